Source: an optimization exercise on an open RTL-to-GDS flow (aim: small area and a short achievable clock period). Production flows keep margins and buffers that such runs may drop. Where RTL was checked, it was by simulation tests only, not by an equivalence proof against the original. Runs are listed by start time; runs that overlapped did not see each other's results, and the first one shown may already differ from the original design. The series may have gaps, and a smaller design here may also do less where the tests do not look. Function not checked in runs 8, 10, 11, 13 and 14: the RTL went through the layout flow alone. Power is estimated from default activity; no workload was simulated.

File: config.mk
export PLATFORM = sky130hd
export DESIGN_NAME = ALU2
export DESIGN_NICKNAME = ALU2
export VERILOG_FILES = /design/flow/design.v
export SDC_FILE = /design/flow/constraint.sdc
export NUM_CORES = 4
export LEC_CHECK = 0
export CAP_MARGIN = 20
export CORE_MARGIN = 2
export CORE_UTILIZATION = 55
export PLACE_DENSITY = 0.7
export SLEW_MARGIN = 20
File: constraint.sdc
create_clock -name core_clock -period 75.0 [get_ports {clk}]
set_input_delay 15.0000 -clock core_clock [delete_from_list [all_inputs] [get_ports {clk}]]
set_output_delay 15.0000 -clock core_clock [all_outputs]
set_load 0.01 [all_outputs]
File: design.v
module NOT_gate(
	input logic a,
	output logic y
);
	assign y = ~a;
endmodule
module AND_gate
	#(parameter width = 4)(
	input logic [width-1:0]a,
	input logic [width-1:0]b,
	output logic [width-1:0]y,
	output logic N,
   output logic Z,
   output logic C,
   output logic V
);		
	assign y = a & b;
	assign N = y[3];        
	assign Z = (y == 4'd0);  
	assign C = 1'b0;         
	assign V = 1'b0;        
endmodule
module OR_gate
	#(parameter width = 4)(
	input logic  [width-1:0]a,
	input logic  [width-1:0]b,
	output logic [width-1:0]y,
	output logic N,
   output logic Z,
   output logic C,
   output logic V
);			
	assign y = a | b;
	assign N = y[3];        
	assign Z = (y == 4'd0);  
	assign C = 1'b0;         
	assign V = 1'b0;         
endmodule
module XOR_gate
	#(parameter width = 4)(
	input logic [width-1:0]a,
	input logic [width-1:0]b,
	output logic [width-1:0]y,
	output logic N,
   output logic Z,
   output logic C,
   output logic V
);		
	assign y = a ^ b;
	assign N = y[3];        
	assign Z = (y == 4'd0);  
	assign C = 1'b0;	 
	assign V = 1'b0;         
endmodule
module Full_Adder(
	input logic A,
	input logic B,
	input logic Cin,
	output logic Sum,
	output logic Cout
);
	logic xor1;
	XOR_gate xora (.a(A),    .b(B),   .y(xor1));
	XOR_gate xorb (.a(xor1), .b(Cin), .y(Sum));
	logic and1, and2;
	AND_gate anda (.a(A),  .b(B),    .y(and1));
	AND_gate andb(.a(Cin), .b(xor1), .y(and2));
	OR_gate ora(.a(and1),  .b(and2), .y(Cout));
endmodule
module Full_Substractor (
	input logic A,
	input logic B,
	input logic Cin,
	output logic Sub,
	output logic Cout
);
	logic xor1;
	XOR_gate xora(.a(A), .b(B), .y(xor1));
	XOR_gate xorb(.a(xor1), .b(Cin), .y(Sub));
	logic and1, and2, nA, nxor1;
	NOT_gate nota(.a(A), .y(nA));
	NOT_gate notb(.a(xor1), .y(nxor1));
	AND_gate anda(.a(nA), .b(B), .y(and1));
	AND_gate andb(.a(Cin), .b(nxor1), .y(and2));
	OR_gate or1(.a(and1), .b(and2), .y(Cout));
endmodule
module Ripple_carry_adder32(
	input logic [31:0] A,
	input logic [31:0] B, 
	input logic Cin,
	output logic [31:0] Sum,
	output logic Cout,
	output logic N,
   output logic Z,
   output logic C,
   output logic V
);
	logic c[31:0];
	Full_Adder a0 (.A(A[0]), .B(B[0]), .Cin(Cin), .Sum(Sum[0]), .Cout(c[0]));
	Full_Adder a1 (.A(A[1]), .B(B[1]), .Cin(c[0]), .Sum(Sum[1]), .Cout(c[1]));
	Full_Adder a2 (.A(A[2]), .B(B[2]), .Cin(c[1]), .Sum(Sum[2]), .Cout(c[2]));
	Full_Adder a3 (.A(A[3]), .B(B[3]), .Cin(c[2]), .Sum(Sum[3]), .Cout(c[3]));
	Full_Adder a4 (.A(A[4]), .B(B[4]), .Cin(c[3]), .Sum(Sum[4]), .Cout(c[4]));
	Full_Adder a5 (.A(A[5]), .B(B[5]), .Cin(c[4]), .Sum(Sum[5]), .Cout(c[5]));
	Full_Adder a6 (.A(A[6]), .B(B[6]), .Cin(c[5]), .Sum(Sum[6]), .Cout(c[6]));
	Full_Adder a7 (.A(A[7]), .B(B[7]), .Cin(c[6]), .Sum(Sum[7]), .Cout(c[7]));
	Full_Adder a8 (.A(A[8]), .B(B[8]), .Cin(c[7]), .Sum(Sum[8]), .Cout(c[8]));
	Full_Adder a9 (.A(A[9]), .B(B[9]), .Cin(c[8]), .Sum(Sum[9]), .Cout(c[9]));
	Full_Adder a10 (.A(A[10]), .B(B[10]), .Cin(c[9]), .Sum(Sum[10]), .Cout(c[10]));
	Full_Adder a11 (.A(A[11]), .B(B[11]), .Cin(c[10]), .Sum(Sum[11]), .Cout(c[11]));
	Full_Adder a12 (.A(A[12]), .B(B[12]), .Cin(c[11]), .Sum(Sum[12]), .Cout(c[12]));
	Full_Adder a13 (.A(A[13]), .B(B[13]), .Cin(c[12]), .Sum(Sum[13]), .Cout(c[13]));
	Full_Adder a14 (.A(A[14]), .B(B[14]), .Cin(c[13]), .Sum(Sum[14]), .Cout(c[14]));
	Full_Adder a15 (.A(A[15]), .B(B[15]), .Cin(c[14]), .Sum(Sum[15]), .Cout(c[15]));
	Full_Adder a16 (.A(A[16]), .B(B[16]), .Cin(c[15]), .Sum(Sum[16]), .Cout(c[16]));
	Full_Adder a17 (.A(A[17]), .B(B[17]), .Cin(c[16]), .Sum(Sum[17]), .Cout(c[17]));
	Full_Adder a18 (.A(A[18]), .B(B[18]), .Cin(c[17]), .Sum(Sum[18]), .Cout(c[18]));
	Full_Adder a19 (.A(A[19]), .B(B[19]), .Cin(c[18]), .Sum(Sum[19]), .Cout(c[19]));
	Full_Adder a20 (.A(A[20]), .B(B[20]), .Cin(c[19]), .Sum(Sum[20]), .Cout(c[20]));
	Full_Adder a21 (.A(A[21]), .B(B[21]), .Cin(c[20]), .Sum(Sum[21]), .Cout(c[21]));
	Full_Adder a22 (.A(A[22]), .B(B[22]), .Cin(c[21]), .Sum(Sum[22]), .Cout(c[22]));
	Full_Adder a23 (.A(A[23]), .B(B[23]), .Cin(c[22]), .Sum(Sum[23]), .Cout(c[23]));
	Full_Adder a24 (.A(A[24]), .B(B[24]), .Cin(c[23]), .Sum(Sum[24]), .Cout(c[24]));
	Full_Adder a25 (.A(A[25]), .B(B[25]), .Cin(c[24]), .Sum(Sum[25]), .Cout(c[25]));
	Full_Adder a26 (.A(A[26]), .B(B[26]), .Cin(c[25]), .Sum(Sum[26]), .Cout(c[26]));
	Full_Adder a27 (.A(A[27]), .B(B[27]), .Cin(c[26]), .Sum(Sum[27]), .Cout(c[27]));
	Full_Adder a28 (.A(A[28]), .B(B[28]), .Cin(c[27]), .Sum(Sum[28]), .Cout(c[28]));
	Full_Adder a29 (.A(A[29]), .B(B[29]), .Cin(c[28]), .Sum(Sum[29]), .Cout(c[29]));
	Full_Adder a30 (.A(A[30]), .B(B[30]), .Cin(c[29]), .Sum(Sum[30]), .Cout(c[30]));
	Full_Adder a31 (.A(A[31]), .B(B[31]), .Cin(c[30]), .Sum(Sum[31]), .Cout(Cout));
   assign N = Sum[31];           
   assign Z = (Sum == 32'd0);    
   assign C = Cout;             
   assign V = (~(A[31] ^ B[31])) & (A[31] ^ Sum[31]);  
endmodule
module Full_subtractor32(
	input logic [31:0] A,
	input logic [31:0] B, 
	input logic Cin,
	output logic [31:0] Sub,
	output logic Cout,
	output logic N,
   output logic Z,
   output logic C,
   output logic V
);
	logic c[31:0];
	Full_Substractor a0 (.A(A[0]), .B(B[0]), .Cin(Cin), .Sub(Sub[0]), .Cout(c[0]));
	Full_Substractor a1 (.A(A[1]), .B(B[1]), .Cin(c[0]), .Sub(Sub[1]), .Cout(c[1]));
	Full_Substractor a2 (.A(A[2]), .B(B[2]), .Cin(c[1]), .Sub(Sub[2]), .Cout(c[2]));
	Full_Substractor a3 (.A(A[3]), .B(B[3]), .Cin(c[2]), .Sub(Sub[3]), .Cout(c[3]));
	Full_Substractor a4 (.A(A[4]), .B(B[4]), .Cin(c[3]), .Sub(Sub[4]), .Cout(c[4]));
	Full_Substractor a5 (.A(A[5]), .B(B[5]), .Cin(c[4]), .Sub(Sub[5]), .Cout(c[5]));
	Full_Substractor a6 (.A(A[6]), .B(B[6]), .Cin(c[5]), .Sub(Sub[6]), .Cout(c[6]));
	Full_Substractor a7 (.A(A[7]), .B(B[7]), .Cin(c[6]), .Sub(Sub[7]), .Cout(c[7]));
	Full_Substractor a8 (.A(A[8]), .B(B[8]), .Cin(c[7]), .Sub(Sub[8]), .Cout(c[8]));
	Full_Substractor a9 (.A(A[9]), .B(B[9]), .Cin(c[8]), .Sub(Sub[9]), .Cout(c[9]));
	Full_Substractor a10 (.A(A[10]), .B(B[10]), .Cin(c[9]), .Sub(Sub[10]), .Cout(c[10]));
	Full_Substractor a11 (.A(A[11]), .B(B[11]), .Cin(c[10]), .Sub(Sub[11]), .Cout(c[11]));
	Full_Substractor a12 (.A(A[12]), .B(B[12]), .Cin(c[11]), .Sub(Sub[12]), .Cout(c[12]));
	Full_Substractor a13 (.A(A[13]), .B(B[13]), .Cin(c[12]), .Sub(Sub[13]), .Cout(c[13]));
	Full_Substractor a14 (.A(A[14]), .B(B[14]), .Cin(c[13]), .Sub(Sub[14]), .Cout(c[14]));
	Full_Substractor a15 (.A(A[15]), .B(B[15]), .Cin(c[14]), .Sub(Sub[15]), .Cout(c[15]));
	Full_Substractor a16 (.A(A[16]), .B(B[16]), .Cin(c[15]), .Sub(Sub[16]), .Cout(c[16]));
	Full_Substractor a17 (.A(A[17]), .B(B[17]), .Cin(c[16]), .Sub(Sub[17]), .Cout(c[17]));
	Full_Substractor a18 (.A(A[18]), .B(B[18]), .Cin(c[17]), .Sub(Sub[18]), .Cout(c[18]));
	Full_Substractor a19 (.A(A[19]), .B(B[19]), .Cin(c[18]), .Sub(Sub[19]), .Cout(c[19]));
	Full_Substractor a20 (.A(A[20]), .B(B[20]), .Cin(c[19]), .Sub(Sub[20]), .Cout(c[20]));
	Full_Substractor a21 (.A(A[21]), .B(B[21]), .Cin(c[20]), .Sub(Sub[21]), .Cout(c[21]));
	Full_Substractor a22 (.A(A[22]), .B(B[22]), .Cin(c[21]), .Sub(Sub[22]), .Cout(c[22]));
	Full_Substractor a23 (.A(A[23]), .B(B[23]), .Cin(c[22]), .Sub(Sub[23]), .Cout(c[23]));
	Full_Substractor a24 (.A(A[24]), .B(B[24]), .Cin(c[23]), .Sub(Sub[24]), .Cout(c[24]));
	Full_Substractor a25 (.A(A[25]), .B(B[25]), .Cin(c[24]), .Sub(Sub[25]), .Cout(c[25]));
	Full_Substractor a26 (.A(A[26]), .B(B[26]), .Cin(c[25]), .Sub(Sub[26]), .Cout(c[26]));
	Full_Substractor a27 (.A(A[27]), .B(B[27]), .Cin(c[26]), .Sub(Sub[27]), .Cout(c[27]));
	Full_Substractor a28 (.A(A[28]), .B(B[28]), .Cin(c[27]), .Sub(Sub[28]), .Cout(c[28]));
	Full_Substractor a29 (.A(A[29]), .B(B[29]), .Cin(c[28]), .Sub(Sub[29]), .Cout(c[29]));
	Full_Substractor a30 (.A(A[30]), .B(B[30]), .Cin(c[29]), .Sub(Sub[30]), .Cout(c[30]));
	Full_Substractor a31 (.A(A[31]), .B(B[31]), .Cin(c[30]), .Sub(Sub[31]), .Cout(Cout));
   assign N = Sub[31];           
   assign Z = (Sub == 32'd0);    
   assign C = Cout;             
   assign V = (~(A[31] ^ B[31])) & (A[31] ^ Sub[31]);  
endmodule
module Multiplicacion32 (
    input logic [31:0] A,
    input logic [31:0] B,
    output logic [31:0] P,    
    output logic N,
    output logic Z,
    output logic C,
    output logic V
);
	logic [63:0] Pf;
   assign Pf = A * B;
   assign P = Pf[31:0];
   assign N = P[31];                 
   assign Z = (P == 32'd0);          
   assign C = 1'b0;                  
   assign V = (Pf[63:32] != 0);  
endmodule
module Division
	#(parameter width = 4)(
	input logic [width-1:0] a,
	input logic [width-1:0] b,
	output logic [width-1:0] y,
	output logic N,
   output logic Z,
   output logic C,
   output logic V
);		
	assign y = (b == '0) ? {width{1'b1}} : a / b;
   assign N = y[3];           
   assign Z = (y == 4'd0);    
   assign C = 1'b0;            
   assign V = 1'b0;            
endmodule
module Modulo
	#(parameter width = 4)(
	input logic [width-1:0] a,
	input logic [width-1:0] b,
	output logic [width-1:0] y,
	output logic N,
   output logic Z,
   output logic C,
   output logic V
);	
	assign y = (b == '0) ? a : a % b;
   assign N = y[3];           
   assign Z = (y == 4'd0);    
   assign C = 1'b0;            
   assign V = 1'b0;            
endmodule
module shift_left
	#(parameter width = 4)(
	input logic [width-1:0]a,
	input logic [width-1:0]b,     
	output logic [width-1:0]y,
	output logic N,
   output logic Z,
   output logic C,
   output logic V
);				
	logic [width:0] temp;
	assign temp = {1'b0, a} << b;
	assign y = temp[width-1:0];
   assign N    = y[width-1];                 
   assign Z    = (y == 4'd0);          
	assign C    = temp[width];              
   assign V    = 1'b0;                 
endmodule
module shift_right
	#(parameter width = 4)(
	input logic [width-1:0]a,
	input logic [width-1:0]b,     
	output logic [width-1:0]y,
	output logic N,
   output logic Z,
   output logic C,
   output logic V
);				
	logic [width:0] temp;
	assign temp = {a, 1'b0} >> b;
	assign y = temp[width:1];
   assign N    = y[width-1];                 
   assign Z    = (y == 4'd0);          
	assign C    = temp[0];              
   assign V    = 1'b0;                 
endmodule
module Alu_control2(
    input  logic [31:0] A,
    input  logic [31:0] B,
    input  logic [3:0] op,
    output logic [31:0] Y,
    output logic N,
    output logic Z,
    output logic C,
    output logic V
);
    logic [31:0] y_sum, y_sub, y_mult, y_div, y_mod, y_and, y_or, y_xor, y_shiftl, y_shiftr;
    logic z_sum, n_sum, c_sum, v_sum;
    logic z_sub, n_sub, c_sub, v_sub;
    logic z_mult, n_mult, c_mult, v_mult;
    logic z_div, n_div, c_div, v_div;
    logic z_mod, n_mod, c_mod, v_mod;
    logic z_and, n_and, c_and, v_and;  
    logic z_or, n_or, c_or, v_or;
    logic z_xor, n_xor, c_xor, v_xor;   
    logic z_shiftl, n_shiftl, c_shiftl, v_shiftl;
    logic z_shiftr, n_shiftr, c_shiftr, v_shiftr;
    Ripple_carry_adder32 suma (.A(A), .B(B), .Cin(1'b0), .Sum(y_sum), .N(n_sum), .Z(z_sum), .C(c_sum), .V(v_sum));
    Full_subtractor32 suba (.A(A), .B(B), .Cin(1'b0), .Sub(y_sub), .N(n_sub), .Z(z_sub), .C(c_sub), .V(v_sub));
    Multiplicacion32 multi (.A(A), .B(B), .P(y_mult), .N(n_mult), .Z(z_mult), .C(c_mult), .V(v_mult));
    Division #(32) diva (.a(A), .b(B), .y(y_div), .N(n_div), .Z(z_div), .C(c_div), .V(v_div));
    Modulo #(32) moda (.a(A), .b(B), .y(y_mod), .N(n_mod), .Z(z_mod), .C(c_mod), .V(v_mod));
    AND_gate #(32) anda (.a(A), .b(B), .y(y_and), .N(n_and), .Z(z_and), .C(c_and), .V(v_and));
    OR_gate #(32) ora (.a(A), .b(B), .y(y_or), .N(n_or), .Z(z_or), .C(c_or), .V(v_or));
    XOR_gate #(32) xora (.a(A), .b(B), .y(y_xor), .N(n_xor), .Z(z_xor), .C(c_xor), .V(v_xor));
    shift_left #(32) shiftl (.a(A), .b(B), .y(y_shiftl), .N(n_shiftl), .Z(z_shiftl), .C(c_shiftl), .V(v_shiftl));
    shift_right #(32) shiftr (.a(A), .b(B), .y(y_shiftr), .N(n_shiftr), .Z(z_shiftr), .C(c_shiftr), .V(v_shiftr));
    logic sel_sum, sel_sub, sel_mult, sel_div, sel_mod, sel_and, sel_or, sel_xor, sel_shiftl, sel_shiftr;
    assign sel_sum = (op == 4'b0000);
    assign sel_sub = (op == 4'b0001);
    assign sel_mult = (op == 4'b0010);
    assign sel_div = (op == 4'b0011);
    assign sel_mod = (op == 4'b0100);
    assign sel_and = (op == 4'b0101);
    assign sel_or = (op == 4'b0110);
    assign sel_xor = (op == 4'b0111);
    assign sel_shiftl = (op == 4'b1000);
    assign sel_shiftr = (op == 4'b1001);
    genvar i;
    generate
      for (i = 0; i < 32; i++) begin: loop
        assign Y[i] =
             (y_sum[i] & sel_sum)    |
             (y_sub[i] & sel_sub)    |
             (y_mult[i] & sel_mult)   |
             (y_div[i] & sel_div)    |
             (y_mod[i] & sel_mod)    |
             (y_and[i] & sel_and)    |
             (y_or[i] & sel_or)     |
             (y_xor[i] & sel_xor)    |
             (y_shiftl[i] & sel_shiftl) |
             (y_shiftr[i] & sel_shiftr);
      end
    endgenerate
    assign N = (n_sum & sel_sum) |
               (n_sub & sel_sub) |
               (n_mult & sel_mult) |
               (n_div & sel_div) |
               (n_mod & sel_mod) |
               (n_and & sel_and) |
               (n_or & sel_or) |
               (n_xor & sel_xor) |
               (n_shiftl & sel_shiftl) |
               (n_shiftr & sel_shiftr);
    assign Z = (z_sum & sel_sum) |
               (z_sub & sel_sub) |
               (z_mult & sel_mult) |
               (z_div & sel_div) |
               (z_mod & sel_mod) |
               (z_and & sel_and) |
               (z_or & sel_or) |
               (z_xor & sel_xor) |
               (z_shiftl & sel_shiftl) |
               (z_shiftr & sel_shiftr);
    assign C = (c_sum & sel_sum) |
               (c_sub & sel_sub) |
               (c_mult & sel_mult) |
               (c_div & sel_div) |
               (c_mod & sel_mod) |
               (c_and & sel_and) |
               (c_or & sel_or) |
               (c_xor & sel_xor) |
               (c_shiftl & sel_shiftl) |
               (c_shiftr & sel_shiftr);
    assign V = (v_sum & sel_sum) |
               (v_sub & sel_sub) |
               (v_mult & sel_mult) |
               (v_div & sel_div) |
               (v_mod & sel_mod) |
               (v_and & sel_and) |
               (v_or & sel_or) |
               (v_xor & sel_xor) |
               (v_shiftl & sel_shiftl) |
               (v_shiftr & sel_shiftr);
endmodule
module ALU2 (
    input  logic clk,
    input  logic reset,
    input  logic [31:0] A, B,
    input  logic [3:0] op,
    output logic [31:0] Y
);
    logic [31:0] regA, regB;
    logic [31:0] aluO;
    always_ff @(posedge clk or posedge reset) begin
        if (reset) begin
            regA <= '0;
            regB <= '0;
        end else begin
            regA <= A;
            regB <= B;
        end
    end
    Alu_control2 alu (.A(regA), .B(regB), .op(op), .Y(aluO));
    always_ff @(posedge clk or posedge reset) begin
        if (reset)
            Y <= '0;
        else
            Y <= aluO;
    end
endmodule
File: run.sh
#!/bin/bash
# synth_recipe.tcl (not shown) runs the flow's synth.tcl, then flattens the netlist and writes it again
# the make line also repeats each setting of config.mk as NAME=value (left out here)
make -C /OpenROAD-flow-scripts/flow DESIGN_CONFIG=/design/flow/config.mk WORK_HOME=/design/flow/orfs CLKGATE_MAP_FILE= SYNTH_SCRIPT=/design/flow/synth_recipe.tcl finish
==> results.json, run 1 <==
{
  "grt_pass1_vias": 62776,
  "initial_core_util_pct": 55.7,
  "synth_top_family_by_area": "adder cells",
  "ant_nets": 0,
  "rows": 116,
  "preCtsSetupSlack_ps": -1210,
  "power_density_nw_per_um2": 39.6,
  "drive_above_1_share_pct": 11.8,
  "crit_family": "compound AO/OA/AOI/OAI gates",
  "netlist_area_um2": 55800,
  "yosysSeqAreaShare_pct": 4.30,
  "core-area_um2": 100000,
  "crit_type": "register to register",
  "cts_max_level": 3,
  "place_congestion": 1.14,
  "hold_path_class": "register to register",
  "worstReg2RegEnd": "Y[20]",
  "cp.required_ps": 75300,
  "synthArstFlopShare_pct": 100,
  "synthSimpleGateAreaFrac_pct": 20.8,
  "cp_slowest_cell": "nor3_2",
  "yosys.area_share.adder_pct": 32.9,
  "worstPathMaxFanout": 23,
  "die-area_um2": 104000,
  "yosys.area.top_type": "fa_1",
  "grt_max_degree": 84,
  "min_period_ps": 72040,
  "synth_fp_nets": 8816,
  "worstHoldEndpoint": "Y[30]",
  "synth_edf_count": 0,
  "cts_tree": "yes",
  "period_share_pct": 96.1,
  "hold_depth": 3,
  "ys.flop_type": "dfrtp_1",
  "r2r_setup_slack_ps": 2960,
  "slew-limit-headroom_pct": 12.3,
  "drt_pass1_iterations": 12,
  "wirelength_mm": 277,
  "timing.final.ws_setup_ps": 2960,
  "vdd_ir_drop_max_mv": 0.131,
  "vias": 65172,
  "slowest_delay_ps": 870,
  "worstReg2RegStart": "regB[31]",
  "ios": 102,
  "clk-insertion-delay-late_ps": 430,
  "place_area_um2": 62100,
  "hold_viol": 0,
  "fin_area_um2": 63000,
  "cts_buffer_depth": 2,
  "cts_sinks": 96,
  "nets": 9214,
  "p_leak_nw": 29.0,
  "grt.overflow.total": 0,
  "max_cap_viol_count": 0,
  "wire_per_inst_um": 29.7,
  "seq_area_um2": 2410,
  "tightest_slew_ps": 1300,
  "clock.fmax_ghz": 0.0139,
  "dpl.hpwl_mm": 216,
  "setup_viol": 0,
  "r2r.worst_path.cells": 293,
  "synth_area_leaders": "fa_1 17%, ha_1 16%, nor2_1 7.2%",
  "slew_viol_final": 0,
  "n_fill_cell": 8904,
  "synthMuxAreaShare_pct": 2.62,
  "synth_xor_area_share_pct": 6.89,
  "synth_cell_types": 113,
  "multiInputGateArea_um2": 50300,
  "antenna_found_initial": 22,
  "area_growth_pct": 12.9,
  "synth_warnings": 35,
  "avgSynthCellArea_um2": 7.39,
  "drc": 0,
  "skew_ps": 21.3,
  "portBuffers": 101,
  "timing.critical_path.mode_cell": "ha_1",
  "synth_top_area_share_pct": 16.8,
  "cts_root_buffer": "clkbuf_16",
  "outcome": "no timing/DRC/antenna violations",
  "min_from": "regA[30]",
  "die_x_um": 323,
  "clk_pin_slew_ps": 90,
  "worstSetupStartpointType": "register",
  "via_per_inst": 6.99,
  "cts_hold_buf": 0,
  "syn-instance-count": 7558,
  "cts-buffers-inserted": 9,
  "final_core_util_pct": 62.8,
  "grt_pass1_wl_mm": 401,
  "dr.first_iter.drc_count": 9682,
  "cp.arrival_ps": 72340,
  "cp.depth": 293,
  "grt.total_usage_pct": 51.9,
  "yosys_register_bits": 96,
  "path_buf_inv": 34,
  "end_kind": "register",
  "dieHeight_um": 323,
  "synth_compound_area_share_pct": 25.8
}
[through the flow]
step	hold slack [ps]	total power, mW	TNS (ps)	instances
floorplan	675	1.62	0	7558
finish	897	2.49	0	9330
detailed placement	859	2.31	-29180	9288
global placement	856	2.26	-15620	9288
CTS	876	2.39	0	9304
global route	917	2.66	-870	9318
[cell usage in the layout (no fill, tap or decap), types with 72 or more instances in the layout]
| cell | synthesis | layout |
|---|---|---|
| buf_4 | 1 | 616 |
| clkdlybuf4s50_1 | 0 | 101 |
| or3_1 | 72 | 72 |
| o21a_1 | 122 | 119 |
| fa_1 | 469 | 469 |
| a211oi_1 | 91 | 85 |
| dfrtp_1 | 96 | 93 |
| a31oi_1 | 85 | 83 |
| nand4_1 | 77 | 77 |
| nand3_1 | 144 | 141 |
| inv_1 | 604 | 592 |
| xor2_1 | 160 | 160 |
| a21o_1 | 205 | 204 |
| nand2_1 | 616 | 615 |
| o211ai_1 | 109 | 109 |
| nor2_1 | 1077 | 1064 |
| nor3_1 | 179 | 171 |
| xnor2_1 | 279 | 279 |
| ha_1 | 719 | 719 |
| a21oi_1 | 527 | 517 |
| o21ai_0 | 446 | 432 |
[per-layer routing]
metal / routed length (µm) / track usage (%)
met2: 110000 / 74.8
met1: 98200 / 63.9
met4: 27200 / 40.2
met3: 40900 / 17.1
met5: 77 / 0.139
[layout make-up]
class / count / share of cell area (%)
Clock inverter: 5 / 0.0914
Multi-Input combinational cell: 6496 / 79.9
Tap cell: 1357 / 2.70
Clock buffer: 11 / 0.369
Sequential cell: 96 / 3.82
Antenna cell: 12 / 0.0477
Inverter: 624 / 3.74
Timing Repair Buffer: 729 / 9.31
[state kept, by name, indices dropped and copies added (netlist names)]
name	cells
Y	32
regA	32
regB	32
[what timing repair did]
action / CTS / global route
setup buffers: 0 / 13
setup endpoints to repair: 32 / 32
gates cloned: 0 / 1
pin swaps: 0 / 10
gates resized for setup: 12 / 99
[logic make-up after synthesis]
family | after synthesis
simple gates | 2563
compound gates | 2177
fa+ha+maj | 1188
buf+inv | 967
xor+xnor | 439
mux | 128
flops | 96
[synth_stat cells, types with 160 or more instances]
master,count
nor2_1,1077
xnor2_1,279
a21oi_1,527
xor2_1,160
o21ai_0,446
ha_1,719
fa_1,469
inv_1,604
nor3_1,179
nand2_1,616
clkbuf_1,257
a21o_1,205
[power breakdown]
part           switching, mW  internal (mW)
combinational           1.43          0.942
sequential            0.0111         0.0598
clock                 0.0286         0.0259
[worst max path at each step]
stage / startpoint / to
after floorplan: regB[0] / Y[9]
after global placement: regB[31] / Y[20]
after detailed placement: regB[31] / Y[20]
after CTS: regB[31] / Y[20]
after global routing: regB[19] / Y[20]
final: regB[31] / Y[20]
[worst min-delay path, cell delays in order (launching register included)]
cell and delay, ps:
dfrtp_1 360, buf_4 210, o211ai_1 210, o21ai_1 70
==> run 2: changes to the inputs <==
==> design.v (replaced) <==
module ALU2 #(parameter K = 16) (
    input  logic clk,
    input  logic reset,
    input  logic [31:0] A, B,
    input  logic [3:0] op,
    output logic [31:0] Y
);
    logic [31:0] x1 [32:K];
    logic [31:K] q1;
    assign x1[32] = A;
    genvar j;
    generate
      for (j = 31; j >= K; j--) begin : s1
        localparam int W = 32 - j;
        logic [W:0] d;
        logic hi;
        assign d  = {1'b0, x1[j+1][31:j]} - {1'b0, B[W-1:0]};
        if (W < 32) begin : g_hi
          assign hi = |B[31:W];
        end else begin : g_nohi
          assign hi = 1'b0;
        end
        assign q1[j] = ~d[W] & ~hi;
        if (j > 0) begin : g_lo
          assign x1[j] = q1[j] ? {d[W-1:0], x1[j+1][j-1:0]} : x1[j+1];
        end else begin : g_nolo
          assign x1[j] = q1[j] ? d[W-1:0] : x1[j+1];
        end
      end
    endgenerate
    logic [31:0] regA, regB;
    logic [31:K] regR, regQ;
    always_ff @(posedge clk or posedge reset) begin
        if (reset) begin
            regA <= '0;
            regB <= '0;
            regR <= '0;
            regQ <= '1;
        end else begin
            regA <= A;
            regB <= B;
            regR <= x1[K][31:K];
            regQ <= q1;
        end
    end
    logic [31:0] x2 [K:0];
    logic [K-1:0] q2;
    assign x2[K] = {regR, regA[K-1:0]};
    generate
      for (j = K-1; j >= 0; j--) begin : s2
        localparam int W = 32 - j;
        logic [W:0] d;
        logic hi;
        assign d  = {1'b0, x2[j+1][31:j]} - {1'b0, regB[W-1:0]};
        if (W < 32) begin : g_hi
          assign hi = |regB[31:W];
        end else begin : g_nohi
          assign hi = 1'b0;
        end
        assign q2[j] = ~d[W] & ~hi;
        if (j > 0) begin : g_lo
          assign x2[j] = q2[j] ? {d[W-1:0], x2[j+1][j-1:0]} : x2[j+1];
        end else begin : g_nolo
          assign x2[j] = q2[j] ? d[W-1:0] : x2[j+1];
        end
      end
    endgenerate
    logic [31:0] quo, rem, prod, aluO;
    assign quo  = {regQ, q2};
    assign rem  = x2[0];
    assign prod = regA * regB;
    always_comb begin
        case (op)
            4'd0: aluO = regA + regB;
            4'd1: aluO = regA - regB;
            4'd2: aluO = prod;
            4'd3: aluO = quo;
            4'd4: aluO = rem;
            4'd5: aluO = regA & regB;
            4'd6: aluO = regA | regB;
            4'd7: aluO = regA ^ regB;
            4'd8: aluO = regA << regB;
            4'd9: aluO = regA >> regB;
            default: aluO = '0;
        endcase
    end
    always_ff @(posedge clk or posedge reset) begin
        if (reset)
            Y <= '0;
        else
            Y <= aluO;
    end
endmodule
==> run 2 against run 1 <==
Effect of this change: setup slack improved by 22000 ps; hold slack improved by 180 ps; clock skew increased by 12 ps; non-clock buffer count decreased by 476; first-iteration DRC count decreased by 23%.
==> results.json, run 2 <==
{
  "max_cap_viol_count": 0,
  "synth_area_leaders": "ha_1 16%, fa_1 15%, nand2_1 6.5%",
  "end_kind": "register",
  "grt_pass1_wl_mm": 375,
  "p_leak_nw": 29.3,
  "p_comb_share_pct": 93.3,
  "period_share_pct": 67.2,
  "r2r.worst_path.cells": 151,
  "drt_pass1_iterations": 9,
  "cp_slowest_cell": "dfrtp_1",
  "clock.fmax_ghz": 0.0198,
  "slew-limit-headroom_pct": 8.91,
  "ant_nets": 0,
  "crit_type": "register to register",
  "synthArstFlopShare_pct": 100,
  "vdd_ir_drop_max_mv": 0.217,
  "top_regs": "Y x32, regA x32, regB x32",
  "layout.cells.non_filler": 9449,
  "cp.depth": 151,
  "cts-buffers-inserted": 17,
  "hold_path_class": "register to register",
  "yosysSeqAreaShare_pct": 5.46,
  "drive_above_1_share_pct": 4.90,
  "rsz0062_at_grt": "false",
  "worstPathMaxFanout": 46,
  "cts_max_level": 4,
  "p_sw_share_pct": 61.0,
  "dieHeight_um": 332,
  "path_buf_inv": 12,
  "area_growth_pct": 5.75,
  "synth_warnings": 3,
  "layout_common_cells": "1,027 x nand2_1, 760 x ha_1, 748 x inv_1, 721 x nor2_1, 570 x a21oi_1",
  "wirelength_mm": 253,
  "syn-instance-count": 8067,
  "clk_pin_slew_ps": 90,
  "ys.flop_type": "dfrtp_1",
  "worstReg2RegEnd": "Y[26]",
  "drc": 0,
  "initial_core_util_pct": 55.3,
  "switching_power_mw": 1.61,
  "crit_family": "compound AO/OA/AOI/OAI gates",
  "slowest_delay_ps": 980,
  "vias": 63616,
  "nets": 9292,
  "die-area_um2": 110000,
  "skew_ps": 33.0,
  "setup_viol": 0,
  "antenna_found_initial": 17,
  "dpl.hpwl_mm": 197,
  "cp-startpoint": "regB[16]",
  "die_x_um": 332,
  "place_congestion": 1.08,
  "dr.first_iter.drc_count": 7486,
  "synth_edf_count": 0,
  "yosys.area.top_type": "ha_1",
  "hold_viol": 0,
  "grt.overflow.total": 0,
  "via_per_inst": 6.73,
  "critPathCapture": "Y[26]",
  "avgSynthCellArea_um2": 7.32,
  "timing.critical_path.mode_cell": "ha_1",
  "worstSetupStartpointType": "register",
  "r2r_setup_slack_ps": 24580,
  "clk-insertion-delay-late_ps": 530,
  "cts_sinks": 128,
  "synth_fp_nets": 9337,
  "cts_buffer_depth": 2,
  "cts_root_buffer": "clkbuf_16",
  "outcome": "no timing/DRC/antenna violations",
  "p_clk_share_pct": 3.3,
  "synth_cell_types": 90,
  "dp_cells": 9404,
  "cp.required_ps": 75320,
  "rows": 120,
  "core-area_um2": 107000,
  "tightest_slew_ps": 1350,
  "grt_pass1_vias": 60325,
  "ios": 102,
  "synth_top_area_share_pct": 16.1,
  "cp.arrival_ps": 50740,
  "cts_resized": 0,
  "cts_setup_buffers": 0,
  "worstReg2RegStart": "regB[16]",
  "slew_viol_final": 0,
  "cts_hold_buf": 0,
  "cts_tree": "yes",
  "yosys_register_bits": 128,
  "grt.total_usage_pct": 44.7,
  "tns_ps": 0,
  "synthTopCellsByCount": "1,027 x nand2_1, 760 x ha_1, 751 x inv_1, 723 x nor2_1, 572 x a21oi_1",
  "grt_max_degree": 69,
  "final_core_util_pct": 58.5,
  "min_period_ps": 50420,
  "portBuffers": 101,
  "seqPwrFrac_pct": 3.4,
  "mostFrequentLayoutCell": "nand2_1",
  "wire_per_inst_um": 26.8,
  "power_density_nw_per_um2": 42.2,
  "yosysMostFrequentCell": "nand2_1",
  "intPower_mw": 1.03,
  "netlist_area_um2": 59100
}
## run 2: power groups by stage
stage	Sequential, mW	Clock (mW)	Combinational (mW)
after global routing	0.0890	0.0908	2.64
after global placement	0.0891	0	2.35
after CTS	0.0878	0.0882	2.38
after detailed placement	0.0889	0	2.36
after floorplan	0.0855	0	1.60
final	0.0891	0.0877	2.46
## run 2: routing by layer
metal	GRT usage, %	vias up	share of wire (%)
met2	64.7	3944	40
met3	15.2	960	14
met1	58.0	30285	39
met5	0.304	-	0.063
li1	-	28409	-
met4	25.3	18	6.9
## run 2: final cells by class
class	count	area, µm²
antenna	11	27.5
clock buffer	19	443
timing repair buffer	253	2150
multi-input combinational	6856	51900
clock inverter	13	103
sequential	128	3240
tap	1403	1760
fill	10352	44300
inverter	766	2880
## run 2: tightest hold or removal path, cell delays in order, from the launching register on
cell and delay (ps):
dfrtp_1 360, buf_4 270, mux2i_1 190, o221ai_1 170
## run 2: how the worst min path moves through the flow
stage	start	end	slack (ps)	cells past startpoint
floorplan	regB[19]	Y[19]	790	6
CTS	regA[0]	Y[0]	1050	3
detailed placement	regA[0]	Y[0]	1040	3
global placement	regA[0]	Y[0]	1040	3
global route	regA[0]	Y[0]	1080	3
finish	regA[0]	Y[0]	1080	3
## run 2: logic make-up after synthesis
group	after synthesis	synth area share, %
flip-flops	128	5.46
buffers and inverters	1083	6.90
multiplexers	161	2.95
adder cells (fa/ha/maj)	1200	31.0
XOR/XNOR	490	7.26
AND/OR/NAND/NOR	2656	20.3
AO/OA/AOI/OAI	2349	26.1
## run 2: metrics by stage
stage / instance area [µm²] / hold WS [ps] / total power [mW] / setup WS [ps]
6_report: 62500 / 1080 / 2.64 / 24580
2_1_floorplan: 59100 / 792 / 1.68 / 31120
4_1_cts: 62400 / 1050 / 2.56 / 25440
3_3_place_gp: 61900 / 1040 / 2.44 / 25200
5_1_grt: 62500 / 1080 / 2.82 / 21940
3_5_place_dp: 61900 / 1040 / 2.45 / 25040
--- run 3: outline of the changes from run 2 ---
design.v: 93 -> 6949 lines; modules unchanged: 0
  FA: new, 4 lines
  HA: new, 4 lines
  XOR2: new, 3 lines
  NOR2: new, 3 lines
  ALU2: edited, 93 -> 6935 lines, shown in part
==> module FA as of run 3 <==
module FA (input logic a, b, c, output logic s, co);
    assign s  = a ^ b ^ c;
    assign co = (a & b) | (a & c) | (b & c);
endmodule
==> module HA as of run 3 <==
module HA (input logic a, b, output logic s, co);
    assign s  = a ^ b;
    assign co = a & b;
endmodule
==> module XOR2 as of run 3 <==
module XOR2 (input logic a, b, output logic y);
    assign y = a ^ b;
endmodule
==> module NOR2 as of run 3 <==
module NOR2 (input logic a, b, output logic y);
    assign y = ~(a | b);
endmodule
==> module ALU2, changes in run 3, first 52 of 6978 lines <==
@@ -1,3 +1,3 @@
-module ALU2 #(parameter K = 16) (
+module ALU2 (
     input  logic clk,
     input  logic reset,
@@ -6,29 +6,865 @@
     output logic [31:0] Y
 );
-    logic [31:0] x1 [32:K];
-    logic [31:K] q1;
-    assign x1[32] = A;
-    genvar j;
-    generate
-      for (j = 31; j >= K; j--) begin : s1
-        localparam int W = 32 - j;
-        logic [W:0] d;
-        logic hi;
-        assign d  = {1'b0, x1[j+1][31:j]} - {1'b0, B[W-1:0]};
-        if (W < 32) begin : g_hi
-          assign hi = |B[31:W];
-        end else begin : g_nohi
-          assign hi = 1'b0;
-        end
-        assign q1[j] = ~d[W] & ~hi;
-        if (j > 0) begin : g_lo
-          assign x1[j] = q1[j] ? {d[W-1:0], x1[j+1][j-1:0]} : x1[j+1];
-        end else begin : g_nolo
-          assign x1[j] = q1[j] ? d[W-1:0] : x1[j+1];
-        end
-      end
-    endgenerate
+    wire [31:0] nB = ~B;
+    wire [31:18] q1;
+    wire s1_hi31 = |B[31:1];
+    wire s1_r31_t0, s1_r31_g0_0;
+    HA s1_r31_ha0 (.a(A[31]), .b(nB[0]), .s(s1_r31_t0), .co(s1_r31_g0_0));
+    wire s1_r31_g0_0x = s1_r31_g0_0 | s1_r31_t0;
+    assign q1[31] = s1_r31_g0_0x & ~s1_hi31;
+    wire s1_r31_d0 = ~s1_r31_t0;
+    wire s1_x31_0 = q1[31] ? s1_r31_d0 : A[31];
+    wire s1_hi30 = |B[31:2];
+    wire s1_r30_t0, s1_r30_g0_0;
+    HA s1_r30_ha0 (.a(A[30]), .b(nB[0]), .s(s1_r30_t0), .co(s1_r30_g0_0));
+    wire s1_r30_t1, s1_r30_g1_1;
+    HA s1_r30_ha1 (.a(s1_x31_0), .b(nB[1]), .s(s1_r30_t1), .co(s1_r30_g1_1));
+    wire s1_r30_p1_1 = s1_r30_t1;
+    wire s1_r30_g0_0x = s1_r30_g0_0 | s1_r30_t0;
+    wire s1_r30_g0_1 = s1_r30_g1_1 | (s1_r30_p1_1 & s1_r30_g0_0x);
+    assign q1[30] = s1_r30_g0_1 & ~s1_hi30;
+    wire s1_r30_d0 = ~s1_r30_t0;
+    wire s1_x30_0 = q1[30] ? s1_r30_d0 : A[30];
+    wire s1_r30_d1;
--- a/config.mk
+++ b/config.mk
@@ -6,4 +6,5 @@
 export NUM_CORES = 4
 export LEC_CHECK = 0
+export ABC_AREA = 1
 export CAP_MARGIN = 20
 export CORE_MARGIN = 2
@@ -11,2 +12,4 @@
 export PLACE_DENSITY = 0.7
 export SLEW_MARGIN = 20
+export SYNTH_HIERARCHICAL = 1
+export SYNTH_MINIMUM_KEEP_SIZE = 0
==> run 3 against run 2 <==
Effect of this change: still clean; highest routed layer unchanged; synthesized cell count down 16%; area after synthesis down 15%; clock skew down 6.7 ps; utilization up 0.57 points.
==> results.json, run 3 <==
{
  "outcome": "no timing/DRC/antenna violations",
  "period_share_pct": 68.8,
  "dr.first_iter.drc_count": 4593,
  "dpl.hpwl_mm": 142,
  "skew_ps": 26.3,
  "synth_edf_count": 0,
  "rsz0062_at_grt": "false",
  "end_kind": "register",
  "hold_path_class": "register to register",
  "worstPathMaxFanout": 60,
  "cp.arrival_ps": 52040,
  "grt_pass1_wl_mm": 281,
  "area_growth_pct": 6.11,
  "synth_area_leaders": "ha_1 28%, fa_1 19%, nand2_1 10%",
  "drt_pass1_iterations": 9,
  "clk-insertion-delay-late_ps": 530,
  "min_period_ps": 51630,
  "synth_fp_nets": 8411,
  "cp_slowest_cell": "nand2_2",
  "timing.critical_path.mode_cell": "nand2_1",
  "ys.flop_type": "dfrtp_1",
  "yosys.area.top_type": "ha_1",
  "cts_sinks": 124,
  "die-area_um2": 93900,
  "yosysSeqAreaShare_pct": 6.21,
  "setup_viol": 0,
  "initial_core_util_pct": 55.7,
  "slew_viol_final": 0,
  "drc": 0,
  "ios": 102,
  "yosysMostFrequentCell": "nand2_1",
  "worstSetupStartpointType": "register",
  "cts_buffer_depth": 2,
  "final_core_util_pct": 59.1,
  "vias": 47399,
  "synthArstFlopShare_pct": 100,
  "place_congestion": 1.04,
  "hold_viol": 0,
  "tightest_slew_ps": 1150,
  "grt_max_degree": 61,
  "wire_per_inst_um": 22.9,
  "fin_area_um2": 53400,
  "synth_cell_types": 71,
  "cts_max_level": 4,
  "wirelength_mm": 183,
  "grt.total_usage_pct": 39.4,
  "cts_setup_buffers": 0,
  "slowest_delay_ps": 670,
  "synth_top_area_share_pct": 27.8,
  "grt.overflow.total": 0,
  "synthTopCellsByCount": "1,403 x nand2_1, 1,118 x ha_1, 882 x nor2_1, 718 x inv_1, 467 x fa_1",
  "top_regs": "Y x32, regA x32, regB x32",
  "cts-buffers-inserted": 17,
  "antenna_found_initial": 6,
  "grt_pass1_vias": 47101,
  "layout_common_cells": "1,402 x nand2_1, 1,118 x ha_1, 876 x nor2_1, 699 x inv_1, 467 x fa_1",
  "via_per_inst": 5.91,
  "netlist_area_um2": 50300,
  "max_cap_viol_count": 0,
  "clk_pin_slew_ps": 70,
  "drive_above_1_share_pct": 7.00,
  "cts_resized": 0,
  "synth_warnings": 7,
  "cts_hold_buf": 0,
  "ant_nets": 0,
  "avgSynthCellArea_um2": 7.44,
  "vdd_ir_drop_max_mv": 0.300,
  "yosys_register_bits": 124,
  "die_x_um": 306,
  "power_density_nw_per_um2": 24.5,
  "place_area_um2": 52800,
  "rows": 110,
  "portBuffers": 101,
  "whs_ps": 927,
  "syn-instance-count": 6756,
  "clock.fmax_ghz": 0.0194,
  "mostFrequentLayoutCell": "nand2_1",
  "slew-limit-headroom_pct": 23.2,
  "nets": 8480,
  "cts_tree": "yes",
  "core-area_um2": 90300,
  "p_leak_nw": 29.6,
  "dieHeight_um": 306,
  "cp.required_ps": 75410,
  "tns_ps": 0,
  "cts_root_buffer": "clkbuf_16",
  "crit_type": "register to register"
}
[run 3: per-layer routing]
| metal | up-vias | wire, µm | global-route usage (%) |
|---|---|---|---|
| li1 | 22003 | - | - |
| met1 | 22118 | 73000 | 50.1 |
| met2 | 2529 | 77500 | 60.4 |
| met3 | 747 | 19100 | 9.24 |
| met4 | 2 | 13800 | 24.6 |
| met5 | - | 12 | 0 |
[run 3: cells by family after synthesis]
kind of cell | Yosys count | synth area share [%]
AO/OA/AOI/OAI | 881 | 11.2
XOR/XNOR | 61 | 1.06
adder cells (fa/ha/maj) | 1585 | 46.4
buffers and inverters | 891 | 7.11
flip-flops | 124 | 6.21
multiplexers | 8 | 0.159
AND/OR/NAND/NOR | 3206 | 27.8
[run 3: through the flow]
step                      std cells  total power, mW  setup slack [ps]
after detailed placement       7982             1.17             24200
after floorplan                6756            0.805             36340
final                          8020             1.31             23370
after global routing           8018             1.43             17430
after global placement         7982             1.17             25930
after CTS                      8014             1.28             24060
[run 3: Yosys stat by module (local to each module, per instance)]
module  copies in the design  cells inside
HA                      1054             1
NOR2                     528             1
FA                       467             1
XOR2                      32             5
ALU2                       1          4547
[run 3: path summary, 6_finish.rpt]
kind | startpoint | endpoint | slack (ps) | depth (start not counted)
worst min-delay path | regQ[20] | Y[20] | 930 | 4
min in group asynchronous | reset | regA[12] | 14830 | 2
worst max register to register | regB[2] | Y[1] | 23370 | 299
max in group asynchronous | reset | regB[30] | 58460 | 4
worst min register to register | regQ[20] | Y[20] | 930 | 4
worst max-delay path | regB[2] | Y[1] | 23370 | 299
[run 3: layout make-up]
| type | count | area [µm²] |
|---|---|---|
| multi-input cells | 5741 | 43600 |
| fillers | 8474 | 36900 |
| flip-flops and latches | 124 | 3120 |
| inverters | 743 | 2800 |
| repair buffers | 198 | 1740 |
| well taps | 1176 | 1470 |
| clock buffers | 19 | 443 |
| clock inverters | 13 | 133 |
| diodes | 6 | 15.0 |
[run 3: worst max-delay path, delay by kind of cell (launching register included)]
family	cells	cell delay, ps
and+or+nand+nor	165	23580
AOI/OAI and AO/OA	81	14980
adders and majority gates	18	6210
buffers and inverters	35	6130
DFF	1	330
[run 3: where the power goes]
group / switching, mW / internal (mW)
registers: 0.00927 / 0.0747
clock network: 0.0441 / 0.0473
logic: 0.663 / 0.472
total: 0.716 / 0.594
==> run 4: too many edits to list; what changed since run 3 <==
design.v: 6949 -> 8411 lines; modules unchanged: 4
  ALU2: edited, 6935 -> 8397 lines, shown in part
==> module ALU2, changes in run 4, first 33 of 4732 lines <==
@@ -39,6 +39,8 @@
     wire s1_r29_p2_2 = s1_r29_t2;
     wire s1_r29_g0_0x = s1_r29_g0_0 | s1_r29_t0;
+    wire s1_r29_g1_2 = s1_r29_g2_2 | (s1_r29_p2_2 & s1_r29_g1_1);
+    wire s1_r29_p1_2 = s1_r29_p2_2 & s1_r29_p1_1;
     wire s1_r29_g0_1 = s1_r29_g1_1 | (s1_r29_p1_1 & s1_r29_g0_0x);
-    wire s1_r29_g0_2 = s1_r29_g2_2 | (s1_r29_p2_2 & s1_r29_g0_1);
+    wire s1_r29_g0_2 = s1_r29_g1_2 | (s1_r29_p1_2 & s1_r29_g0_0x);
     assign q1[29] = s1_r29_g0_2 & ~s1_hi29;
     wire s1_r29_d0 = ~s1_r29_t0;
@@ -63,9 +65,11 @@
     wire s1_r28_p3_3 = s1_r28_t3;
     wire s1_r28_g0_0x = s1_r28_g0_0 | s1_r28_t0;
-    wire s1_r28_g0_1 = s1_r28_g1_1 | (s1_r28_p1_1 & s1_r28_g0_0x);
     wire s1_r28_g2_3 = s1_r28_g3_3 | (s1_r28_p3_3 & s1_r28_g2_2);
     wire s1_r28_p2_3 = s1_r28_p3_3 & s1_r28_p2_2;
-    wire s1_r28_g0_2 = s1_r28_g2_2 | (s1_r28_p2_2 & s1_r28_g0_1);
+    wire s1_r28_g1_2 = s1_r28_g2_2 | (s1_r28_p2_2 & s1_r28_g1_1);
+    wire s1_r28_p1_2 = s1_r28_p2_2 & s1_r28_p1_1;
+    wire s1_r28_g0_1 = s1_r28_g1_1 | (s1_r28_p1_1 & s1_r28_g0_0x);
     wire s1_r28_g0_3 = s1_r28_g2_3 | (s1_r28_p2_3 & s1_r28_g0_1);
+    wire s1_r28_g0_2 = s1_r28_g1_2 | (s1_r28_p1_2 & s1_r28_g0_0x);
     assign q1[28] = s1_r28_g0_3 & ~s1_hi28;
     wire s1_r28_d0 = ~s1_r28_t0;
@@ -96,10 +100,16 @@
     wire s1_r27_p4_4 = s1_r27_t4;
     wire s1_r27_g0_0x = s1_r27_g0_0 | s1_r27_t0;
-    wire s1_r27_g0_1 = s1_r27_g1_1 | (s1_r27_p1_1 & s1_r27_g0_0x);
+    wire s1_r27_g3_4 = s1_r27_g4_4 | (s1_r27_p4_4 & s1_r27_g3_3);
+    wire s1_r27_p3_4 = s1_r27_p4_4 & s1_r27_p3_3;
     wire s1_r27_g2_3 = s1_r27_g3_3 | (s1_r27_p3_3 & s1_r27_g2_2);
     wire s1_r27_p2_3 = s1_r27_p3_3 & s1_r27_p2_2;
-    wire s1_r27_g0_2 = s1_r27_g2_2 | (s1_r27_p2_2 & s1_r27_g0_1);
removed: run.sh
==> flow/run.sh (new file) <==
#!/bin/bash
set -euo pipefail
bash standard.sh SETUP_SLACK_MARGIN=33 finish > standard_flow.log 2>&1
==> standard.sh (new file) <==
#!/bin/bash
# synth_recipe.tcl (not shown) runs the flow's synth.tcl, then flattens the netlist and writes it again
# the make line also repeats each setting of config.mk as NAME=value (left out here)
make -C /OpenROAD-flow-scripts/flow DESIGN_CONFIG=/design/flow/config.mk WORK_HOME=/design/flow/orfs CLKGATE_MAP_FILE= SYNTH_SCRIPT=/design/flow/synth_recipe.tcl "${@:-finish}"
==> run 4 against run 3 <==
Effect of this change: register-to-register slack improved by 12000 ps; sequential share of layout area fell by 0.43 points; clock skew fell by 0.99 ps; via count rose by 7.7%; fmax rose by 28%; non-clock buffer count rose by 195; first-iteration DRC count rose by 15%; highest routed layer unchanged; sequential cell count did not move; final area rose by 8.4%.
==> results.json, run 4 <==
{
  "outcome": "no timing/DRC/antenna violations",
  "yosys.area_share.adder_pct": 45.8,
  "cts_max_level": 4,
  "netlist_area_um2": 50900,
  "place_area_um2": 53600,
  "synth_edf_count": 0,
  "core-area_um2": 91700,
  "slew_viol_final": 0,
  "clock.fmax_ghz": 0.0249,
  "crit_family": "compound AO/OA/AOI/OAI gates",
  "grt_pass1_vias": 48121,
  "synthSimpleGateAreaFrac_pct": 27.8,
  "synth_top_area_share_pct": 27.5,
  "synth_area_leaders": "ha_1 27%, fa_1 18%, nand2_1 12%",
  "cts_sinks": 124,
  "die_x_um": 308,
  "worstSetupStartpointType": "input port",
  "antenna_found_initial": 14,
  "n_fill_cell": 8379,
  "grt.overflow.total": 0,
  "slowest_delay_ps": 460,
  "area_growth_pct": 13.6,
  "cts_tree": "yes",
  "wire_per_inst_um": 22.7,
  "yosysSeqAreaShare_pct": 6.13,
  "die-area_um2": 95000,
  "yosys_register_bits": 124,
  "nets": 8993,
  "cts-buffers-inserted": 17,
  "rows": 111,
  "grt.total_usage_pct": 39.4,
  "synth_top_family_by_area": "adder cells",
  "top_regs": "Y x32, regA x32, regB x32",
  "cp.required_ps": 75390,
  "slew-limit-headroom_pct": 21.0,
  "mostFrequentLayoutCell": "nand2_1",
  "setup_viol": 0,
  "synthArstFlopShare_pct": 100,
  "drive_above_1_share_pct": 12.4,
  "power_density_nw_per_um2": 26.3,
  "cts_buffer_depth": 2,
  "crit_type": "input port to register",
  "vias": 51067,
  "hold_viol": 0,
  "worstReg2RegEnd": "Y[29]",
  "synth_compound_area_share_pct": 12.2,
  "synthTopCellsByCount": "1,627 x nand2_1, 1,118 x ha_1, 819 x nor2_1, 710 x inv_1, 524 x nand3_1",
  "synth_fp_nets": 8708,
  "hold_path_class": "register to register",
  "ant_nets": 0,
  "rsz0062_at_grt": "false",
  "ios": 102,
  "cp_slowest_cell": "clkdlybuf4s50_1",
  "ys.flop_type": "dfrtp_1",
  "dieHeight_um": 308,
  "r2r_setup_slack_ps": 35710,
  "clk_pin_slew_ps": 70,
  "portBuffers": 101,
  "final_core_util_pct": 63.1,
  "syn-instance-count": 7053,
  "cts_root_buffer": "clkbuf_16",
  "cp.arrival_ps": 40610,
  "avgSynthCellArea_um2": 7.22,
  "dr.first_iter.drc_count": 5284,
  "initial_core_util_pct": 55.6,
  "period_share_pct": 53.6,
  "path_buf_inv": 46,
  "end_kind": "register",
  "layout_common_cells": "1,574 x nand2_1, 1,082 x ha_1, 802 x nor2_1, 673 x inv_1, 515 x nand3_1",
  "preCtsSetupSlack_ps": 27740,
  "yosysMostFrequentCell": "nand2_1",
  "vdd_ir_drop_max_mv": 0.0976,
  "dpl.hpwl_mm": 143,
  "r2r.worst_path.cells": 295,
  "drt_pass1_iterations": 6,
  "skew_ps": 25.3,
  "p_leak_nw": 31.0,
  "timing.final.ws_setup_ps": 34780,
  "clk-insertion-delay-late_ps": 470,
  "via_per_inst": 5.98,
  "grt_pass1_wl_mm": 284,
  "wirelength_mm": 194,
  "fin_area_um2": 57900,
  "max_cap_viol_count": 0,
  "drc": 0,
  "min_period_ps": 40220,
  "worstPathMaxFanout": 13,
  "synth_xor_area_share_pct": 1.05,
  "grt_max_degree": 68,
  "place_congestion": 1.06,
  "worstHoldEndpoint": "Y[29]",
  "yosys.area.top_type": "ha_1",
  "synthMuxAreaShare_pct": 0.157,
  "worstReg2RegStart": "regB[2]",
  "tightest_slew_ps": 1170,
  "hold_depth": 2,
  "min_from": "regQ[29]",
  "synth_cell_types": 65,
  "tns_ps": 0,
  "timing.critical_path.mode_cell": "inv_1",
  "synth_warnings": 7
}
-- run 4: cell families (layout without fill, tap and decap cells) --
group                      Yosys count  count (layout)
and+or+nand+nor                   3342            3362
adders and majority gates         1585            1585
AOI/OAI and AO/OA                 1056            1056
buffers and inverters              877            1155
DFF                                124             124
xor gates and xnor gates            61              61
muxes                                8               8
other                                0               3
-- run 4: timing repair --
action                                  4_1_cts  5_1_grt
hold buffers                                  0        0
setup buffers                                13      157
pin swaps                                    10      135
endpoints found under the setup margin       47       47
gates cloned                                 10       23
gates resized for setup                      85      389
-- run 4: modules after synthesis (local to each module, per instance) --
| module | area [µm²] | flip-flops and latches | copies in the design |
|---|---|---|---|
| HA | 12.5 | 0 | 1054 |
| ALU2 | 25800 | 124 | 1 |
| FA | 20.0 | 0 | 467 |
| NOR2 | 3.75 | 0 | 528 |
| XOR2 | 18.8 | 0 | 32 |
-- run 4: through the flow --
stage          cells  hold WS (ps)  total power, mW
2_1_floorplan   7053           639            0.846
3_3_place_gp    8301           775             1.31
3_5_place_dp    8302           768             1.31
4_1_cts         8357           779             1.44
5_1_grt         8537           789             1.62
6_report        8540           749             1.52
-- run 4: report_power, final --
| group | switching, mW | internal, mW |
|---|---|---|
| Combinational | 0.792 | 0.548 |
| Clock | 0.0380 | 0.0572 |
| Sequential | 0.00817 | 0.0748 |
| Total | 0.839 | 0.680 |
-- run 4: cell type report --
cell class	count	area (µm²)	area share [%]
antenna	3	7.51	0.0130
sequential	124	3140	5.42
inverter	727	2850	4.92
clock buffer	18	439	0.759
timing repair buffer	393	3570	6.18
multi-input combinational	6072	46200	79.8
timing repair inverter	3	17.5	0.0303
tap	1186	1480	2.56
clock inverter	14	203	0.350
-- run 4: how the worst max path moves through the flow --
| stage | end | startpoint | slack, ps | depth (start not counted) |
|---|---|---|---|---|
| floorplan | Y[31] | regB[1] | 36930 | 311 |
| global placement | Y[31] | regB[20] | 28400 | 299 |
| detailed placement | Y[29] | regB[28] | 27740 | 302 |
| CTS | Y[29] | regB[1] | 33000 | 314 |
| global route | Y[27] | regB[2] | 32520 | 310 |
| finish | regR[27] | B[28] | 34780 | 195 |
-- run 4: worst min-delay path, delay by kind of cell, from the launching register on --
family / cells / cell delay (ps)
DFF: 1 / 530
AOI/OAI and AO/OA: 1 / 110
and+or+nand+nor: 1 / 80
-- run 4: per-layer routing --
| layer | track usage, % | share of wire, % |
|---|---|---|
| met5 | 0 | 0.087 |
| met4 | 20.6 | 6.5 |
| met3 | 11.7 | 12 |
| met2 | 59.2 | 42 |
| met1 | 51.0 | 40 |
==> run 5: changes to the inputs <==
==> flow/run.sh (replaced) <==
#!/bin/bash
set -euo pipefail
bash standard.sh SETUP_SLACK_MARGIN=38 finish > standard_flow.log 2>&1
==> run 5 against run 4 <==
Effect of this change: the layout now fails its checks (max-capacitance violations, max-slew violations); fmax shrank 1.1%; sequential share of layout area is 0.88 points lower; synthesized cell count unchanged; count of clock-buffer cells in the layout down 1; area after synthesis did not move; largest cell class unchanged; first-iteration DRC count rose by 42%; critical path type unchanged.
==> results.json, run 5 <==
{
  "ant_nets": 0,
  "grt_pass1_wl_mm": 325,
  "hold_path_class": "register to register",
  "top_regs": "Y x32, regA x32, regB x32",
  "dieHeight_um": 308,
  "place_area_um2": 53600,
  "n_fill_cell": 6262,
  "place_congestion": 1.03,
  "die_x_um": 308,
  "grt_pass1_vias": 56531,
  "slew_viol_final": 2,
  "dpl.hpwl_mm": 141,
  "grt_max_degree": 65,
  "syn-instance-count": 7053,
  "tightest_slew_ps": 2480,
  "power_density_nw_per_um2": 25.2,
  "fin_area_um2": 69300,
  "layout.cells.non_filler": 9361,
  "dr.first_iter.drc_count": 7519,
  "cts_sinks": 124,
  "vias": 60027,
  "outcome": "failed layout checks",
  "dp_cells": 8294,
  "synthTopCellsByCount": "1,627 x nand2_1, 1,118 x ha_1, 819 x nor2_1, 710 x inv_1, 524 x nand3_1",
  "min_period_ps": 40670,
  "rows": 111,
  "synth_cell_types": 65,
  "synth_area_leaders": "ha_1 27%, fa_1 18%, nand2_1 12%",
  "portBuffers": 101,
  "cts_buffer_depth": 2,
  "via_per_inst": 6.41,
  "synth_warnings": 7,
  "cp.arrival_ps": 41010,
  "end_kind": "register",
  "slew-limit-headroom_pct": -69.8,
  "vdd_ir_drop_max_mv": 0.189,
  "cts_root_buffer": "clkbuf_16",
  "cts_max_level": 4,
  "core-area_um2": 91700,
  "seq_area_um2": 3150,
  "rsz0062_at_grt": "true",
  "whs_ps": 795,
  "ios": 102,
  "mostFrequentLayoutCell": "nand2_1",
  "synthArstFlopShare_pct": 100,
  "layout_common_cells": "1,327 x nand2_1, 1,012 x buf_4, 910 x ha_1, 763 x nor2_1, 585 x inv_1",
  "setup_viol": 0,
  "clk_pin_slew_ps": 70,
  "timing.critical_path.mode_cell": "a21oi_2",
  "skew_ps": 20.6,
  "wire_per_inst_um": 26.0,
  "crit_type": "input port to register",
  "drive_above_1_share_pct": 31.1,
  "yosys_register_bits": 124,
  "timing.final.ws_setup_ps": 34330,
  "p_leak_nw": 35.8,
  "tns_ps": 0,
  "preCtsSetupSlack_ps": 26690,
  "grt.total_usage_pct": 45.1,
  "period_share_pct": 54.2,
  "slowest_delay_ps": 340,
  "synth_edf_count": 0,
  "yosysMostFrequentCell": "nand2_1",
  "clock.fmax_ghz": 0.0246,
  "initial_core_util_pct": 55.6,
  "cts_tree": "yes",
  "cts_hold_buf": 0,
  "ys.flop_type": "dfrtp_1",
  "antenna_found_initial": 15,
  "clk-insertion-delay-late_ps": 480,
  "max_cap_viol_count": 1,
  "drt_pass1_iterations": 10,
  "synth_top_area_share_pct": 27.5,
  "worstSetupStartpointType": "input port",
  "wirelength_mm": 243,
  "hold_viol": 0,
  "yosysSeqAreaShare_pct": 6.13,
  "drc": 0,
  "cts-buffers-inserted": 17,
  "area_growth_pct": 36.1,
  "avgSynthCellArea_um2": 7.22,
  "multiInputGateArea_um2": 51100,
  "cp_slowest_cell": "ha_1",
  "synth_fp_nets": 8708,
  "nets": 9810,
  "failed_checks": "max-capacitance violations, max-slew violations",
  "worstPathMaxFanout": 10,
  "yosys.area.top_type": "ha_1",
  "grt.overflow.total": 0,
  "netlist_area_um2": 50900,
  "cp.required_ps": 75340,
  "die-area_um2": 95000
}
==> run 5: cell counts after synthesis <==
No cell type changed its count.
==> run 5: final cells by class <==
type,count,share of cell area (%)
clock buffer,17,0.614
inverter,727,4.25
clock inverter,15,0.184
timing repair buffer,1200,14.3
antenna,7,0.0253
sequential,124,4.54
timing repair inverter,12,0.222
multi-input combinational,6073,73.7
tap,1186,2.14
==> run 5: Yosys stat by module (local to each module, per instance) <==
module | copies in the design | area (µm²)
ALU2 | 1 | 25800
NOR2 | 528 | 3.75
FA | 467 | 20.0
HA | 1054 | 12.5
XOR2 | 32 | 18.8
==> run 5: cell families (layout without fill, tap and decap cells) <==
group	count (synthesis)	in the layout	synth area share, %
other cells	0	7	0
mux	8	8	0.157
compound gates	1056	1056	12.2
xor+xnor	61	61	1.05
flops	124	124	6.13
fa+ha+maj	1585	1585	45.8
buf+inv	877	1971	6.76
simple gates	3342	3363	27.8
==> run 5: per-layer routing <==
metal	vias to the layer above	track usage (%)	routed length [µm]
li1	25270	-	-
met1	27926	53.6	83900
met2	4939	68.6	99700
met3	1866	15.4	34700
met4	26	31.3	24600
met5	-	0.827	208
==> run 5: stage by stage <==
step | power, mW | utilization (%)
final | 1.74 | 75.6
after global routing | 1.83 | 75.6
after CTS | 1.55 | 69.3
after detailed placement | 1.35 | 58.4
after floorplan | 0.846 | -
after global placement | 1.35 | 58.4
==> run 5: worst paths after layout <==
path	slack, ps	startpoint	depth (start not counted)	to
min	800	regQ[29]	2	Y[29]
max	34330	B[21]	193	regR[31]
max in group asynchronous	58620	reset	3	regB[0]
min reg2reg	800	regQ[29]	2	Y[29]
min in group asynchronous	14990	reset	2	regR[29]
max reg2reg	35410	regB[6]	290	Y[28]
==> run 5: repair_timing <==
item                                    in CTS  in global routing
cloned                                      39                  6
buffers inserted                           761                221
hold endpoints to repair                     0                  0
resized for setup                          776                883
pin swaps                                  358                562
endpoints found under the setup margin      48                 48
==> run 5: critical path: cells and delay by family <==
kind / cells / cell delay [ps]
compound gates: 72 / 11710
fa+ha+maj: 14 / 3750
buf+inv: 48 / 4270
simple gates: 59 / 6260
==> run 5: power by group <==
group,internal (mW),switching (mW)
sequential,0.0749,0.00862
combinational,0.642,0.934
clock,0.0433,0.0417
==> run 6: changes to the inputs <==
==> flow/run.sh (replaced) <==
#!/bin/bash
set -euo pipefail
bash standard.sh SETUP_SLACK_MARGIN=30 finish > standard_flow.log 2>&1
==> run 6 against run 5 <==
Effect of this change: now clean on timing, DRC and antenna; register-to-register slack got worse by 1800 ps; final cell count fell by 10%; synthesized cell count did not move; die area did not move; utilization fell by 15 points; hold slack got worse by 43 ps; final area fell by 20%; critical path depth fell by 2; power fell by 14%; first-iteration DRC count fell by 32%; global-route usage fell by 6.1 points; critical endpoint is now regR[26]; largest cell class unchanged; largest power group unchanged.
==> results.json, run 6 <==
{
  "multiInputGateArea_um2": 45000,
  "worstPathMaxFanout": 24,
  "nets": 8878,
  "top_regs": "Y x32, regA x32, regB x32",
  "via_per_inst": 5.95,
  "cts_sinks": 124,
  "power_density_nw_per_um2": 27.0,
  "synth_warnings": 7,
  "cp_slowest_cell": "clkdlybuf4s50_1",
  "wirelength_mm": 188,
  "crit_type": "input port to register",
  "clk_pin_slew_ps": 70,
  "slowest_delay_ps": 460,
  "p_leak_nw": 30.2,
  "drc": 0,
  "die-area_um2": 95000,
  "initial_core_util_pct": 55.6,
  "synthTopCellsByCount": "1,627 x nand2_1, 1,118 x ha_1, 819 x nor2_1, 710 x inv_1, 524 x nand3_1",
  "antenna_found_initial": 14,
  "yosys_register_bits": 124,
  "netlist_area_um2": 50900,
  "skew_ps": 24.8,
  "synthArstFlopShare_pct": 100,
  "layout.cells.non_filler": 8429,
  "mostFrequentLayoutCell": "nand2_1",
  "synth_top_area_share_pct": 27.5,
  "ys.flop_type": "dfrtp_1",
  "n_fill_cell": 8695,
  "min_period_ps": 42200,
  "drt_pass1_iterations": 6,
  "max_cap_viol_count": 0,
  "slew-limit-headroom_pct": 12.9,
  "tightest_slew_ps": 1300,
  "cts_tree": "yes",
  "grt_pass1_vias": 47746,
  "syn-instance-count": 7053,
  "cts_max_level": 4,
  "cts_buffer_depth": 2,
  "cp.arrival_ps": 42550,
  "cts_root_buffer": "clkbuf_16",
  "dieHeight_um": 308,
  "drive_above_1_share_pct": 8.17,
  "dr.first_iter.drc_count": 5092,
  "cts-buffers-inserted": 17,
  "grt_max_degree": 68,
  "yosysSeqAreaShare_pct": 6.13,
  "synth_edf_count": 0,
  "synth_fp_nets": 8708,
  "ios": 102,
  "vias": 50139,
  "avgSynthCellArea_um2": 7.22,
  "core-area_um2": 91700,
  "end_kind": "register",
  "dpl.hpwl_mm": 143,
  "grt.overflow.total": 0,
  "worstSetupStartpointType": "input port",
  "hold_viol": 0,
  "dp_cells": 8302,
  "layout_common_cells": "1,611 x nand2_1, 1,116 x ha_1, 808 x nor2_1, 683 x inv_1, 522 x nand3_1",
  "hold_path_class": "register to register",
  "cp.required_ps": 75350,
  "grt.total_usage_pct": 39.0,
  "outcome": "no timing/DRC/antenna violations",
  "period_share_pct": 56.3,
  "setup_viol": 0,
  "area_growth_pct": 9.12,
  "cts_hold_buf": 0,
  "rows": 111,
  "clock.fmax_ghz": 0.0237,
  "die_x_um": 308,
  "synth_area_leaders": "ha_1 27%, fa_1 18%, nand2_1 12%",
  "yosysMostFrequentCell": "nand2_1",
  "yosys.area.top_type": "ha_1",
  "synth_cell_types": 65,
  "rsz0062_at_grt": "false",
  "tns_ps": 0,
  "place_congestion": 1.06,
  "slew_viol_final": 0,
  "ant_nets": 0,
  "clk-insertion-delay-late_ps": 470,
  "grt_pass1_wl_mm": 281,
  "wire_per_inst_um": 22.3,
  "vdd_ir_drop_max_mv": 0.100,
  "portBuffers": 101,
  "seq_area_um2": 3120
}
## run 6: critical path: cells and delay by family
kind	cells	cell delay [ps]
adder cells (fa/ha/maj)	13	3940
AND/OR/NAND/NOR	57	7770
AO/OA/AOI/OAI	77	11880
buffers and inverters	44	3940
## run 6: kinds of logic after synthesis
family                   after synthesis  synth area share (%)
AO/OA/AOI/OAI                       1056                  12.2
AND/OR/NAND/NOR                     3342                  27.8
XOR/XNOR                              61                  1.05
multiplexers                           8                 0.157
buffers and inverters                877                  6.76
flip-flops                           124                  6.13
adder cells (fa/ha/maj)             1585                  45.8
## run 6: metal layers
layer  global-route usage (%)  vias to the layer above  routed length (µm)
li1                         -                    23357                   -
met1                     50.3                    23546               75300
met2                     58.6                     2553               78800
met3                     12.1                      665               22700
met4                     20.2                       18               11200
met5                        0                        -                 117
## run 6: worst paths after layout
check	start	endpoint	slack [ps]	depth (start not counted)
worst min-delay path	regQ[29]	Y[29]	750	2
worst max register to register	regB[2]	Y[31]	33560	304
max in group asynchronous	reset	Y[1]	58650	3
worst min register to register	regQ[29]	Y[29]	750	2
worst max-delay path	B[28]	regR[26]	32800	191
min in group asynchronous	reset	regB[18]	14970	2
## run 6: per-stage QoR
stage	utilization, %	instance area, µm²	hold WS (ps)	power [mW]	worst slack (ps)
floorplan	-	50900	639	0.846	36930
global placement	58.4	53600	775	1.31	28400
detailed placement	58.5	53600	768	1.31	27740
CTS	59.2	54300	779	1.43	30120
global route	60.6	55500	786	1.61	29730
finish	60.6	55600	752	1.50	32800
## run 6: report_power, final
group	internal [mW]	total, mW	switching [mW]
Clock	0.0572	0.0950	0.0378
Sequential	0.0748	0.0828	0.00802
Combinational	0.538	1.32	0.786
Total	0.670	1.50	0.831
## run 6: repair_timing
item                                    CTS  global route
buffers inserted                          0            68
endpoints found under the setup margin   32            47
gates cloned                              1            19
resized for setup                        13           168
endpoints found under the hold margin     0             0
pin swaps                                 0            22
## run 6: cell type report
type | instances | area share [%]
Antenna cell | 7 | 0.0315
Inverter | 727 | 5.04
Tap cell | 1186 | 2.67
Timing Repair inverter | 3 | 0.0270
Timing Repair Buffer | 282 | 4.51
Clock buffer | 18 | 0.790
Multi-Input combinational cell | 6068 | 81.0
Sequential cell | 124 | 5.62
Clock inverter | 14 | 0.365
## run 6: Yosys stat by module, one instance, submodules excluded
module	area, µm²	cells inside	flip-flops and latches	copies in the design
ALU2	25800	4844	124	1
XOR2	18.8	5	0	32
NOR2	3.75	1	0	528
FA	20.0	1	0	467
HA	12.5	1	0	1054
==> run 7: changes to the inputs <==
==> flow/run.sh (replaced) <==
#!/bin/bash
set -euo pipefail
R=$PWD/orfs/results/sky130hd/ALU2/base
bash standard.sh $R/1_2_yosys.v > synth_flow.log 2>&1
python3 flow/ha2xor.py $R/1_2_yosys.v > ha2xor.log 2>&1
bash standard.sh SETUP_SLACK_MARGIN=33 finish > layout_flow.log 2>&1
==> flow/ha2xor.py (new file) <==
#!/usr/bin/env python3
"""Replace each sky130 half adder whose carry output drives nothing with an
XOR2 cell (same function on the used output, a third less area).
usage: ha2xor.py NETLIST.v   (edited in place)"""
import re, sys
p = sys.argv[1]
t = open(p).read()
inst = re.compile(r'(  sky130_fd_sc_hd__ha_1 (\S+) \(\n\s*\.A\(([^)]*)\),\n\s*\.B\(([^)]*)\),\n\s*\.COUT\(([^)]*)\),\n\s*\.SUM\(([^)]*)\)\n\s*\);)')
# count every use of every net name in pin connections / assigns
uses = {}
for m in re.finditer(r'\.\w+\(([^()]*)\)', t):
    n = m.group(1).strip()
    uses[n] = uses.get(n, 0) + 1
for m in re.finditer(r'assign\s+([^=]+)=([^;]+);', t):
    for n in re.findall(r'[\\\w$.\[\]:]+ ?', m.group(0)):
        n = n.strip()
        uses[n] = uses.get(n, 0) + 1
cnt = 0
def rep(m):
    global cnt
    whole, name, a, b, co, s = m.groups()
    co = co.strip()
    if co == '' or uses.get(co, 0) <= 1:
        cnt += 1
        return f"  sky130_fd_sc_hd__xor2_1 {name} (\n    .A({a}),\n    .B({b}),\n    .X({s})\n  );"
    return whole
t2 = inst.sub(rep, t)
open(p, 'w').write(t2)
print(f"ha2xor: replaced {cnt} half adders")
==> run 7 against run 6 <==
Effect of this change: still clean on timing, DRC and antenna; area after synthesis is 3.7% lower; utilization is 3.5 points higher; die area fell by 3.6%; sequential power up 2%; sequential share of layout area down 0.066 points; combinational power is 11% lower; count of clock-buffer cells in the layout shrank 1; setup slack better by 2100 ps; final cell count up 1.2%; first-iteration DRC count is 3.1% lower; clock power up 7%; power is 8.7% lower; critical endpoint is now regR[28]; highest routed layer unchanged.
==> results.json, run 7 <==
{
  "outcome": "no timing/DRC/antenna violations",
  "min_period_ps": 40150,
  "ant_nets": 0,
  "rsz0062_at_grt": "true",
  "avgSynthCellArea_um2": 6.96,
  "slew_viol_final": 0,
  "cts_tree": "yes",
  "hold_path_class": "register to register",
  "nets": 8509,
  "finalPower_mw": 1.37,
  "core-area_um2": 88400,
  "grt.overflow.total": 0,
  "dieHeight_um": 303,
  "mostFrequentLayoutCell": "nand2_1",
  "worstPathMaxFanout": 13,
  "p_clk_share_pct": 7.4,
  "via_per_inst": 5.99,
  "max_cap_viol_count": 0,
  "synth_warnings": 7,
  "crit_type": "input port to register",
  "grt_max_degree": 66,
  "grt.total_usage_pct": 39.7,
  "grt_pass1_vias": 48411,
  "wire_per_inst_um": 22.3,
  "drt_pass1_iterations": 6,
  "end_kind": "register",
  "cts_sinks": 124,
  "skew_ps": 20.9,
  "initial_core_util_pct": 55.5,
  "drc": 0,
  "drive_above_1_share_pct": 13.0,
  "slew-limit-headroom_pct": 15.2,
  "setup_viol": 0,
  "dpl.hpwl_mm": 138,
  "die_x_um": 303,
  "period_share_pct": 53.5,
  "antenna_found_initial": 6,
  "cts_hold_buf": 0,
  "clock.fmax_ghz": 0.0249,
  "cp.required_ps": 75410,
  "switching_power_mw": 0.724,
  "rows": 109,
  "power_density_nw_per_um2": 24.2,
  "slowest_delay_ps": 490,
  "clk-insertion-delay-late_ps": 490,
  "tightest_slew_ps": 1270,
  "p_leak_nw": 29.5,
  "seqPwrFrac_pct": 6.2,
  "worstSetupStartpointType": "input port",
  "tns_ps": 0,
  "area_growth_pct": 15.4,
  "clk_pin_slew_ps": 70,
  "top_regs": "Y x32, regA x32, regB x32",
  "timing.critical_path.mode_cell": "inv_1",
  "cp.arrival_ps": 40560,
  "place_congestion": 1.03,
  "cts_max_level": 4,
  "grt_pass1_wl_mm": 277,
  "wirelength_mm": 190,
  "vias": 51067,
  "cts_root_buffer": "clkbuf_16",
  "final_core_util_pct": 64.1,
  "p_comb_share_pct": 86.4,
  "ios": 102,
  "portBuffers": 101,
  "synth_fp_nets": 8212,
  "p_sw_share_pct": 52.8,
  "hold_viol": 0,
  "vdd_ir_drop_max_mv": 0.0697,
  "netlist_area_um2": 49100,
  "cts_buffer_depth": 2,
  "cts-buffers-inserted": 17,
  "intPower_mw": 0.647,
  "layout_common_cells": "1,565 x nand2_1, 798 x nor2_1, 674 x inv_1, 566 x ha_1, 524 x xor2_1",
  "whs_ps": 811,
  "n_fill_cell": 8084,
  "cp_slowest_cell": "clkdlybuf4s50_1",
  "syn-instance-count": 7053,
  "dr.first_iter.drc_count": 4933,
  "die-area_um2": 91600
}
## run 7: worst paths after layout
kind                            end  slack [ps]      from  cells past startpoint
hold / removal                Y[29]         810  regQ[29]                      2
max in group asynchronous  regB[30]       58700     reset                      3
hold reg to reg               Y[29]         810  regQ[29]                      2
setup / recovery           regR[28]       34850     B[30]                    196
min in group asynchronous  regA[14]       15000     reset                      2
setup reg to reg              Y[31]       35450   regB[2]                    295
## run 7: power by group through the flow
stage                     Sequential [mW]  Combinational [mW]  Clock, mW
after floorplan                    0.0825               0.788          0
after global placement             0.0852                1.09          0
after detailed placement           0.0853                1.11          0
after CTS                          0.0843                1.13      0.102
after global routing               0.0847                1.30      0.105
final                              0.0845                1.18      0.102
## run 7: final cells by class
cell class                      count  area [µm²]  share of cell area (%)
Antenna cell                        1        2.50                 0.00442
Inverter                          727        2890                    5.09
Clock inverter                     15         259                   0.457
Tap cell                         1165        1460                    2.57
Sequential cell                   124        3140                    5.55
Clock buffer                       17         425                   0.751
Timing Repair Buffer              401        3720                    6.57
Multi-Input combinational cell   6076       44700                    79.0
Timing Repair inverter              3        20.0                  0.0353
## run 7: per-layer routing
layer | global-route usage (%) | part of all wire [%]
met4 | 23.5 | 7.3
met1 | 50.1 | 38
met5 | 0 | 0.027
met2 | 61.3 | 43
met3 | 10.5 | 11
## run 7: metrics by stage
step / instances / area, µm² / setup WS, ps
floorplan: 7053 / 49100 / 36590
global placement: 8260 / 51500 / 26880
detailed placement: 8260 / 51500 / 26010
CTS: 8316 / 52800 / 33000
global route: 8528 / 56600 / 32330
finish: 8529 / 56600 / 34850
## run 7: repair_timing
action                                  CTS  global route
buffers inserted                         14           184
pin swaps                                 8           161
resized for setup                       126           443
cloned                                   10            28
endpoints found under the setup margin   47            47
## run 7: critical path, delay by kind of cell
kind / cells / cell delay [ps]
buffers and inverters: 46 / 4190
adders and majority gates: 13 / 3930
and+or+nand+nor: 60 / 6220
AOI/OAI and AO/OA: 77 / 11160
--- run 8: outline of the changes from run 7 ---
design.v: 8411 -> 6485 lines; modules unchanged: 4
  ALU2: edited, 8397 -> 6471 lines, shown in part
==> module ALU2, changes in run 8, first 34 of 4268 lines <==
@@ -39,8 +39,6 @@
     wire s1_r29_p2_2 = s1_r29_t2;
     wire s1_r29_g0_0x = s1_r29_g0_0 | s1_r29_t0;
-    wire s1_r29_g1_2 = s1_r29_g2_2 | (s1_r29_p2_2 & s1_r29_g1_1);
-    wire s1_r29_p1_2 = s1_r29_p2_2 & s1_r29_p1_1;
     wire s1_r29_g0_1 = s1_r29_g1_1 | (s1_r29_p1_1 & s1_r29_g0_0x);
-    wire s1_r29_g0_2 = s1_r29_g1_2 | (s1_r29_p1_2 & s1_r29_g0_0x);
+    wire s1_r29_g0_2 = s1_r29_g2_2 | (s1_r29_p2_2 & s1_r29_g0_1);
     assign q1[29] = s1_r29_g0_2 & ~s1_hi29;
     wire s1_r29_d0 = ~s1_r29_t0;
@@ -65,11 +63,9 @@
     wire s1_r28_p3_3 = s1_r28_t3;
     wire s1_r28_g0_0x = s1_r28_g0_0 | s1_r28_t0;
+    wire s1_r28_g0_1 = s1_r28_g1_1 | (s1_r28_p1_1 & s1_r28_g0_0x);
     wire s1_r28_g2_3 = s1_r28_g3_3 | (s1_r28_p3_3 & s1_r28_g2_2);
     wire s1_r28_p2_3 = s1_r28_p3_3 & s1_r28_p2_2;
-    wire s1_r28_g1_2 = s1_r28_g2_2 | (s1_r28_p2_2 & s1_r28_g1_1);
-    wire s1_r28_p1_2 = s1_r28_p2_2 & s1_r28_p1_1;
-    wire s1_r28_g0_1 = s1_r28_g1_1 | (s1_r28_p1_1 & s1_r28_g0_0x);
     wire s1_r28_g0_3 = s1_r28_g2_3 | (s1_r28_p2_3 & s1_r28_g0_1);
-    wire s1_r28_g0_2 = s1_r28_g1_2 | (s1_r28_p1_2 & s1_r28_g0_0x);
+    wire s1_r28_g0_2 = s1_r28_g2_2 | (s1_r28_p2_2 & s1_r28_g0_1);
     assign q1[28] = s1_r28_g0_3 & ~s1_hi28;
     wire s1_r28_d0 = ~s1_r28_t0;
@@ -100,16 +96,10 @@
     wire s1_r27_p4_4 = s1_r27_t4;
     wire s1_r27_g0_0x = s1_r27_g0_0 | s1_r27_t0;
-    wire s1_r27_g3_4 = s1_r27_g4_4 | (s1_r27_p4_4 & s1_r27_g3_3);
-    wire s1_r27_p3_4 = s1_r27_p4_4 & s1_r27_p3_3;
+    wire s1_r27_g0_1 = s1_r27_g1_1 | (s1_r27_p1_1 & s1_r27_g0_0x);
     wire s1_r27_g2_3 = s1_r27_g3_3 | (s1_r27_p3_3 & s1_r27_g2_2);
     wire s1_r27_p2_3 = s1_r27_p3_3 & s1_r27_p2_2;
-    wire s1_r27_g1_2 = s1_r27_g2_2 | (s1_r27_p2_2 & s1_r27_g1_1);
-    wire s1_r27_p1_2 = s1_r27_p2_2 & s1_r27_p1_1;
==> run 8 against run 7 <==
Effect of this change: sequential share of layout area about the same; combinational power about the same; hold slack improved by 64 ps; setup slack got worse by 580 ps; first-iteration DRC count decreased by 7.4%; global-route usage decreased by 0.46 points; via count decreased by 4.7%; largest cell class unchanged; sequential cell count unchanged; register-to-register slack got worse by 950 ps; utilization increased by 1.8 points; still clean; highest routed layer unchanged.
==> results.json, run 8 <==
{
  "via_per_inst": 5.99,
  "slowest_delay_ps": 320,
  "cts_max_level": 4,
  "rsz0062_at_grt": "false",
  "crit_family": "compound AO/OA/AOI/OAI gates",
  "clock.fmax_ghz": 0.0246,
  "hold_path_class": "register to register",
  "vias": 48676,
  "clk_pin_slew_ps": 70,
  "grt_max_degree": 86,
  "cts_sinks": 124,
  "setup_viol": 0,
  "grt_pass1_vias": 46867,
  "cts_buffer_depth": 2,
  "finalPower_mw": 1.38,
  "preCtsSetupSlack_ps": 21430,
  "cp.arrival_ps": 41160,
  "final_core_util_pct": 65.9,
  "slew_viol_final": 0,
  "vdd_ir_drop_max_mv": 0.0663,
  "ios": 102,
  "hold_viol": 0,
  "tns_ps": 0,
  "max_cap_viol_count": 0,
  "drc": 0,
  "grt_pass1_wl_mm": 269,
  "cts_root_buffer": "clkbuf_16",
  "layout_common_cells": "1,280 x nand2_1, 710 x nor2_1, 577 x inv_1, 540 x ha_1, 524 x xor2_1",
  "drive_above_1_share_pct": 18.3,
  "worstSetupStartpointType": "input port",
  "clk-insertion-delay-late_ps": 570,
  "rows": 108,
  "cts_tree": "yes",
  "top_regs": "Y x32, regA x32, regB x32",
  "cp.required_ps": 75430,
  "wire_per_inst_um": 22.6,
  "core-area_um2": 86500,
  "crit_type": "input port to register",
  "area_growth_pct": 19.0,
  "p_leak_nw": 29.5,
  "syn-instance-count": 6595,
  "grt.overflow.total": 0,
  "place_congestion": 1.02,
  "die-area_um2": 89500,
  "netlist_area_um2": 47900,
  "initial_core_util_pct": 55.4,
  "dieHeight_um": 299,
  "synth_warnings": 7,
  "portBuffers": 101,
  "dpl.hpwl_mm": 129,
  "path_buf_inv": 33,
  "cp_slowest_cell": "dlygate4sd2_1",
  "synth_fp_nets": 7754,
  "wirelength_mm": 184,
  "drt_pass1_iterations": 6,
  "period_share_pct": 54.3,
  "dr.first_iter.drc_count": 4567,
  "grt.total_usage_pct": 39.3,
  "avgSynthCellArea_um2": 7.26,
  "outcome": "no timing/DRC/antenna violations",
  "power_density_nw_per_um2": 24.2,
  "slew-limit-headroom_pct": 6.87,
  "nets": 8121,
  "r2r_setup_slack_ps": 34500,
  "ant_nets": 0,
  "worstPathMaxFanout": 7,
  "min_period_ps": 40730,
  "cts-buffers-inserted": 17,
  "timing.critical_path.mode_cell": "a21o_1",
  "mostFrequentLayoutCell": "nand2_1",
  "tightest_slew_ps": 1390,
  "die_x_um": 299,
  "timing.final.ws_setup_ps": 34270,
  "skew_ps": 48.4,
  "antenna_found_initial": 3,
  "end_kind": "register"
}
run 8: changes by cell type in the layout (fill, tap and decap cells not counted), moves of 47 or more:
cell     previous run  this run
a21o_1            104       186
a21oi_1           357       149
and2_1            106       159
buf_4             263       335
inv_1             674       577
nand2_1          1565      1280
nand2_2            73       190
nand3_1           517       381
nand3_2             6        86
nor2_1            798       710
o21ai_0           244       164
or2_2             145        98
run 8: layout make-up:
class,instances,area [µm²]
repair buffers,463,4020
repair inverters,8,78.8
multi-input cells,5690,45100
inverters,658,2640
clock buffers,18,429
fillers,7414,29500
well taps,1155,1450
flip-flops and latches,124,3150
diodes,1,2.50
clock inverters,14,175
run 8: power by group:
group / total [mW] / internal [mW] / switching [mW]
clock: 0.0968 / 0.0503 / 0.0465
sequential: 0.0838 / 0.0749 / 0.00894
combinational: 1.20 / 0.526 / 0.674
total: 1.38 / 0.651 / 0.729
run 8: path summary, 6_finish.rpt:
kind,from,endpoint,cells past startpoint
setup / recovery,B[31],regR[25],196
hold / removal,regA[0],Y[0],2
setup reg to reg,regB[9],Y[0],365
hold reg to reg,regA[0],Y[0],2
max in group asynchronous,reset,regB[30],3
min in group asynchronous,reset,regA[11],2
run 8: stage by stage:
| step | instances | hold WS [ps] | instance area [µm²] |
|---|---|---|---|
| final | 8131 | 875 | 57000 |
| after global routing | 8130 | 904 | 57000 |
| after CTS | 7930 | 876 | 52600 |
| after detailed placement | 7771 | 862 | 50100 |
| after global placement | 7770 | 861 | 50100 |
| after floorplan | 6595 | 639 | 47900 |
run 8: routing by layer:
layer  routed length [µm]  GRT usage (%)
met1                69900           48.8
met2                82200           62.3
met3                18500           8.61
met4                13400           24.2
met5                   23              0
run 8: worst min-delay path, cell delays in order, from the launching register on:
cell and delay [ps]:
dfrtp_1 510, o21ai_0 220, o21ai_0 90
run 8: timing repair:
item,CTS,global route
hold buffers,0,0
endpoints found under the setup margin,47,47
resized for setup,196,574
buffers inserted,97,184
cloned,30,16
pin swaps,74,293
==> run 9: changes to the inputs <==
==> design.v: back to that of run 3 <==
==> run 9 against run 8 <==
Effect of this change: sequential share of layout area increased by 0.17 points; critical path type unchanged; critical endpoint is now regR[29]; die area increased by 1.1%; combinational power decreased by 4%; clock skew decreased by 21 ps; largest cell class unchanged; area after synthesis increased by 1.1%.
==> results.json, run 9 <==
{
  "cp_slowest_cell": "clkdlybuf4s50_1",
  "cts-buffers-inserted": 17,
  "timing.final.ws_setup_ps": 34890,
  "ant_nets": 0,
  "switching_power_mw": 0.709,
  "crit_type": "input port to register",
  "synth_fp_nets": 7915,
  "final_core_util_pct": 63.5,
  "grt_pass1_vias": 46895,
  "cts_buffer_depth": 2,
  "cts_root_buffer": "clkbuf_16",
  "intPower_mw": 0.625,
  "period_share_pct": 53.5,
  "area_growth_pct": 14.1,
  "setup_viol": 0,
  "seqPwrFrac_pct": 6.5,
  "r2r.worst_path.cells": 303,
  "via_per_inst": 5.98,
  "nets": 8178,
  "max_cap_viol_count": 0,
  "drive_above_1_share_pct": 13.0,
  "place_congestion": 1.02,
  "rsz0062_at_grt": "false",
  "p_clk_share_pct": 7.4,
  "worstPathMaxFanout": 11,
  "p_comb_share_pct": 86.2,
  "cp.required_ps": 75420,
  "mostFrequentLayoutCell": "nand2_1",
  "wire_per_inst_um": 23.1,
  "slew-limit-headroom_pct": 25.2,
  "cts_tree": "yes",
  "drt_pass1_iterations": 6,
  "clock.fmax_ghz": 0.0249,
  "p_leak_nw": 29.3,
  "worstSetupStartpointType": "input port",
  "cp-startpoint": "B[25]",
  "dp_cells": 7947,
  "netlist_area_um2": 48400,
  "worstReg2RegStart": "regB[29]",
  "skew_ps": 27.3,
  "power_density_nw_per_um2": 24.1,
  "grt_pass1_wl_mm": 275,
  "min_period_ps": 40110,
  "grt_max_degree": 76,
  "tightest_slew_ps": 1120,
  "outcome": "no timing/DRC/antenna violations",
  "dieHeight_um": 301,
  "ios": 102,
  "clk_pin_slew_ps": 70,
  "vdd_ir_drop_max_mv": 0.0778,
  "avgSynthCellArea_um2": 7.17,
  "drc": 0,
  "rows": 108,
  "slowest_delay_ps": 460,
  "dr.first_iter.drc_count": 4768,
  "timing.critical_path.mode_cell": "nand2_1",
  "cp.arrival_ps": 40530,
  "min_from": "regA[0]",
  "hold_viol": 0,
  "grt.overflow.total": 0,
  "clk-insertion-delay-late_ps": 530,
  "tns_ps": 0,
  "portBuffers": 101,
  "die_x_um": 301,
  "grt.total_usage_pct": 40.3,
  "p_sw_share_pct": 53.2,
  "vias": 48937,
  "layout_common_cells": "1,343 x nand2_1, 868 x nor2_1, 690 x inv_1, 576 x ha_1, 525 x xor2_1",
  "core-area_um2": 87000,
  "wirelength_mm": 189,
  "slew_viol_final": 0,
  "hold_path_class": "register to register",
  "cts_sinks": 124,
  "synth_warnings": 7,
  "critPathCapture": "regR[29]",
  "r2r_setup_slack_ps": 35000,
  "layout.cells.non_filler": 8188,
  "die-area_um2": 90400,
  "antenna_found_initial": 7,
  "syn-instance-count": 6756,
  "initial_core_util_pct": 55.6,
  "cts_max_level": 4,
  "preCtsSetupSlack_ps": 23700,
  "worstReg2RegEnd": "Y[23]",
  "end_kind": "register",
  "dpl.hpwl_mm": 137,
  "top_regs": "Y x32, regA x32, regB x32"
}
[run 9: changes by cell type in the layout (fill, tap and decap cells not counted), sizes merged, moves of 16 or more]
cell,previous run,this run
inv,655,734
a21oi,218,198
nor2,727,891
nand3b,0,18
o21bai,24,8
nand2,1552,1462
or2,193,159
o21ai,239,287
buf,355,254
a221oi,46,29
[run 9: metal layers]
metal / vias up / global-route usage, % / wire (µm)
li1: 22432 / - / -
met1: 22968 / 48.7 / 70700
met2: 2679 / 63.5 / 83500
met3: 848 / 11.0 / 20400
met4: 10 / 25.3 / 14200
met5: - / 0 / 57
[run 9: worst max-delay path, delay by kind of cell]
family | cells | cell delay (ps)
adder cells (fa/ha/maj) | 13 | 3760
buffers and inverters | 26 | 2530
AO/OA/AOI/OAI | 75 | 12210
AND/OR/NAND/NOR | 79 | 6950
[run 9: how the worst min path moves through the flow]
stage / end / slack (ps) / cells past startpoint
2_1_floorplan: Y[0] / 630 / 2
3_3_place_gp: Y[0] / 780 / 2
3_5_place_dp: Y[0] / 760 / 2
4_1_cts: Y[0] / 790 / 2
5_1_grt: Y[0] / 830 / 2
6_report: Y[0] / 800 / 2
[run 9: what timing repair did]
item | 4_1_cts | 5_1_grt
pin swaps | 19 | 91
setup endpoints to repair | 47 | 47
cloned | 18 | 20
gates resized for setup | 108 | 323
setup buffers | 30 | 140
hold buffers | 0 | 0
[run 9: final cells by class]
type                       instances  area [µm²]
fill                            7918       31800
inverter                         743        2940
multi-input combinational       5761       43500
tap                             1155        1450
timing repair inverter             7        56.3
clock inverter                    12         159
clock buffer                      20         467
sequential                       124        3140
timing repair buffer             365        3520
antenna                            1        2.50
[run 9: per-stage QoR]
step	cell area (µm²)	total power, mW	hold slack [ps]
global route	55300	1.45	833
floorplan	48400	0.830	629
detailed placement	50800	1.16	764
CTS	52300	1.28	786
finish	55300	1.33	801
global placement	50800	1.15	781
[run 9: power by group through the flow]
stage               clock, mW  sequential, mW  combinational, mW
CTS                     0.100          0.0859               1.10
global placement            0          0.0870               1.06
detailed placement          0          0.0870               1.07
floorplan                   0          0.0825              0.748
finish                 0.0983          0.0865               1.15
global route            0.101          0.0867               1.27
## Run 10: large edit since run 9, in outline
design.v: 6949 -> 11133 lines; modules unchanged: 4
  ALU2: edited, 6935 -> 11119 lines, shown in part
==> module ALU2 as of run 10, first 40 of 11119 lines <==
module ALU2 (
    input  logic clk,
    input  logic reset,
    input  logic [31:0] A, B,
    input  logic [3:0] op,
    output logic [31:0] Y
);
    wire [31:0] nB = ~B;
    wire [33:0] B3 = {2'b00, B} + {1'b0, B, 1'b0};
    wire [33:0] nB3 = ~B3;
    wire [31:16] q1;
    wire s1_r30_at0, s1_r30_ag0_0;
    HA s1_r30_aha0 (.a(A[30]), .b(nB[0]), .s(s1_r30_at0), .co(s1_r30_ag0_0));
    wire s1_r30_at1, s1_r30_ag1_1;
    HA s1_r30_aha1 (.a(A[31]), .b(nB[1]), .s(s1_r30_at1), .co(s1_r30_ag1_1));
    wire s1_r30_ap1_1 = s1_r30_at1;
    wire s1_r30_ag0_0x = s1_r30_ag0_0 | s1_r30_at0;
    wire s1_r30_ag0_1 = s1_r30_ag1_1 | (s1_r30_ap1_1 & s1_r30_ag0_0x);
    wire s1_r30_ad0 = ~s1_r30_at0;
    wire s1_r30_ad1;
    HA s1_r30_axd1 (.a(s1_r30_at1), .b(s1_r30_ag0_0x), .s(s1_r30_ad1), .co());
    wire s1_r30_bt0, s1_r30_bg0_0;
    HA s1_r30_bha0 (.a(A[31]), .b(nB[0]), .s(s1_r30_bt0), .co(s1_r30_bg0_0));
    wire s1_r30_bg0_0x = s1_r30_bg0_0 | s1_r30_bt0;
    wire s1_r30_bd0 = ~s1_r30_bt0;
    wire s1_r30_ct0, s1_r30_cg0_0;
    HA s1_r30_cha0 (.a(A[30]), .b(nB3[0]), .s(s1_r30_ct0), .co(s1_r30_cg0_0));
    wire s1_r30_ct1, s1_r30_cg1_1;
    HA s1_r30_cha1 (.a(A[31]), .b(nB3[1]), .s(s1_r30_ct1), .co(s1_r30_cg1_1));
    wire s1_r30_cp1_1 = s1_r30_ct1;
    wire s1_r30_cg0_0x = s1_r30_cg0_0 | s1_r30_ct0;
    wire s1_r30_cg0_1 = s1_r30_cg1_1 | (s1_r30_cp1_1 & s1_r30_cg0_0x);
    wire s1_r30_cd0 = ~s1_r30_ct0;
    wire s1_r30_cd1;
    HA s1_r30_cxd1 (.a(s1_r30_ct1), .b(s1_r30_cg0_0x), .s(s1_r30_cd1), .co());
    wire s1_r30_c1 = s1_r30_ag0_1 & ~(|B[31:2]);
    wire s1_r30_c2 = s1_r30_bg0_0x & ~(|B[31:1]);
    wire s1_r30_c3 = s1_r30_cg0_1 & ~(|B3[33:2]);
    assign q1[31] = s1_r30_c2;
    assign q1[30] = s1_r30_c2 ? s1_r30_c3 : s1_r30_c1;
==> flow/run.sh (replaced) <==
#!/bin/bash
set -euo pipefail
R=$PWD/orfs/results/sky130hd/ALU2/base
bash standard.sh $R/1_2_yosys.v > synth_flow.log 2>&1
python3 flow/ha2xor.py $R/1_2_yosys.v > ha2xor.log 2>&1
bash standard.sh SETUP_SLACK_MARGIN=43 finish > layout_flow.log 2>&1
==> run 10 against run 9 <==
Effect of this change: critical path type unchanged; count of clock-buffer cells in the layout is 3 lower; utilization down 3.3 points; first-iteration DRC count grew 53%; synthesized cell count increased by 46%; clock power fell by 2.4%; largest power group unchanged; sequential cell count rose by 37; die area increased by 35%; final area grew 29%; sequential power is 25% higher; combinational power up 31%; critical path depth fell by 71.
==> results.json, run 10 <==
{
  "grt_max_degree": 76,
  "cts_root_buffer": "clkbuf_16",
  "cp.arrival_ps": 31360,
  "die-area_um2": 122000,
  "syn-instance-count": 9837,
  "r2r.worst_path.cells": 135,
  "regMostFlops": "regB3",
  "grt_pass1_wl_mm": 411,
  "slew-limit-headroom_pct": 18.1,
  "cp_slowest_cell": "ha_1",
  "crit_type": "input port to register",
  "hold_viol": 0,
  "timing.critical_path.mode_cell": "nand2_1",
  "netlist_area_um2": 65600,
  "top_regs": "regB3 x34, Y x32, regA x32",
  "initial_core_util_pct": 55.5,
  "synth_fp_nets": 11332,
  "rows": 126,
  "cp.depth": 122,
  "n_fill_cell": 11490,
  "cts_max_level": 4,
  "wirelength_mm": 280,
  "place_congestion": 1.05,
  "cts_tree": "yes",
  "grt.total_usage_pct": 45.0,
  "largest_reg_flops": 34,
  "cts_buffer_depth": 2,
  "clk_pin_slew_ps": 80,
  "avgSynthCellArea_um2": 6.67,
  "drt_pass1_iterations": 8,
  "drive_above_1_share_pct": 7.00,
  "area_growth_pct": 8.52,
  "hold_path_class": "register to register",
  "end_kind": "register",
  "power_density_nw_per_um2": 24.0,
  "ios": 102,
  "p_leak_nw": 38.2,
  "slew_viol_final": 0,
  "finalPower_mw": 1.71,
  "clock.fmax_ghz": 0.0323,
  "cts-buffers-inserted": 17,
  "rsz0062_at_grt": "true",
  "min_period_ps": 30950,
  "core-area_um2": 118000,
  "vias": 70116,
  "synth_warnings": 7,
  "dpl.hpwl_mm": 217,
  "dieHeight_um": 349,
  "via_per_inst": 6.08,
  "layout_common_cells": "2,345 x nand2_1, 1,196 x inv_1, 914 x ha_1, 886 x nor2_1, 788 x xor2_1",
  "worstPathMaxFanout": 10,
  "skew_ps": 21.3,
  "critPathCapture": "regR[31]",
  "die_x_um": 349,
  "slowest_delay_ps": 370,
  "vdd_ir_drop_max_mv": 0.0530,
  "cts_sinks": 161,
  "cp.required_ps": 75410,
  "ant_nets": 0,
  "outcome": "no timing/DRC/antenna violations",
  "drc": 0,
  "tightest_slew_ps": 1220,
  "tns_ps": 0,
  "worstReg2RegEnd": "Y[22]",
  "cp-startpoint": "B[24]",
  "wire_per_inst_um": 24.2,
  "path_buf_inv": 21,
  "antenna_found_initial": 17,
  "mostFrequentLayoutCell": "nand2_1",
  "max_cap_viol_count": 0,
  "setup_viol": 0,
  "portBuffers": 101,
  "dr.first_iter.drc_count": 7309,
  "crit_family": "simple AND/OR/NAND/NOR gates",
  "nets": 11468,
  "worstReg2RegStart": "regB[29]",
  "r2r_setup_slack_ps": 47050,
  "period_share_pct": 41.3,
  "clk-insertion-delay-late_ps": 530,
  "worstSetupStartpointType": "input port",
  "cts_hold_buf": 0,
  "grt.overflow.total": 0,
  "grt_pass1_vias": 67429
}
==> run 10: final cells by class <==
class	instances	area [µm²]	share of cell area, %
diodes	9	22.5	0.0316
clock buffers	17	425	0.597
clock inverters	15	160	0.225
inverters	1269	4830	6.79
multi-input cells	8219	57300	80.4
flip-flops and latches	161	4050	5.69
well taps	1536	1920	2.70
repair buffers	305	2530	3.56
==> run 10: worst min-delay path by stage <==
stage                     slack (ps)      start  endpoint  cells after the start
after floorplan                  720   regQ[22]     Y[22]                      4
after global placement           940  regB3[32]      Y[3]                      5
after detailed placement         950  regB3[32]      Y[3]                      5
after CTS                        960  regB3[32]      Y[3]                      5
after global routing            1000   regQ[31]     Y[31]                      4
final                            980  regB3[32]      Y[3]                      5
==> run 10: metrics by stage <==
stage / hold WS, ps / util [%] / worst slack (ps) / cell area (µm²) / cells
floorplan: 718 / - / 44540 / 65600 / 9837
global placement: 936 / 58.2 / 40310 / 68800 / 11413
detailed placement: 946 / 58.2 / 39870 / 68800 / 11413
CTS: 962 / 59.1 / 43010 / 69900 / 11471
global route: 1000 / 60.2 / 42830 / 71200 / 11528
finish: 982 / 60.2 / 44050 / 71200 / 11531
==> run 10: worst reg2reg max path, delay by kind of cell (launching register included) <==
kind                       cells  cell delay [ps]
AOI/OAI and AO/OA             36             7190
xor gates and xnor gates       1              130
adders and majority gates      7             2410
buffers and inverters         24             6430
DFF                            1              510
and+or+nand+nor               67            11150
==> run 10: repair_timing <==
item	in CTS	in global routing
gates resized for setup	100	268
endpoints found under the setup margin	19	18
cloned	0	1
pin swaps	7	57
setup buffers	26	50
==> run 10: per-layer routing <==
metal	part of all wire, %	vias up	global-route usage, %
met1	36	32606	51.7
met3	11	1244	13.2
met2	43	3803	69.9
li1	-	32445	-
met5	0.090	-	1.02
met4	9.8	18	35.8
==> run 10: power breakdown <==
part           switching (mW)  internal (mW)  leakage [nW]
logic                   0.906          0.599          36.0
clock network          0.0512         0.0447         0.291
registers              0.0106         0.0977          1.90
total                   0.968          0.742          38.2
--- run 11: outline of the changes from run 10 ---
design.v: 11133 -> 8923 lines; modules unchanged: 4
  ALU2: edited, 11119 -> 8909 lines, shown in part
==> module ALU2, changes in run 11, first 33 of 7190 lines <==
@@ -53,11 +53,9 @@
     wire s1_r28_ap3_3 = s1_r28_at3;
     wire s1_r28_ag0_0x = s1_r28_ag0_0 | s1_r28_at0;
+    wire s1_r28_ag0_1 = s1_r28_ag1_1 | (s1_r28_ap1_1 & s1_r28_ag0_0x);
     wire s1_r28_ag2_3 = s1_r28_ag3_3 | (s1_r28_ap3_3 & s1_r28_ag2_2);
     wire s1_r28_ap2_3 = s1_r28_ap3_3 & s1_r28_ap2_2;
-    wire s1_r28_ag1_2 = s1_r28_ag2_2 | (s1_r28_ap2_2 & s1_r28_ag1_1);
-    wire s1_r28_ap1_2 = s1_r28_ap2_2 & s1_r28_ap1_1;
-    wire s1_r28_ag0_1 = s1_r28_ag1_1 | (s1_r28_ap1_1 & s1_r28_ag0_0x);
+    wire s1_r28_ag0_2 = s1_r28_ag2_2 | (s1_r28_ap2_2 & s1_r28_ag0_1);
     wire s1_r28_ag0_3 = s1_r28_ag2_3 | (s1_r28_ap2_3 & s1_r28_ag0_1);
-    wire s1_r28_ag0_2 = s1_r28_ag1_2 | (s1_r28_ap1_2 & s1_r28_ag0_0x);
     wire s1_r28_ad0 = ~s1_r28_at0;
     wire s1_r28_ad1;
@@ -76,8 +74,6 @@
     wire s1_r28_bp2_2 = s1_r28_bt2;
     wire s1_r28_bg0_0x = s1_r28_bg0_0 | s1_r28_bt0;
-    wire s1_r28_bg1_2 = s1_r28_bg2_2 | (s1_r28_bp2_2 & s1_r28_bg1_1);
-    wire s1_r28_bp1_2 = s1_r28_bp2_2 & s1_r28_bp1_1;
     wire s1_r28_bg0_1 = s1_r28_bg1_1 | (s1_r28_bp1_1 & s1_r28_bg0_0x);
-    wire s1_r28_bg0_2 = s1_r28_bg1_2 | (s1_r28_bp1_2 & s1_r28_bg0_0x);
+    wire s1_r28_bg0_2 = s1_r28_bg2_2 | (s1_r28_bp2_2 & s1_r28_bg0_1);
     wire s1_r28_bd0 = ~s1_r28_bt0;
     wire s1_r28_bd1;
@@ -97,11 +93,9 @@
     wire s1_r28_cp3_3 = s1_r28_ct3;
     wire s1_r28_cg0_0x = s1_r28_cg0_0 | s1_r28_ct0;
+    wire s1_r28_cg0_1 = s1_r28_cg1_1 | (s1_r28_cp1_1 & s1_r28_cg0_0x);
     wire s1_r28_cg2_3 = s1_r28_cg3_3 | (s1_r28_cp3_3 & s1_r28_cg2_2);
     wire s1_r28_cp2_3 = s1_r28_cp3_3 & s1_r28_cp2_2;
-    wire s1_r28_cg1_2 = s1_r28_cg2_2 | (s1_r28_cp2_2 & s1_r28_cg1_1);
-    wire s1_r28_cp1_2 = s1_r28_cp2_2 & s1_r28_cp1_1;
-    wire s1_r28_cg0_1 = s1_r28_cg1_1 | (s1_r28_cp1_1 & s1_r28_cg0_0x);
==> flow/run.sh (replaced) <==
#!/bin/bash
set -euo pipefail
R=$PWD/orfs/results/sky130hd/ALU2/base
bash standard.sh $R/1_2_yosys.v > synth_flow.log 2>&1
python3 flow/ha2xor.py $R/1_2_yosys.v > ha2xor.log 2>&1
bash standard.sh SETUP_SLACK_MARGIN=46 finish > layout_flow.log 2>&1
==> run 11 against run 10 <==
Effect of this change: largest cell class unchanged; combinational power is 5% lower; critical endpoint is now regR[24]; highest routed layer unchanged; area after synthesis decreased by 2.9%; die area down 2.9%; still clean; critical path depth fell by 2; critical path type unchanged; register-to-register slack gained 720 ps; first-iteration DRC count fell by 4.7%; global-route usage decreased by 0.18 points.
==> results.json, run 11 <==
{
  "hold_depth": 2,
  "portBuffers": 101,
  "synth_fp_nets": 10701,
  "mostFrequentLayoutCell": "nand2_1",
  "slew-limit-headroom_pct": 16.1,
  "cts_max_level": 4,
  "place_congestion": 1.03,
  "clk_pin_slew_ps": 70,
  "dr_wl_met2_mm": 116,
  "cp.required_ps": 75410,
  "regMostFlops": "regB3",
  "vdd_ir_drop_max_mv": 0.107,
  "p_leak_nw": 39.0,
  "grt_pass1_wl_mm": 399,
  "grt_max_degree": 108,
  "ant_nets": 0,
  "worstReg2RegEnd": "Y[18]",
  "vias": 67690,
  "drc": 0,
  "area_growth_pct": 15.2,
  "min_period_ps": 30330,
  "cts-buffers-inserted": 17,
  "cts_root_buffer": "clkbuf_16",
  "cts_buffer_depth": 2,
  "initial_core_util_pct": 55.6,
  "top_regs": "regB3 x34, Y x32, regA x32",
  "whs_ps": 960,
  "cts_tree": "yes",
  "syn-instance-count": 9206,
  "rsz0062_at_grt": "true",
  "crit_type": "input port to register",
  "switching_power_mw": 0.895,
  "synth_warnings": 7,
  "period_share_pct": 40.4,
  "wire_per_inst_um": 24.3,
  "ios": 102,
  "slowest_delay_ps": 440,
  "top_layer": "met5",
  "core-area_um2": 115000,
  "hold_viol": 0,
  "grt.overflow.total": 0,
  "grt_pass1_vias": 64879,
  "outcome": "no timing/DRC/antenna violations",
  "skew_ps": 21.6,
  "wl_met3_mm": 31.4,
  "intPower_mw": 0.744,
  "tns_ps": 0,
  "clk-insertion-delay-late_ps": 540,
  "p_sw_share_pct": 54.6,
  "p_clk_share_pct": 6.0,
  "p_comb_share_pct": 87.3,
  "worstSetupStartpointType": "input port",
  "r2r.worst_path.cells": 146,
  "slew_viol_final": 0,
  "antenna_found_initial": 16,
  "wirelength_mm": 272,
  "r2r_setup_slack_ps": 47770,
  "netlist_area_um2": 63700,
  "avgSynthCellArea_um2": 6.92,
  "met1_length_mm": 100,
  "cp_slowest_cell": "fa_2",
  "die-area_um2": 119000,
  "setup_viol": 0,
  "cts_sinks": 161,
  "crit_family": "compound AO/OA/AOI/OAI gates",
  "drive_above_1_share_pct": 14.0,
  "dieHeight_um": 344,
  "path_buf_inv": 26,
  "tightest_slew_ps": 1250,
  "min_from": "regA[0]",
  "finalPower_mw": 1.64,
  "hold_path_class": "register to register",
  "seqPwrFrac_pct": 6.7,
  "layout_common_cells": "2,011 x nand2_1, 1,055 x inv_1, 916 x nor2_1, 878 x ha_1, 784 x xor2_1",
  "worstHoldEndpoint": "Y[0]",
  "grt.total_usage_pct": 44.8,
  "worstReg2RegStart": "regB[2]",
  "timing.critical_path.mode_cell": "nand2_2",
  "dr.first_iter.drc_count": 6963,
  "largest_reg_flops": 34,
  "worstPathMaxFanout": 10,
  "power_density_nw_per_um2": 22.3,
  "clock.fmax_ghz": 0.0330,
  "max_cap_viol_count": 0,
  "dpl.hpwl_mm": 203,
  "cp.arrival_ps": 30740,
  "end_kind": "register",
  "cts_hold_buf": 0,
  "die_x_um": 344,
  "nets": 11134,
  "via_per_inst": 6.06,
  "drt_pass1_iterations": 8,
  "rows": 124
}
==> run 11: cell types whose count changed in the layout (fill, tap and decap cells not counted), moves of 37 or more <==
cell | before | now
ha_4 | 40 | 77
nand2_1 | 2345 | 2011
nand2_2 | 85 | 150
a21o_1 | 103 | 231
nand3_1 | 586 | 500
inv_1 | 1196 | 1055
o21ai_0 | 545 | 360
a21oi_1 | 730 | 320
a21oi_2 | 31 | 72
buf_4 | 197 | 455
==> run 11: worst max path at each step <==
stage | end | cells after the start | startpoint
floorplan | regR[31] | 133 | B[1]
global placement | regR[26] | 121 | B[1]
detailed placement | regR[26] | 108 | B[2]
CTS | regR[31] | 134 | B[1]
global route | regR[31] | 128 | B[29]
finish | regR[24] | 120 | B[1]
==> run 11: worst reg2reg max path: cells and delay by family (launching register included) <==
family | cells | cell delay, ps
buffers and inverters | 23 | 5650
AOI/OAI and AO/OA | 32 | 6690
and+or+nand+nor | 83 | 11330
DFF | 1 | 430
adders and majority gates | 8 | 3060
==> run 11: power groups by stage <==
stage                     combinational (mW)  clock (mW)  sequential, mW
after floorplan                        0.939           0           0.107
final                                   1.43      0.0983           0.109
after CTS                               1.37      0.0984           0.108
after global placement                  1.31           0           0.110
after detailed placement                1.32           0           0.110
after global routing                    1.55       0.102           0.110
==> run 11: repair_timing <==
| action | in CTS | in global routing |
|---|---|---|
| pin swaps | 213 | 218 |
| cloned | 4 | 4 |
| setup buffers | 285 | 87 |
| resized for setup | 622 | 240 |
| endpoints found under the setup margin | 25 | 51 |
| endpoints found under the hold margin | 0 | 0 |
==> run 11: layout make-up <==
| cell class | instances | area [µm²] |
|---|---|---|
| Timing Repair inverter | 4 | 35.0 |
| Inverter | 1155 | 4480 |
| Tap cell | 1512 | 1890 |
| Multi-Input combinational cell | 7708 | 57400 |
| Timing Repair Buffer | 592 | 4890 |
| Sequential cell | 161 | 4050 |
| Clock inverter | 14 | 160 |
| Antenna cell | 10 | 25.0 |
| Clock buffer | 18 | 439 |
| Fill cell | 10421 | 41300 |
==> run 11: per-stage QoR <==
stage               setup slack (ps)  cells  instance area [µm²]  utilization, %
detailed placement             40740  10748                66900            58.4
finish                         44670  11174                73400            64.0
global placement               41190  10748                66900            58.4
CTS                            45070  11069                71500            62.3
floorplan                      45640   9206                64200               -
global route                   43880  11165                73400            64.0
==> run 11: per-layer routing <==
metal  vias up  global-route usage [%]
met1     31932                    53.3
li1      30850                       -
met4        14                    32.9
met3      1174                    13.6
met5         -                       0
met2      3720                    68.5
==> run 12: changes to the inputs <==
==> design.v: back to that of run 3 <==
==> flow/run.sh (replaced) <==
#!/bin/bash
set -euo pipefail
R=$PWD/orfs/results/sky130hd/ALU2/base
bash standard.sh $R/1_2_yosys.v > synth_flow.log 2>&1
python3 flow/ha2xor.py $R/1_2_yosys.v > ha2xor.log 2>&1
bash standard.sh "BUFFER_PORTS_ARGS=-buffer_cell sky130_fd_sc_hd__buf_1" SETUP_SLACK_MARGIN=33 finish > layout_flow.log 2>&1
--- a/config.mk
+++ b/config.mk
@@ -9,6 +9,6 @@
 export CAP_MARGIN = 20
 export CORE_MARGIN = 2
-export CORE_UTILIZATION = 55
-export PLACE_DENSITY = 0.7
+export CORE_UTILIZATION = 65
+export PLACE_DENSITY = 0.75
 export SLEW_MARGIN = 20
 export SYNTH_HIERARCHICAL = 1
==> run 12 against run 11 <==
Effect of this change: still clean on timing, DRC and antenna; via count shrank 27%; count of clock-buffer cells in the layout grew 2; combinational power fell by 19%; power fell by 18%; sequential share of layout area grew 0.27 points; global-route usage up 2.0 points; setup slack worse by 9800 ps; die area is 35% lower; fmax fell by 25%; highest routed layer unchanged.
==> results.json, run 12 <==
{
  "outcome": "no timing/DRC/antenna violations",
  "slew_viol_final": 0,
  "top_regs": "Y x32, regA x32, regB x32",
  "grt.total_usage_pct": 46.8,
  "crit_type": "input port to register",
  "min_from": "regA[0]",
  "wirelength_mm": 187,
  "drive_above_1_share_pct": 13.0,
  "area_growth_pct": 12.0,
  "cts-buffers-inserted": 17,
  "r2r_setup_slack_ps": 35040,
  "hold_depth": 2,
  "worstReg2RegStart": "regB[0]",
  "tns_ps": 0,
  "timing.critical_path.mode_cell": "nand2_1",
  "cp.required_ps": 75380,
  "die_x_um": 277,
  "clock.fmax_ghz": 0.0249,
  "drc": 0,
  "fin_area_um2": 54200,
  "min_period_ps": 40180,
  "antenna_found_initial": 10,
  "grt_pass1_wl_mm": 274,
  "grt.overflow.total": 0,
  "drt_pass1_iterations": 10,
  "grt.busiest_layer": "met2",
  "worstSetupStartpointType": "input port",
  "netlist_area_um2": 48400,
  "seq_area_um2": 3140,
  "layout_common_cells": "1,346 x nand2_1, 870 x nor2_1, 693 x inv_1, 580 x ha_1, 523 x xor2_1",
  "cts_sinks": 124,
  "core-area_um2": 74100,
  "period_share_pct": 53.6,
  "ant_nets": 0,
  "initial_core_util_pct": 65.4,
  "slew-limit-headroom_pct": 11.9,
  "clk_pin_slew_ps": 60,
  "grt_use_met3_pct": 16.8,
  "hold_viol": 0,
  "setup_viol": 0,
  "slowest_delay_ps": 330,
  "avgSynthCellArea_um2": 7.17,
  "cts_buffer_depth": 2,
  "end_kind": "register",
  "via_per_inst": 6.18,
  "cp_slowest_cell": "ha_1",
  "max_cap_viol_count": 0,
  "cts_root_buffer": "clkbuf_16",
  "grt_max_degree": 68,
  "syn-instance-count": 6756,
  "multiInputGateArea_um2": 43500,
  "n_fill_cell": 6029,
  "path_buf_inv": 28,
  "met1_usage_pct": 54.7,
  "dpl.hpwl_mm": 134,
  "power_density_nw_per_um2": 24.7,
  "worstPathMaxFanout": 11,
  "worstHoldEndpoint": "Y[0]",
  "synth_fp_nets": 7915,
  "use_met2_pct": 72.2,
  "portBuffers": 101,
  "mostFrequentLayoutCell": "nand2_1",
  "place_area_um2": 49900,
  "nets": 8187,
  "r2r.worst_path.cells": 303,
  "crit_family": "compound AO/OA/AOI/OAI gates",
  "cts_max_level": 4,
  "cts_tree": "yes",
  "rows": 100,
  "grt_pass1_vias": 47504,
  "rsz0062_at_grt": "false",
  "p_leak_nw": 29.0,
  "hold_path_class": "register to register",
  "skew_ps": 51.8,
  "dieHeight_um": 277,
  "synth_warnings": 7,
  "layout.cells.non_filler": 8012,
  "vias": 49525,
  "wire_per_inst_um": 23.4,
  "ios": 102,
  "dp_cells": 7760,
  "tightest_slew_ps": 1320,
  "vdd_ir_drop_max_mv": 0.119,
  "die-area_um2": 76700,
  "place_congestion": 1.02,
  "dr.first_iter.drc_count": 5243,
  "cp.arrival_ps": 40560,
  "worstReg2RegEnd": "Y[23]",
  "clk-insertion-delay-late_ps": 520
}
[run 12: changes by cell type in the layout (fill, tap and decap cells not counted), sizes merged, moves of 121 or more]
cell	delta
o21ai	-148
buf	-148
nand2	-746
xor2	-262
ha	-335
a21oi	-211
and2	+121
inv	-403
[run 12: how the worst max path moves through the flow]
stage                   from        to  cells past startpoint  slack, ps
floorplan            regB[0]     Y[29]                    315      35620
global placement    regB[29]     Y[10]                    299      25890
detailed placement  regB[29]     Y[20]                    305      24020
CTS                    B[29]  regR[26]                    190      33010
global route         regB[0]      Y[7]                    310      32500
finish                 B[19]  regR[24]                    196      34820
[run 12: per-stage QoR]
stage | utilization (%) | power, mW | setup WS (ps) | hold WS [ps]
6_report | 73.2 | 1.34 | 34820 | 743
5_1_grt | 73.2 | 1.44 | 32500 | 822
4_1_cts | 69.2 | 1.26 | 33010 | 752
3_5_place_dp | 67.4 | 1.15 | 24020 | 737
3_3_place_gp | 67.4 | 1.13 | 25890 | 720
2_1_floorplan | - | 0.830 | 35620 | 629
[run 12: cell type report]
class / instances / share of cell area, %
clock buffers: 20 / 0.860
flip-flops and latches: 124 / 5.78
well taps: 969 / 2.23
inverters: 743 / 5.39
repair buffers: 375 / 5.14
repair inverters: 4 / 0.0554
diodes: 2 / 0.00923
multi-input cells: 5763 / 80.2
clock inverters: 12 / 0.293
[run 12: what timing repair did]
action | 4_1_cts | 5_1_grt
cloned | 14 | 20
gates resized for setup | 94 | 307
pin swaps | 14 | 105
buffers inserted | 31 | 152
hold buffers | 0 | 0
endpoints found under the setup margin | 47 | 47
[run 12: worst min-delay path, cell delays in order, from the launching register on]
cell and delay (ps):
dfrtp_1 480, o211ai_1 150, nand4_1 80
[run 12: report_power, final]
group	total (mW)	switching [mW]	internal, mW	leakage [nW]
clock	0.0957	0.0406	0.0551	0.303
sequential	0.0852	0.0103	0.0748	1.46
combinational	1.16	0.673	0.488	27.3
total	1.34	0.724	0.618	29.0
[run 12: per-layer routing]
| metal | share of wire, % | routed length (µm) | vias up |
|---|---|---|---|
| met3 | 13 | 24000 | 1044 |
| met4 | 8.6 | 16100 | 18 |
| met1 | 36 | 66900 | 22998 |
| met5 | 0.076 | 143 | - |
| li1 | - | - | 22430 |
| met2 | 43 | 79900 | 3035 |
--- run 13: outline of the changes from run 12 ---
design.v: 6949 -> 8951 lines; modules unchanged: 3
  ALU2: edited, 6935 -> 8940 lines, shown in part
  removed: XOR2
==> module ALU2 as of run 13, first 40 of 8940 lines <==
module ALU2 (
    input  logic clk,
    input  logic reset,
    input  logic [31:0] A, B,
    input  logic [3:0] op,
    output logic [31:0] Y
);
    wire [31:0] nB = ~B;
    wire [33:0] B3 = {2'b00, B} + {1'b0, B, 1'b0};
    wire [33:0] nB3 = ~B3;
    wire [31:16] q1;
    wire s1_r30_at0, s1_r30_ag0_0;
    HA s1_r30_aha0 (.a(A[30]), .b(nB[0]), .s(s1_r30_at0), .co(s1_r30_ag0_0));
    wire s1_r30_at1, s1_r30_ag1_1;
    HA s1_r30_aha1 (.a(A[31]), .b(nB[1]), .s(s1_r30_at1), .co(s1_r30_ag1_1));
    wire s1_r30_ap1_1 = s1_r30_at1;
    wire s1_r30_ag0_0x = s1_r30_ag0_0 | s1_r30_at0;
    wire s1_r30_ag0_1 = s1_r30_ag1_1 | (s1_r30_ap1_1 & s1_r30_ag0_0x);
    wire s1_r30_ad0 = ~s1_r30_at0;
    wire s1_r30_ad1;
    HA s1_r30_axd1 (.a(s1_r30_at1), .b(s1_r30_ag0_0x), .s(s1_r30_ad1), .co());
    wire s1_r30_bt0, s1_r30_bg0_0;
    HA s1_r30_bha0 (.a(A[31]), .b(nB[0]), .s(s1_r30_bt0), .co(s1_r30_bg0_0));
    wire s1_r30_bg0_0x = s1_r30_bg0_0 | s1_r30_bt0;
    wire s1_r30_bd0 = ~s1_r30_bt0;
    wire s1_r30_ct0, s1_r30_cg0_0;
    HA s1_r30_cha0 (.a(A[30]), .b(nB3[0]), .s(s1_r30_ct0), .co(s1_r30_cg0_0));
    wire s1_r30_ct1, s1_r30_cg1_1;
    HA s1_r30_cha1 (.a(A[31]), .b(nB3[1]), .s(s1_r30_ct1), .co(s1_r30_cg1_1));
    wire s1_r30_cp1_1 = s1_r30_ct1;
    wire s1_r30_cg0_0x = s1_r30_cg0_0 | s1_r30_ct0;
    wire s1_r30_cg0_1 = s1_r30_cg1_1 | (s1_r30_cp1_1 & s1_r30_cg0_0x);
    wire s1_r30_cd0 = ~s1_r30_ct0;
    wire s1_r30_cd1;
    HA s1_r30_cxd1 (.a(s1_r30_ct1), .b(s1_r30_cg0_0x), .s(s1_r30_cd1), .co());
    wire s1_r30_c1 = s1_r30_ag0_1 & ~(|B[31:2]);
    wire s1_r30_c2 = s1_r30_bg0_0x & ~(|B[31:1]);
    wire s1_r30_c3 = s1_r30_cg0_1 & ~(|B3[33:2]);
    assign q1[31] = s1_r30_c2;
    assign q1[30] = s1_r30_c2 ? s1_r30_c3 : s1_r30_c1;
==> flow/run.sh (replaced) <==
#!/bin/bash
set -euo pipefail
R=$PWD/orfs/results/sky130hd/ALU2/base
bash standard.sh $R/1_2_yosys.v > synth_flow.log 2>&1
python3 flow/ha2xor.py $R/1_2_yosys.v > ha2xor.log 2>&1
bash standard.sh "BUFFER_PORTS_ARGS=-buffer_cell sky130_fd_sc_hd__buf_1" SETUP_SLACK_MARGIN=43 finish > layout_flow.log 2>&1
==> run 13 against run 12 <==
Effect of this change: still clean; routed wire length up 38%; synthesized cell count is 34% higher; global-route usage is 3.8 points higher; non-clock buffer count fell by 65; clock power increased by 4%; critical path type unchanged; largest cell class unchanged.
==> results.json, run 13 <==
{
  "outcome": "no timing/DRC/antenna violations",
  "dpl.hpwl_mm": 194,
  "p_comb_share_pct": 87.2,
  "intPower_mw": 0.715,
  "wirelength_mm": 259,
  "end_kind": "register",
  "timing.critical_path.mode_cell": "nand2_1",
  "cts_root_buffer": "clkbuf_16",
  "die_x_um": 316,
  "avgSynthCellArea_um2": 7.01,
  "n_fill_cell": 8233,
  "p_sw_share_pct": 56.2,
  "clock.fmax_ghz": 0.0319,
  "grt_max_degree": 70,
  "skew_ps": 33.5,
  "critPathCapture": "regR[26]",
  "grt.total_usage_pct": 50.7,
  "fin_area_um2": 67800,
  "vias": 66879,
  "seqPwrFrac_pct": 6.7,
  "mostFrequentLayoutCell": "nand2_1",
  "antenna_found_initial": 23,
  "drc": 0,
  "cp.required_ps": 75410,
  "tns_ps": 0,
  "worstPathMaxFanout": 12,
  "layout.cells.non_filler": 10476,
  "hold_path_class": "register to register",
  "cts_tree": "yes",
  "netlist_area_um2": 63300,
  "wire_per_inst_um": 24.7,
  "rsz0062_at_grt": "false",
  "slowest_delay_ps": 420,
  "initial_core_util_pct": 65.6,
  "ant_nets": 0,
  "clk_pin_slew_ps": 90,
  "worstReg2RegEnd": "Y[12]",
  "slew-limit-headroom_pct": 11.6,
  "grt_pass1_wl_mm": 380,
  "hold_depth": 4,
  "cts-buffers-inserted": 17,
  "ios": 102,
  "slew_viol_final": 0,
  "synth_fp_nets": 10555,
  "syn-instance-count": 9030,
  "grt_pass1_vias": 63920,
  "max_cap_viol_count": 0,
  "top_regs": "regB3 x34, Y x32, regA x32",
  "hold_viol": 0,
  "core-area_um2": 96600,
  "vdd_ir_drop_max_mv": 0.226,
  "area_growth_pct": 7.15,
  "switching_power_mw": 0.918,
  "p_leak_nw": 36.7,
  "worstSetupStartpointType": "input port",
  "die-area_um2": 99900,
  "portBuffers": 101,
  "nets": 10703,
  "crit_type": "input port to register",
  "layout_common_cells": "2,036 x nand2_1, 995 x inv_1, 954 x nor2_1, 916 x ha_1, 791 x xor2_1",
  "rows": 114,
  "period_share_pct": 41.8,
  "cp-startpoint": "B[0]",
  "via_per_inst": 6.38,
  "tightest_slew_ps": 1320,
  "regMostFlops": "regB3",
  "r2r.worst_path.cells": 146,
  "synth_warnings": 7,
  "clk-insertion-delay-late_ps": 540,
  "dr.first_iter.drc_count": 8654,
  "cts_sinks": 161,
  "setup_viol": 0,
  "dp_cells": 10328,
  "cts_max_level": 4,
  "p_clk_share_pct": 6.1,
  "min_period_ps": 31380,
  "power_density_nw_per_um2": 24.1,
  "cts_buffer_depth": 2,
  "cp_slowest_cell": "fa_2",
  "cp.arrival_ps": 31800,
  "finalPower_mw": 1.63,
  "worstReg2RegStart": "regB3[0]",
  "drive_above_1_share_pct": 8.04,
  "r2r_setup_slack_ps": 45320,
  "dieHeight_um": 316,
  "place_congestion": 1.07,
  "drt_pass1_iterations": 10,
  "largest_reg_flops": 34,
  "place_area_um2": 65000,
  "grt.overflow.total": 0
}
## run 13: cell type report
type	instances	area [µm²]	share of cell area, %
Inverter	1082	4130	6.08
Clock inverter	15	185	0.273
Timing Repair Buffer	310	2060	3.03
Antenna cell	9	22.5	0.0332
Tap cell	1276	1600	2.35
Multi-Input combinational cell	7606	55400	81.6
Sequential cell	161	4050	5.97
Clock buffer	17	425	0.627
## run 13: worst min path at each step
| stage | start | endpoint |
|---|---|---|
| floorplan | regQ[29] | Y[29] |
| global placement | regA[0] | Y[0] |
| detailed placement | regA[0] | Y[0] |
| CTS | regA[0] | Y[0] |
| global route | regA[0] | Y[0] |
| finish | regA[0] | Y[0] |
## run 13: metrics by stage
step	setup slack, ps	hold WS, ps	utilization [%]
3_3_place_gp	40310	877	67.3
4_1_cts	43000	966	68.4
2_1_floorplan	44180	669	-
3_5_place_dp	39750	955	67.3
5_1_grt	42660	1010	70.2
6_report	43620	1000	70.3
## run 13: layer usage
| metal | GRT usage (%) | vias to the layer above | routed length, µm |
|---|---|---|---|
| li1 | - | 29777 | - |
| met1 | 57.9 | 30862 | 89200 |
| met2 | 75.4 | 4614 | 107000 |
| met3 | 19.6 | 1586 | 36100 |
| met4 | 40.8 | 40 | 25900 |
| met5 | 0.616 | - | 348 |
## run 13: what timing repair did
| item | in CTS | in global routing |
|---|---|---|
| gates cloned | 0 | 3 |
| buffers inserted | 21 | 82 |
| pin swaps | 10 | 72 |
| gates resized for setup | 84 | 255 |
| hold buffers | 0 | 0 |
| endpoints found under the setup margin | 18 | 18 |
## run 13: worst max-delay path: cells and delay by family
family | cells | cell delay (ps)
AO/OA/AOI/OAI | 41 | 6430
AND/OR/NAND/NOR | 51 | 5150
buffers and inverters | 22 | 2550
adder cells (fa/ha/maj) | 9 | 2460
XOR/XNOR | 1 | 180
## run 13: power by group through the flow
stage                     Clock (mW)  Combinational (mW)  Sequential, mW
after floorplan                    0               0.915           0.107
final                          0.100                1.42           0.109
after CTS                     0.0999                1.34           0.108
after global routing           0.103                1.52           0.109
after detailed placement           0                1.33           0.109
after global placement             0                1.29           0.109
--- run 14: outline of the changes from run 13 ---
design.v: 8951 -> 11225 lines; modules unchanged: 3
  ALU2: edited, 8940 -> 11214 lines, shown in part
==> module ALU2, changes in run 14, first 31 of 7878 lines <==
@@ -39,6 +39,10 @@
     assign q1[31] = s1_r30_c2;
     assign q1[30] = s1_r30_c2 ? s1_r30_c3 : s1_r30_c1;
-    wire s1_x30_0 = s1_r30_c2 ? (s1_r30_c3 ? s1_r30_cd0 : A[30]) : (s1_r30_c1 ? s1_r30_ad0 : A[30]);
-    wire s1_x30_1 = s1_r30_c2 ? (s1_r30_c3 ? s1_r30_cd1 : s1_r30_bd0) : (s1_r30_c1 ? s1_r30_ad1 : A[31]);
+    wire s1_r30_s3 = s1_r30_c3;
+    wire s1_r30_s2 = s1_r30_c2 & ~s1_r30_c3;
+    wire s1_r30_s1 = s1_r30_c1 & ~s1_r30_c2;
+    wire s1_r30_s0 = ~s1_r30_c1;
+    wire s1_x30_0 = (s1_r30_s3 & s1_r30_cd0) | (s1_r30_s2 & A[30]) | (s1_r30_s1 & s1_r30_ad0) | (s1_r30_s0 & A[30]);
+    wire s1_x30_1 = (s1_r30_s3 & s1_r30_cd1) | (s1_r30_s2 & s1_r30_bd0) | (s1_r30_s1 & s1_r30_ad1) | (s1_r30_s0 & A[31]);
     wire s1_r28_at0, s1_r28_ag0_0;
     HA s1_r28_aha0 (.a(A[28]), .b(nB[0]), .s(s1_r28_at0), .co(s1_r28_ag0_0));
@@ -53,9 +57,11 @@
     wire s1_r28_ap3_3 = s1_r28_at3;
     wire s1_r28_ag0_0x = s1_r28_ag0_0 | s1_r28_at0;
-    wire s1_r28_ag0_1 = s1_r28_ag1_1 | (s1_r28_ap1_1 & s1_r28_ag0_0x);
     wire s1_r28_ag2_3 = s1_r28_ag3_3 | (s1_r28_ap3_3 & s1_r28_ag2_2);
     wire s1_r28_ap2_3 = s1_r28_ap3_3 & s1_r28_ap2_2;
-    wire s1_r28_ag0_2 = s1_r28_ag2_2 | (s1_r28_ap2_2 & s1_r28_ag0_1);
+    wire s1_r28_ag1_2 = s1_r28_ag2_2 | (s1_r28_ap2_2 & s1_r28_ag1_1);
+    wire s1_r28_ap1_2 = s1_r28_ap2_2 & s1_r28_ap1_1;
+    wire s1_r28_ag0_1 = s1_r28_ag1_1 | (s1_r28_ap1_1 & s1_r28_ag0_0x);
     wire s1_r28_ag0_3 = s1_r28_ag2_3 | (s1_r28_ap2_3 & s1_r28_ag0_1);
+    wire s1_r28_ag0_2 = s1_r28_ag1_2 | (s1_r28_ap1_2 & s1_r28_ag0_0x);
     wire s1_r28_ad0 = ~s1_r28_at0;
     wire s1_r28_ad1;
@@ -74,6 +80,8 @@
     wire s1_r28_bp2_2 = s1_r28_bt2;
     wire s1_r28_bg0_0x = s1_r28_bg0_0 | s1_r28_bt0;
+    wire s1_r28_bg1_2 = s1_r28_bg2_2 | (s1_r28_bp2_2 & s1_r28_bg1_1);
==> run 14 against run 13 <==
Effect of this change: final area increased by 0.93%; sequential cell count unchanged; die area grew 0.66%; clock power hardly changed; critical path depth shrank 14; register-to-register slack lost 660 ps; still clean on timing, DRC and antenna; area after synthesis increased by 0.67%; final cell count up 3.0%; global-route usage grew 0.97 points; non-clock buffer count shrank 29; clock skew down 6.3 ps.
==> results.json, run 14 <==
{
  "setup_viol": 0,
  "grt_pass1_wl_mm": 391,
  "hold_viol": 0,
  "cts_max_level": 4,
  "worstReg2RegStart": "regB3[0]",
  "clk_pin_slew_ps": 100,
  "met1_length_mm": 93.3,
  "seqPwrFrac_pct": 6.2,
  "p_clk_share_pct": 5.6,
  "intPower_mw": 0.735,
  "p_comb_share_pct": 88.1,
  "synth_fp_nets": 10869,
  "initial_core_util_pct": 65.7,
  "skew_ps": 27.2,
  "via_per_inst": 6.50,
  "timing.critical_path.mode_cell": "inv_1",
  "tightest_slew_ps": 1320,
  "slew_viol_final": 0,
  "cts_buffer_depth": 2,
  "p_sw_share_pct": 57.5,
  "dieHeight_um": 317,
  "layout_common_cells": "2,257 x nand2_1, 1,028 x nor2_1, 1,010 x inv_1, 913 x ha_1, 802 x a21oi_1",
  "largest_reg_flops": 34,
  "drive_above_1_share_pct": 6.46,
  "cp-startpoint": "B[30]",
  "dr_wl_met2_mm": 105,
  "power_density_nw_per_um2": 25.3,
  "crit_type": "input port to register",
  "regMostFlops": "regB3",
  "grt_max_degree": 105,
  "max_cap_viol_count": 0,
  "cp.arrival_ps": 31640,
  "end_kind": "register",
  "vdd_ir_drop_max_mv": 0.102,
  "dr.first_iter.drc_count": 9494,
  "slowest_delay_ps": 370,
  "wire_per_inst_um": 24.6,
  "antenna_found_initial": 25,
  "p_leak_nw": 36.9,
  "wl_met3_mm": 40.9,
  "dpl.hpwl_mm": 200,
  "avgSynthCellArea_um2": 6.82,
  "cp_slowest_cell": "ha_1",
  "place_congestion": 1.08,
  "clk-insertion-delay-late_ps": 550,
  "rows": 114,
  "top_regs": "regB3 x34, Y x32, regA x32",
  "cts-buffers-inserted": 17,
  "syn-instance-count": 9344,
  "worstSetupStartpointType": "input port",
  "die-area_um2": 101000,
  "layout.cells.non_filler": 10793,
  "wirelength_mm": 265,
  "switching_power_mw": 0.995,
  "die_x_um": 317,
  "min_from": "regB[31]",
  "period_share_pct": 41.6,
  "tns_ps": 0,
  "top_layer": "met5",
  "grt.total_usage_pct": 51.6,
  "drc": 0,
  "cts_tree": "yes",
  "min_period_ps": 31210,
  "netlist_area_um2": 63700,
  "cts_root_buffer": "clkbuf_16",
  "ant_nets": 0,
  "whs_ps": 917,
  "cp.required_ps": 75430,
  "rsz0062_at_grt": "false",
  "grt.overflow.total": 0,
  "nets": 11014,
  "clock.fmax_ghz": 0.0320,
  "worstPathMaxFanout": 16,
  "mostFrequentLayoutCell": "nand2_1",
  "vias": 70171,
  "outcome": "no timing/DRC/antenna violations",
  "drt_pass1_iterations": 10,
  "area_growth_pct": 7.42,
  "synth_warnings": 7,
  "hold_path_class": "register to register",
  "cts_sinks": 161,
  "core-area_um2": 97000,
  "grt_pass1_vias": 66494,
  "ios": 102,
  "slew-limit-headroom_pct": 11.3,
  "dp_cells": 10682,
  "portBuffers": 101
}
run 14: changes by cell type in the layout (fill, tap and decap cells not counted), moves of 30 or more:
cell      delta
nor2_1      +74
a21oi_1    +420
nand2_1    +221
and2_1      -32
nand3_1     -97
nand3b_1    -42
a21o_1     -124
a22o_1      +40
buf_4       -30
run 14: critical path, delay by kind of cell:
family,cells,cell delay (ps)
AND/OR/NAND/NOR,29,4200
buffers and inverters,26,2960
XOR/XNOR,1,140
AO/OA/AOI/OAI,46,6890
adder cells (fa/ha/maj),8,2410
run 14: area by class of cell:
cell class | count | area, µm²
flip-flops and latches | 161 | 4050
fillers | 8480 | 28500
inverters | 1066 | 4060
repair buffers | 281 | 1850
well taps | 1276 | 1600
clock inverters | 13 | 139
multi-input cells | 7962 | 56300
diodes | 15 | 37.5
clock buffers | 19 | 433
run 14: timing repair:
item | CTS | global route
hold buffers | 0 | 0
pin swaps | 9 | 52
setup buffers | 26 | 37
cloned | 0 | 0
endpoints found under the hold margin | 0 | 0
setup endpoints to repair | 18 | 19
gates resized for setup | 79 | 233
run 14: final timing paths:
kind / slack [ps] / endpoint / depth (start not counted)
worst min register to register: 920 / Y[1] / 3
min in group asynchronous: 14720 / regA[10] / 2
max in group asynchronous: 58880 / regB3[1] / 3
worst max register to register: 44660 / Y[31] / 129
worst min-delay path: 920 / Y[1] / 3
worst max-delay path: 43790 / regR[25] / 110
run 14: power groups by stage:
stage | clock, mW | sequential [mW] | combinational [mW]
2_1_floorplan | 0 | 0.107 | 0.965
3_3_place_gp | 0 | 0.108 | 1.38
3_5_place_dp | 0 | 0.109 | 1.42
4_1_cts | 0.0960 | 0.107 | 1.44
5_1_grt | 0.100 | 0.109 | 1.64
6_report | 0.0974 | 0.108 | 1.53
run 14: per-stage QoR:
| step | area, µm² | power, mW | setup slack [ps] | utilization, % |
|---|---|---|---|---|
| detailed placement | 66000 | 1.53 | 39620 | 68.0 |
| floorplan | 63700 | 1.07 | 44490 | - |
| CTS | 67000 | 1.64 | 43020 | 69.1 |
| global placement | 66000 | 1.49 | 40200 | 68.0 |
| finish | 68500 | 1.73 | 43790 | 70.6 |
| global route | 68500 | 1.85 | 42690 | 70.6 |
run 14: per-layer routing:
layer,track usage [%],up-vias
li1,-,30984
met1,61.0,32263
met2,74.0,5268
met3,22.2,1623
met4,38.4,33
met5,3.08,-
## Run 15: large edit since run 14, in outline
design.v: 11225 -> 9015 lines; modules unchanged: 3
  ALU2: edited, 11214 -> 9004 lines, shown in part
==> module ALU2, changes in run 15, first 33 of 7190 lines <==
@@ -57,11 +57,9 @@
     wire s1_r28_ap3_3 = s1_r28_at3;
     wire s1_r28_ag0_0x = s1_r28_ag0_0 | s1_r28_at0;
+    wire s1_r28_ag0_1 = s1_r28_ag1_1 | (s1_r28_ap1_1 & s1_r28_ag0_0x);
     wire s1_r28_ag2_3 = s1_r28_ag3_3 | (s1_r28_ap3_3 & s1_r28_ag2_2);
     wire s1_r28_ap2_3 = s1_r28_ap3_3 & s1_r28_ap2_2;
-    wire s1_r28_ag1_2 = s1_r28_ag2_2 | (s1_r28_ap2_2 & s1_r28_ag1_1);
-    wire s1_r28_ap1_2 = s1_r28_ap2_2 & s1_r28_ap1_1;
-    wire s1_r28_ag0_1 = s1_r28_ag1_1 | (s1_r28_ap1_1 & s1_r28_ag0_0x);
+    wire s1_r28_ag0_2 = s1_r28_ag2_2 | (s1_r28_ap2_2 & s1_r28_ag0_1);
     wire s1_r28_ag0_3 = s1_r28_ag2_3 | (s1_r28_ap2_3 & s1_r28_ag0_1);
-    wire s1_r28_ag0_2 = s1_r28_ag1_2 | (s1_r28_ap1_2 & s1_r28_ag0_0x);
     wire s1_r28_ad0 = ~s1_r28_at0;
     wire s1_r28_ad1;
@@ -80,8 +78,6 @@
     wire s1_r28_bp2_2 = s1_r28_bt2;
     wire s1_r28_bg0_0x = s1_r28_bg0_0 | s1_r28_bt0;
-    wire s1_r28_bg1_2 = s1_r28_bg2_2 | (s1_r28_bp2_2 & s1_r28_bg1_1);
-    wire s1_r28_bp1_2 = s1_r28_bp2_2 & s1_r28_bp1_1;
     wire s1_r28_bg0_1 = s1_r28_bg1_1 | (s1_r28_bp1_1 & s1_r28_bg0_0x);
-    wire s1_r28_bg0_2 = s1_r28_bg1_2 | (s1_r28_bp1_2 & s1_r28_bg0_0x);
+    wire s1_r28_bg0_2 = s1_r28_bg2_2 | (s1_r28_bp2_2 & s1_r28_bg0_1);
     wire s1_r28_bd0 = ~s1_r28_bt0;
     wire s1_r28_bd1;
@@ -101,11 +97,9 @@
     wire s1_r28_cp3_3 = s1_r28_ct3;
     wire s1_r28_cg0_0x = s1_r28_cg0_0 | s1_r28_ct0;
+    wire s1_r28_cg0_1 = s1_r28_cg1_1 | (s1_r28_cp1_1 & s1_r28_cg0_0x);
     wire s1_r28_cg2_3 = s1_r28_cg3_3 | (s1_r28_cp3_3 & s1_r28_cg2_2);
     wire s1_r28_cp2_3 = s1_r28_cp3_3 & s1_r28_cp2_2;
-    wire s1_r28_cg1_2 = s1_r28_cg2_2 | (s1_r28_cp2_2 & s1_r28_cg1_1);
-    wire s1_r28_cp1_2 = s1_r28_cp2_2 & s1_r28_cp1_1;
-    wire s1_r28_cg0_1 = s1_r28_cg1_1 | (s1_r28_cp1_1 & s1_r28_cg0_0x);
==> run 15 against run 14 <==
Effect of this change: still clean on timing, DRC and antenna; via count down 5.4%; sequential power about the same; highest routed layer unchanged; register-to-register slack gained 1600 ps; area after synthesis fell by 2.0%; critical path type unchanged; global-route usage grew 0.12 points; largest cell class unchanged; critical path depth rose by 6; first-iteration DRC count shrank 8.3%.
==> results.json, run 15 <==
{
  "outcome": "no timing/DRC/antenna violations",
  "vdd_ir_drop_max_mv": 0.105,
  "grt.busiest_layer": "met2",
  "grt_max_degree": 67,
  "cts_hold_buf": 0,
  "tns_ps": 0,
  "dieHeight_um": 314,
  "hold_path_class": "register to register",
  "synth_fp_nets": 10520,
  "tightest_slew_ps": 1200,
  "end_kind": "register",
  "worstSetupStartpointType": "input port",
  "via_per_inst": 6.35,
  "cts-buffers-inserted": 17,
  "rows": 113,
  "area_growth_pct": 6.93,
  "grt_use_met3_pct": 21.9,
  "slew_viol_final": 0,
  "drive_above_1_share_pct": 7.30,
  "preCtsSetupSlack_ps": 40070,
  "met1_usage_pct": 58.3,
  "grt_pass1_vias": 63197,
  "largest_reg_flops": 34,
  "n_fill_cell": 8348,
  "dpl.hpwl_mm": 193,
  "nets": 10689,
  "dr.first_iter.drc_count": 8706,
  "regMostFlops": "regB3",
  "cp_slowest_cell": "fa_2",
  "syn-instance-count": 8995,
  "antenna_found_initial": 35,
  "min_period_ps": 31240,
  "die-area_um2": 98600,
  "period_share_pct": 41.7,
  "vias": 66407,
  "die_x_um": 314,
  "slew-limit-headroom_pct": 20.2,
  "crit_type": "input port to register",
  "grt.overflow.total": 0,
  "portBuffers": 101,
  "worstReg2RegStart": "regB[6]",
  "slowest_delay_ps": 390,
  "core-area_um2": 95200,
  "cts_root_buffer": "clkbuf_16",
  "clock.fmax_ghz": 0.0320,
  "wirelength_mm": 260,
  "p_leak_nw": 37.1,
  "netlist_area_um2": 62400,
  "clk_pin_slew_ps": 100,
  "timing.critical_path.mode_cell": "nand2_1",
  "cp.required_ps": 75460,
  "worstReg2RegEnd": "Y[17]",
  "timing.final.ws_setup_ps": 43760,
  "rsz0062_at_grt": "false",
  "synth_warnings": 7,
  "grt.total_usage_pct": 51.8,
  "cts_buffer_depth": 2,
  "r2r.worst_path.cells": 137,
  "drc": 0,
  "wire_per_inst_um": 24.8,
  "setup_viol": 0,
  "worstPathMaxFanout": 9,
  "max_cap_viol_count": 0,
  "power_density_nw_per_um2": 27.2,
  "top_regs": "regB3 x34, Y x32, regA x32",
  "drt_pass1_iterations": 7,
  "avgSynthCellArea_um2": 6.94,
  "grt_pass1_wl_mm": 380,
  "cts_max_level": 4,
  "layout_common_cells": "2,172 x nand2_1, 1,196 x nor2_1, 997 x inv_1, 927 x ha_1, 793 x xor2_1",
  "clk-insertion-delay-late_ps": 550,
  "cts_sinks": 161,
  "use_met2_pct": 75.5,
  "hold_viol": 0,
  "initial_core_util_pct": 65.6,
  "skew_ps": 40.2,
  "place_congestion": 1.10,
  "cts_tree": "yes",
  "ios": 102,
  "cp-startpoint": "B[0]",
  "finalPower_mw": 1.82,
  "r2r_setup_slack_ps": 46280,
  "critPathCapture": "regR[23]",
  "ant_nets": 0,
  "cp.arrival_ps": 31710,
  "mostFrequentLayoutCell": "nand2_1"
}
## run 15: what timing repair did
item                                    CTS  global route
gates cloned                              1             0
endpoints found under the setup margin   18            18
setup buffers                            20            56
pin swaps                                 5            44
gates resized for setup                  57           179
## run 15: routing by layer
layer / share of wire, % / wire length [µm]
met3: 15 / 37900
met5: 0.24 / 621
met1: 34 / 88100
met2: 41 / 106000
met4: 10 / 26700
## run 15: worst max-delay path: cells and delay by family
kind	cells	cell delay, ps
buffers and inverters	11	1260
XOR/XNOR	1	220
adder cells (fa/ha/maj)	9	2920
AND/OR/NAND/NOR	70	7900
AO/OA/AOI/OAI	25	4380
## run 15: how the worst min path moves through the flow
stage	start	to	slack, ps	cells past startpoint
detailed placement	regQ[17]	Y[17]	880	3
global placement	regQ[27]	Y[27]	880	2
global route	regQ[27]	Y[27]	920	2
finish	regQ[27]	Y[27]	940	2
CTS	regQ[17]	Y[17]	920	3
floorplan	regQ[27]	Y[27]	650	2
## run 15: area by class of cell
class                      instances  area, µm²  area share (%)
inverter                        1055       4020            6.02
sequential                       161       4050            6.06
clock buffer                      18        439           0.658
multi-input combinational       7631      54600            81.7
tap                             1265       1580            2.37
timing repair buffer             297       1910            2.87
clock inverter                    14        146           0.219
antenna                           23       57.6          0.0862
timing repair inverter             1       7.51          0.0112
## run 15: power by group
group	internal [mW]	switching [mW]
Clock	0.0451	0.0549
Sequential	0.0979	0.0121
Combinational	0.608	1.00
## run 15: through the flow
stage / cell area (µm²) / hold slack [ps] / instances / util (%)
after floorplan: 62400 / 645 / 8995 / -
after global placement: 64600 / 875 / 10332 / 67.8
after detailed placement: 64600 / 881 / 10332 / 67.8
after CTS: 65500 / 915 / 10385 / 68.8
after global routing: 66700 / 919 / 10451 / 70.1
final: 66800 / 935 / 10465 / 70.2
==> run 16: changes to the inputs <==
==> flow/run.sh (replaced) <==
#!/bin/bash
set -euo pipefail
R=$PWD/orfs/results/sky130hd/ALU2/base
bash standard.sh $R/1_2_yosys.v > synth_flow.log 2>&1
python3 flow/ha2xor.py $R/1_2_yosys.v > ha2xor.log 2>&1
bash standard.sh "BUFFER_PORTS_ARGS=-buffer_cell sky130_fd_sc_hd__buf_1" SETUP_SLACK_MARGIN=45 finish > layout_flow.log 2>&1
==> run 16 against run 15 <==
Effect of this change: synthesized cell count did not move; fmax up 3.0%; count of clock-buffer cells in the layout is the same; via count is 2.6% higher; highest routed layer unchanged.
==> results.json, run 16 <==
{
  "outcome": "no timing/DRC/antenna violations",
  "cp_slowest_cell": "fa_2",
  "place_area_um2": 64500,
  "cts_buffer_depth": 2,
  "period_share_pct": 40.5,
  "clk-insertion-delay-late_ps": 580,
  "nets": 10839,
  "drive_above_1_share_pct": 12.8,
  "crit_type": "input port to register",
  "clk_pin_slew_ps": 90,
  "die_x_um": 314,
  "die-area_um2": 98600,
  "dr.first_iter.drc_count": 8705,
  "worstSetupStartpointType": "input port",
  "initial_core_util_pct": 65.6,
  "wirelength_mm": 267,
  "drt_pass1_iterations": 9,
  "cp.arrival_ps": 30820,
  "cts-buffers-inserted": 17,
  "cp.required_ps": 75480,
  "worstReg2RegStart": "regB3[0]",
  "hold_path_class": "register to register",
  "grt_pass1_vias": 64943,
  "mostFrequentLayoutCell": "nand2_1",
  "cts_tree": "yes",
  "synth_fp_nets": 10520,
  "min_from": "regQ[17]",
  "syn-instance-count": 8995,
  "skew_ps": 56.9,
  "end_kind": "register",
  "setup_viol": 0,
  "regMostFlops": "regB3",
  "grt_pass1_wl_mm": 383,
  "tightest_slew_ps": 1210,
  "dieHeight_um": 314,
  "grt_max_degree": 107,
  "slew-limit-headroom_pct": 19.2,
  "p_leak_nw": 38.1,
  "grt.total_usage_pct": 52.0,
  "min_period_ps": 30340,
  "via_per_inst": 6.42,
  "grt.overflow.total": 0,
  "top_regs": "regB3 x34, Y x32, regA x32",
  "area_growth_pct": 12.3,
  "n_fill_cell": 7701,
  "vdd_ir_drop_max_mv": 0.106,
  "cp-startpoint": "B[0]",
  "antenna_found_initial": 35,
  "ios": 102,
  "place_congestion": 1.09,
  "max_cap_viol_count": 0,
  "cts_sinks": 161,
  "slowest_delay_ps": 400,
  "cts_root_buffer": "clkbuf_16",
  "vias": 68157,
  "slew_viol_final": 0,
  "netlist_area_um2": 62400,
  "tns_ps": 0,
  "drc": 0,
  "rsz0062_at_grt": "true",
  "power_density_nw_per_um2": 26.6,
  "core-area_um2": 95200,
  "cts_max_level": 4,
  "hold_viol": 0,
  "wire_per_inst_um": 25.2,
  "clock.fmax_ghz": 0.0330,
  "timing.critical_path.mode_cell": "nand2_2",
  "rows": 113,
  "worstPathMaxFanout": 8,
  "ant_nets": 0,
  "portBuffers": 101,
  "avgSynthCellArea_um2": 6.94,
  "r2r_setup_slack_ps": 46450,
  "largest_reg_flops": 34,
  "fin_area_um2": 70100,
  "synth_warnings": 7,
  "dpl.hpwl_mm": 192,
  "cts_hold_buf": 0,
  "layout_common_cells": "2,007 x nand2_1, 1,178 x nor2_1, 958 x inv_1, 882 x ha_1, 791 x xor2_1"
}
run 16: final timing paths:
path | end | cells past startpoint
min | Y[17] | 3
min reg2reg | Y[17] | 3
max in group asynchronous | Y[25] | 3
min in group asynchronous | Y[12] | 2
max | regR[22] | 110
max reg2reg | Y[12] | 143
run 16: layout make-up:
cell class	instances	area (µm²)	share of cell area (%)
multi-input cells	7633	56600	80.7
inverters	1055	4070	5.80
flip-flops and latches	161	4050	5.77
repair buffers	444	3200	4.57
well taps	1265	1580	2.26
clock buffers	18	439	0.626
clock inverters	14	144	0.205
diodes	25	62.6	0.0892
repair inverters	2	12.5	0.0178
run 16: power by group:
group | leakage [nW] | switching (mW) | internal [mW]
Clock | 0.286 | 0.0532 | 0.0479
Sequential | 1.90 | 0.0122 | 0.0979
Combinational | 36.0 | 1.02 | 0.639
run 16: worst max-delay path: cells and delay by family:
| family | cells | cell delay [ps] |
|---|---|---|
| adders and majority gates | 9 | 2770 |
| AOI/OAI and AO/OA | 25 | 4320 |
| and+or+nand+nor | 58 | 6240 |
| buffers and inverters | 17 | 2040 |
| xor gates and xnor gates | 1 | 390 |
run 16: layer usage:
metal  track usage (%)  vias up  wire [µm]
li1                  -    29741          -
met2              76.6     5071     109000
met3              21.7     1840      39100
met4              43.9       36      29000
met1              57.9    31469      89800
met5              3.63        -        363
run 16: repair_timing:
action | in CTS | in global routing
gates cloned | 1 | 5
gates resized for setup | 273 | 492
endpoints found under the setup margin | 22 | 50
pin swaps | 65 | 253
buffers inserted | 87 | 142
run 16: metrics by stage:
stage                     hold WS [ps]  cells  util, %  worst slack [ps]  power (mW)
final                              920  10617     73.7             44660        1.87
after global routing               914  10599     73.7             44050        2.00
after CTS                          863  10444     70.3             45030        1.72
after detailed placement           840  10324     67.8             40760        1.60
after global placement             883  10324     67.8             41270        1.56
after floorplan                    645   8995        -             45080        1.03
==> run 17: changes to the inputs <==
==> flow/run.sh (replaced) <==
#!/bin/bash
set -euo pipefail
R=$PWD/orfs/results/sky130hd/ALU2/base
bash standard.sh $R/1_2_yosys.v > synth_flow.log 2>&1
python3 flow/ha2xor.py $R/1_2_yosys.v > ha2xor.log 2>&1
bash standard.sh "BUFFER_PORTS_ARGS=-buffer_cell sky130_fd_sc_hd__buf_1" SETUP_SLACK_MARGIN=43 finish > layout_flow.log 2>&1
--- a/config.mk
+++ b/config.mk
@@ -9,6 +9,6 @@
 export CAP_MARGIN = 20
 export CORE_MARGIN = 2
-export CORE_UTILIZATION = 65
-export PLACE_DENSITY = 0.75
+export CORE_UTILIZATION = 70
+export PLACE_DENSITY = 0.8
 export SLEW_MARGIN = 20
 export SYNTH_HIERARCHICAL = 1
==> run 17 against run 16 <==
Effect of this change: count of clock-buffer cells in the layout is 1 higher; synthesized cell count stayed put; area after synthesis stayed put; hold slack worse by 7.9 ps; non-clock buffer count is 149 lower; register-to-register slack worse by 2100 ps; routed wire length is 1.6% lower; via count hardly changed; highest routed layer unchanged; clock skew is 30 ps lower; clock power hardly changed; fmax is 3.6% lower; still clean.
==> results.json, run 17 <==
{
  "antenna_found_initial": 36,
  "slowest_delay_ps": 460,
  "regMostFlops": "regB3",
  "cts_sinks": 161,
  "setup_viol": 0,
  "drc": 0,
  "slew-limit-headroom_pct": 7.96,
  "cts_max_level": 4,
  "core-area_um2": 88400,
  "outcome": "no timing/DRC/antenna violations",
  "cts_hold_buf": 0,
  "synth_warnings": 7,
  "min_period_ps": 31490,
  "worstReg2RegStart": "regB[3]",
  "tns_ps": 0,
  "drive_above_1_share_pct": 7.18,
  "vdd_ir_drop_max_mv": 0.113,
  "clock.fmax_ghz": 0.0318,
  "clk-insertion-delay-late_ps": 560,
  "tightest_slew_ps": 1370,
  "skew_ps": 26.5,
  "synth_fp_nets": 10520,
  "power_density_nw_per_um2": 29.0,
  "cts_tree": "yes",
  "min_from": "regQ[27]",
  "via_per_inst": 6.57,
  "p_leak_nw": 37.0,
  "period_share_pct": 42.0,
  "avgSynthCellArea_um2": 6.94,
  "dr.first_iter.drc_count": 10089,
  "preCtsSetupSlack_ps": 40350,
  "cts_buffer_depth": 2,
  "place_congestion": 1.10,
  "die_x_um": 303,
  "final_core_util_pct": 75.3,
  "cp.arrival_ps": 31890,
  "cp-startpoint": "B[0]",
  "seq_area_um2": 4050,
  "grt_max_degree": 75,
  "slew_viol_final": 0,
  "grt.overflow.total": 0,
  "top_regs": "regB3 x34, Y x32, regA x32",
  "wirelength_mm": 263,
  "rows": 109,
  "finalPower_mw": 1.93,
  "cp_slowest_cell": "ha_4",
  "cts-buffers-inserted": 17,
  "initial_core_util_pct": 70.7,
  "area_growth_pct": 6.61,
  "rsz0062_at_grt": "false",
  "ios": 102,
  "largest_reg_flops": 34,
  "wire_per_inst_um": 25.4,
  "n_fill_cell": 7092,
  "dp_cells": 10230,
  "grt.total_usage_pct": 56.9,
  "crit_type": "input port to register",
  "ant_nets": 0,
  "hold_path_class": "register to register",
  "max_cap_viol_count": 0,
  "portBuffers": 101,
  "vias": 68111,
  "dpl.hpwl_mm": 191,
  "hold_viol": 0,
  "mostFrequentLayoutCell": "nand2_1",
  "grt_pass1_vias": 65114,
  "layout.cells.non_filler": 10369,
  "netlist_area_um2": 62400,
  "dieHeight_um": 303,
  "timing.final.ws_setup_ps": 43510,
  "multiInputGateArea_um2": 54400,
  "end_kind": "register",
  "drt_pass1_iterations": 17,
  "syn-instance-count": 8995,
  "layout_common_cells": "2,174 x nand2_1, 1,200 x nor2_1, 995 x inv_1, 926 x ha_1, 793 x xor2_1",
  "grt_pass1_wl_mm": 387,
  "timing.critical_path.mode_cell": "nand2_1",
  "nets": 10687,
  "clk_pin_slew_ps": 90,
  "worstSetupStartpointType": "input port",
  "cts_root_buffer": "clkbuf_16",
  "worstPathMaxFanout": 10,
  "die-area_um2": 91600,
  "cp.required_ps": 75400
}
[run 17: final timing paths]
| check | endpoint | slack [ps] | cells past startpoint |
|---|---|---|---|
| max | regR[16] | 43510 | 105 |
| min | Y[27] | 910 | 2 |
| max reg2reg | Y[17] | 44340 | 143 |
| min reg2reg | Y[27] | 910 | 2 |
| max in group asynchronous | Y[13] | 59050 | 3 |
| min in group asynchronous | regR[26] | 14510 | 2 |
[run 17: timing repair]
item                       CTS  global route
buffers inserted            15            60
pin swaps                    3            36
setup endpoints to repair   18            18
gates cloned                 1             0
gates resized for setup     38           194
hold endpoints to repair     0             0
[run 17: report_power, final]
group / internal (mW) / switching (mW)
Clock: 0.0488 / 0.0529
Combinational: 0.621 / 1.10
Sequential: 0.0978 / 0.0126
[run 17: area by class of cell]
class / count / area share [%]
multi-input combinational: 7631 / 81.7
inverter: 1055 / 6.05
clock inverter: 13 / 0.218
sequential: 161 / 6.08
antenna: 29 / 0.109
timing repair buffer: 295 / 2.92
clock buffer: 19 / 0.680
tap: 1165 / 2.19
timing repair inverter: 1 / 0.0113
[run 17: worst max-delay path: cells and delay by family]
kind | cells | cell delay [ps]
AOI/OAI and AO/OA | 25 | 4480
adders and majority gates | 9 | 3080
and+or+nand+nor | 60 | 7940
buffers and inverters | 11 | 1300
[run 17: stage by stage]
stage | hold WS (ps) | area, µm²
6_report | 912 | 66600
5_1_grt | 893 | 66500
4_1_cts | 909 | 65300
3_5_place_dp | 875 | 64400
3_3_place_gp | 848 | 64400
2_1_floorplan | 645 | 62400
[run 17: routing by layer]
metal / global-route usage, % / vias up / wire length (µm)
met3: 31.4 / 2118 / 44400
li1: - / 29465 / -
met1: 61.3 / 30967 / 84300
met4: 51.6 / 43 / 31100
met2: 78.8 / 5518 / 103000
met5: 7.87 / - / 939
==> run 18: changes to the inputs <==
==> flow/run.sh (replaced) <==
#!/bin/bash
set -euo pipefail
R=$PWD/orfs/results/sky130hd/ALU2/base
bash standard.sh $R/1_2_yosys.v > synth_flow.log 2>&1
python3 flow/ha2xor.py $R/1_2_yosys.v > ha2xor.log 2>&1
bash standard.sh "BUFFER_PORTS_ARGS=-buffer_cell sky130_fd_sc_hd__buf_1" SETUP_SLACK_MARGIN=41 finish > layout_flow.log 2>&1
--- a/config.mk
+++ b/config.mk
@@ -9,6 +9,6 @@
 export CAP_MARGIN = 20
 export CORE_MARGIN = 2
-export CORE_UTILIZATION = 70
-export PLACE_DENSITY = 0.8
+export CORE_UTILIZATION = 65
+export PLACE_DENSITY = 0.75
 export SLEW_MARGIN = 20
 export SYNTH_HIERARCHICAL = 1
==> run 18 against run 17 <==
Effect of this change: register-to-register slack improved by 1800 ps; critical path depth increased by 8; setup slack got worse by 1300 ps; routed wire length decreased by 2.3%; hold slack improved by 6.8 ps; synthesized cell count unchanged; die area increased by 7.6%; final cell count increased by 0.47%; global-route usage decreased by 5.4 points.
==> results.json, run 18 <==
{
  "cts_root_buffer": "clkbuf_16",
  "worstReg2RegEnd": "Y[17]",
  "cts_hold_buf": 0,
  "grt_pass1_wl_mm": 379,
  "vias": 65872,
  "min_from": "regQ[27]",
  "ant_nets": 0,
  "place_area_um2": 64600,
  "place_congestion": 1.10,
  "period_share_pct": 43.7,
  "timing.critical_path.mode_cell": "nand2_1",
  "cts_buffer_depth": 2,
  "crit_type": "input port to register",
  "core-area_um2": 95200,
  "end_kind": "register",
  "worstReg2RegStart": "regB[12]",
  "outcome": "no timing/DRC/antenna violations",
  "use_met2_pct": 75.2,
  "grt_use_met3_pct": 21.2,
  "top_regs": "regB3 x34, Y x32, regA x32",
  "drt_pass1_iterations": 7,
  "min_period_ps": 32800,
  "synth_fp_nets": 10520,
  "mostFrequentLayoutCell": "nand2_1",
  "grt.total_usage_pct": 51.5,
  "cts_max_level": 4,
  "dpl.hpwl_mm": 193,
  "grt_pass1_vias": 63016,
  "rsz0062_at_grt": "false",
  "wire_per_inst_um": 24.7,
  "tightest_slew_ps": 1210,
  "ios": 102,
  "largest_reg_flops": 34,
  "dr.first_iter.drc_count": 8664,
  "die_x_um": 314,
  "cp_slowest_cell": "ha_1",
  "slowest_delay_ps": 490,
  "grt_max_degree": 67,
  "tns_ps": 0,
  "nets": 10636,
  "layout_common_cells": "2,195 x nand2_1, 1,224 x nor2_1, 1,012 x inv_1, 955 x ha_1, 793 x xor2_1",
  "netlist_area_um2": 62400,
  "initial_core_util_pct": 65.6,
  "dieHeight_um": 314,
  "cts-buffers-inserted": 17,
  "via_per_inst": 6.32,
  "rows": 113,
  "clk_pin_slew_ps": 100,
  "r2r_setup_slack_ps": 46140,
  "drc": 0,
  "slew_viol_final": 0,
  "layout.cells.non_filler": 10418,
  "avgSynthCellArea_um2": 6.94,
  "grt.busiest_layer": "met2",
  "p_leak_nw": 36.7,
  "drive_above_1_share_pct": 5.17,
  "hold_viol": 0,
  "max_cap_viol_count": 0,
  "worstSetupStartpointType": "input port",
  "hold_depth": 2,
  "worstHoldEndpoint": "Y[27]",
  "cp.required_ps": 75440,
  "crit_family": "simple AND/OR/NAND/NOR gates",
  "clk-insertion-delay-late_ps": 550,
  "wirelength_mm": 257,
  "grt.overflow.total": 0,
  "regMostFlops": "regB3",
  "setup_viol": 0,
  "clock.fmax_ghz": 0.0305,
  "syn-instance-count": 8995,
  "power_density_nw_per_um2": 27.3,
  "met1_usage_pct": 58.2,
  "area_growth_pct": 5.09,
  "antenna_found_initial": 32,
  "skew_ps": 43.6,
  "r2r.worst_path.cells": 137,
  "path_buf_inv": 14,
  "vdd_ir_drop_max_mv": 0.0864,
  "cts_tree": "yes",
  "worstPathMaxFanout": 10,
  "dp_cells": 10332,
  "synth_warnings": 7,
  "portBuffers": 101,
  "cp.arrival_ps": 33240,
  "cts_sinks": 161,
  "die-area_um2": 98600,
  "slew-limit-headroom_pct": 19.1,
  "finalPower_mw": 1.79,
  "fin_area_um2": 65600,
  "hold_path_class": "register to register"
}
run 18: cell types whose count changed in the layout (fill, tap and decap cells not counted), sizes merged:
cell / delta
inv: +5
buf: -30
clkinvlp: -5
bufinv: -1
clkinv: +1
clkbuf: -21
run 18: layout make-up:
cell class              count  area (µm²)
well taps                1265        1580
clock inverters            14         146
flip-flops and latches    161        4050
clock buffers              18         439
fillers                  8493       29500
inverters                1055        4010
repair buffers            245        1500
multi-input cells        7631       53800
diodes                     29        72.6
run 18: repair_timing:
action                     CTS  global route
resized for setup            4            46
pin swaps                    0             5
setup endpoints to repair   17            18
cloned                       0             0
setup buffers                1            24
run 18: per-layer routing:
layer	vias up	routed length (µm)
li1	29314	-
met1	30404	87900
met2	4558	106000
met3	1552	36600
met4	44	26300
met5	-	902
run 18: power by group:
part | internal (mW) | switching, mW
registers | 0.0979 | 0.0122
clock network | 0.0451 | 0.0551
logic | 0.601 | 0.978
total | 0.743 | 1.05
run 18: worst max path at each step:
stage                     startpoint       end  cells past startpoint
after CTS                       B[6]  regR[23]                    115
after global routing            B[2]  regR[23]                    117
final                           B[1]  regR[17]                    113
after detailed placement        B[2]  regR[16]                    112
after global placement          B[2]  regR[16]                    112
after floorplan                op[0]     Y[31]                     41
run 18: stage by stage:
stage / setup WS (ps) / hold slack, ps / utilization [%]
floorplan: 44560 / 645 / -
finish: 42200 / 919 / 69.0
CTS: 41040 / 915 / 68.5
global placement: 40710 / 875 / 67.8
global route: 40880 / 919 / 68.9
detailed placement: 40070 / 881 / 67.8
run 18: worst register-to-register path: cells and delay by family, from the launching register on:
family          cells  cell delay [ps]
flops               1              580
simple gates       88            16160
compound gates     25             4810
fa+ha+maj           8             3000
buf+inv            16             4250
==> run 19: changes to the inputs <==
==> flow/run.sh (replaced) <==
#!/bin/bash
set -euo pipefail
R=$PWD/orfs/results/sky130hd/ALU2/base
bash standard.sh $R/1_2_yosys.v > synth_flow.log 2>&1
python3 flow/ha2xor.py $R/1_2_yosys.v > ha2xor.log 2>&1
bash standard.sh "BUFFER_PORTS_ARGS=-buffer_cell sky130_fd_sc_hd__buf_1" SETUP_SLACK_MARGIN=43 finish > layout_flow.log 2>&1
--- a/config.mk
+++ b/config.mk
@@ -6,5 +6,5 @@
 export NUM_CORES = 4
 export LEC_CHECK = 0
-export ABC_AREA = 1
+export ABC_AREA = 0
 export CAP_MARGIN = 20
 export CORE_MARGIN = 2
==> run 19 against run 18 <==
Effect of this change: count of clock-buffer cells in the layout is 1 higher; still clean on timing, DRC and antenna; setup slack worse by 720 ps; non-clock buffer count is 254 higher; clock power hardly changed; hold slack better by 180 ps; power is 6.7% higher; final area is 5.4% higher; synthesized cell count is 20% lower.
==> results.json, run 19 <==
{
  "rows": 112,
  "preCtsSetupSlack_ps": 36580,
  "nets": 9075,
  "antenna_found_initial": 29,
  "power_density_nw_per_um2": 27.6,
  "critPathCapture": "regR[24]",
  "period_share_pct": 44.7,
  "grt_pass1_vias": 64236,
  "grt.overflow.total": 0,
  "die-area_um2": 97100,
  "tns_ps": 0,
  "wire_per_inst_um": 31.7,
  "cp.depth": 91,
  "fin_area_um2": 69100,
  "area_growth_pct": 12.4,
  "worstReg2RegEnd": "Y[31]",
  "p_leak_nw": 35.1,
  "drt_pass1_iterations": 11,
  "clk_pin_slew_ps": 80,
  "slew_viol_final": 0,
  "dpl.hpwl_mm": 205,
  "crit_type": "input port to register",
  "layout_common_cells": "890 x ha_1, 791 x xor2_1, 759 x nor2_1, 662 x a21o_1, 497 x fa_1",
  "portBuffers": 101,
  "core-area_um2": 93600,
  "vias": 66864,
  "drc": 0,
  "regMostFlops": "regB3",
  "outcome": "no timing/DRC/antenna violations",
  "synth_warnings": 7,
  "synth_fp_nets": 8728,
  "top_regs": "regB3 x34, Y x32, regA x32",
  "cts_tree": "yes",
  "avgSynthCellArea_um2": 8.54,
  "slowest_delay_ps": 550,
  "grt_max_degree": 70,
  "min_period_ps": 33520,
  "skew_ps": 37.0,
  "setup_viol": 0,
  "cts_sinks": 161,
  "cts_root_buffer": "clkbuf_16",
  "hold_path_class": "register to register",
  "dr.first_iter.drc_count": 11540,
  "worstPathMaxFanout": 6,
  "timing.critical_path.mode_cell": "o21a_1",
  "cp.arrival_ps": 33920,
  "vdd_ir_drop_max_mv": 0.0824,
  "cts_hold_buf": 0,
  "syn-instance-count": 7203,
  "finalPower_mw": 1.91,
  "slew-limit-headroom_pct": 15.3,
  "tightest_slew_ps": 1270,
  "place_area_um2": 64400,
  "mostFrequentLayoutCell": "ha_1",
  "hold_viol": 0,
  "dieHeight_um": 312,
  "cp-startpoint": "B[3]",
  "place_congestion": 1.10,
  "wirelength_mm": 280,
  "rsz0062_at_grt": "true",
  "die_x_um": 312,
  "cts-buffers-inserted": 17,
  "n_fill_cell": 7001,
  "cp.required_ps": 75400,
  "hold_depth": 3,
  "grt.total_usage_pct": 55.0,
  "clock.fmax_ghz": 0.0298,
  "netlist_area_um2": 61500,
  "crit_family": "compound AO/OA/AOI/OAI gates",
  "largest_reg_flops": 34,
  "worstSetupStartpointType": "input port",
  "end_kind": "register",
  "dp_cells": 8540,
  "cts_buffer_depth": 2,
  "cp_slowest_cell": "or4b_4",
  "worstReg2RegStart": "regB[1]",
  "ios": 102,
  "initial_core_util_pct": 65.7,
  "timing.final.ws_setup_ps": 41480,
  "via_per_inst": 7.57,
  "r2r.worst_path.cells": 97,
  "path_buf_inv": 12,
  "cts_max_level": 4,
  "max_cap_viol_count": 0,
  "layout.cells.non_filler": 8831,
  "drive_above_1_share_pct": 14.3,
  "grt_pass1_wl_mm": 401,
  "ant_nets": 0,
  "clk-insertion-delay-late_ps": 530,
  "r2r_setup_slack_ps": 43580
}
## run 19: changes by cell type in the layout (fill, tap and decap cells not counted), sizes merged, moves of 78 or more
cell and change:
nand2 -1799, a21o +442, a222oi +84, o21a +86, buf +255, inv -786, nand3 -174, nor2 -471
o21ai -96, mux2i +78, or2 +88
## run 19: how the worst min path moves through the flow
stage	start	endpoint	slack [ps]
2_1_floorplan	regB[1]	Y[1]	740
3_3_place_gp	regA[0]	Y[0]	1060
3_5_place_dp	regA[0]	Y[0]	1060
4_1_cts	regA[0]	Y[0]	1070
5_1_grt	regA[0]	Y[0]	1160
6_report	regA[0]	Y[0]	1100
## run 19: cell type report
cell class / instances / area (µm²) / share of cell area, %
Antenna cell: 14 / 35.0 / 0.0507
Clock buffer: 19 / 453 / 0.655
Clock inverter: 13 / 170 / 0.246
Inverter: 265 / 1060 / 1.53
Multi-Input combinational cell: 6606 / 58200 / 84.2
Sequential cell: 161 / 4050 / 5.86
Tap cell: 1254 / 1570 / 2.27
Timing Repair Buffer: 499 / 3620 / 5.24
## run 19: routing by layer
metal  track usage [%]  share of wire, %
met5             0.642              0.16
met4              41.3                10
met3              24.7                17
met2              77.0                39
met1              66.0                34
## run 19: timing repair
item | CTS | global route
resized for setup | 315 | 164
setup endpoints to repair | 40 | 50
pin swaps | 144 | 123
setup buffers | 173 | 69
gates cloned | 2 | 1
## run 19: per-stage QoR
stage | util [%] | hold slack (ps)
global route | 73.8 | 1160
CTS | 72.5 | 1070
global placement | 68.8 | 1060
detailed placement | 68.8 | 1060
finish | 73.9 | 1100
floorplan | - | 736
## run 19: power by group
group | internal (mW) | switching, mW
clock | 0.0495 | 0.0488
combinational | 0.666 | 1.03
sequential | 0.0977 | 0.0129
total | 0.813 | 1.10
## run 19: tightest hold or removal path, delay by kind of cell, from the launching register on
kind            cells  cell delay (ps)
flops               1              610
compound gates      3              450
==> run 20: changes to the inputs <==
==> flow/run.sh (replaced) <==
#!/bin/bash
set -euo pipefail
R=$PWD/orfs/results/sky130hd/ALU2/base
bash standard.sh $R/1_2_yosys.v > synth_flow.log 2>&1
python3 flow/ha2xor.py $R/1_2_yosys.v > ha2xor.log 2>&1
bash standard.sh "BUFFER_PORTS_ARGS=-buffer_cell sky130_fd_sc_hd__buf_1" SETUP_SLACK_MARGIN=44 finish > layout_flow.log 2>&1
--- a/config.mk
+++ b/config.mk
@@ -6,5 +6,5 @@
 export NUM_CORES = 4
 export LEC_CHECK = 0
-export ABC_AREA = 0
+export ABC_AREA = 1
 export CAP_MARGIN = 20
 export CORE_MARGIN = 2
==> run 20 against run 19 <==
Effect of this change: routed wire length fell by 6.2%; global-route usage fell by 3.3 points; sequential share of layout area rose by 0.063 points; utilization fell by 2.0 points; sequential power barely moved; power fell by 5.4%; largest cell class unchanged; via count rose by 0.36%; area after synthesis rose by 1.5%; critical path type unchanged; non-clock buffer count fell by 131.
==> results.json, run 20 <==
{
  "rows": 113,
  "rsz0062_at_grt": "true",
  "slew-limit-headroom_pct": 15.4,
  "antenna_found_initial": 38,
  "n_fill_cell": 8120,
  "cp_slowest_cell": "ha_1",
  "grt_max_degree": 67,
  "avgSynthCellArea_um2": 6.94,
  "drc": 0,
  "cts-buffers-inserted": 17,
  "largest_reg_flops": 34,
  "dpl.hpwl_mm": 193,
  "cp.required_ps": 75460,
  "grt.overflow.total": 0,
  "area_growth_pct": 9.54,
  "via_per_inst": 6.37,
  "ios": 102,
  "syn-instance-count": 8995,
  "worstPathMaxFanout": 14,
  "mostFrequentLayoutCell": "nand2_1",
  "cts_root_buffer": "clkbuf_16",
  "core-area_um2": 95200,
  "cp.arrival_ps": 31280,
  "timing.final.ws_setup_ps": 44180,
  "ant_nets": 0,
  "crit_type": "input port to register",
  "wirelength_mm": 262,
  "clk_pin_slew_ps": 90,
  "drive_above_1_share_pct": 9.81,
  "grt_pass1_vias": 63591,
  "cts_hold_buf": 0,
  "vdd_ir_drop_max_mv": 0.0882,
  "nets": 10760,
  "cts_sinks": 161,
  "p_leak_nw": 37.5,
  "die-area_um2": 98600,
  "min_period_ps": 30820,
  "die_x_um": 314,
  "drt_pass1_iterations": 13,
  "hold_viol": 0,
  "cts_buffer_depth": 2,
  "cts_max_level": 4,
  "finalPower_mw": 1.81,
  "tightest_slew_ps": 1270,
  "initial_core_util_pct": 65.6,
  "synth_fp_nets": 10520,
  "slew_viol_final": 0,
  "hold_path_class": "register to register",
  "place_congestion": 1.10,
  "power_density_nw_per_um2": 26.4,
  "clock.fmax_ghz": 0.0324,
  "layout_common_cells": "2,108 x nand2_1, 1,186 x nor2_1, 987 x inv_1, 895 x ha_1, 793 x xor2_1",
  "dr.first_iter.drc_count": 8838,
  "r2r_setup_slack_ps": 46340,
  "outcome": "no timing/DRC/antenna violations",
  "skew_ps": 40.1,
  "vias": 67102,
  "period_share_pct": 41.1,
  "clk-insertion-delay-late_ps": 540,
  "dieHeight_um": 314,
  "worstSetupStartpointType": "input port",
  "tns_ps": 0,
  "path_buf_inv": 17,
  "slowest_delay_ps": 390,
  "grt.total_usage_pct": 51.8,
  "portBuffers": 101,
  "end_kind": "register",
  "preCtsSetupSlack_ps": 40070,
  "wire_per_inst_um": 24.9,
  "netlist_area_um2": 62400,
  "setup_viol": 0,
  "max_cap_viol_count": 0,
  "top_regs": "regB3 x34, Y x32, regA x32",
  "grt_pass1_wl_mm": 381,
  "timing.critical_path.mode_cell": "nand2_1",
  "synth_warnings": 7,
  "regMostFlops": "regB3",
  "cts_tree": "yes",
  "crit_family": "simple AND/OR/NAND/NOR gates"
}
## run 20: cell type report
type                            count  area [µm²]  share of cell area [%]
Antenna cell                       23        57.6                  0.0841
Clock buffer                       18         439                   0.642
Clock inverter                     14         146                   0.214
Inverter                         1055        4030                    5.90
Multi-Input combinational cell   7631       55600                    81.2
Sequential cell                   161        4050                    5.92
Tap cell                         1265        1580                    2.31
Timing Repair Buffer              368        2510                    3.67
Timing Repair inverter              1        7.51                  0.0110
## run 20: worst paths after layout
| path | endpoint | startpoint | depth (start not counted) |
|---|---|---|---|
| setup reg to reg | Y[17] | regB[12] | 137 |
| max in group asynchronous | Y[8] | reset | 3 |
| hold reg to reg | Y[27] | regQ[27] | 2 |
| min in group asynchronous | regR[26] | reset | 2 |
| hold / removal | Y[27] | regQ[27] | 2 |
| setup / recovery | regR[23] | B[4] | 122 |
## run 20: stage by stage
stage	hold WS, ps	instance area, µm²	util (%)	std cells
global route	906	68400	71.8	10519
CTS	915	66100	69.5	10412
floorplan	645	62400	-	8995
global placement	875	64600	67.8	10332
finish	934	68400	71.9	10536
detailed placement	881	64600	67.8	10332
## run 20: timing repair
item	in CTS	in global routing
resized for setup	157	306
setup buffers	47	101
pin swaps	26	108
endpoints found under the setup margin	19	20
gates cloned	1	0
## run 20: where the power goes
part           internal [mW]  switching, mW
Sequential            0.0979         0.0122
Clock                 0.0451         0.0546
Combinational          0.615          0.981
Total                  0.758           1.05
## run 20: per-layer routing
layer  up-vias  part of all wire (%)  track usage [%]
met3      1665                    15             22.0
met4        30                    11             44.3
met5         -                  0.15             3.05
met2      4850                    41             75.6
met1     30979                    34             57.9
li1      29578                     -                -
## run 20: worst reg2reg max path, delay by kind of cell (launching register included)
| family | cells | cell delay (ps) |
|---|---|---|
| AND/OR/NAND/NOR | 88 | 16100 |
| AO/OA/AOI/OAI | 25 | 4710 |
| buffers and inverters | 16 | 4200 |
| adder cells (fa/ha/maj) | 8 | 2990 |
| flip-flops | 1 | 570 |

[static timing again, ports no longer ideal]
The results above use ideal ports. As a check the final layouts listed here were re-extracted and re-timed, cells and wires unchanged. Step 1 (the two cells are an assumption about what drives the block):
set clk [get_ports {clk}]
set_driving_cell -lib_cell sky130_fd_sc_hd__clkbuf_16 $clk
set_driving_cell -lib_cell sky130_fd_sc_hd__buf_2 [delete_from_list [all_inputs] $clk]
Step 2 moves the port delays by t, midway between the first and last clock arrival at a register: inputs arrive t later, outputs are due t later. That takes back most of the time a late clock gives input paths. Three values: no drivers, after step 1, after step 2; two values: the first two.
| run | t, ns | slack for setup (ns) | latest minus earliest clock arrival (ns) | worst slew at a driven data input, ns | pins driven straight from the clock port |
|---|---|---|---|---|---|
| run 1 | 0.483 | 2.957 / 2.957 / 2.957 | 0.021 / 0.021 | 0.12 | 1 |
| run 2 | 0.584 | 24.584 / 24.584 / 24.295 | 0.034 / 0.034 | 0.05 | 1 |
| run 3 | 0.582 | 23.371 / 23.371 / 23.371 | 0.026 / 0.026 | 0.14 | 1 |
| run 4 | 0.516 | 34.780 / 34.815 / 34.298 | 0.025 / 0.025 | 0.05 | 1 |
| run 5 | 0.522 | 34.327 / 34.360 / 33.837 | 0.022 / 0.021 | 0.07 | 1 |
| run 6 | 0.516 | 32.801 / 32.834 / 32.317 | 0.025 / 0.025 | 0.05 | 1 |
| run 7 | 0.536 | 34.851 / 34.889 / 34.353 | 0.027 / 0.028 | 0.11 | 1 |
| run 8 | 0.611 | 34.268 / 34.313 / 33.702 | 0.049 / 0.049 | 0.06 | 1 |
| run 9 | 0.591 | 34.886 / 34.936 / 34.345 | 0.035 / 0.035 | 0.06 | 1 |
| run 10 | 0.585 | 44.052 / 44.003 / 43.418 | 0.023 / 0.024 | 0.22 | 1 |
| run 11 | 0.604 | 44.667 / 44.660 / 44.056 | 0.021 / 0.022 | 0.15 | 1 |
| run 12 | 0.555 | 34.824 / 34.839 / 34.284 | 0.052 / 0.052 | 0.09 | 1 |
| run 13 | 0.603 | 43.616 / 43.621 / 43.019 | 0.034 / 0.035 | 0.23 | 1 |
| run 14 | 0.601 | 43.793 / 43.818 / 43.217 | 0.027 / 0.027 | 0.14 | 1 |
| run 15 | 0.599 | 43.757 / 43.747 / 43.148 | 0.041 / 0.041 | 0.20 | 1 |
| run 16 | 0.625 | 44.656 / 44.682 / 44.056 | 0.057 / 0.057 | 0.19 | 1 |
| run 17 | 0.616 | 43.508 / 43.557 / 42.941 | 0.030 / 0.030 | 0.18 | 1 |
| run 18 | 0.601 | 42.197 / 42.194 / 41.593 | 0.045 / 0.045 | 0.19 | 1 |
| run 19 | 0.585 | 41.478 / 41.485 / 40.899 | 0.037 / 0.037 | 0.19 | 1 |
| run 20 | 0.595 | 44.180 / 44.134 / 43.539 | 0.042 / 0.041 | 0.18 | 1 |
The setup slack of run 20, which loses most, moves by -0.046 ns with the drivers and by -0.641 ns with both steps.
